Source: an optimization exercise on an open RTL-to-GDS flow (aim: small area). Production flows keep margins and buffers that such runs may drop.
At most, simulation tests tie the RTL to the original design; equivalence was not proved.
The runs stand in the order in which they began. Some may have run side by side, so a run need not build on the results above it, and the first need not be the original design.
Not every run is shown, and edits may drop behaviour that the tests do not exercise.
The RTL of runs 1 to 4, 13, 16 and 17 was laid out without a check of its function.
The clock port is modelled as an ideal driver, which makes a skipped or thinned clock tree look cheaper than it is; a real chip needs a root buffer or a tree.

**constraint.sdc**
```tcl
create_clock -name core_clock -period 20.0 [get_ports {clk}]
set_input_delay 4.0000 -clock core_clock [delete_from_list [all_inputs] [get_ports {clk}]]
set_output_delay 4.0000 -clock core_clock [all_outputs]
set_load 0.01 [all_outputs]
```
**config.mk**
```make
export PLATFORM = sky130hd
export DESIGN_NAME = UART_wrapper
export DESIGN_NICKNAME = UART_wrapper
export VERILOG_FILES = /design/flow/design.v
export SDC_FILE = /design/flow/constraint.sdc
export NUM_CORES = 4
export LEC_CHECK = 0
export CAP_MARGIN = 20
export CORE_MARGIN = 2
export CORE_UTILIZATION = 40
export SLEW_MARGIN = 20
```
**design.v**
```verilog
`timescale 1ns / 1ps
module baud_rate_gen (clk, rst, S_tick);
    input clk, rst;
    output S_tick;
    reg [8:0] count;
    assign S_tick = (count == 9'd325);
    always @ (posedge clk, posedge rst) begin
        if (rst)
            count <= 9'd0;
        else if (S_tick)
            count <= 9'd1;
        else
            count <= count + 1'b1;
    end
endmodule
`timescale 1ns / 1ps
module UART_FIFO (clk, rst, wr_en, wr_data, rd_en, rd_data, empty, full, head);
    input clk, rst, wr_en, rd_en;
    input [7:0] wr_data;
    output empty, full;
    output reg [7:0] rd_data;
    output [7:0] head;
    reg [7:0] fifo [15:0];
    reg [4:0] wr_ptr, rd_ptr;
    wire [4:0] diff = wr_ptr ^ rd_ptr;
    assign empty = (diff == 5'b00000);
    assign full  = (diff == 5'b10000);
    assign head  = fifo[rd_ptr[3:0]];
    wire do_wr = wr_en & ~full;
    wire do_rd = rd_en & ~empty;
    always @ (posedge clk) begin
        if (do_wr)
            fifo[wr_ptr[3:0]] <= wr_data;
    end
    always @ (posedge clk) begin
        if (rst) begin
            rd_data <= 8'd0;
            wr_ptr <= 5'd0;
            rd_ptr <= 5'd0;
        end
        else begin
            if (do_wr)
                wr_ptr <= wr_ptr + 1'b1;
            if (do_rd) begin
                rd_ptr <= rd_ptr + 1'b1;
                rd_data <= head;
            end
        end
    end
endmodule
`timescale 1ns / 1ps
module UART_TX (clk, S_tick, tx_start, rst, din, head, tx, tx_done_tick);
    input clk, tx_start, rst;
    input S_tick;
    input [7:0] din, head;
    output reg tx_done_tick;
    output reg tx;
    reg active, same, ready;
    reg [3:0] idx, tick_count;
    wire bit_end = S_tick & (tick_count == 4'd15);
    wire last = (idx == 4'd10);
    reg frame_bit;
    always @ (*) begin
        case (idx)
            4'd0: frame_bit = 1'b0;
            4'd1: frame_bit = din[0];
            4'd2: frame_bit = din[1];
            4'd3: frame_bit = din[2];
            4'd4: frame_bit = din[3];
            4'd5: frame_bit = din[4];
            4'd6: frame_bit = din[5];
            4'd7: frame_bit = din[6];
            4'd8: frame_bit = din[7];
            4'd9: frame_bit = ^din;
            default: frame_bit = 1'b1;
        endcase
    end
    always @ (posedge clk, posedge rst) begin
        if (rst) begin
            active <= 1'b0;
            same <= 1'b0;
            ready <= 1'b0;
            tx <= 1'b1;
            tx_done_tick <= 1'b0;
        end
        else begin
            tx <= active ? frame_bit : 1'b1;
            tx_done_tick <= active & bit_end & last;
            ready <= ~active & same;
            if (~active & tx_start)
                same <= tx_done_tick ? (head == din) : 1'b1;
            if (~active)
                active <= tx_start & ready;
            else if (bit_end & last)
                active <= 1'b0;
        end
    end
    always @ (posedge clk) begin
        if (~active) begin
            tick_count <= 4'd0;
            idx <= 4'd0;
        end
        else if (S_tick) begin
            tick_count <= tick_count + 1'b1;
            if (tick_count == 4'd15)
                idx <= idx + 1'b1;
        end
    end
endmodule
`timescale 1ns / 1ps
module UART_RX (clk, S_tick, rst, rx, dout, rx_done_tick, parity_error, frame_error);
    parameter IDLE = 2'b00;
    parameter START = 2'b01;
    parameter SHIFT = 2'b10;
    parameter STOP = 2'b11;
    input clk, rst;
    input S_tick;
    input rx;
    output [7:0] dout;
    output reg rx_done_tick;
    output reg parity_error, frame_error;
    reg [1:0] cs;
    reg [3:0] tick_count, bit_count;
    reg [7:0] data;
    reg par, start_bit;
    assign dout = data;
    wire bit_end = S_tick & (tick_count == 4'd15);
    always @ (posedge clk, posedge rst) begin
        if (rst) begin
            cs <= IDLE;
            rx_done_tick <= 1'b0;
            parity_error <= 1'b0;
            frame_error <= 1'b0;
        end
        else begin
            rx_done_tick <= (cs == STOP) & bit_end;
            parity_error <= (cs == STOP) & par;
            frame_error <= (cs == STOP) & bit_end & (start_bit | ~rx);
            case (cs)
                IDLE:  if (~rx) cs <= START;
                START: if (bit_end) cs <= SHIFT;
                SHIFT: if (bit_end & bit_count[3]) cs <= STOP;
                STOP:  if (bit_end & rx) cs <= IDLE;
            endcase
        end
    end
    always @ (posedge clk) begin
        if (cs == IDLE) begin
            tick_count <= 4'd8;
            bit_count <= 4'd0;
        end
        else if (S_tick)
            tick_count <= tick_count + 1'b1;
        if (bit_end) begin
            if (cs == START) begin
                start_bit <= rx;
                par <= 1'b0;
            end
            if (cs == SHIFT) begin
                par <= par ^ rx;
                bit_count <= bit_count + 1'b1;
                if (~bit_count[3])
                    data <= {rx, data[7:1]};
            end
        end
    end
endmodule
`timescale 1ns / 1ps
module Transmitter_TOP (clk, rst, S_tick, tx_wr_data, tx_wr_en, tx, tx_full);
    input clk, rst, S_tick, tx_wr_en;
    input [7:0] tx_wr_data;
    output tx, tx_full;
    wire tx_rd_en;
    wire [7:0] tx_rd_data, tx_head;
    wire tx_empty;
    UART_TX transmitter (.clk(clk), .S_tick(S_tick), .rst(rst), .tx_start(~tx_empty),
                         .din(tx_rd_data), .head(tx_head), .tx(tx), .tx_done_tick(tx_rd_en));
    UART_FIFO tx_fifo (.clk(clk), .rst(rst), .wr_en(tx_wr_en), .wr_data(tx_wr_data),
                       .rd_en(tx_rd_en), .rd_data(tx_rd_data), .empty(tx_empty), .full(tx_full),
                       .head(tx_head));
endmodule
`timescale 1ns / 1ps
module Receiver_TOP (clk, rst, S_tick, rx, rx_rd_en, rx_rd_data, rx_empty, rx_full, rx_parity_error, rx_frame_error);
    input clk, rst, S_tick, rx, rx_rd_en;
    output [7:0] rx_rd_data;
    output rx_empty, rx_full, rx_parity_error, rx_frame_error;
    wire rx_wr_en;
    wire [7:0] rx_wr_data;
    wire [7:0] rx_head;
    UART_RX receiver (.clk(clk), .S_tick(S_tick), .rst(rst), .rx(rx), .dout(rx_wr_data),
                      .rx_done_tick(rx_wr_en), .parity_error(rx_parity_error), .frame_error(rx_frame_error));
    UART_FIFO rx_fifo (.clk(clk), .rst(rst), .wr_en(rx_wr_en), .wr_data(rx_wr_data), .rd_en(rx_rd_en),
                       .rd_data(rx_rd_data), .empty(rx_empty), .full(rx_full), .head(rx_head));
endmodule
`timescale 1ns / 1ps
module UART_wrapper (clk, rst, rx, rx_rd_en, tx_wr_data, tx_wr_en, rx_rd_data, rx_empty, rx_full, tx, tx_full,
                     rx_parity_error, rx_frame_error);
    parameter N_BIT = 8;   
    input clk, rst;
    input rx;   
    input rx_rd_en;   
    input tx_wr_en;   
    input [N_BIT - 1 : 0] tx_wr_data;   
    output rx_empty, rx_full;   
    output tx;   
    output tx_full;   
    output rx_parity_error, rx_frame_error;   
    output [N_BIT - 1 : 0] rx_rd_data;   
    wire S_tick;   
    baud_rate_gen baud_rate_generator (.clk(clk), .rst(rst), .S_tick(S_tick));
    Transmitter_TOP tx_top (.clk(clk), .rst(rst), .S_tick(S_tick), .tx_wr_data(tx_wr_data), .tx_wr_en(tx_wr_en),
                           .tx(tx), .tx_full(tx_full));
    Receiver_TOP rx_top (.clk(clk), .rst(rst), .S_tick(S_tick), .rx(rx), .rx_rd_en(rx_rd_en), .rx_rd_data(rx_rd_data),
                         .rx_empty(rx_empty), .rx_full(rx_full), .rx_parity_error(rx_parity_error), .rx_frame_error(rx_frame_error));
endmodule
```
**run.sh**
```bash
#!/bin/bash
# synth_recipe.tcl (not shown) runs the flow's synth.tcl, then flattens the netlist and writes it again
# the make line also repeats each setting of config.mk as NAME=value (left out here)
make -C /OpenROAD-flow-scripts/flow DESIGN_CONFIG=/design/flow/config.mk WORK_HOME=/design/flow/orfs CLKGATE_MAP_FILE= SYNTH_SCRIPT=/design/flow/synth_recipe.tcl finish
```
==> results_dict.tcl, run 1 <==
set metrics [dict create \
    drv_cap 0 \
    cp_top_family "simple AND/OR/NAND/NOR gates" \
    grt_pass1_wl_um 41830 \
    ys_top_cells_by_area "edfxtp_1, mux4_2, dfxtp_1, dfrtp_1, mux2i_1" \
    critPathBufInv 2 \
    syn_nets 878 \
    r2r_cells 8 \
    cts.clk_slew.worst_paths_ps 60 \
    die_w_um 190.3 \
    routed_wl_um 26950 \
    hold_class "register to register" \
    globalRouteOverflowTotal 0 \
    clock_path_buffers 3 \
    drc 0 \
    min_path_cells 1 \
    synth_edf_count 266 \
    multi_input_area_um2 4026 \
    arrival_ps 2920 \
    r2r-end "tx_top.transmitter.same" \
    cts_made_buffers 36 \
    fin_nets 910 \
    cp_slowest_cell "dfxtp_1" \
    synth-seq-cells 341 \
    start_kind "register" \
    firstDrtPassIters 5 \
    max-slew-margin-rel_pct 31.24 \
    tightest_slew_ps 1024 \
    clock-sinks 341 \
    postCtsSetupBuffers 0 \
    antenna_found_initial 0 \
    yosysWarnings 4 \
    yosysTopAreaCell "edfxtp_1" \
    grt_max_degree 39 \
    area_growth_pct 13.75 \
    stdcell_count 1355 \
    critPathCaptureType "primary output" \
    setup_viol 0 \
    dpl.hpwl_um 17380 \
    setup_ws_ps 13080 \
    fin_skew_ps 15.52 \
    hp-start "tx_top.transmitter.ready" \
    num_rows 68 \
    yosysMostFrequentCell "edfxtp_1" \
    antenna_left 0 \
    synth_cell_types 52 \
    port-buffer-count 26 \
    insertion_delay_ps 520 \
    htreeDepth 2 \
    die_h_um 190.3 \
    dpl.cell_count 1291 \
    period_minus_slack_ps 6924 \
    status "timing/DRC/antenna clean" \
    async_flop_share_pct 5.572 \
    slew_violations 0 \
    layout_worst_path_cycle_share_pct 34.62 \
    final-seq-area_um2 9588 \
    max_clock_freq_mhz 144.4 \
    viasPerCell 5.227 \
    tns_ps 0 \
    path_class "register to primary output" \
    slowest_delay_ps 750 \
    drtIter0Drc 728 \
    die-area_um2 36230 \
    vias 7083 \
    cp_max_fo 12 \
    synth_top_area_share_pct 57.51 \
    path_cells "xor2_1 > nor4_1 > nand2b_1 > inv_1 > clkdlybuf4s50_1" \
    cts_root_buffer "clkbuf_16" \
    place_ws_ps 13650 \
    routedWlPerCell_um 19.89 \
    ctsHoldBuffers 0 \
    finalHoldViolations 0 \
    initial_core_util_pct 40.40 \
    core_area_um2 34370 \
    holdPathEnd "tx_top.transmitter.active" \
    required_ps 16000 \
    reg2reg_slack_ps 16660 \
    grt_pass1_vias 7007 \
    ys.flop_type "edfxtp_1" \
    cts_tree "yes" \
    rsz0062_at_grt "no" \
    n_fill_cell 2948 \
    drive_gt1_share_pct 15.33 \
    gp_congestion 0.7641 \
    cts_resized 0 \
    avgSynthCellArea_um2 16.49 \
    synthCells 842 \
    num_antenna_cells 0 \
    synth_commonest_cells "edfxtp_1, nor2_1, mux4_2" \
    io_pins 27 \
    track_usage_pct 15.20 \
    synthesis.area_um2 13890 \
    synth_seq_area_share_pct 69.02 \
    cp-startpoint "rx_top.rx_fifo.rd_ptr[2]" \
]
-- placed cells by master (no fill, tap or decap), types with 23 or more instances in the layout --
cell	count
clkbuf_16	37
mux4_2	57
clkdlybuf4s50_1	26
nor2_1	79
dfxtp_1	54
ha_1	23
mux2i_1	35
xnor2_1	23
nand2_1	44
edfxtp_1	266
xor2_1	34
-- flip-flops by register name, indices dropped and copies added (netlist names), 2 cells and up, named ones only --
name and cells:
baud_rate_generator.count 9, tx_top.transmitter.idx 4, tx_top.tx_fifo.wr_ptr 5, rx_top.rx_fifo.fifo 128
tx_top.transmitter.tick_count 4, rx_top.rx_fifo.rd_data 8, rx_top.receiver.cs 2, rx_top.rx_fifo.wr_ptr 5
tx_top.tx_fifo.rd_data 8, rx_top.receiver.bit_count 4, rx_top.receiver.tick_count 4, tx_top.tx_fifo.fifo 128
tx_top.tx_fifo.rd_ptr 5, rx_top.rx_fifo.rd_ptr 5, rx_top.receiver.data 8
-- cell type report --
type                    count  share of cell area, %
inverters                  18                 0.4277
well taps                 455                  3.604
clock buffers              49                  6.399
multi-input cells         440                  25.49
flip-flops and latches    341                  60.69
clock inverters            15                  1.220
repair buffers             37                  2.170
-- through the flow --
step / hold slack, ps / instance area [um2] / util, %
6_report: 472.8 / 15800 / 45.96
5_1_grt: 484.1 / 15800 / 45.96
4_1_cts: 472.8 / 15790 / 45.95
3_5_place_dp: 466.7 / 14590 / 42.44
3_3_place_gp: 454.3 / 14590 / 42.44
2_1_floorplan: 437.3 / 13890 / -
-- cells by family after synthesis --
group,Yosys count,synth area share [%]
fa+ha+maj,23,2.072
flops,341,69.02
compound gates,44,2.063
xor+xnor,57,3.595
mux,109,13.90
simple gates,207,7.324
buf+inv,61,2.027
-- per-layer routing --
metal	up-vias	track usage [%]	share of wire, %
li1	3276	-	-
met1	3589	22.98	48
met2	175	22.27	45
met3	43	2.742	5.0
met4	0	4.830	2.2
met5	-	0	0
-- how the worst max path moves through the flow --
stage / end / slack (ps) / cells after the start
2_1_floorplan: tx_top.tx_fifo.fifo[3][0] / 14490 / 4
4_1_cts: rx_full / 13110 / 5
5_1_grt: rx_full / 12930 / 5
3_3_place_gp: rx_empty / 13680 / 5
6_report: rx_full / 13080 / 5
3_5_place_dp: tx_top.tx_fifo.fifo[3][5] / 13650 / 4
Power of run 1 is not shown: the default activity estimate is doubtful for this run.
==> run 2, diff against run 1 <==
--- a/config.mk
+++ b/config.mk
@@ -8,4 +8,6 @@
 export CAP_MARGIN = 20
 export CORE_MARGIN = 2
 export CORE_UTILIZATION = 40
+export CTS_BUF_LIST = sky130_fd_sc_hd__clkbuf_8
+export CTS_CLUSTER_SIZE = 20
 export SLEW_MARGIN = 20
==> run 2 against run 1 <==
- hold slack is essentially flat
- final cell count grew 2.7%
- count of clock-buffer cells in the layout grew 12
- die area is the same
- maximum frequency increased by 0.26%
- design area is 1.2% lower
- global-route usage increased by 0.081 points
- register-to-register slack about the same
- core utilization shrank 0.56 points
- first-iteration DRC count decreased by 14%
- routed wire length grew 0.43%
- worst setup slack better by 18 ps
- largest cell class unchanged
==> results_dict.tcl, run 2 <==
set metrics [dict create \
    die_h_um 190.3 \
    die_w_um 190.3 \
    viasPerCell 5.134 \
    final-seq-area_um2 9588 \
    fin_skew_ps 32.69 \
    hold_class "register to register" \
    dpl.hpwl_um 17380 \
    fin_nets 928 \
    synth_top_area_share_pct 57.51 \
    antenna_left 0 \
    yosysTopAreaCell "edfxtp_1" \
    grt_max_degree 39 \
    port-buffer-count 26 \
    core_area_um2 34370 \
    num_antenna_cells 0 \
    grt_pass1_vias 7139 \
    required_ps 16000 \
    slowest_delay_ps 740 \
    yosysMostFrequentCell "edfxtp_1" \
    cts_made_buffers 54 \
    drv_cap 0 \
    start_kind "register" \
    htreeDepth 2 \
    num_rows 68 \
    routedWlPerCell_um 19.45 \
    synthesis.area_um2 13890 \
    cts_root_buffer "clkbuf_8" \
    drc 0 \
    cts_tree "yes" \
    ys.flop_type "edfxtp_1" \
    firstDrtPassIters 5 \
    period_minus_slack_ps 6906 \
    insertion_delay_ps 590 \
    layout_common_cells "edfxtp_1, nor2_1, clkbuf_8, mux4_2, dfxtp_1" \
    synth_cell_types 52 \
    path_cells "xor2_1 > nor4_1 > nand2b_1 > inv_1 > clkdlybuf4s50_1" \
    synth_seq_area_share_pct 69.02 \
    setup_ws_ps 13090 \
    ctsHoldBuffers 0 \
    max-slew-margin-rel_pct 30.55 \
    gp_congestion 0.7641 \
    area_growth_pct 12.36 \
    path_class "register to primary output" \
    drtIter0Drc 629 \
    multi_input_area_um2 4026 \
    async_flop_share_pct 5.572 \
    place_ws_ps 13650 \
    finalHoldViolations 0 \
    cts.clk_slew.worst_paths_ps 60 \
    cp_slowest_cell "dfxtp_1" \
    routed_wl_um 27060 \
    synth-seq-cells 341 \
    cts_resized 0 \
    rsz0062_at_grt "no" \
    status "timing/DRC/antenna clean" \
    synth_commonest_cells "edfxtp_1, nor2_1, mux4_2" \
    grt_pass1_wl_um 41940 \
    tns_ps 0 \
    syn_nets 878 \
    max_clock_freq_mhz 144.8 \
    die-area_um2 36230 \
    layout_worst_path_cycle_share_pct 34.53 \
    track_usage_pct 15.28 \
    ys_top_cells_by_area "edfxtp_1, mux4_2, dfxtp_1, dfrtp_1, mux2i_1" \
    clock-sinks 341 \
    tightest_slew_ps 1034 \
    slew_violations 0 \
    globalRouteOverflowTotal 0 \
    clock_path_buffers 3 \
    arrival_ps 2910 \
    avgSynthCellArea_um2 16.49 \
    io_pins 27 \
    n_fill_cell 2993 \
    initial_core_util_pct 40.40 \
    critPathCaptureType "primary output" \
    vias 7142 \
    yosysWarnings 4 \
    drive_gt1_share_pct 16.77 \
    post-route-util_pct 45.40 \
    cp_max_fo 12 \
    synth_edf_count 266 \
    synthCells 842 \
    final_common_cell "edfxtp_1" \
    setup_viol 0 \
    antenna_found_initial 0 \
    postCtsSetupBuffers 0 \
]
==> run 2: cell count changes in the layout (fill, tap and decap cells not counted), moves of 6 or more <==
| cell | delta |
|---|---|
| inv_1 | +16 |
| clkbuf_8 | +57 |
| clkinv_2 | +6 |
| clkbuf_1 | -8 |
| clkbuf_16 | -37 |
| clkinv_1 | +9 |
==> run 2: layer usage <==
metal | GRT usage, % | vias to the layer above | routed length [um]
li1 | - | 3312 | -
met1 | 22.72 | 3620 | 13120
met2 | 22.48 | 165 | 12070
met3 | 3.184 | 45 | 1277
met4 | 4.890 | 0 | 585
met5 | 0 | - | 0
==> run 2: cell type report <==
type	count	area share (%)
clock buffer	61	5.380
clock inverter	39	1.098
inverter	18	0.4330
multi-input combinational	440	25.80
sequential	341	61.44
tap	455	3.648
timing repair buffer	37	2.197
==> run 2: cells by family (layout without fill, tap and decap cells) <==
family	after synthesis	after routing	share of synthesized area (%)
DFF	341	341	69.02
and+or+nand+nor	207	207	7.324
muxes	109	109	13.90
buffers and inverters	61	155	2.027
xor gates and xnor gates	57	57	3.595
AOI/OAI and AO/OA	44	44	2.063
adders and majority gates	23	23	2.072
==> run 2: worst max-delay path: cells and delay by family, from the launching register on <==
family	cells	cell delay (ps)
flops	1	740
xor+xnor	1	150
buf+inv	2	620
simple gates	2	830
==> run 2: path summary, 6_finish.rpt <==
| check | slack (ps) | to | startpoint | depth (start not counted) |
|---|---|---|---|---|
| worst max-delay path | 13090 | rx_full | rx_top.rx_fifo.rd_ptr[2] | 5 |
| worst min-delay path | 470 | tx_top.transmitter.active | tx_top.transmitter.ready | 1 |
| worst max register to register | 16670 | tx_top.transmitter.same | register | 8 |
| worst min register to register | 470 | tx_top.transmitter.active | tx_top.transmitter.ready | 1 |
| max in group asynchronous | 15300 | baud_rate_generator.count[7] | rst | 3 |
| min in group asynchronous | 4200 | tx_top.transmitter.same | rst | 3 |
==> run 2: through the flow <==
step	cell area [um2]	cells	hold WS (ps)
global placement	14590	1291	454.3
global route	15610	1391	484.4
detailed placement	14590	1291	466.7
CTS	15600	1391	465.6
floorplan	13890	842	437.3
finish	15610	1391	472.8
Power of run 2 is not shown: the default activity estimate is doubtful for this run.
==> run 3, diff against run 2 <==
--- a/design.v
+++ b/design.v
@@ -2,15 +2,13 @@
 module baud_rate_gen (clk, rst, S_tick);
     input clk, rst;
     output S_tick;
-    reg [8:0] count;
-    assign S_tick = (count == 9'd325);
+    reg [8:0] lfsr;
+    assign S_tick = ~lfsr[8] & lfsr[6] & ~lfsr[4] & ~lfsr[3] & lfsr[2] & ~lfsr[1] & ~lfsr[0];
     always @ (posedge clk, posedge rst) begin
         if (rst)
-            count <= 9'd0;
-        else if (S_tick)
-            count <= 9'd1;
+            lfsr <= 9'h164;
         else
-            count <= count + 1'b1;
+            lfsr <= {lfsr[7:0], (lfsr[8] ^ lfsr[4]) | S_tick};
     end
 endmodule
 `timescale 1ns / 1ps
@@ -20,31 +18,29 @@
     output empty, full;
     output reg [7:0] rd_data;
     output [7:0] head;
-    reg [7:0] fifo [15:0];
-    reg [4:0] wr_ptr, rd_ptr;
-    wire [4:0] diff = wr_ptr ^ rd_ptr;
-    assign empty = (diff == 5'b00000);
-    assign full  = (diff == 5'b10000);
-    assign head  = fifo[rd_ptr[3:0]];
+    reg [127:0] mem;
+    reg [4:0] last;
+    assign empty = (last == 5'b11111);
+    assign full  = (last == 5'b01111);
+    assign head  = mem[{last[3:0], 3'b000} +: 8];
     wire do_wr = wr_en & ~full;
     wire do_rd = rd_en & ~empty;
     always @ (posedge clk) begin
         if (do_wr)
-            fifo[wr_ptr[3:0]] <= wr_data;
+            mem <= {mem[119:0], wr_data};
     end
     always @ (posedge clk) begin
         if (rst) begin
             rd_data <= 8'd0;
-            wr_ptr <= 5'd0;
-            rd_ptr <= 5'd0;
+            last <= 5'b11111;
         end
         else begin
-            if (do_wr)
-                wr_ptr <= wr_ptr + 1'b1;
-            if (do_rd) begin
-                rd_ptr <= rd_ptr + 1'b1;
+            if (do_wr & ~do_rd)
+                last <= last + 1'b1;
+            else if (do_rd & ~do_wr)
+                last <= last - 1'b1;
+            if (do_rd)
                 rd_data <= head;
-            end
         end
     end
 endmodule
--- a/config.mk
+++ b/config.mk
@@ -8,6 +8,6 @@
 export CAP_MARGIN = 20
 export CORE_MARGIN = 2
 export CORE_UTILIZATION = 40
-export CTS_BUF_LIST = sky130_fd_sc_hd__clkbuf_8
-export CTS_CLUSTER_SIZE = 20
+export CTS_BUF_LIST = sky130_fd_sc_hd__clkbuf_2 sky130_fd_sc_hd__clkbuf_4 sky130_fd_sc_hd__clkbuf_8
+export CTS_CLUSTER_SIZE = 16
 export SLEW_MARGIN = 20
==> run 3 against run 2 <==
- clock skew about the same
- hold slack worse by 120 ps
- critical path type unchanged
- worst setup slack improved by 250 ps
- via count down 1.5%
- die area down 2.5%
- core utilization up 0.33 points
- routed wire length down 9.8%
- synthesized cell count is 5.1% lower
- critical endpoint is now tx_full
- critical path depth down 1
- sequential cell count decreased by 14
- register-to-register slack got worse by 220 ps
- still clean on timing, DRC and antenna
- largest cell class unchanged
- final cell count decreased by 3.6%
==> results_dict.tcl, run 3 <==
set metrics [dict create \
    layout_worst_path_cycle_share_pct 33.29 \
    core_area_um2 33450 \
    firstDrtPassIters 5 \
    ys_top_cells_by_area "edfxtp_1, mux4_2, dfxtp_1, mux2i_1, dfrtp_1" \
    final_common_cell "edfxtp_1" \
    hold_class "register to register" \
    viasPerCell 5.248 \
    arrival_ps 2660 \
    ctsHoldBuffers 0 \
    avgSynthCellArea_um2 16.93 \
    drv_cap 0 \
    vias 7037 \
    grt_pass1_wl_um 39420 \
    grt_pass1_vias 7065 \
    routedWlPerCell_um 18.20 \
    synthCells 799 \
    cts_made_buffers 53 \
    synth-seq-cells 327 \
    max_clock_freq_mhz 150.2 \
    status "timing/DRC/antenna clean" \
    synth_seq_area_share_pct 68.82 \
    cts_tree "yes" \
    die_h_um 187.9 \
    fin_skew_ps 32.83 \
    htreeDepth 2 \
    gp_congestion 0.7399 \
    yosysMostFrequentCell "edfxtp_1" \
    initial_core_util_pct 40.44 \
    synth_top_area_share_pct 59.05 \
    path_class "register to primary output" \
    die-area_um2 35310 \
    tightest_slew_ps 1067 \
    insertion_delay_ps 630 \
    yosysTopAreaCell "edfxtp_1" \
    drc 0 \
    antenna_left 0 \
    num_rows 67 \
    synth_edf_count 266 \
    cts_root_buffer "clkbuf_8" \
    track_usage_pct 14.10 \
    async_flop_share_pct 5.810 \
    fin_nets 884 \
    die_w_um 187.9 \
    drive_gt1_share_pct 19.04 \
    period_minus_slack_ps 6658 \
    syn_nets 833 \
    slew_violations 0 \
    clock-sinks 327 \
    rsz0062_at_grt "no" \
    dpl.hpwl_um 14150 \
    tns_ps 0 \
    drtIter0Drc 609 \
    grt_max_degree 88 \
    num_antenna_cells 0 \
    layout_common_cells "edfxtp_1, clkbuf_8, mux2i_1, mux4_2, nor2_1" \
    globalRouteOverflowTotal 0 \
    synthesis.area_um2 13530 \
    routed_wl_um 24410 \
    cp_max_fo 58 \
    port-buffer-count 26 \
    synth_cell_types 63 \
    postCtsSetupBuffers 0 \
    clock_path_buffers 3 \
    io_pins 27 \
    area_growth_pct 13.07 \
    required_ps 16000 \
    setup_viol 0 \
    antenna_found_initial 0 \
    yosysWarnings 4 \
    finalHoldViolations 0 \
    critPathCaptureType "primary output" \
    synth_commonest_cells "edfxtp_1, mux2i_1, mux4_2" \
    cts_resized 0 \
    max-slew-margin-rel_pct 28.86 \
    start_kind "register" \
    ys.flop_type "edfxtp_1" \
    cts.clk_slew.worst_paths_ps 60 \
]
-- run 3: cell types whose count changed after synthesis, sizes merged, moves of 8 or more --
cell / previous run / this run
mux2i: 35 / 55
nor2: 79 / 47
dfxtp: 56 / 42
nand2: 44 / 33
mux2: 10 / 2
xor2: 34 / 16
o21ai: 10 / 21
nor3: 8 / 20
xnor2: 23 / 13
-- run 3: layout make-up --
type / instances / area (um2)
Clock buffer: 77 / 922.1
Clock inverter: 21 / 156.4
Sequential cell: 327 / 9314
Timing Repair Buffer: 38 / 350.3
Tap cell: 448 / 560.5
Inverter: 24 / 90.09
Multi-Input combinational cell: 406 / 3902
Fill cell: 2898 / 18150
-- run 3: worst paths after layout --
check | from | to | slack (ps) | cells after the start
worst min register to register | baud_rate_generator.lfsr[5] | baud_rate_generator.lfsr[6] | 350 | 0
worst max-delay path | tx_top.tx_fifo.last[2] | tx_full | 13340 | 4
max in group asynchronous | rst | rx_top.receiver.rx_done_tick | 15560 | 3
worst min-delay path | baud_rate_generator.lfsr[5] | baud_rate_generator.lfsr[6] | 350 | 0
min in group asynchronous | rst | tx_top.transmitter.same | 4020 | 3
worst max register to register | tx_top.tx_fifo.last[2] | tx_top.tx_fifo.last[4] | 16450 | 13
-- run 3: stage by stage --
| step | cells | hold WS, ps | area (um2) | setup WS, ps | utilization [%] |
|---|---|---|---|---|---|
| floorplan | 799 | 333.0 | 13530 | 8212 | - |
| global placement | 1243 | 340.1 | 14220 | 13110 | 42.51 |
| detailed placement | 1243 | 339.4 | 14220 | 13060 | 42.51 |
| CTS | 1341 | 353.5 | 15300 | 13210 | 45.73 |
| global route | 1341 | 361.0 | 15300 | 13120 | 45.73 |
| finish | 1341 | 351.9 | 15300 | 13340 | 45.73 |
-- run 3: kinds of logic (layout without fill, tap and decap cells) --
family | Yosys count | count (layout) | synth area share (%)
flops | 327 | 327 | 68.82
simple gates | 162 | 162 | 5.957
buf+inv | 66 | 160 | 2.442
xor+xnor | 29 | 29 | 1.878
mux | 120 | 120 | 15.12
fa+ha+maj | 21 | 21 | 2.053
compound gates | 74 | 74 | 3.727
-- run 3: per-layer routing --
layer	vias up	part of all wire (%)	wire [um]	global-route usage [%]
met3	50	4.8	1169	2.845
li1	3253	-	-	-
met4	0	3.0	729	6.390
met5	-	0	0	0
met2	152	43	10410	19.74
met1	3582	50	12100	21.16
-- run 3: critical path, cell delays in order, from the launching register on --
cell and delay, ps:
dfxtp_2 310, buf_4 580, nand4_1 210, nor2_1 330, clkdlybuf4s50_1 610
Power of run 3 is not shown: the default activity estimate is doubtful for this run.
==> run 4, diff against run 3 <==
==> flow/run.sh (new file) <==
#!/bin/bash
# Own flow: the standard synthesis, then the standard ORFS steps with
#  - cells downsized to their smallest equivalent before placement (flow/downsize.tcl),
#  - port buffers made with buf_1,
#  - a clock tree of small clock buffers without dummy loads.
set -euo pipefail
HERE=$(pwd)
bash standard.sh synth > synth.log 2>&1
export PRE_GLOBAL_PLACE_TCL=$HERE/flow/downsize.tcl
export BUFFER_PORTS_ARGS="-buffer_cell sky130_fd_sc_hd__buf_1"
export CTS_ARGS="-sink_clustering_enable -repair_clock_nets -buf_list {sky130_fd_sc_hd__clkbuf_4 sky130_fd_sc_hd__clkbuf_8} -sink_clustering_size 12 -sink_clustering_max_diameter 60 -dont_use_dummy_load"
bash standard.sh > layout.log 2>&1
==> flow/downsize.tcl (new file) <==
# Area recovery before placement: give every cell the smallest-area cell of the same function
# and pins (its drive strength may change; a register stays the same kind of register). Repair
# later in the flow upsizes or buffers again where slew, capacitance or timing need it.
set lib [lindex [get_libs *] 0]
sta::make_equiv_cells $lib
set dont_use_pat {probe|lpflow|clkdlybuf|dlygate|dlymetal|clkbuf|clkinv}
set saved 0.0
set n 0
foreach inst [[ord::get_db_block] getInsts] {
  set master [$inst getMaster]
  if { [$master getType] ne "CORE" } { continue }
  set name [$master getName]
  set cell [get_lib_cells -quiet $name]
  if { $cell eq "" } { continue }
  set best $name
  set best_area [expr { [$master getWidth] * [$master getHeight] }]
  foreach eq [sta::find_equiv_cells $cell] {
    set en [get_name $eq]
    if { [regexp $dont_use_pat $en] } { continue }
    set m [[ord::get_db] findMaster $en]
    if { $m eq "NULL" } { continue }
    set a [expr { [$m getWidth] * [$m getHeight] }]
    if { $a < $best_area } { set best $en; set best_area $a }
  }
  if { $best ne $name } {
    set old [expr { [$master getWidth] * [$master getHeight] }]
    set saved [expr { $saved + $old - $best_area }]
    incr n
    replace_cell [$inst getName] $best
  }
}
set dbu [[ord::get_db_block] getDbUnitsPerMicron]
puts "downsize: $n cells replaced, [expr { $saved / $dbu / $dbu }] um2 saved"
==> standard.sh (new file) <==
#!/bin/bash
# synth_recipe.tcl (not shown) runs the flow's synth.tcl, then flattens the netlist and writes it again
# the make line also repeats each setting of config.mk as NAME=value (left out here)
make -C /OpenROAD-flow-scripts/flow DESIGN_CONFIG=/design/flow/config.mk WORK_HOME=/design/flow/orfs CLKGATE_MAP_FILE= SYNTH_SCRIPT=/design/flow/synth_recipe.tcl "${@:-finish}"
--- a/config.mk
+++ b/config.mk
@@ -8,6 +8,4 @@
 export CAP_MARGIN = 20
 export CORE_MARGIN = 2
 export CORE_UTILIZATION = 40
-export CTS_BUF_LIST = sky130_fd_sc_hd__clkbuf_2 sky130_fd_sc_hd__clkbuf_4 sky130_fd_sc_hd__clkbuf_8
-export CTS_CLUSTER_SIZE = 16
 export SLEW_MARGIN = 20
removed: run.sh
==> run 4 against run 3 <==
- still clean on timing, DRC and antenna
- via count is 3.8% lower
- non-clock buffer count rose by 1
- synthesized cell count unchanged
- global-route usage fell by 0.87 points
- clock skew rose by 38 ps
- largest cell class unchanged
==> results_dict.tcl, run 4 <==
set metrics [dict create \
    synth_edf_count 266 \
    cts.clk_slew.worst_paths_ps 80 \
    postCtsSetupBuffers 0 \
    rsz0062_at_grt "no" \
    layout_worst_path_cycle_share_pct 31.81 \
    track_usage_pct 13.23 \
    stdcell_count 1275 \
    initial_core_util_pct 40.44 \
    post-route-util_pct 43.11 \
    path_class "register to primary output" \
    synth-seq-cells 327 \
    avgSynthCellArea_um2 16.93 \
    fin_hold_ws_ps 357.5 \
    dpl.hpwl_um 14260 \
    vias 6770 \
    gp_congestion 0.7702 \
    clock_path_buffers 3 \
    antenna_found_initial 0 \
    io_pins 27 \
    core_area_um2 33450 \
    final_common_cell "edfxtp_1" \
    arrival_ps 2360 \
    finalHoldViolations 0 \
    viasPerCell 5.310 \
    cp_top_family "buffers and inverters" \
    syn_nets 833 \
    cts_made_buffers 31 \
    num_antenna_cells 0 \
    met3_usage_pct 1.928 \
    setup_viol 0 \
    grt_pass1_vias 6740 \
    async_flop_share_pct 5.810 \
    critPathBufInv 2 \
    synth_commonest_cells "edfxtp_1, mux2i_1, mux4_2" \
    required_ps 16000 \
    routedWlPerCell_um 18.52 \
    grt-busiest-layer "met1" \
    grt_pass1_wl_um 37520 \
    status "timing/DRC/antenna clean" \
    path_cells "buf_4 > nand4_1 > nor2_1 > buf_1" \
    synth_seq_area_share_pct 68.82 \
    synthesis.area_um2 13530 \
    yosysMostFrequentCell "edfxtp_1" \
    reg2reg_slack_ps 16290 \
    num_rows 67 \
    hold_class "register to register" \
    cts_resized 0 \
    dpl.cell_count 1244 \
    ys_top_cells_by_area "edfxtp_1, mux4_2, dfxtp_1, mux2i_1, dfrtp_1" \
    n_fill_cell 2940 \
    die-area_um2 35310 \
    drv_cap 0 \
    layout_common_cells "edfxtp_1, mux4_2, mux2i_1, nor2_1, dfxtp_1" \
    max-slew-margin-rel_pct 34.61 \
    drc 0 \
    fin_skew_ps 71.14 \
    firstDrtPassIters 4 \
    globalRouteOverflowTotal 0 \
    use_met1_pct 20.22 \
    die_w_um 187.9 \
    cp_slowest_cell "buf_4" \
    clock-sinks 327 \
    cp_max_fo 58 \
    drive_gt1_share_pct 14.87 \
    period_minus_slack_ps 6361 \
    routed_wl_um 23620 \
    antenna_left 0 \
    area_growth_pct 6.595 \
    cts_tree "yes" \
    htreeDepth 1 \
    die_h_um 187.9 \
    ys.flop_type "edfxtp_1" \
    fin_nets 863 \
    slowest_delay_ps 640 \
    synth_cell_types 63 \
    critPathCaptureType "primary output" \
    ctsHoldBuffers 0 \
    drtIter0Drc 540 \
    tns_ps 0 \
    max_clock_freq_mhz 157.2 \
    cts_root_buffer "clkbuf_8" \
    synthCells 799 \
    start_kind "register" \
    tightest_slew_ps 980.8 \
    yosysTopAreaCell "edfxtp_1" \
    met2_usage_pct 19.94 \
    insertion_delay_ps 600 \
    synth_top_area_share_pct 59.05 \
    port-buffer-count 26 \
    slew_violations 0 \
    yosysWarnings 4 \
    grt_max_degree 78 \
]
[run 4: cell families after synthesis]
kind of cell	count (synthesis)	share of synthesized area, %
xor gates and xnor gates	29	1.878
AOI/OAI and AO/OA	74	3.727
adders and majority gates	21	2.053
buffers and inverters	66	2.442
and+or+nand+nor	162	5.957
DFF	327	68.82
muxes	120	15.12
[run 4: stage by stage]
stage | instance area [um2] | setup slack (ps)
final | 14420 | 13640
after global placement | 13990 | 13550
after detailed placement | 13990 | 13460
after CTS | 14420 | 13580
after global routing | 14420 | 13460
after floorplan | 13530 | 8212
[run 4: layout make-up]
type	count	area [um2]	share of cell area (%)
flip-flops and latches	327	9314	64.59
multi-input cells	406	3834	26.59
well taps	448	560.5	3.887
clock buffers	31	426.7	2.959
repair buffers	39	195.2	1.354
inverters	24	90.09	0.6247
[run 4: worst paths after layout]
path | start | to | cells after the start
worst max-delay path | tx_top.tx_fifo.last[2] | tx_full | 4
worst min-delay path | baud_rate_generator.lfsr[7] | baud_rate_generator.lfsr[8] | 0
worst max register to register | tx_top.tx_fifo.last[2] | tx_top.tx_fifo.last[4] | 14
worst min register to register | baud_rate_generator.lfsr[7] | baud_rate_generator.lfsr[8] | 0
max in group asynchronous | rst | tx_top.transmitter.ready | 3
min in group asynchronous | rst | baud_rate_generator.lfsr[7] | 3
[run 4: routing by layer]
layer  part of all wire, %  up-vias
li1                      -     3143
met1                    49     3454
met2                    45      141
met3                   4.3       32
met4                   1.9        0
met5                     0        -
Power of run 4 is not shown: the default activity estimate is doubtful for this run.
==> run 5, diff against run 4 <==
--- a/design.v
+++ b/design.v
@@ -49,10 +49,11 @@
     input clk, tx_start, rst;
     input S_tick;
     input [7:0] din, head;
-    output reg tx_done_tick;
+    output tx_done_tick;
     output reg tx;
-    reg active, same, ready;
+    reg active, same, ready, par;
     reg [3:0] idx, tick_count;
+    assign tx_done_tick = ~active & idx[3];
     wire bit_end = S_tick & (tick_count == 4'd15);
     wire last = (idx == 4'd10);
     reg frame_bit;
@@ -67,7 +68,7 @@
             4'd6: frame_bit = din[5];
             4'd7: frame_bit = din[6];
             4'd8: frame_bit = din[7];
-            4'd9: frame_bit = ^din;
+            4'd9: frame_bit = par;
             default: frame_bit = 1'b1;
         endcase
     end
@@ -77,11 +78,9 @@
             same <= 1'b0;
             ready <= 1'b0;
             tx <= 1'b1;
-            tx_done_tick <= 1'b0;
         end
         else begin
             tx <= active ? frame_bit : 1'b1;
-            tx_done_tick <= active & bit_end & last;
             ready <= ~active & same;
             if (~active & tx_start)
                 same <= tx_done_tick ? (head == din) : 1'b1;
@@ -95,11 +94,15 @@
         if (~active) begin
             tick_count <= 4'd0;
             idx <= 4'd0;
+            par <= 1'b0;
         end
         else if (S_tick) begin
             tick_count <= tick_count + 1'b1;
-            if (tick_count == 4'd15)
+            if (tick_count == 4'd15) begin
                 idx <= idx + 1'b1;
+                if (idx != 4'd0 && idx <= 4'd8)
+                    par <= par ^ frame_bit;
+            end
         end
     end
 endmodule
@@ -114,24 +117,24 @@
     input rx;
     output [7:0] dout;
     output reg rx_done_tick;
-    output reg parity_error, frame_error;
+    output reg parity_error;
+    output frame_error;
     reg [1:0] cs;
     reg [3:0] tick_count, bit_count;
     reg [7:0] data;
     reg par, start_bit;
     assign dout = data;
     wire bit_end = S_tick & (tick_count == 4'd15);
+    assign frame_error = rx_done_tick & (start_bit | (cs == STOP));
     always @ (posedge clk, posedge rst) begin
         if (rst) begin
             cs <= IDLE;
             rx_done_tick <= 1'b0;
             parity_error <= 1'b0;
-            frame_error <= 1'b0;
         end
         else begin
             rx_done_tick <= (cs == STOP) & bit_end;
             parity_error <= (cs == STOP) & par;
-            frame_error <= (cs == STOP) & bit_end & (start_bit | ~rx);
             case (cs)
                 IDLE:  if (~rx) cs <= START;
                 START: if (bit_end) cs <= SHIFT;
==> run 5 against run 4 <==
- hold slack about the same
- synthesized cell count decreased by 5.4%
- largest cell class unchanged
- global-route usage increased by 0.57 points
==> results_dict.tcl, run 5 <==
set metrics [dict create \
    yosysWarnings 4 \
    yosysTopAreaCell "edfxtp_1" \
    gp_congestion 0.7549 \
    synth_commonest_cells "edfxtp_1, mux4_2, mux2i_1" \
    synthCells 756 \
    avgSynthCellArea_um2 17.40 \
    die_h_um 185.4 \
    path_class "register to primary output" \
    rsz0062_at_grt "no" \
    antenna_left 0 \
    dpl.hpwl_um 13770 \
    grt_max_degree 70 \
    cts_made_buffers 34 \
    period_minus_slack_ps 6285 \
    initial_core_util_pct 40.54 \
    postCtsSetupBuffers 0 \
    reg2reg_slack_ps 16280 \
    dr.max_layer_used "met4" \
    synth_top_area_share_pct 60.71 \
    vias 6502 \
    layout_worst_path_cycle_share_pct 31.42 \
    synth-seq-cells 326 \
    drtIter0Drc 625 \
    synthesis.area_um2 13160 \
    start_kind "register" \
    grt_pass1_vias 6578 \
    num_antenna_cells 0 \
    ctsHoldBuffers 0 \
    synth_cell_types 56 \
    core_area_um2 32450 \
    wl_met2_um 9909 \
    async_flop_share_pct 5.215 \
    slew_violations 0 \
    drv_cap 0 \
    required_ps 16000 \
    path_cells "nand4_1 > nor2_1 > buf_1" \
    critPathCaptureType "primary output" \
    drc 0 \
    yosysMostFrequentCell "edfxtp_1" \
    cp_slowest_cell "dfxtp_1" \
    slowest_delay_ps 800 \
    ys.flop_type "edfxtp_1" \
    synth_edf_count 266 \
    clock-sinks 326 \
    tns_ps 0 \
    cp_top_family "flip-flops" \
    setup_viol 0 \
    fin_skew_ps 52.25 \
    max-slew-margin-rel_pct 38.66 \
    globalRouteOverflowTotal 0 \
    cts.clk_slew.worst_paths_ps 80 \
    ys_top_cells_by_area "edfxtp_1, mux4_2, dfxtp_1, mux2i_1, dfrtp_1" \
    area_growth_pct 8.046 \
    status "timing/DRC/antenna clean" \
    final_common_cell "edfxtp_1" \
    hold_class "register to register" \
    max_clock_freq_mhz 159.1 \
    cts_tree "yes" \
    routed_wl_um 22890 \
    cts_root_buffer "clkbuf_8" \
    clock_path_buffers 3 \
    antenna_found_initial 0 \
    n_fill_cell 2854 \
    critPathBufInv 1 \
    port-buffer-count 26 \
    drive_gt1_share_pct 16.16 \
    routedWlPerCell_um 18.55 \
    fin_nets 828 \
    wl_met1_um 11660 \
    cp_max_fo 11 \
    viasPerCell 5.269 \
    finalHoldViolations 0 \
    num_rows 66 \
    wl_met3_um 877 \
    track_usage_pct 13.80 \
    tightest_slew_ps 914.5 \
    arrival_ps 2280 \
    die_w_um 185.4 \
    insertion_delay_ps 540 \
    syn_nets 790 \
    htreeDepth 2 \
    layout_common_cells "edfxtp_1, mux4_2, mux2i_1, nand2_1, dfxtp_1" \
    die-area_um2 34360 \
    firstDrtPassIters 4 \
    io_pins 27 \
    synth_seq_area_share_pct 70.54 \
    cts_resized 0 \
    grt_pass1_wl_um 37080 \
]
## run 5: changes by cell type in the layout (fill, tap and decap cells not counted), sizes merged, moves of 5 or more
cell    before  now
o211ai       3    8
nand2       33   41
and2         7   13
nor4        12    3
a22oi        3    9
nor3        20    1
o21ai       21    9
mux4        63   56
inv         23   12
a22o         6    1
nor2b        6   11
mux2         2   17
nor2        47   33
## run 5: through the flow
stage / std cells / setup slack (ps) / util, % / hold WS, ps / area [um2]
floorplan: 756 / 8214 / - / 333.0 / 13160
global placement: 1200 / 13920 / 42.36 / 339.3 / 13750
detailed placement: 1200 / 13900 / 42.36 / 347.1 / 13750
CTS: 1234 / 13640 / 43.80 / 359.2 / 14210
global route: 1234 / 13440 / 43.80 / 363.3 / 14210
finish: 1234 / 13720 / 43.80 / 357.6 / 14210
## run 5: cells by family (layout without fill, tap and decap cells)
family / Yosys count / after routing / synth area share (%)
compound gates: 74 / 74 / 3.814
xor+xnor: 32 / 32 / 2.130
fa+ha+maj: 21 / 21 / 2.111
buf+inv: 48 / 84 / 1.464
flops: 326 / 326 / 70.54
mux: 124 / 124 / 14.95
simple gates: 131 / 131 / 4.993
## run 5: area by class of cell
type | count | area (um2) | area share (%)
Sequential cell | 326 | 9283 | 65.30
Multi-Input combinational cell | 382 | 3682 | 25.90
Tap cell | 442 | 553.0 | 3.890
Clock buffer | 34 | 467.9 | 3.292
Timing Repair Buffer | 37 | 180.2 | 1.267
Inverter | 13 | 48.80 | 0.3433
## run 5: worst paths after layout
| kind | startpoint | endpoint | cells after the start |
|---|---|---|---|
| max | rx_top.rx_fifo.last[2] | rx_full | 3 |
| min | baud_rate_generator.lfsr[5] | baud_rate_generator.lfsr[6] | 0 |
| max reg2reg | rx_top.rx_fifo.last[2] | rx_top.rx_fifo.last[4] | 12 |
| min reg2reg | baud_rate_generator.lfsr[5] | baud_rate_generator.lfsr[6] | 0 |
| max in group asynchronous | rst | tx_top.transmitter.ready | 3 |
| min in group asynchronous | rst | baud_rate_generator.lfsr[7] | 3 |
## run 5: metal layers
| layer | track usage, % | up-vias |
|---|---|---|
| met2 | 19.75 | 107 |
| met1 | 21.67 | 3353 |
| met3 | 2.300 | 35 |
| li1 | - | 3007 |
| met5 | 0 | - |
| met4 | 3.746 | 0 |
## run 5: worst reg2reg max path: cells and delay by family (launching register included)
family                   cells  cell delay (ps)
buffers and inverters        2              540
AO/OA/AOI/OAI                2              350
adder cells (fa/ha/maj)      2              650
XOR/XNOR                     1               90
AND/OR/NAND/NOR              5             1180
flip-flops                   1              800
Power of run 5 is not shown: the default activity estimate is doubtful for this run.
==> run 6, diff against run 5 <==
--- a/flow/run.sh
+++ b/flow/run.sh
@@ -8,5 +8,5 @@
 bash standard.sh synth > synth.log 2>&1
 export PRE_GLOBAL_PLACE_TCL=$HERE/flow/downsize.tcl
 export BUFFER_PORTS_ARGS="-buffer_cell sky130_fd_sc_hd__buf_1"
-export CTS_ARGS="-sink_clustering_enable -repair_clock_nets -buf_list {sky130_fd_sc_hd__clkbuf_4 sky130_fd_sc_hd__clkbuf_8} -sink_clustering_size 12 -sink_clustering_max_diameter 60 -dont_use_dummy_load"
+export CTS_ARGS="-sink_clustering_enable -repair_clock_nets -buf_list {sky130_fd_sc_hd__clkbuf_8} -sink_clustering_size 16 -sink_clustering_max_diameter 60 -dont_use_dummy_load"
 bash standard.sh > layout.log 2>&1
--- a/config.mk
+++ b/config.mk
@@ -7,5 +7,5 @@
 export LEC_CHECK = 0
 export CAP_MARGIN = 20
 export CORE_MARGIN = 2
-export CORE_UTILIZATION = 40
+export CORE_UTILIZATION = 55
 export SLEW_MARGIN = 20
==> run 6 against run 5 <==
- still clean on timing, DRC and antenna
- first-iteration DRC count is 9.9% lower
- worst setup slack got worse by 68 ps
- design area shrank 1.4%
- register-to-register slack got worse by 40 ps
- routed wire length rose by 0.94%
- largest cell class unchanged
- highest routed layer unchanged
==> results_dict.tcl, run 6 <==
set metrics [dict create \
    viasPerCell 5.916 \
    arrival_ps 2350 \
    die_h_um 158.7 \
    synth_top_area_share_pct 60.71 \
    num_rows 56 \
    slowest_delay_ps 620 \
    slew_violations 0 \
    synth.area.mux_share_pct 14.95 \
    critPathBufInv 2 \
    dr.max_layer_used "met4" \
    setup_viol 0 \
    async_flop_share_pct 5.215 \
    final_common_cell "edfxtp_1" \
    cp_slowest_cell "buf_4" \
    cp_top_family "buffers and inverters" \
    cts_tree "yes" \
    avgSynthCellArea_um2 17.40 \
    antenna_found_initial 0 \
    finalHoldViolations 0 \
    start_kind "register" \
    tns_ps 0 \
    gp_congestion 0.8348 \
    drc 0 \
    wl_met3_um 1062 \
    dpl.hpwl_um 14380 \
    synth_commonest_cells "edfxtp_1, mux4_2, mux2i_1" \
    layout_common_cells "edfxtp_1, mux4_2, mux2i_1, nand2_1, dfxtp_1" \
    path_class "register to primary output" \
    synth_edf_count 266 \
    grt_pass1_vias 6775 \
    grt_pass1_wl_um 37280 \
    clock-sinks 326 \
    synth_compound_area_share_pct 3.814 \
    yosys.area_share.simple_pct 4.993 \
    cp_max_fo 53 \
    fin_nets 824 \
    drv_cap 0 \
    yosysTopAreaCell "edfxtp_1" \
    globalRouteOverflowTotal 0 \
    grt_max_degree 93 \
    cts.clk_slew.worst_paths_ps 90 \
    yosysWarnings 4 \
    routedWlPerCell_um 20.87 \
    status "timing/DRC/antenna clean" \
    cts_resized 0 \
    insertion_delay_ps 580 \
    area_growth_pct 6.486 \
    synth-seq-cells 326 \
    max_clock_freq_mhz 157.4 \
    critPathCaptureType "primary output" \
    firstDrtPassIters 5 \
    num_antenna_cells 0 \
    drtIter0Drc 563 \
    htreeDepth 1 \
    cts_root_buffer "clkbuf_8" \
    vias 6549 \
    antenna_left 0 \
    synthesis.area_um2 13160 \
    rsz0062_at_grt "no" \
    ys_top_cells_by_area "edfxtp_1, mux4_2, dfxtp_1, mux2i_1, dfrtp_1" \
    die-area_um2 25170 \
    n_fill_cell 1790 \
    track_usage_pct 19.17 \
    drive_gt1_share_pct 15.74 \
    die_w_um 158.7 \
    port-buffer-count 26 \
    synth_top_family_by_area "multiplexers" \
    required_ps 16000 \
    synth_seq_area_share_pct 70.54 \
    max-slew-margin-rel_pct 30.11 \
    period_minus_slack_ps 6353 \
    fin_skew_ps 49.69 \
    wl_met1_um 11030 \
    core_area_um2 23470 \
    clock_path_buffers 3 \
    synth_cell_types 56 \
    initial_core_util_pct 56.05 \
    synthAdderAreaFrac_pct 2.111 \
    syn_nets 790 \
    hold_class "register to register" \
    routed_wl_um 23110 \
    synthCells 756 \
    tightest_slew_ps 1048 \
    postCtsSetupBuffers 0 \
    wl_met2_um 10550 \
    ys.flop_type "edfxtp_1" \
    ctsHoldBuffers 0 \
    synth_xor_area_share_pct 2.130 \
    layout_worst_path_cycle_share_pct 31.76 \
    io_pins 27 \
    cts_made_buffers 30 \
    yosysMostFrequentCell "edfxtp_1" \
    path_cells "buf_4 > nand2_1 > nor3_1 > buf_1" \
]
## run 6: cell counts after synthesis
No cell type changed its count.
## run 6: worst reg2reg max path, cell delays in order, from the launching register on
cell	delay, ps
dfxtp_2	330
buf_4	620
and2_1	330
a41oi_1	190
nand2_1	510
ha_1	360
inv_1	110
ha_1	350
a21o_1	200
a21oi_1	180
xnor2_1	90
or3_1	310
nand3_1	80
## run 6: per-layer routing
metal  vias up  track usage, %
li1       2992               -
met1      3382           29.97
met2       144           28.80
met3        31           2.940
met4         0           4.290
met5         -               0
## run 6: per-stage QoR
step                util [%]  hold WS [ps]  cell area [um2]  setup WS (ps)  std cells
finish                 59.69         334.7            14010          13650       1107
global placement       57.91         339.7            13590          13930       1077
global route           59.69         338.4            14010          13400       1107
CTS                    59.67         337.8            14010          13570       1107
floorplan                  -         333.0            13160           8214        756
detailed placement     57.91         345.7            13590          13870       1077
## run 6: area by class of cell
cell class | instances | area (um2) | area share (%)
Sequential cell | 326 | 9283 | 66.26
Multi-Input combinational cell | 382 | 3682 | 26.28
Clock buffer | 30 | 412.9 | 2.947
Tap cell | 319 | 399.1 | 2.849
Timing Repair Buffer | 37 | 183.9 | 1.313
Inverter | 13 | 48.80 | 0.3483
## run 6: worst paths after layout
kind / startpoint / to / slack (ps) / cells after the start
max in group asynchronous: rst / tx_top.transmitter.same / 15840 / 3
setup / recovery: tx_top.tx_fifo.last[1] / tx_full / 13650 / 4
hold / removal: baud_rate_generator.lfsr[5] / baud_rate_generator.lfsr[6] / 330 / 0
hold reg to reg: baud_rate_generator.lfsr[5] / baud_rate_generator.lfsr[6] / 330 / 0
setup reg to reg: tx_top.tx_fifo.last[1] / tx_top.tx_fifo.last[4] / 16240 / 12
min in group asynchronous: rst / baud_rate_generator.lfsr[4] / 3710 / 3
## run 6: cells by family (layout without fill, tap and decap cells)
kind of cell               Yosys count  in the layout
AOI/OAI and AO/OA                   74             74
xor gates and xnor gates            32             32
adders and majority gates           21             21
buffers and inverters               48             80
DFF                                326            326
muxes                              124            124
and+or+nand+nor                    131            131
Power of run 6 is not shown: the default activity estimate is doubtful for this run.
==> run 7, diff against run 6 <==
--- a/flow/run.sh
+++ b/flow/run.sh
@@ -8,5 +8,5 @@
 bash standard.sh synth > synth.log 2>&1
 export PRE_GLOBAL_PLACE_TCL=$HERE/flow/downsize.tcl
 export BUFFER_PORTS_ARGS="-buffer_cell sky130_fd_sc_hd__buf_1"
-export CTS_ARGS="-sink_clustering_enable -repair_clock_nets -buf_list {sky130_fd_sc_hd__clkbuf_8} -sink_clustering_size 16 -sink_clustering_max_diameter 60 -dont_use_dummy_load"
+export CTS_ARGS="-sink_clustering_enable -repair_clock_nets -buf_list {sky130_fd_sc_hd__clkbuf_16} -sink_clustering_size 28 -sink_clustering_max_diameter 80 -dont_use_dummy_load"
 bash standard.sh > layout.log 2>&1
==> run 7 against run 6 <==
- still clean
- core utilization fell by 0.053 points
- sequential cell count did not move
- non-clock buffer count did not move
- global-route usage fell by 0.23 points
- critical endpoint unchanged
==> results_dict.tcl, run 7 <==
set metrics [dict create \
    vias 6505 \
    start_kind "register" \
    place_area_um2 13590 \
    slew_violations 0 \
    path_cells "buf_4 > nand2_1 > nor3_1 > buf_1" \
    fin_skew_ps 51.63 \
    hold_class "register to register" \
    synth_xor_area_share_pct 2.130 \
    synth_top_area_share_pct 60.71 \
    critPathBufInv 2 \
    period_minus_slack_ps 6265 \
    critPathCaptureType "primary output" \
    synth_edf_count 266 \
    yosysMostFrequentCell "edfxtp_1" \
    required_ps 16000 \
    place_ws_ps 13870 \
    globalRouteOverflowTotal 0 \
    core_area_um2 23470 \
    initial_core_util_pct 56.05 \
    routed_wl_um 22960 \
    max-slew-margin-rel_pct 30.24 \
    ys_top_cells_by_area "edfxtp_1, mux4_2, dfxtp_1, mux2i_1, dfrtp_1" \
    layout_worst_path_cycle_share_pct 31.32 \
    slowest_delay_ps 620 \
    grt_max_degree 93 \
    finalHoldViolations 0 \
    antenna_found_initial 0 \
    yosysWarnings 4 \
    viasPerCell 5.952 \
    async_flop_share_pct 5.215 \
    cp_slowest_cell "buf_4" \
    max_clock_freq_mhz 159.6 \
    yosys.area_share.simple_pct 4.993 \
    status "timing/DRC/antenna clean" \
    synthesis.area_um2 13160 \
    cts_made_buffers 16 \
    insertion_delay_ps 500 \
    num_rows 56 \
    final_common_cell "edfxtp_1" \
    synthCells 756 \
    cts.clk_slew.worst_paths_ps 100 \
    design_area_um2 14000 \
    drive_gt1_share_pct 14.21 \
    die_w_um 158.7 \
    arrival_ps 2260 \
    path_class "register to primary output" \
    cp_top_family "buffers and inverters" \
    gp_congestion 0.8348 \
    syn_nets 790 \
    tightest_slew_ps 1046 \
    cts_tree "yes" \
    drc 0 \
    synth.area.mux_share_pct 14.95 \
    fin_nets 810 \
    die-area_um2 25170 \
    htreeDepth 1 \
    port-buffer-count 26 \
    dpl.hpwl_um 14380 \
    grt_pass1_wl_um 36840 \
    rsz0062_at_grt "no" \
    clock_path_buffers 3 \
    fin_hold_ws_ps 367.6 \
    layout_common_cells "edfxtp_1, mux4_2, mux2i_1, nand2_1, dfxtp_1" \
    synth_commonest_cells "edfxtp_1, mux4_2, mux2i_1" \
    synth_top_family_by_area "multiplexers" \
    die_h_um 158.7 \
    yosysTopAreaCell "edfxtp_1" \
    synth_cell_types 56 \
    postCtsSetupBuffers 0 \
    setup_viol 0 \
    synth_compound_area_share_pct 3.814 \
    drv_cap 0 \
    area_growth_pct 6.391 \
    tns_ps 0 \
    track_usage_pct 18.93 \
    reg2reg_slack_ps 16250 \
    ys.flop_type "edfxtp_1" \
    setup_ws_ps 13740 \
    routedWlPerCell_um 21.01 \
    firstDrtPassIters 5 \
    synth_seq_area_share_pct 70.54 \
    cts_root_buffer "clkbuf_16" \
    avgSynthCellArea_um2 17.40 \
    io_pins 27 \
    synth-seq-cells 326 \
    antenna_left 0 \
    ctsHoldBuffers 0 \
    clock-sinks 326 \
    num_antenna_cells 0 \
    grt_pass1_vias 6641 \
    cts_resized 0 \
    drtIter0Drc 506 \
    synthAdderAreaFrac_pct 2.111 \
    cp_max_fo 53 \
]
-- run 7: logic make-up after synthesis --
logic type      after synthesis
compound gates               74
mux                         124
flops                       326
buf+inv                      48
simple gates                131
fa+ha+maj                    21
xor+xnor                     32
-- run 7: layout make-up --
cell class / instances / area (um2)
clock buffer: 16 / 400.4
fill: 1777 / 9475
inverter: 13 / 48.80
multi-input combinational: 382 / 3682
sequential: 326 / 9283
tap: 319 / 399.1
timing repair buffer: 37 / 183.9
-- run 7: final timing paths --
| path | start | end | cells past startpoint |
|---|---|---|---|
| setup reg to reg | tx_top.tx_fifo.last[1] | tx_top.tx_fifo.last[4] | 12 |
| max in group asynchronous | rst | rx_top.receiver.cs[0] | 3 |
| hold reg to reg | baud_rate_generator.lfsr[7] | baud_rate_generator.lfsr[8] | 0 |
| setup / recovery | tx_top.tx_fifo.last[1] | tx_full | 4 |
| min in group asynchronous | rst | tx_top.transmitter.same | 3 |
| hold / removal | baud_rate_generator.lfsr[7] | baud_rate_generator.lfsr[8] | 0 |
-- run 7: through the flow --
step | std cells | utilization [%]
2_1_floorplan | 756 | -
3_3_place_gp | 1077 | 57.91
3_5_place_dp | 1077 | 57.91
4_1_cts | 1093 | 59.62
5_1_grt | 1093 | 59.63
6_report | 1093 | 59.63
-- run 7: worst reg2reg max path: cells and delay by family, from the launching register on --
kind / cells / cell delay [ps]
xor gates and xnor gates: 1 / 90
AOI/OAI and AO/OA: 3 / 580
and+or+nand+nor: 4 / 1230
buffers and inverters: 2 / 730
DFF: 1 / 330
adders and majority gates: 2 / 710
-- run 7: metal layers --
| metal | routed length, um | track usage, % |
|---|---|---|
| met3 | 954 | 2.940 |
| met5 | 0 | 0 |
| met4 | 352 | 3.432 |
| met2 | 10590 | 28.90 |
| met1 | 11070 | 29.52 |
Power of run 7 is not shown: the default activity estimate is doubtful for this run.
==> run 8, diff against run 7 <==
--- a/flow/downsize.tcl
+++ b/flow/downsize.tcl
@@ -1,6 +1,8 @@
 # Area recovery before placement: give every cell the smallest-area cell of the same function
 # and pins (its drive strength may change; a register stays the same kind of register). Repair
 # later in the flow upsizes or buffers again where slew, capacitance or timing need it.
+# Synthesis buffers go first; repair adds back only those that slew and capacitance need.
+remove_buffers
 set lib [lindex [get_libs *] 0]
 sta::make_equiv_cells $lib
 set dont_use_pat {probe|lpflow|clkdlybuf|dlygate|dlymetal|clkbuf|clkinv}
--- a/config.mk
+++ b/config.mk
@@ -5,7 +5,8 @@
 export SDC_FILE = /design/flow/constraint.sdc
 export NUM_CORES = 4
 export LEC_CHECK = 0
-export CAP_MARGIN = 20
+export CAP_MARGIN = 10
 export CORE_MARGIN = 2
 export CORE_UTILIZATION = 55
-export SLEW_MARGIN = 20
+export GPL_TIMING_DRIVEN = 0
+export SLEW_MARGIN = 10
==> run 8 against run 7 <==
- core utilization up 0.82 points
- hold slack worse by 2.7 ps
- first-iteration DRC count is 4.0% higher
- sequential share of layout area decreased by 0.84 points
- maximum frequency decreased by 0.34%
- die area stayed put
==> results_dict.tcl, run 8 <==
set metrics [dict create \
    syn_nets 790 \
    dpl.cell_count 1078 \
    critPathCaptureType "primary output" \
    max_clock_freq_mhz 159.1 \
    ys.flop_type "edfxtp_1" \
    status "timing/DRC/antenna clean" \
    arrival_ps 2290 \
    num_antenna_cells 0 \
    cp_max_fo 20 \
    synth_top_area_share_pct 60.71 \
    start_kind "register" \
    clock-sinks 326 \
    gp_congestion 0.8444 \
    cts_tree "yes" \
    routedWlPerCell_um 20.67 \
    grt_pass1_vias 6519 \
    setup_viol 0 \
    r2r_cells 12 \
    viasPerCell 5.916 \
    initial_core_util_pct 56.05 \
    drv_cap 0 \
    ys_top_cells_by_area "edfxtp_1, mux4_2, dfxtp_1, mux2i_1, dfrtp_1" \
    synth_cell_types 56 \
    slew_violations 0 \
    hold_class "register to register" \
    synthesis.area_um2 13160 \
    synth-seq-cells 326 \
    yosysWarnings 4 \
    firstDrtPassIters 5 \
    drtIter0Drc 526 \
    drive_gt1_share_pct 14.84 \
    design_area_um2 14190 \
    die-area_um2 25170 \
    drc 0 \
    antenna_found_initial 0 \
    num_rows 56 \
    cts_resized 0 \
    layout_worst_path_cycle_share_pct 31.43 \
    die_w_um 158.7 \
    required_ps 16000 \
    port-buffer-count 26 \
    final_common_cell "edfxtp_1" \
    cts.clk_slew.worst_paths_ps 100 \
    r2r-start "tx_top.tx_fifo.last[0]" \
    worstSetupEndpoint "tx_full" \
    period_minus_slack_ps 6286 \
    grt_max_degree 41 \
    cts_made_buffers 16 \
    reg2reg_slack_ps 16260 \
    cts_root_buffer "clkbuf_16" \
    tns_ps 0 \
    die_h_um 158.7 \
    io_pins 27 \
    clock_path_buffers 3 \
    dpl.hpwl_um 14320 \
    synth_commonest_cells "edfxtp_1, mux4_2, mux2i_1" \
    antenna_left 0 \
    globalRouteOverflowTotal 0 \
    ctsHoldBuffers 0 \
    max-slew-margin-rel_pct 36.99 \
    yosysTopAreaCell "edfxtp_1" \
    stdcell_count 1094 \
    postCtsSetupBuffers 0 \
    avgSynthCellArea_um2 17.40 \
    place_area_um2 13790 \
    vias 6472 \
    fin_skew_ps 52.78 \
    r2r-end "tx_top.tx_fifo.last[4]" \
    tightest_slew_ps 943.9 \
    synthCells 756 \
    htreeDepth 1 \
    core_area_um2 23470 \
    grt_pass1_wl_um 36020 \
    layout_common_cells "edfxtp_1, mux4_2, mux2i_1, nand2_1, dfxtp_1" \
    synth_seq_area_share_pct 70.54 \
    yosysMostFrequentCell "edfxtp_1" \
    track_usage_pct 18.54 \
    async_flop_share_pct 5.215 \
    finalHoldViolations 0 \
    path_class "register to primary output" \
    insertion_delay_ps 490 \
    fin_nets 811 \
    routed_wl_um 22610 \
    rsz0062_at_grt "no" \
    fin_hold_ws_ps 364.9 \
    area_growth_pct 7.846 \
    synth_edf_count 266 \
    cp-startpoint "tx_top.tx_fifo.last[0]" \
]
[run 8: cell counts after synthesis]
Identical to the previous run, type by type.
[run 8: how the worst min path moves through the flow]
stage                                            from                          end  slack [ps]  cells after the start
after floorplan           baud_rate_generator.lfsr[7]  baud_rate_generator.lfsr[8]         330                      0
after global placement    baud_rate_generator.lfsr[7]  baud_rate_generator.lfsr[8]         340                      0
after detailed placement  baud_rate_generator.lfsr[7]  baud_rate_generator.lfsr[8]         340                      0
after CTS                 baud_rate_generator.lfsr[5]  baud_rate_generator.lfsr[6]         370                      0
after global routing      baud_rate_generator.lfsr[5]  baud_rate_generator.lfsr[6]         370                      0
final                     baud_rate_generator.lfsr[5]  baud_rate_generator.lfsr[6]         360                      0
[run 8: final cells by class]
class                      instances  area (um2)
tap                              319       399.1
clock buffer                      16       400.4
multi-input combinational        382        3686
inverter                          13       48.80
sequential                       326        9290
timing repair buffer              38       364.1
fill                            1753        9284
[run 8: kinds of logic (layout without fill, tap and decap cells)]
group           count (synthesis)  in the layout  share of synthesized area [%]
compound gates                 74             74                          3.814
xor+xnor                       32             32                          2.130
fa+ha+maj                      21             21                          2.111
buf+inv                        48             67                          1.464
flops                         326            326                          70.54
mux                           124            124                          14.95
simple gates                  131            131                          4.993
[run 8: metrics by stage]
stage | setup WS (ps) | utilization, %
after global routing | 13540 | 60.45
after global placement | 6232 | 57.46
after floorplan | 8214 | -
final | 13710 | 60.45
after CTS | 13680 | 60.44
after detailed placement | 13350 | 58.74
[run 8: per-layer routing]
layer  track usage [%]  wire (um)  vias up
li1                  -          -     2970
met1             29.43      10920     3341
met2             27.46      10220      133
met3             2.695       1021       28
met4             4.204        440        0
met5                 0          0        -
[run 8: critical path: stages, from the launching register on]
cell     delay [ps]
dfxtp_1         950
nand2_1         150
nor3_1          470
buf_1           210
Power of run 8 is not shown: the default activity estimate is doubtful for this run.
==> run 9, diff against run 8 <==
--- a/flow/downsize.tcl
+++ b/flow/downsize.tcl
@@ -1,8 +1,6 @@
 # Area recovery before placement: give every cell the smallest-area cell of the same function
 # and pins (its drive strength may change; a register stays the same kind of register). Repair
 # later in the flow upsizes or buffers again where slew, capacitance or timing need it.
-# Synthesis buffers go first; repair adds back only those that slew and capacitance need.
-remove_buffers
 set lib [lindex [get_libs *] 0]
 sta::make_equiv_cells $lib
 set dont_use_pat {probe|lpflow|clkdlybuf|dlygate|dlymetal|clkbuf|clkinv}
==> config.mk (replaced) <==
export PLATFORM = sky130hd
export DESIGN_NAME = UART_wrapper
export DESIGN_NICKNAME = UART_wrapper
export VERILOG_FILES = /design/flow/design.v
export SDC_FILE = /design/flow/constraint.sdc
export NUM_CORES = 4
export LEC_CHECK = 0
export CAP_MARGIN = 20
export CORE_MARGIN = 2
export CORE_UTILIZATION = 70
export SLEW_MARGIN = 20
==> run 9 against run 8 <==
- non-clock buffer count decreased by 1
- die area decreased by 21%
- maximum frequency increased by 0.45%
- critical path type unchanged
- first-iteration DRC count increased by 21%
- global-route usage increased by 3.6 points
- clock skew decreased by 18 ps
- synthesized cell count unchanged
- via count increased by 0.36%
- sequential share of layout area increased by 1.4 points
==> results_dict.tcl, run 9 <==
set metrics [dict create \
    status "timing/DRC/antenna clean" \
    slowest_delay_ps 650 \
    holdPathEnd "baud_rate_generator.lfsr[6]" \
    num_antenna_cells 0 \
    async_flop_share_pct 5.215 \
    area_growth_pct 5.487 \
    fin_nets 809 \
    yosysTopAreaCell "edfxtp_1" \
    drv_cap 0 \
    finalHoldViolations 0 \
    rsz0062_at_grt "no" \
    start_kind "register" \
    critPathBufInv 2 \
    syn_nets 790 \
    ys_top_cells_by_area "edfxtp_1, mux4_2, dfxtp_1, mux2i_1, dfrtp_1" \
    final_common_cell "edfxtp_1" \
    r2r-end "tx_top.tx_fifo.last[4]" \
    cts_tree "yes" \
    cts_root_buffer "clkbuf_16" \
    yosysMostFrequentCell "edfxtp_1" \
    path_class "register to primary output" \
    htreeDepth 1 \
    slew_violations 0 \
    grt_pass1_wl_um 34850 \
    tns_ps 0 \
    setup_viol 0 \
    port-buffer-count 26 \
    reg2reg_slack_ps 16260 \
    die_h_um 141.1 \
    synthesis.area_um2 13160 \
    avgSynthCellArea_um2 17.40 \
    fin_skew_ps 34.44 \
    antenna_left 0 \
    cts_made_buffers 15 \
    antenna_found_initial 0 \
    required_ps 16000 \
    track_usage_pct 22.09 \
    period_minus_slack_ps 6258 \
    hold_class "register to register" \
    max_clock_freq_mhz 159.8 \
    n_fill_cell 1128 \
    hp-start "baud_rate_generator.lfsr[5]" \
    layout_common_cells "edfxtp_1, mux4_2, mux2i_1, nand2_1, dfxtp_1" \
    postCtsSetupBuffers 0 \
    synth_seq_area_share_pct 70.54 \
    cts.clk_slew.worst_paths_ps 120 \
    vias 6495 \
    clock-sinks 326 \
    arrival_ps 2260 \
    die-area_um2 19910 \
    cp_top_family "buffers and inverters" \
    core_area_um2 18580 \
    yosysWarnings 4 \
    critPathCaptureType "primary output" \
    clock_path_buffers 3 \
    routedWlPerCell_um 21.43 \
    ys.flop_type "edfxtp_1" \
    die_w_um 141.1 \
    max-slew-margin-rel_pct 32.04 \
    io_pins 27 \
    r2r-start "tx_top.tx_fifo.last[1]" \
    synth_cell_types 56 \
    r2r_cells 13 \
    grt_pass1_vias 6510 \
    routed_wl_um 21580 \
    cp_slowest_cell "buf_4" \
    firstDrtPassIters 5 \
    cts_resized 0 \
    initial_core_util_pct 70.81 \
    gp_congestion 0.7745 \
    dpl.hpwl_um 13340 \
    drtIter0Drc 636 \
    drc 0 \
    synth_edf_count 266 \
    min_path_cells 0 \
    cp_max_fo 53 \
    synth-seq-cells 326 \
    tightest_slew_ps 1019 \
    globalRouteOverflowTotal 0 \
    layout_worst_path_cycle_share_pct 31.29 \
    drive_gt1_share_pct 14.23 \
    grt_max_degree 86 \
    insertion_delay_ps 500 \
    synth_top_area_share_pct 60.71 \
    synth_commonest_cells "edfxtp_1, mux4_2, mux2i_1" \
    synthCells 756 \
    viasPerCell 6.450 \
    path_cells "buf_4 > nand2_1 > nor3_1 > buf_1" \
    num_rows 50 \
    cp-startpoint "tx_top.tx_fifo.last[1]" \
    ctsHoldBuffers 0 \
]
==> run 9: cell counts after synthesis <==
No cell type changed its count.
==> run 9: per-layer routing <==
layer | part of all wire, % | vias to the layer above | track usage [%]
li1 | - | 2964 | -
met3 | 4.8 | 24 | 2.751
met5 | 0 | - | 0
met2 | 46 | 158 | 33.65
met1 | 48 | 3349 | 35.65
met4 | 1.3 | 0 | 4.263
==> run 9: cell families (layout without fill, tap and decap cells) <==
family | after synthesis | after routing | share of synthesized area [%]
xor+xnor | 32 | 32 | 2.130
simple gates | 131 | 131 | 4.993
buf+inv | 48 | 65 | 1.464
flops | 326 | 326 | 70.54
mux | 124 | 124 | 14.95
fa+ha+maj | 21 | 21 | 2.111
compound gates | 74 | 74 | 3.814
==> run 9: layout make-up <==
class                           count  area [um2]  share of cell area [%]
Tap cell                          234       292.8                   2.110
Timing Repair Buffer               37       192.7                   1.388
Multi-Input combinational cell    382        3686                   26.56
Clock buffer                       15       375.4                   2.705
Inverter                           13       48.80                  0.3516
Sequential cell                   326        9283                   66.89
==> run 9: metrics by stage <==
step / setup WS [ps] / instance area, um2 / std cells / util, % / hold WS (ps)
2_1_floorplan: 8214 / 13160 / 756 / - / 333.0
3_3_place_gp: 13540 / 13480 / 991 / 72.55 / 343.1
3_5_place_dp: 13440 / 13480 / 991 / 72.55 / 349.2
4_1_cts: 13660 / 13850 / 1006 / 74.57 / 323.5
5_1_grt: 13560 / 13880 / 1007 / 74.69 / 331.2
6_report: 13740 / 13880 / 1007 / 74.69 / 330.0
==> run 9: how the worst max path moves through the flow <==
stage | endpoint | slack, ps | cells past startpoint
finish | tx_full | 13740 | 4
global route | tx_full | 13560 | 4
CTS | tx_full | 13660 | 4
detailed placement | rx_top.rx_fifo.last[4] | 13440 | 10
global placement | rx_top.rx_fifo.last[4] | 13540 | 10
floorplan | tx_top.tx_fifo.last[4] | 8210 | 9
Power of run 9 is not shown: the default activity estimate is doubtful for this run.
==> run 10, diff against run 9 <==
--- a/flow/run.sh
+++ b/flow/run.sh
@@ -8,5 +8,5 @@
 bash standard.sh synth > synth.log 2>&1
 export PRE_GLOBAL_PLACE_TCL=$HERE/flow/downsize.tcl
 export BUFFER_PORTS_ARGS="-buffer_cell sky130_fd_sc_hd__buf_1"
-export CTS_ARGS="-sink_clustering_enable -repair_clock_nets -buf_list {sky130_fd_sc_hd__clkbuf_16} -sink_clustering_size 28 -sink_clustering_max_diameter 80 -dont_use_dummy_load"
+export CTS_ARGS="-sink_clustering_enable -repair_clock_nets -buf_list {sky130_fd_sc_hd__clkbuf_16} -sink_clustering_size 34 -sink_clustering_max_diameter 100 -dont_use_dummy_load"
 bash standard.sh > layout.log 2>&1
--- a/config.mk
+++ b/config.mk
@@ -7,5 +7,5 @@
 export LEC_CHECK = 0
 export CAP_MARGIN = 20
 export CORE_MARGIN = 2
-export CORE_UTILIZATION = 70
+export CORE_UTILIZATION = 55
 export SLEW_MARGIN = 20
==> run 10 against run 9 <==
- still clean
- global-route usage decreased by 3.3 points
- count of clock-buffer cells in the layout decreased by 2
- first-iteration DRC count decreased by 10%
- critical path depth unchanged
- via count about the same
- area after synthesis unchanged
- die area increased by 26%
- clock skew decreased by 4.2 ps
- final cell count increased by 8.2%
- sequential cell count unchanged
- core utilization decreased by 15 points
- routed wire length increased by 6.3%
- critical path type unchanged
- largest cell class unchanged
==> results_dict.tcl, run 10 <==
set metrics [dict create \
    status "timing/DRC/antenna clean" \
    tns_ps 0 \
    die_w_um 158.7 \
    period_minus_slack_ps 6272 \
    start_kind "register" \
    track_usage_pct 18.79 \
    setup_viol 0 \
    arrival_ps 2270 \
    dpl.cell_count 1077 \
    ys.flop_type "edfxtp_1" \
    insertion_delay_ps 500 \
    synth_edf_count 266 \
    ys_top_cells_by_area "edfxtp_1, mux4_2, dfxtp_1, mux2i_1, dfrtp_1" \
    yosysWarnings 4 \
    r2r_cells 12 \
    fin_nets 807 \
    drive_gt1_share_pct 13.88 \
    antenna_found_initial 0 \
    firstDrtPassIters 5 \
    synth_top_area_share_pct 60.71 \
    drtIter0Drc 570 \
    cts_root_buffer "clkbuf_16" \
    hold_class "register to register" \
    rsz0062_at_grt "no" \
    cp_max_fo 53 \
    synth_cell_types 56 \
    tightest_slew_ps 1054 \
    design_area_um2 13920 \
    hp-start "baud_rate_generator.lfsr[5]" \
    cts_tree "yes" \
    port-buffer-count 26 \
    cts_resized 0 \
    required_ps 16000 \
    postCtsSetupBuffers 0 \
    r2r-start "tx_top.tx_fifo.last[1]" \
    num_antenna_cells 0 \
    grt_pass1_vias 6582 \
    core_area_um2 23470 \
    die-area_um2 25170 \
    drc 0 \
    routedWlPerCell_um 21.05 \
    grt_pass1_wl_um 36600 \
    synthesis.area_um2 13160 \
    synth_seq_area_share_pct 70.54 \
    area_growth_pct 5.820 \
    async_flop_share_pct 5.215 \
    dpl.hpwl_um 14380 \
    setup_ws_ps 13730 \
    finalHoldViolations 0 \
    ctsHoldBuffers 0 \
    num_rows 56 \
    synth_commonest_cells "edfxtp_1, mux4_2, mux2i_1" \
    vias 6499 \
    die_h_um 158.7 \
    clock-sinks 326 \
    path_class "register to primary output" \
    fin_skew_ps 30.19 \
    viasPerCell 5.962 \
    reg2reg_slack_ps 16240 \
    cts_made_buffers 13 \
    routed_wl_um 22950 \
    htreeDepth 1 \
    io_pins 27 \
    critPathCaptureType "primary output" \
    slew_violations 0 \
    drv_cap 0 \
    stdcell_count 1090 \
    synthCells 756 \
    syn_nets 790 \
    globalRouteOverflowTotal 0 \
    initial_core_util_pct 56.05 \
    clock_path_buffers 3 \
    min_path_cells 0 \
    final_common_cell "edfxtp_1" \
    cts.clk_slew.worst_paths_ps 120 \
    antenna_left 0 \
    max-slew-margin-rel_pct 29.71 \
    layout_worst_path_cycle_share_pct 31.36 \
    place_area_um2 13590 \
    layout_common_cells "edfxtp_1, mux4_2, mux2i_1, nand2_1, dfxtp_1" \
    place_ws_ps 13870 \
    synth-seq-cells 326 \
    avgSynthCellArea_um2 17.40 \
    holdPathEnd "baud_rate_generator.lfsr[6]" \
    max_clock_freq_mhz 159.4 \
    gp_congestion 0.8348 \
    yosysTopAreaCell "edfxtp_1" \
    yosysMostFrequentCell "edfxtp_1" \
    grt_max_degree 93 \
    r2r-end "tx_top.tx_fifo.last[4]" \
]
## run 10: cell counts after synthesis
Identical to the previous run, type by type.
## run 10: how the worst max path moves through the flow
stage | from | to | slack [ps] | cells after the start
after floorplan | tx_wr_en | tx_top.tx_fifo.last[4] | 8210 | 9
after global placement | rx_rd_en | rx_top.rx_fifo.last[4] | 13930 | 11
after detailed placement | rx_rd_en | rx_top.rx_fifo.last[4] | 13870 | 11
after CTS | tx_top.tx_fifo.last[1] | tx_full | 13670 | 4
after global routing | tx_top.tx_fifo.last[1] | tx_full | 13480 | 4
final | tx_top.tx_fifo.last[1] | tx_full | 13730 | 4
## run 10: layout make-up
class	count	area, um2
fillers	1786	9550
clock buffers	13	325.3
flip-flops and latches	326	9283
well taps	319	399.1
repair buffers	37	183.9
inverters	13	48.80
multi-input cells	382	3682
## run 10: stage by stage
step                      hold WS [ps]  utilization, %
after floorplan                  333.0               -
after global placement           339.7           57.91
after detailed placement         345.7           57.91
after CTS                        373.8           59.30
after global routing             364.2           59.31
final                            359.9           59.31
## run 10: critical path, stage by stage, from the launching register on
cell     delay, ps
dfxtp_2        330
buf_4          620
nand2_1        170
nor3_1         410
buf_1          210
## run 10: cell families (layout without fill, tap and decap cells)
family                     Yosys count  count (layout)  synth area share [%]
muxes                              124             124                 14.95
AOI/OAI and AO/OA                   74              74                 3.814
adders and majority gates           21              21                 2.111
xor gates and xnor gates            32              32                 2.130
buffers and inverters               48              63                 1.464
DFF                                326             326                 70.54
and+or+nand+nor                    131             131                 4.993
## run 10: layer usage
layer	routed length, um	GRT usage (%)	vias to the layer above
met1	11160	29.93	3423
met5	0	0	-
li1	-	-	2961
met4	230	2.960	0
met3	891	2.586	17
met2	10660	28.49	98
Power of run 10 is not shown: the default activity estimate is doubtful for this run.
==> run 11, diff against run 10 <==
--- a/flow/run.sh
+++ b/flow/run.sh
@@ -8,5 +8,5 @@
 bash standard.sh synth > synth.log 2>&1
 export PRE_GLOBAL_PLACE_TCL=$HERE/flow/downsize.tcl
 export BUFFER_PORTS_ARGS="-buffer_cell sky130_fd_sc_hd__buf_1"
-export CTS_ARGS="-sink_clustering_enable -repair_clock_nets -buf_list {sky130_fd_sc_hd__clkbuf_16} -sink_clustering_size 34 -sink_clustering_max_diameter 100 -dont_use_dummy_load"
+export CTS_ARGS="-sink_clustering_enable -repair_clock_nets -buf_list {sky130_fd_sc_hd__clkbuf_16} -sink_clustering_size 40 -sink_clustering_max_diameter 70 -dont_use_dummy_load"
 bash standard.sh > layout.log 2>&1
==> run 11 against run 10 <==
- clock skew is 23 ps higher
- non-clock buffer count stayed put
- worst setup slack worse by 3.4 ps
- critical path type unchanged
- critical endpoint unchanged
- highest routed layer unchanged
==> results_dict.tcl, run 11 <==
set metrics [dict create \
    arrival_ps 2280 \
    synth_top_area_share_pct 60.71 \
    synth_edf_count 266 \
    yosysWarnings 4 \
    hold_class "register to register" \
    firstDrtPassIters 5 \
    r2r-end "tx_top.tx_fifo.last[4]" \
    start_kind "register" \
    multi_input_area_um2 3682 \
    tightest_slew_ps 1044 \
    synthCells 756 \
    final_common_cell "edfxtp_1" \
    grt_max_degree 93 \
    async_flop_share_pct 5.215 \
    cts_root_buffer "clkbuf_16" \
    cts.clk_slew.worst_paths_ps 90 \
    final-seq-area_um2 9283 \
    critPathCaptureType "primary output" \
    dpl.hpwl_um 14380 \
    vias 6482 \
    antenna_found_initial 0 \
    clock-sinks 326 \
    syn_nets 790 \
    path_class "register to primary output" \
    cts_made_buffers 18 \
    reg2reg_slack_ps 16260 \
    required_ps 16000 \
    avgSynthCellArea_um2 17.40 \
    synth-seq-cells 326 \
    n_fill_cell 1773 \
    port-buffer-count 26 \
    track_usage_pct 19.00 \
    drc 0 \
    drive_gt1_share_pct 14.43 \
    io_pins 27 \
    finalHoldViolations 0 \
    synth_seq_area_share_pct 70.54 \
    postCtsSetupBuffers 0 \
    min_path_cells 0 \
    grt_pass1_wl_um 36980 \
    die_w_um 158.7 \
    fin_skew_ps 52.82 \
    ys.flop_type "edfxtp_1" \
    drtIter0Drc 585 \
    synth_commonest_cells "edfxtp_1, mux4_2, mux2i_1" \
    rsz0062_at_grt "no" \
    die_h_um 158.7 \
    globalRouteOverflowTotal 0 \
    fin_hold_ws_ps 347.8 \
    num_antenna_cells 0 \
    fin_nets 812 \
    antenna_left 0 \
    ctsHoldBuffers 0 \
    drv_cap 0 \
    layout_common_cells "edfxtp_1, mux4_2, mux2i_1, nand2_1, dfxtp_1" \
    layout_worst_path_cycle_share_pct 31.38 \
    r2r_cells 12 \
    insertion_delay_ps 520 \
    slew_violations 0 \
    htreeDepth 1 \
    viasPerCell 5.920 \
    synth_cell_types 56 \
    max-slew-margin-rel_pct 30.40 \
    initial_core_util_pct 56.05 \
    routedWlPerCell_um 20.93 \
    period_minus_slack_ps 6275 \
    clock_path_buffers 3 \
    cts_resized 0 \
    die-area_um2 25170 \
    grt_pass1_vias 6632 \
    ys_top_cells_by_area "edfxtp_1, mux4_2, dfxtp_1, mux2i_1, dfrtp_1" \
    holdPathEnd "baud_rate_generator.lfsr[2]" \
    status "timing/DRC/antenna clean" \
    num_rows 56 \
    gp_congestion 0.8348 \
    setup_viol 0 \
    core_area_um2 23470 \
    cp_max_fo 53 \
    r2r-start "tx_top.tx_fifo.last[1]" \
    yosysTopAreaCell "edfxtp_1" \
    tns_ps 0 \
    hp-start "baud_rate_generator.lfsr[1]" \
    yosysMostFrequentCell "edfxtp_1" \
    routed_wl_um 22920 \
    synthesis.area_um2 13160 \
    cts_tree "yes" \
    area_growth_pct 6.771 \
    max_clock_freq_mhz 159.4 \
]
==> run 11: layer usage <==
metal / vias to the layer above / GRT usage (%) / share of wire, % / routed length, um
met5: - / 0 / 0 / 0
met4: 0 / 3.432 / 1.4 / 320
met3: 18 / 3.021 / 4.5 / 1030
met2: 128 / 28.76 / 46 / 10590
met1: 3364 / 29.81 / 48 / 10980
li1: 2972 / - / - / -
==> run 11: critical path, cell delays in order (launching register included) <==
cell and delay, ps:
dfxtp_2 330, buf_4 620, nand2_1 170, nor3_1 410, buf_1 210
==> run 11: cells by family (layout without fill, tap and decap cells) <==
logic type	Yosys count	count (layout)	synth area share (%)
flip-flops	326	326	70.54
buffers and inverters	48	68	1.464
AO/OA/AOI/OAI	74	74	3.814
AND/OR/NAND/NOR	131	131	4.993
multiplexers	124	124	14.95
XOR/XNOR	32	32	2.130
adder cells (fa/ha/maj)	21	21	2.111
==> run 11: cell type report <==
cell class	instances	share of cell area [%]
Clock buffer	18	3.207
Inverter	13	0.3474
Multi-Input combinational cell	382	26.21
Sequential cell	326	66.08
Tap cell	319	2.841
Timing Repair Buffer	37	1.309
==> run 11: worst max-delay path by stage <==
stage	startpoint	end	slack, ps	cells after the start
floorplan	tx_wr_en	tx_top.tx_fifo.last[4]	8210	9
global placement	rx_rd_en	rx_top.rx_fifo.last[4]	13930	11
detailed placement	rx_rd_en	rx_top.rx_fifo.last[4]	13870	11
CTS	tx_top.tx_fifo.last[1]	tx_full	13650	4
global route	tx_top.tx_fifo.last[1]	tx_full	13470	4
finish	tx_top.tx_fifo.last[1]	tx_full	13730	4
==> run 11: stage by stage <==
stage / instance area (um2) / utilization (%) / setup slack, ps / std cells
6_report: 14050 / 59.85 / 13730 / 1095
5_1_grt: 14050 / 59.85 / 13470 / 1095
4_1_cts: 14040 / 59.83 / 13650 / 1095
3_5_place_dp: 13590 / 57.91 / 13870 / 1077
3_3_place_gp: 13590 / 57.91 / 13930 / 1077
2_1_floorplan: 13160 / - / 8214 / 756
Power of run 11 is not shown: the default activity estimate is doubtful for this run.
==> run 12, diff against run 11 <==
--- a/flow/run.sh
+++ b/flow/run.sh
@@ -8,5 +8,5 @@
 bash standard.sh synth > synth.log 2>&1
 export PRE_GLOBAL_PLACE_TCL=$HERE/flow/downsize.tcl
 export BUFFER_PORTS_ARGS="-buffer_cell sky130_fd_sc_hd__buf_1"
-export CTS_ARGS="-sink_clustering_enable -repair_clock_nets -buf_list {sky130_fd_sc_hd__clkbuf_16} -sink_clustering_size 40 -sink_clustering_max_diameter 70 -dont_use_dummy_load"
+export CTS_ARGS="-sink_clustering_enable -repair_clock_nets -buf_list {sky130_fd_sc_hd__clkbuf_16} -sink_clustering_size 34 -sink_clustering_max_diameter 100 -dont_use_dummy_load"
 bash standard.sh > layout.log 2>&1
--- a/config.mk
+++ b/config.mk
@@ -7,5 +7,5 @@
 export LEC_CHECK = 0
 export CAP_MARGIN = 20
 export CORE_MARGIN = 2
-export CORE_UTILIZATION = 55
+export CORE_UTILIZATION = 70
 export SLEW_MARGIN = 20
==> run 12 against run 11 <==
- still clean
- hold slack improved by 20 ps
- maximum frequency about the same
- register-to-register slack about the same
- die area decreased by 21%
- area after synthesis unchanged
- worst setup slack improved by 4.0 ps
- synthesized cell count unchanged
- count of clock-buffer cells in the layout decreased by 5
- clock skew decreased by 34 ps
- first-iteration DRC count increased by 20%
- non-clock buffer count unchanged
- sequential share of layout area increased by 1.0 points
- critical path type unchanged
- critical endpoint unchanged
==> results_dict.tcl, run 12 <==
set metrics [dict create \
    status "timing/DRC/antenna clean" \
    die-area_um2 19910 \
    viasPerCell 6.468 \
    drv_cap 0 \
    period_minus_slack_ps 6271 \
    min_path_cells 0 \
    max_clock_freq_mhz 159.5 \
    required_ps 16000 \
    final_common_cell "edfxtp_1" \
    num_rows 50 \
    tns_ps 0 \
    multi_input_area_um2 3686 \
    clock-sinks 326 \
    r2r-end "tx_top.tx_fifo.last[4]" \
    n_fill_cell 1127 \
    tightest_slew_ps 1011 \
    area_growth_pct 5.107 \
    start_kind "register" \
    yosysMostFrequentCell "edfxtp_1" \
    drtIter0Drc 700 \
    avgSynthCellArea_um2 17.40 \
    fin_nets 807 \
    antenna_found_initial 0 \
    routedWlPerCell_um 21.46 \
    ys_top_cells_by_area "edfxtp_1, mux4_2, dfxtp_1, mux2i_1, dfrtp_1" \
    die_w_um 141.1 \
    cts_made_buffers 13 \
    ys.flop_type "edfxtp_1" \
    port-buffer-count 26 \
    cp-startpoint "tx_top.tx_fifo.last[1]" \
    synth_edf_count 266 \
    initial_core_util_pct 70.81 \
    cts_resized 0 \
    cts.clk_slew.worst_paths_ps 120 \
    layout_worst_path_cycle_share_pct 31.36 \
    ctsHoldBuffers 0 \
    setup_viol 0 \
    grt_pass1_vias 6414 \
    core_area_um2 18580 \
    postCtsSetupBuffers 0 \
    grt_pass1_wl_um 34560 \
    drive_gt1_share_pct 14.01 \
    htreeDepth 1 \
    clock_path_buffers 3 \
    gp_congestion 0.7745 \
    hold_class "register to register" \
    firstDrtPassIters 7 \
    globalRouteOverflowTotal 0 \
    synthCells 756 \
    synth_top_area_share_pct 60.71 \
    cp_max_fo 53 \
    cts_root_buffer "clkbuf_16" \
    layout_common_cells "edfxtp_1, mux4_2, mux2i_1, nand2_1, dfxtp_1" \
    dpl.hpwl_um 13340 \
    arrival_ps 2270 \
    max-slew-margin-rel_pct 32.59 \
    syn_nets 790 \
    final-seq-area_um2 9283 \
    insertion_delay_ps 490 \
    fin_skew_ps 19.10 \
    synthesis.area_um2 13160 \
    vias 6500 \
    worstSetupEndpoint "tx_full" \
    yosysTopAreaCell "edfxtp_1" \
    io_pins 27 \
    slew_violations 0 \
    path_class "register to primary output" \
    num_antenna_cells 0 \
    synth_seq_area_share_pct 70.54 \
    reg2reg_slack_ps 16270 \
    r2r_cells 13 \
    drc 0 \
    r2r-start "tx_top.tx_fifo.last[1]" \
    critPathCaptureType "primary output" \
    track_usage_pct 22.00 \
    yosysWarnings 4 \
    synth_commonest_cells "edfxtp_1, mux4_2, mux2i_1" \
    grt_max_degree 86 \
    synth-seq-cells 326 \
    antenna_left 0 \
    routed_wl_um 21570 \
    rsz0062_at_grt "no" \
    synth_cell_types 56 \
    cts_tree "yes" \
    async_flop_share_pct 5.215 \
    die_h_um 141.1 \
    finalHoldViolations 0 \
]
[run 12: cell counts after synthesis]
Identical to the previous run, type by type.
[run 12: worst max-delay path, cell delays in order (launching register included)]
cell	delay, ps
dfxtp_2	330
buf_4	650
nand2_1	160
nor3_1	440
buf_1	200
[run 12: logic make-up (layout without fill, tap and decap cells)]
group,Yosys count,in the layout,synth area share [%]
flops,326,326,70.54
compound gates,74,74,3.814
buf+inv,48,63,1.464
fa+ha+maj,21,21,2.111
xor+xnor,32,32,2.130
mux,124,124,14.95
simple gates,131,131,4.993
[run 12: worst min-delay path by stage]
stage / slack, ps / end / from
finish: 370 / baud_rate_generator.lfsr[4] / baud_rate_generator.lfsr[3]
global route: 370 / baud_rate_generator.lfsr[6] / baud_rate_generator.lfsr[5]
CTS: 370 / baud_rate_generator.lfsr[6] / baud_rate_generator.lfsr[5]
detailed placement: 350 / baud_rate_generator.lfsr[6] / baud_rate_generator.lfsr[5]
global placement: 340 / baud_rate_generator.lfsr[8] / baud_rate_generator.lfsr[7]
floorplan: 330 / baud_rate_generator.lfsr[8] / baud_rate_generator.lfsr[7]
[run 12: cell type report]
cell class / count / area share [%]
clock buffer: 13 / 2.353
inverter: 13 / 0.3529
multi-input combinational: 382 / 26.66
sequential: 326 / 67.13
tap: 234 / 2.117
timing repair buffer: 37 / 1.393
[run 12: per-layer routing]
metal / up-vias / track usage [%] / routed length (um)
met3: 14 / 3.329 / 934
met1: 3395 / 35.51 / 10230
met2: 140 / 33.62 / 10150
met5: - / 0 / 0
li1: 2951 / - / -
met4: 0 / 3.105 / 255
[run 12: stage by stage]
step                setup WS, ps  util (%)  std cells  hold slack (ps)  area, um2
detailed placement         13440     72.55        991            349.2      13480
finish                     13730     74.42       1005            368.3      13830
global route               13550     74.42       1005            370.5      13830
CTS                        13660     74.30       1004            369.4      13800
global placement           13540     72.55        991            343.1      13480
floorplan                   8214         -        756            333.0      13160
Power of run 12 is not shown: the default activity estimate is doubtful for this run.
==> run 13, diff against run 12 <==
--- a/design.v
+++ b/design.v
@@ -22,7 +22,12 @@
     reg [4:0] last;
     assign empty = (last == 5'b11111);
     assign full  = (last == 5'b01111);
-    assign head  = mem[{last[3:0], 3'b000} +: 8];
+    wire [7:0] g0, g1, g2, g3;
+    UART_MUX4 m0 (.a(mem[7:0]),    .b(mem[15:8]),   .c(mem[23:16]),  .d(mem[31:24]),  .s(last[1:0]), .y(g0));
+    UART_MUX4 m1 (.a(mem[39:32]),  .b(mem[47:40]),  .c(mem[55:48]),  .d(mem[63:56]),  .s(last[1:0]), .y(g1));
+    UART_MUX4 m2 (.a(mem[71:64]),  .b(mem[79:72]),  .c(mem[87:80]),  .d(mem[95:88]),  .s(last[1:0]), .y(g2));
+    UART_MUX4 m3 (.a(mem[103:96]), .b(mem[111:104]), .c(mem[119:112]), .d(mem[127:120]), .s(last[1:0]), .y(g3));
+    UART_MUX4 m4 (.a(g0), .b(g1), .c(g2), .d(g3), .s(last[3:2]), .y(head));
     wire do_wr = wr_en & ~full;
     wire do_rd = rd_en & ~empty;
     always @ (posedge clk) begin
@@ -43,6 +48,12 @@
                 rd_data <= head;
         end
     end
+endmodule
+module UART_MUX4 (a, b, c, d, s, y);
+    input [7:0] a, b, c, d;
+    input [1:0] s;
+    output [7:0] y;
+    assign y = s[1] ? (s[0] ? d : c) : (s[0] ? b : a);
 endmodule
 `timescale 1ns / 1ps
 module UART_TX (clk, S_tick, tx_start, rst, din, head, tx, tx_done_tick);
--- a/config.mk
+++ b/config.mk
@@ -7,5 +7,7 @@
 export LEC_CHECK = 0
 export CAP_MARGIN = 20
 export CORE_MARGIN = 2
-export CORE_UTILIZATION = 70
+export CORE_UTILIZATION = 55
 export SLEW_MARGIN = 20
+export SYNTH_HIERARCHICAL = 1
+export SYNTH_MINIMUM_KEEP_SIZE = 0
==> run 13 against run 12 <==
- routed wire length shrank 6.8%
- clock skew grew 2.1 ps
- area after synthesis shrank 1.3%
- worst setup slack gained 120 ps
- design area shrank 1.7%
- register-to-register slack gained 340 ps
- first-iteration DRC count shrank 31%
- global-route usage shrank 5.2 points
- non-clock buffer count shrank 1
- die area grew 25%
==> results_dict.tcl, run 13 <==
set metrics [dict create \
    hold_class "register to register" \
    gp_congestion 0.8225 \
    vias 5874 \
    die_w_um 157.6 \
    cp_max_fo 36 \
    globalRouteOverflowTotal 0 \
    synth_edf_count 266 \
    area_growth_pct 4.684 \
    viasPerCell 5.851 \
    initial_core_util_pct 55.64 \
    grt_pass1_wl_um 32720 \
    clock_path_buffers 3 \
    synth_commonest_cells "edfxtp_1, mux4_2, dfxtp_1" \
    synthesis.area_um2 12980 \
    path_cells "buf_4 > nand4_1 > nor2_1 > buf_1" \
    setup_viol 0 \
    async_flop_share_pct 5.215 \
    clock-sinks 326 \
    ctsHoldBuffers 0 \
    track_usage_pct 16.85 \
    fin_hold_ws_ps 369.5 \
    firstDrtPassIters 5 \
    slew_violations 0 \
    cts_tree "yes" \
    num_antenna_cells 0 \
    dpl.hpwl_um 12190 \
    antenna_left 0 \
    cts_made_buffers 13 \
    io_pins 27 \
    slowest_delay_ps 560 \
    max-slew-margin-rel_pct 31.54 \
    place_area_um2 13260 \
    layout_worst_path_cycle_share_pct 30.78 \
    insertion_delay_ps 490 \
    die_h_um 157.6 \
    postCtsSetupBuffers 0 \
    synth_seq_area_share_pct 71.48 \
    tightest_slew_ps 1025 \
    synth-seq-cells 326 \
    htreeDepth 1 \
    syn_nets 701 \
    fin_skew_ps 21.16 \
    drive_gt1_share_pct 16.79 \
    core_area_um2 23330 \
    yosysTopAreaCell "edfxtp_1" \
    cp_top_family "buffers and inverters" \
    post-route-util_pct 58.25 \
    required_ps 16000 \
    ys.flop_type "edfxtp_1" \
    cts.clk_slew.worst_paths_ps 120 \
    ys_top_cells_by_area "edfxtp_1, mux4_2, dfxtp_1, dfrtp_1, ha_1" \
    start_kind "register" \
    finalHoldViolations 0 \
    arrival_ps 2150 \
    port-buffer-count 26 \
    synth_cell_types 56 \
    drtIter0Drc 480 \
    critPathCaptureType "primary output" \
    max_clock_freq_mhz 162.5 \
    cts_root_buffer "clkbuf_16" \
    cts_resized 0 \
    synthCells 666 \
    tns_ps 0 \
    drv_cap 0 \
    fin_nets 722 \
    final_common_cell "edfxtp_1" \
    path_class "register to primary output" \
    routedWlPerCell_um 20.01 \
    yosysMostFrequentCell "edfxtp_1" \
    num_rows 56 \
    antenna_found_initial 0 \
    yosysWarnings 10 \
    critPathBufInv 2 \
    design_area_um2 13590 \
    period_minus_slack_ps 6155 \
    cp_slowest_cell "buf_4" \
    avgSynthCellArea_um2 19.49 \
    synth_top_area_share_pct 61.53 \
    status "timing/DRC/antenna clean" \
    grt_pass1_vias 6035 \
    rsz0062_at_grt "no" \
    layout_common_cells "edfxtp_1, mux4_2, dfxtp_1, nor2_1, buf_1" \
    grt_max_degree 95 \
    drc 0 \
    routed_wl_um 20100 \
    die-area_um2 24850 \
]
run 13: cell types whose count changed in the layout (fill, tap and decap cells not counted), sizes merged, moves of 5 or more:
cell    delta
o22ai      -5
xnor2     -11
mux2      -16
mux4      +24
nor2       +7
nand2     -27
a21oi      -7
mux2i     -29
o211ai     -8
and2       -8
a22oi      -6
run 13: layout make-up:
type                       count  area, um2
fill                        1720       9742
tap                          319      399.1
timing repair buffer          36      180.2
sequential                   326       9283
inverter                      15      56.30
clock buffer                  13      325.3
multi-input combinational    295       3347
run 13: Yosys stat by module, one instance, submodules excluded, a selection:
module	flip-flops and latches	copies in the design	cell area [um2]
UART_FIFO	141	2	4479
Transmitter_TOP	0	1	3.754
baud_rate_gen	9	1	295.3
UART_TX	13	1	812.0
UART_RX	22	1	948.4
UART_MUX4	0	10	196.4
run 13: worst paths after layout:
check	from	end	slack, ps	cells past startpoint
max in group asynchronous	rst	baud_rate_generator.lfsr[6]	15990	3
min in group asynchronous	rst	rx_top.receiver.cs[0]	3660	3
hold reg to reg	baud_rate_generator.lfsr[5]	baud_rate_generator.lfsr[6]	370	0
setup reg to reg	tx_top.tx_fifo.last[2]	tx_top.tx_fifo.last[4]	16610	10
setup / recovery	rx_top.rx_fifo.last[0]	rx_full	13850	4
hold / removal	baud_rate_generator.lfsr[5]	baud_rate_generator.lfsr[6]	370	0
run 13: cells by family (layout without fill, tap and decap cells):
family	after synthesis	after routing	synth area share, %
buffers and inverters	45	64	2.313
AO/OA/AOI/OAI	42	42	2.226
AND/OR/NAND/NOR	103	103	4.395
XOR/XNOR	25	25	1.687
multiplexers	103	103	15.66
flip-flops	326	326	71.48
adder cells (fa/ha/maj)	22	22	2.236
run 13: per-stage QoR:
stage,std cells,worst slack [ps]
global placement,991,13700
finish,1004,13850
detailed placement,991,13480
floorplan,666,8514
CTS,1004,13740
global route,1004,13600
run 13: metal layers:
layer  wire length (um)  share of wire (%)  vias up  global-route usage, %
li1                   -                  -     2655                      -
met1               8886                 44     3088                  23.70
met4                350                1.7        0                  3.506
met2              10210                 51      112                  28.67
met5                  0                  0        -                      0
met3                645                3.2       19                  2.245
Power of run 13 is not shown: the default activity estimate is doubtful for this run.
==> run 14, diff against run 13 <==
--- a/design.v
+++ b/design.v
@@ -22,12 +22,19 @@
     reg [4:0] last;
     assign empty = (last == 5'b11111);
     assign full  = (last == 5'b01111);
-    wire [7:0] g0, g1, g2, g3;
-    UART_MUX4 m0 (.a(mem[7:0]),    .b(mem[15:8]),   .c(mem[23:16]),  .d(mem[31:24]),  .s(last[1:0]), .y(g0));
-    UART_MUX4 m1 (.a(mem[39:32]),  .b(mem[47:40]),  .c(mem[55:48]),  .d(mem[63:56]),  .s(last[1:0]), .y(g1));
-    UART_MUX4 m2 (.a(mem[71:64]),  .b(mem[79:72]),  .c(mem[87:80]),  .d(mem[95:88]),  .s(last[1:0]), .y(g2));
-    UART_MUX4 m3 (.a(mem[103:96]), .b(mem[111:104]), .c(mem[119:112]), .d(mem[127:120]), .s(last[1:0]), .y(g3));
-    UART_MUX4 m4 (.a(g0), .b(g1), .c(g2), .d(g3), .s(last[3:2]), .y(head));
+    wire [15:0] sel = 16'd1 << last[3:0];
+    wire [7:0] p0, p1, p2, p3, p4, p5, p6, p7, q0, q1;
+    UART_AOI22 s0 (.a(mem[7:0]),     .b(mem[15:8]),    .sa(sel[0]),  .sb(sel[1]),  .y(p0));
+    UART_AOI22 s1 (.a(mem[23:16]),   .b(mem[31:24]),   .sa(sel[2]),  .sb(sel[3]),  .y(p1));
+    UART_AOI22 s2 (.a(mem[39:32]),   .b(mem[47:40]),   .sa(sel[4]),  .sb(sel[5]),  .y(p2));
+    UART_AOI22 s3 (.a(mem[55:48]),   .b(mem[63:56]),   .sa(sel[6]),  .sb(sel[7]),  .y(p3));
+    UART_AOI22 s4 (.a(mem[71:64]),   .b(mem[79:72]),   .sa(sel[8]),  .sb(sel[9]),  .y(p4));
+    UART_AOI22 s5 (.a(mem[87:80]),   .b(mem[95:88]),   .sa(sel[10]), .sb(sel[11]), .y(p5));
+    UART_AOI22 s6 (.a(mem[103:96]),  .b(mem[111:104]), .sa(sel[12]), .sb(sel[13]), .y(p6));
+    UART_AOI22 s7 (.a(mem[119:112]), .b(mem[127:120]), .sa(sel[14]), .sb(sel[15]), .y(p7));
+    UART_NAND4 n0 (.a(p0), .b(p1), .c(p2), .d(p3), .y(q0));
+    UART_NAND4 n1 (.a(p4), .b(p5), .c(p6), .d(p7), .y(q1));
+    assign head = q0 | q1;
     wire do_wr = wr_en & ~full;
     wire do_rd = rd_en & ~empty;
     always @ (posedge clk) begin
@@ -49,11 +56,16 @@
         end
     end
 endmodule
-module UART_MUX4 (a, b, c, d, s, y);
+module UART_AOI22 (a, b, sa, sb, y);
+    input [7:0] a, b;
+    input sa, sb;
+    output [7:0] y;
+    assign y = ~((a & {8{sa}}) | (b & {8{sb}}));
+endmodule
+module UART_NAND4 (a, b, c, d, y);
     input [7:0] a, b, c, d;
-    input [1:0] s;
     output [7:0] y;
-    assign y = s[1] ? (s[0] ? d : c) : (s[0] ? b : a);
+    assign y = ~(a & b & c & d);
 endmodule
 `timescale 1ns / 1ps
 module UART_TX (clk, S_tick, tx_start, rst, din, head, tx, tx_done_tick);
==> run 14 against run 13 <==
- count of clock-buffer cells in the layout unchanged
- maximum frequency decreased by 2.4%
- core utilization decreased by 3.4 points
- final cell count increased by 14%
- global-route usage increased by 0.38 points
- clock skew about the same
- critical path depth decreased by 1
- via count increased by 15%
- critical path type unchanged
- highest routed layer unchanged
==> results_dict.tcl, run 14 <==
set metrics [dict create \
    async_flop_share_pct 5.215 \
    synthCells 824 \
    clock-sinks 326 \
    ys.flop_type "edfxtp_1" \
    synthesis.area_um2 13570 \
    num_rows 57 \
    drtIter0Drc 585 \
    fin_nets 861 \
    grt_pass1_vias 6602 \
    grt_max_degree 82 \
    arrival_ps 2300 \
    vias 6756 \
    postCtsSetupBuffers 0 \
    synth.area.mux_share_pct 1.706 \
    die-area_um2 25940 \
    slowest_delay_ps 780 \
    hold_class "register to register" \
    required_ps 16000 \
    setup_ws_ps 13700 \
    place_ws_ps 13790 \
    gp_congestion 0.8145 \
    avgSynthCellArea_um2 16.46 \
    yosys.area_share.simple_pct 7.969 \
    rsz0062_at_grt "no" \
    track_usage_pct 17.23 \
    grt_pass1_wl_um 35800 \
    synth_cell_types 56 \
    drv_cap 0 \
    setup_viol 0 \
    routedWlPerCell_um 19.36 \
    synthAdderAreaFrac_pct 2.140 \
    cp_max_fo 11 \
    path_class "register to primary output" \
    slew_violations 0 \
    synth_top_area_share_pct 58.88 \
    insertion_delay_ps 490 \
    viasPerCell 5.885 \
    path_cells "nand2_1 > nor3_1 > buf_1" \
    num_antenna_cells 0 \
    max-slew-margin-rel_pct 24.08 \
    layout_common_cells "edfxtp_1, a22oi_1, nor2_1, dfxtp_1, nand4_1" \
    synth-seq-cells 326 \
    yosysTopAreaCell "edfxtp_1" \
    final_common_cell "edfxtp_1" \
    cts_root_buffer "clkbuf_16" \
    period_minus_slack_ps 6305 \
    cts_tree "yes" \
    synth_commonest_cells "edfxtp_1, a22oi_2, nor2_1" \
    htreeDepth 1 \
    ctsHoldBuffers 0 \
    die_h_um 161.1 \
    status "timing/DRC/antenna clean" \
    antenna_left 0 \
    max_clock_freq_mhz 158.6 \
    core_area_um2 24250 \
    port-buffer-count 26 \
    drive_gt1_share_pct 6.432 \
    initial_core_util_pct 55.94 \
    die_w_um 161.1 \
    tns_ps 0 \
    cts_made_buffers 13 \
    syn_nets 859 \
    ys_top_cells_by_area "edfxtp_1, a22oi_2, dfxtp_1, buf_6, dfrtp_1" \
    synth_top_family_by_area "compound AO/OA/AOI/OAI gates" \
    routed_wl_um 22230 \
    start_kind "register" \
    cts.clk_slew.worst_paths_ps 120 \
    yosysWarnings 10 \
    n_fill_cell 1986 \
    synth_seq_area_share_pct 68.41 \
    yosysMostFrequentCell "edfxtp_1" \
    finalHoldViolations 0 \
    dpl.hpwl_um 15220 \
    antenna_found_initial 1 \
    synth_edf_count 266 \
    critPathCaptureType "primary output" \
    firstDrtPassIters 5 \
    tightest_slew_ps 1130 \
    layout_worst_path_cycle_share_pct 31.52 \
    io_pins 27 \
    cp_slowest_cell "nor3_1" \
    cts_resized 0 \
    area_growth_pct -2.038 \
    globalRouteOverflowTotal 0 \
    drc 0 \
    clock_path_buffers 3 \
    synth_compound_area_share_pct 13.95 \
    fin_skew_ps 20.83 \
    synth_xor_area_share_pct 1.614 \
]
-- run 14: cell types whose count changed after synthesis, sizes merged, moves of 8 or more --
cell	before	now
buf	18	46
nand4	8	38
nor2	40	50
mux4	80	0
clkbuf	12	4
nor3	0	14
a22oi	3	131
or2	0	16
-- run 14: path summary, 6_finish.rpt --
check                      depth (start not counted)                           to  slack (ps)                        start
max                                                3                      rx_full       13700       rx_top.rx_fifo.last[0]
min                                                0  baud_rate_generator.lfsr[6]         370  baud_rate_generator.lfsr[5]
max reg2reg                                       11       rx_top.rx_fifo.last[4]       16460       rx_top.rx_fifo.last[0]
min reg2reg                                        0  baud_rate_generator.lfsr[6]         370  baud_rate_generator.lfsr[5]
max in group asynchronous                          3  baud_rate_generator.lfsr[8]       16000                          rst
min in group asynchronous                          3      tx_top.transmitter.same        3630                          rst
-- run 14: cell type report --
class | count | area (um2) | area share, %
tap | 324 | 405.4 | 3.051
inverter | 15 | 56.30 | 0.4237
multi-input combinational | 433 | 3044 | 22.91
timing repair buffer | 37 | 177.7 | 1.337
clock buffer | 13 | 325.3 | 2.448
sequential | 326 | 9280 | 69.83
-- run 14: modules after synthesis (local to each module, per instance), a selection --
module	cells inside	flops+latches	area, um2
Transmitter_TOP	1	0	3.754
UART_AOI22	10	0	122.6
baud_rate_gen	14	9	295.3
UART_RX	77	22	948.4
UART_NAND4	8	0	50.05
UART_FIFO	225	141	4672
-- run 14: worst max-delay path: cells and delay by family, from the launching register on --
| kind | cells | cell delay (ps) |
|---|---|---|
| buffers and inverters | 1 | 220 |
| AND/OR/NAND/NOR | 2 | 1000 |
| flip-flops | 1 | 600 |
-- run 14: stage by stage --
stage                     utilization [%]  hold slack, ps  cell area [um2]  std cells
final                               54.80           367.3            13290       1148
after global routing                54.80           368.8            13290       1148
after CTS                           54.72           364.6            13270       1147
after detailed placement            53.38           338.4            12940       1134
after global placement              53.38           340.7            12940       1134
after floorplan                         -           333.0            13570        824
-- run 14: routing by layer --
layer | wire length (um) | vias up | global-route usage, % | share of wire (%)
li1 | - | 3178 | - | -
met1 | 10880 | 3411 | 26.65 | 49
met2 | 10070 | 145 | 26.63 | 45
met3 | 1022 | 22 | 2.491 | 4.6
met4 | 257 | 0 | 3.044 | 1.2
met5 | 0 | - | 0 | 0
-- run 14: cells by family after synthesis --
family | Yosys count
muxes | 23
xor gates and xnor gates | 25
buffers and inverters | 65
adders and majority gates | 22
AOI/OAI and AO/OA | 170
and+or+nand+nor | 193
DFF | 326
Power of run 14 is not shown: the default activity estimate is doubtful for this run.
==> run 15, diff against run 14 <==
--- a/design.v
+++ b/design.v
@@ -23,17 +23,20 @@
     assign empty = (last == 5'b11111);
     assign full  = (last == 5'b01111);
     wire [15:0] sel = 16'd1 << last[3:0];
-    wire [7:0] p0, p1, p2, p3, p4, p5, p6, p7, q0, q1;
-    UART_AOI22 s0 (.a(mem[7:0]),     .b(mem[15:8]),    .sa(sel[0]),  .sb(sel[1]),  .y(p0));
-    UART_AOI22 s1 (.a(mem[23:16]),   .b(mem[31:24]),   .sa(sel[2]),  .sb(sel[3]),  .y(p1));
-    UART_AOI22 s2 (.a(mem[39:32]),   .b(mem[47:40]),   .sa(sel[4]),  .sb(sel[5]),  .y(p2));
-    UART_AOI22 s3 (.a(mem[55:48]),   .b(mem[63:56]),   .sa(sel[6]),  .sb(sel[7]),  .y(p3));
-    UART_AOI22 s4 (.a(mem[71:64]),   .b(mem[79:72]),   .sa(sel[8]),  .sb(sel[9]),  .y(p4));
-    UART_AOI22 s5 (.a(mem[87:80]),   .b(mem[95:88]),   .sa(sel[10]), .sb(sel[11]), .y(p5));
-    UART_AOI22 s6 (.a(mem[103:96]),  .b(mem[111:104]), .sa(sel[12]), .sb(sel[13]), .y(p6));
-    UART_AOI22 s7 (.a(mem[119:112]), .b(mem[127:120]), .sa(sel[14]), .sb(sel[15]), .y(p7));
-    UART_NAND4 n0 (.a(p0), .b(p1), .c(p2), .d(p3), .y(q0));
-    UART_NAND4 n1 (.a(p4), .b(p5), .c(p6), .d(p7), .y(q1));
+    wire [7:0] p0, p1, p2, p3, p4, p5, q0, q1;
+    UART_AOI222 s0 (.a(mem[7:0]),     .b(mem[15:8]),    .c(mem[23:16]),
+                    .sa(sel[0]),  .sb(sel[1]),  .sc(sel[2]),  .y(p0));
+    UART_AOI222 s1 (.a(mem[31:24]),   .b(mem[39:32]),   .c(mem[47:40]),
+                    .sa(sel[3]),  .sb(sel[4]),  .sc(sel[5]),  .y(p1));
+    UART_AOI222 s2 (.a(mem[55:48]),   .b(mem[63:56]),   .c(mem[71:64]),
+                    .sa(sel[6]),  .sb(sel[7]),  .sc(sel[8]),  .y(p2));
+    UART_AOI222 s3 (.a(mem[79:72]),   .b(mem[87:80]),   .c(mem[95:88]),
+                    .sa(sel[9]),  .sb(sel[10]), .sc(sel[11]), .y(p3));
+    UART_AOI222 s4 (.a(mem[103:96]),  .b(mem[111:104]), .c(mem[119:112]),
+                    .sa(sel[12]), .sb(sel[13]), .sc(sel[14]), .y(p4));
+    UART_NAND2  s5 (.a(mem[127:120]), .sa(sel[15]), .y(p5));
+    UART_NAND3  n0 (.a(p0), .b(p1), .c(p2), .y(q0));
+    UART_NAND3  n1 (.a(p3), .b(p4), .c(p5), .y(q1));
     assign head = q0 | q1;
     wire do_wr = wr_en & ~full;
     wire do_rd = rd_en & ~empty;
@@ -56,16 +59,22 @@
         end
     end
 endmodule
-module UART_AOI22 (a, b, sa, sb, y);
-    input [7:0] a, b;
-    input sa, sb;
+module UART_AOI222 (a, b, c, sa, sb, sc, y);
+    input [7:0] a, b, c;
+    input sa, sb, sc;
     output [7:0] y;
-    assign y = ~((a & {8{sa}}) | (b & {8{sb}}));
-endmodule
-module UART_NAND4 (a, b, c, d, y);
-    input [7:0] a, b, c, d;
+    assign y = ~((a & {8{sa}}) | (b & {8{sb}}) | (c & {8{sc}}));
+endmodule
+module UART_NAND2 (a, sa, y);
+    input [7:0] a;
+    input sa;
     output [7:0] y;
-    assign y = ~(a & b & c & d);
+    assign y = ~(a & {8{sa}});
+endmodule
+module UART_NAND3 (a, b, c, y);
+    input [7:0] a, b, c;
+    output [7:0] y;
+    assign y = ~(a & b & c);
 endmodule
 `timescale 1ns / 1ps
 module UART_TX (clk, S_tick, tx_start, rst, din, head, tx, tx_done_tick);
==> run 15 against run 14 <==
- sequential share of layout area is 1.0 points higher
- register-to-register slack better by 100 ps
- global-route usage is 1.5 points higher
- worst setup slack better by 83 ps
- critical path type unchanged
- hold slack worse by 2.6 ps
- maximum frequency is 1.3% higher
- sequential cell count stayed put
- die area is 7.4% lower
- area after synthesis is 7.6% lower
- routed wire length is 2.1% higher
- clock skew is 2.4 ps higher
==> results_dict.tcl, run 15 <==
set metrics [dict create \
    critPathCaptureType "primary output" \
    period_minus_slack_ps 6222 \
    cts_made_buffers 13 \
    finalHoldViolations 0 \
    critPathBufInv 1 \
    synth_compound_area_share_pct 8.714 \
    arrival_ps 2220 \
    area_growth_pct 4.472 \
    fin_hold_ws_ps 364.6 \
    synth_edf_count 266 \
    dpl.cell_count 1063 \
    async_flop_share_pct 5.215 \
    required_ps 16000 \
    fin_nets 828 \
    cts.clk_slew.worst_paths_ps 110 \
    layout_common_cells "edfxtp_1, a222oi_1, nor2_1, dfxtp_1, nand3_1" \
    cts_root_buffer "clkbuf_16" \
    max_clock_freq_mhz 160.7 \
    drc 0 \
    gp_congestion 0.7871 \
    path_class "register to primary output" \
    initial_core_util_pct 55.70 \
    tightest_slew_ps 1191 \
    rsz0062_at_grt "no" \
    drv_cap 0 \
    clock-sinks 326 \
    track_usage_pct 18.76 \
    yosysWarnings 10 \
    yosysTopAreaCell "edfxtp_1" \
    fin_skew_ps 23.27 \
    stdcell_count 1076 \
    synth.area.mux_share_pct 1.847 \
    status "timing/DRC/antenna clean" \
    slew_violations 0 \
    routed_wl_um 22700 \
    path_cells "nand2_1 > nor3_1 > buf_1" \
    synth_seq_area_share_pct 74.04 \
    synthCells 782 \
    synth_top_area_share_pct 63.73 \
    cp_top_family "simple AND/OR/NAND/NOR gates" \
    grt_pass1_wl_um 35820 \
    cp_max_fo 11 \
    ys_top_cells_by_area "edfxtp_1, dfxtp_1, a222oi_1, dfrtp_1, ha_1" \
    cts_tree "yes" \
    grt_pass1_vias 6631 \
    synth-seq-cells 326 \
    io_pins 27 \
    synth_commonest_cells "edfxtp_1, a222oi_1, nor2_1" \
    clock_path_buffers 3 \
    die-area_um2 24010 \
    synth_top_family_by_area "simple AND/OR/NAND/NOR gates" \
    antenna_left 0 \
    hold_class "register to register" \
    ys.flop_type "edfxtp_1" \
    synth_xor_area_share_pct 1.747 \
    setup_viol 0 \
    num_rows 55 \
    drive_gt1_share_pct 6.574 \
    postCtsSetupBuffers 0 \
    synth_cell_types 58 \
    grt_max_degree 84 \
    die_w_um 155.0 \
    dpl.hpwl_um 14890 \
    cp_slowest_cell "nor3_1" \
    drtIter0Drc 981 \
    yosysMostFrequentCell "edfxtp_1" \
    num_antenna_cells 0 \
    max-slew-margin-rel_pct 19.98 \
    synthAdderAreaFrac_pct 2.316 \
    final_common_cell "edfxtp_1" \
    layout_worst_path_cycle_share_pct 31.11 \
    port-buffer-count 26 \
    avgSynthCellArea_um2 16.03 \
    firstDrtPassIters 9 \
    antenna_found_initial 0 \
    insertion_delay_ps 490 \
    die_h_um 155.0 \
    slowest_delay_ps 730 \
    start_kind "register" \
    yosys.area_share.simple_pct 8.784 \
    vias 6828 \
    globalRouteOverflowTotal 0 \
    core_area_um2 22500 \
    ctsHoldBuffers 0 \
    post-route-util_pct 58.19 \
    cts_resized 0 \
    viasPerCell 6.346 \
    tns_ps 0 \
    syn_nets 817 \
    htreeDepth 1 \
    synthesis.area_um2 12530 \
    routedWlPerCell_um 21.09 \
]
-- run 15: cell types whose count changed after synthesis --
cell      previous run  this run
a22oi_2            128         0
a222oi_1             0        80
nand4_1             38         6
buf_2                0         2
buf_6               41         9
nand3_1             10        42
clkbuf_2             0        20
nand2_1             16        32
-- run 15: Yosys stat by module (local to each module, per instance), excerpt --
module	area, um2	cells
baud_rate_gen	295.3	14
UART_AOI222	90.09	10
UART_FIFO	4672	225
UART_TX	812.0	90
UART_RX	948.4	77
UART_NAND2	35.03	9
UART_NAND3	40.04	8
Transmitter_TOP	3.754	1
-- run 15: metal layers --
metal | track usage (%) | part of all wire [%] | vias to the layer above
li1 | - | - | 3117
met1 | 28.51 | 46 | 3458
met2 | 29.10 | 45 | 230
met3 | 3.175 | 7.4 | 23
met4 | 3.704 | 1.4 | 0
met5 | 0 | 0 | -
-- run 15: worst paths after layout --
kind,end,slack (ps),depth (start not counted),from
worst max-delay path,rx_full,13780,3,rx_top.rx_fifo.last[0]
worst min-delay path,baud_rate_generator.lfsr[6],360,0,baud_rate_generator.lfsr[5]
worst max register to register,rx_top.rx_fifo.last[4],16560,11,rx_top.rx_fifo.last[0]
worst min register to register,baud_rate_generator.lfsr[6],360,0,baud_rate_generator.lfsr[5]
max in group asynchronous,baud_rate_generator.lfsr[5],16010,3,rst
min in group asynchronous,rx_top.receiver.cs[1],3640,3,rst
-- run 15: logic make-up after synthesis --
kind of cell	count (synthesis)
buffers and inverters	55
DFF	326
AOI/OAI and AO/OA	122
adders and majority gates	22
xor gates and xnor gates	25
muxes	23
and+or+nand+nor	209
-- run 15: layout make-up --
class	count	area, um2
multi-input cells	401	2904
flip-flops and latches	326	9280
fillers	1712	9408
clock buffers	13	325.3
well taps	285	356.6
inverters	15	56.30
repair buffers	36	172.7
-- run 15: through the flow --
stage / instance area, um2 / worst slack, ps
2_1_floorplan: 12530 / 8508
3_3_place_gp: 12750 / 13830
3_5_place_dp: 12760 / 13740
4_1_cts: 13090 / 13760
5_1_grt: 13100 / 13640
6_report: 13100 / 13780
Power of run 15 is not shown: the default activity estimate is doubtful for this run.
==> run 16, diff against run 15 <==
--- a/design.v
+++ b/design.v
@@ -40,6 +40,14 @@
     assign head = q0 | q1;
     wire do_wr = wr_en & ~full;
     wire do_rd = rd_en & ~empty;
+    wire up = do_wr & ~do_rd;
+    wire down = do_rd & ~do_wr;
+    wire [4:0] flip;
+    assign flip[0] = up | down;
+    assign flip[1] = (up & last[0]) | (down & ~last[0]);
+    assign flip[2] = (up & (&last[1:0])) | (down & ~(|last[1:0]));
+    assign flip[3] = (up & (&last[2:0])) | (down & ~(|last[2:0]));
+    assign flip[4] = (up & (&last[3:0])) | (down & ~(|last[3:0]));
     always @ (posedge clk) begin
         if (do_wr)
             mem <= {mem[119:0], wr_data};
@@ -50,10 +58,7 @@
             last <= 5'b11111;
         end
         else begin
-            if (do_wr & ~do_rd)
-                last <= last + 1'b1;
-            else if (do_rd & ~do_wr)
-                last <= last - 1'b1;
+            last <= last ^ flip;
             if (do_rd)
                 rd_data <= head;
         end
@@ -132,8 +137,7 @@
             tick_count <= tick_count + 1'b1;
             if (tick_count == 4'd15) begin
                 idx <= idx + 1'b1;
-                if (idx != 4'd0 && idx <= 4'd8)
-                    par <= par ^ frame_bit;
+                par <= par ^ frame_bit;
             end
         end
     end
@@ -152,10 +156,10 @@
     output reg parity_error;
     output frame_error;
     reg [1:0] cs;
-    reg [3:0] tick_count, bit_count;
-    reg [7:0] data;
+    reg [3:0] tick_count;
+    reg [8:0] data;
     reg par, start_bit;
-    assign dout = data;
+    assign dout = data[8:1];
     wire bit_end = S_tick & (tick_count == 4'd15);
     assign frame_error = rx_done_tick & (start_bit | (cs == STOP));
     always @ (posedge clk, posedge rst) begin
@@ -170,7 +174,7 @@
             case (cs)
                 IDLE:  if (~rx) cs <= START;
                 START: if (bit_end) cs <= SHIFT;
-                SHIFT: if (bit_end & bit_count[3]) cs <= STOP;
+                SHIFT: if (bit_end & data[0]) cs <= STOP;
                 STOP:  if (bit_end & rx) cs <= IDLE;
             endcase
         end
@@ -178,7 +182,7 @@
     always @ (posedge clk) begin
         if (cs == IDLE) begin
             tick_count <= 4'd8;
-            bit_count <= 4'd0;
+            data <= 9'h100;
         end
         else if (S_tick)
             tick_count <= tick_count + 1'b1;
@@ -189,9 +193,8 @@
             end
             if (cs == SHIFT) begin
                 par <= par ^ rx;
-                bit_count <= bit_count + 1'b1;
-                if (~bit_count[3])
-                    data <= {rx, data[7:1]};
+                if (~data[0])
+                    data <= {rx, data[8:1]};
             end
         end
     end
==> run 16 against run 15 <==
- hold slack got worse by 0.78 ps
- global-route usage down 0.33 points
- count of clock-buffer cells in the layout unchanged
- die area shrank 0.37%
- sequential share of layout area fell by 0.24 points
- maximum frequency up 2.7%
- critical endpoint is now tx_full
- highest routed layer unchanged
==> results_dict.tcl, run 16 <==
set metrics [dict create \
    htreeDepth 1 \
    tightest_slew_ps 1071 \
    clock-sinks 323 \
    r2r-end "tx_top.tx_fifo.mem[125]" \
    synth-seq-cells 323 \
    port-buffer-count 26 \
    drv_cap 0 \
    die_w_um 154.7 \
    cp_max_fo 13 \
    grt_pass1_wl_um 35550 \
    cts_resized 0 \
    cp-startpoint "tx_top.tx_fifo.last[0]" \
    drc 0 \
    ys_top_cells_by_area "edfxtp_1, dfxtp_1, a222oi_1, dfrtp_1, ha_1" \
    drtIter0Drc 1087 \
    critPathCaptureType "primary output" \
    final_common_cell "edfxtp_1" \
    synth_seq_area_share_pct 73.20 \
    finalHoldViolations 0 \
    dpl.hpwl_um 14820 \
    yosysWarnings 10 \
    firstDrtPassIters 6 \
    num_antenna_cells 0 \
    cts.clk_slew.worst_paths_ps 110 \
    dr.max_layer_used "met4" \
    gp_congestion 0.7686 \
    die_h_um 154.7 \
    globalRouteOverflowTotal 0 \
    status "timing/DRC/antenna clean" \
    insertion_delay_ps 490 \
    slew_violations 0 \
    setup_ws_ps 13940 \
    grt_pass1_vias 6452 \
    fin_nets 817 \
    r2r-start "tx_top.tx_fifo.last[0]" \
    avgSynthCellArea_um2 15.77 \
    cts_made_buffers 13 \
    required_ps 16000 \
    synth_cell_types 65 \
    cts_tree "yes" \
    wl_met2_um 9740 \
    start_kind "register" \
    ctsHoldBuffers 0 \
    layout_worst_path_cycle_share_pct 30.29 \
    tns_ps 0 \
    post-route-util_pct 57.69 \
    initial_core_util_pct 55.66 \
    synthesis.area_um2 12490 \
    die-area_um2 23920 \
    setup_viol 0 \
    synthCells 792 \
    layout_common_cells "edfxtp_1, a222oi_1, dfxtp_1, nand2_1, nor2_1" \
    antenna_found_initial 0 \
    place_ws_ps 13910 \
    max-slew-margin-rel_pct 28.04 \
    track_usage_pct 18.44 \
    cts_root_buffer "clkbuf_16" \
    synth_edf_count 258 \
    io_pins 27 \
    grt_max_degree 75 \
    synth_top_area_share_pct 62.04 \
    synth_commonest_cells "edfxtp_1, a222oi_1, dfxtp_1" \
    fin_skew_ps 19.79 \
    clock_path_buffers 3 \
    reg2reg_slack_ps 16970 \
    routedWlPerCell_um 20.65 \
    worstSetupEndpoint "tx_full" \
    r2r_cells 4 \
    core_area_um2 22430 \
    rsz0062_at_grt "no" \
    wl_met1_um 10620 \
    async_flop_share_pct 5.263 \
    syn_nets 820 \
    antenna_left 0 \
    yosysTopAreaCell "edfxtp_1" \
    yosysMostFrequentCell "edfxtp_1" \
    hold_class "register to register" \
    routed_wl_um 22140 \
    period_minus_slack_ps 6058 \
    arrival_ps 2060 \
    drive_gt1_share_pct 6.226 \
    vias 6793 \
    path_class "register to primary output" \
    num_rows 55 \
    viasPerCell 6.337 \
    max_clock_freq_mhz 165.1 \
    ys.flop_type "edfxtp_1" \
    area_growth_pct 3.638 \
    postCtsSetupBuffers 0 \
    wl_met3_um 1423 \
    n_fill_cell 1759 \
]
## run 16: cell count changes in the layout (fill, tap and decap cells not counted), moves of 9 or more
cell      previous run  this run
a31o_1               0        12
nor2_1              50        41
o2111a_1             0        16
nand2_1             34        44
mux2i_1             22        10
## run 16: final cells by class
cell class	count	area (um2)	area share [%]
clock buffers	13	325.3	2.514
inverters	21	83.83	0.6478
multi-input cells	400	2910	22.49
flip-flops and latches	323	9140	70.63
well taps	285	356.6	2.755
repair buffers	30	125.1	0.9668
## run 16: cell families (layout without fill, tap and decap cells)
group           Yosys count  count (layout)  share of synthesized area [%]
xor+xnor                 21              21                          1.473
mux                      11              11                         0.9218
buf+inv                  69              64                          2.906
fa+ha+maj                15              15                          1.503
compound gates          156             156                          11.60
flops                   323             323                          73.20
simple gates            197             197                          8.397
## run 16: per-stage QoR
step,instances,hold WS (ps),instance area (um2)
final,1072,363.8,12940
after global routing,1072,371.1,12940
after CTS,1071,367.1,12920
after detailed placement,1058,337.6,12600
after global placement,1058,340.6,12600
after floorplan,792,333.0,12490
## run 16: modules after synthesis, one instance, submodules excluded, excerpt
module / cells / cell area [um2] / flops+latches
UART_AOI222: 10 / 90.09 / 0
UART_FIFO: 225 / 4657 / 141
UART_NAND2: 9 / 35.03 / 0
UART_NAND3: 8 / 40.04 / 0
UART_RX: 92 / 912.1 / 19
UART_TX: 85 / 830.8 / 13
## run 16: how the worst min path moves through the flow
stage | start | end | slack [ps] | cells after the start
2_1_floorplan | baud_rate_generator.lfsr[7] | baud_rate_generator.lfsr[8] | 330 | 0
6_report | baud_rate_generator.lfsr[5] | baud_rate_generator.lfsr[6] | 360 | 0
5_1_grt | baud_rate_generator.lfsr[5] | baud_rate_generator.lfsr[6] | 370 | 0
3_5_place_dp | baud_rate_generator.lfsr[7] | baud_rate_generator.lfsr[8] | 340 | 0
4_1_cts | baud_rate_generator.lfsr[5] | baud_rate_generator.lfsr[6] | 370 | 0
3_3_place_gp | baud_rate_generator.lfsr[7] | baud_rate_generator.lfsr[8] | 340 | 0
## run 16: metal layers
metal | GRT usage (%) | up-vias
met4 | 3.968 | 0
li1 | - | 3147
met5 | 0 | -
met1 | 28.94 | 3400
met2 | 27.85 | 226
met3 | 2.522 | 20
## run 16: worst max-delay path: stages (launching register included)
cell,delay (ps)
dfxtp_1,610
nand4_1,570
nor2_1,220
buf_1,170
Power of run 16 is not shown: the default activity estimate is doubtful for this run.
==> run 17, diff against run 16 <==
--- a/design.v
+++ b/design.v
@@ -90,25 +90,13 @@
     output reg tx;
     reg active, same, ready, par;
     reg [3:0] idx, tick_count;
-    assign tx_done_tick = ~active & idx[3];
+    assign tx_done_tick = ~active & ~idx[0];
     wire bit_end = S_tick & (tick_count == 4'd15);
-    wire last = (idx == 4'd10);
-    reg frame_bit;
-    always @ (*) begin
-        case (idx)
-            4'd0: frame_bit = 1'b0;
-            4'd1: frame_bit = din[0];
-            4'd2: frame_bit = din[1];
-            4'd3: frame_bit = din[2];
-            4'd4: frame_bit = din[3];
-            4'd5: frame_bit = din[4];
-            4'd6: frame_bit = din[5];
-            4'd7: frame_bit = din[6];
-            4'd8: frame_bit = din[7];
-            4'd9: frame_bit = par;
-            default: frame_bit = 1'b1;
-        endcase
-    end
+    wire last = (idx == 4'd1);
+    wire equal;
+    UART_EQ8 compare (.a(head), .b(din), .y(equal));
+    wire frame_bit;
+    UART_FRAME_BIT frame (.idx(idx), .din(din), .par(par), .y(frame_bit));
     always @ (posedge clk, posedge rst) begin
         if (rst) begin
             active <= 1'b0;
@@ -120,7 +108,7 @@
             tx <= active ? frame_bit : 1'b1;
             ready <= ~active & same;
             if (~active & tx_start)
-                same <= tx_done_tick ? (head == din) : 1'b1;
+                same <= ~tx_done_tick | equal;
             if (~active)
                 active <= tx_start & ready;
             else if (bit_end & last)
@@ -130,7 +118,7 @@
     always @ (posedge clk) begin
         if (~active) begin
             tick_count <= 4'd0;
-            idx <= 4'd0;
+            idx <= 4'd7;
             par <= 1'b0;
         end
         else if (S_tick) begin
@@ -141,6 +129,18 @@
             end
         end
     end
+endmodule
+module UART_EQ8 (a, b, y);
+    input [7:0] a, b;
+    output y;
+    assign y = (a == b);
+endmodule
+module UART_FRAME_BIT (idx, din, par, y);
+    input [3:0] idx;
+    input [7:0] din;
+    input par;
+    output y;
+    assign y = idx[3] ? din[idx[2:0]] : (~idx[1] & (idx[0] | par));
 endmodule
 `timescale 1ns / 1ps
 module UART_RX (clk, S_tick, rst, rx, dout, rx_done_tick, parity_error, frame_error);
@@ -183,14 +183,13 @@
         if (cs == IDLE) begin
             tick_count <= 4'd8;
             data <= 9'h100;
+            par <= 1'b0;
         end
         else if (S_tick)
             tick_count <= tick_count + 1'b1;
         if (bit_end) begin
-            if (cs == START) begin
+            if (cs == START)
                 start_bit <= rx;
-                par <= 1'b0;
-            end
             if (cs == SHIFT) begin
                 par <= par ^ rx;
                 if (~data[0])
==> run 17 against run 16 <==
- critical path type unchanged
- largest cell class unchanged
- still clean on timing, DRC and antenna
- core utilization rose by 0.80 points
- highest routed layer unchanged
- sequential share of layout area rose by 0.47 points
- clock skew rose by 28 ps
==> results_dict.tcl, run 17 <==
set metrics [dict create \
    status "timing/DRC/antenna clean" \
    cts_tree "yes" \
    synthCells 783 \
    grt-busiest-layer "met1" \
    fin_skew_ps 48.11 \
    drv_cap 0 \
    n_fill_cell 1672 \
    synth_commonest_cells "edfxtp_1, a222oi_1, dfxtp_1" \
    dpl.hpwl_um 14680 \
    cts_resized 0 \
    synthesis.area_um2 12380 \
    required_ps 16000 \
    yosys.area_share.simple_pct 8.407 \
    antenna_found_initial 0 \
    synth-seq-cells 323 \
    layout_common_cells "edfxtp_1, a222oi_1, dfxtp_1, nor2_1, nand2_1" \
    slew_violations 0 \
    cp_max_fo 13 \
    drc 0 \
    antenna_left 0 \
    area_growth_pct 3.708 \
    ctsHoldBuffers 0 \
    cts_made_buffers 13 \
    drive_gt1_share_pct 6.555 \
    firstDrtPassIters 6 \
    routed_wl_um 22250 \
    io_pins 27 \
    initial_core_util_pct 56.39 \
    fin_nets 806 \
    finalHoldViolations 0 \
    yosysTopAreaCell "edfxtp_1" \
    cp_slowest_cell "dfxtp_1" \
    arrival_ps 2130 \
    use_met1_pct 29.50 \
    setup_viol 0 \
    die_w_um 154.1 \
    path_class "register to primary output" \
    final_common_cell "edfxtp_1" \
    ys.flop_type "edfxtp_1" \
    synthAdderAreaFrac_pct 1.314 \
    routedWlPerCell_um 21.03 \
    globalRouteOverflowTotal 0 \
    vias 6781 \
    tightest_slew_ps 1041 \
    syn_nets 809 \
    tns_ps 0 \
    hold_class "register to register" \
    rsz0062_at_grt "no" \
    critPathCaptureType "primary output" \
    met3_usage_pct 2.255 \
    postCtsSetupBuffers 0 \
    period_minus_slack_ps 6133 \
    synth_top_family_by_area "compound AO/OA/AOI/OAI gates" \
    met2_usage_pct 27.72 \
    grt_max_degree 74 \
    slowest_delay_ps 620 \
    port-buffer-count 26 \
    num_rows 54 \
    num_antenna_cells 0 \
    cts_root_buffer "clkbuf_16" \
    gp_congestion 0.7878 \
    insertion_delay_ps 500 \
    ys_top_cells_by_area "edfxtp_1, dfxtp_1, a222oi_1, dfrtp_1, o2111a_1" \
    drtIter0Drc 961 \
    clock-sinks 323 \
    core_area_um2 21960 \
    synth_compound_area_share_pct 10.85 \
    grt_pass1_wl_um 34980 \
    yosysMostFrequentCell "edfxtp_1" \
    viasPerCell 6.409 \
    synth_cell_types 51 \
    cts.clk_slew.worst_paths_ps 120 \
    synth_edf_count 257 \
    yosysWarnings 10 \
    max_clock_freq_mhz 163.1 \
    max-slew-margin-rel_pct 30.09 \
    synth.area.mux_share_pct 1.374 \
    cp_top_family "simple AND/OR/NAND/NOR gates" \
    layout_worst_path_cycle_share_pct 30.66 \
    grt_pass1_vias 6351 \
    track_usage_pct 18.48 \
    start_kind "register" \
    path_cells "nand4_1 > nor2_1 > buf_1" \
    die-area_um2 23730 \
    die_h_um 154.1 \
    critPathBufInv 1 \
    synth_top_area_share_pct 62.32 \
    synth_seq_area_share_pct 73.73 \
    async_flop_share_pct 5.263 \
    avgSynthCellArea_um2 15.81 \
    clock_path_buffers 3 \
    synth_xor_area_share_pct 1.485 \
    htreeDepth 1 \
]
run 17: per-module statistics from Yosys (local to each module, per instance), excerpt:
module | times used | flops+latches | cells inside
UART_NAND2 | 2 | 0 | 9
baud_rate_gen | 1 | 9 | 14
UART_AOI222 | 10 | 0 | 10
UART_EQ8 | 1 | 0 | 11
UART_FIFO | 2 | 141 | 225
UART_NAND3 | 4 | 0 | 8
Transmitter_TOP | 1 | 0 | 1
UART_TX | 1 | 13 | 57
UART_FRAME_BIT | 1 | 0 | 7
run 17: final timing paths:
| check | startpoint | end | slack, ps | depth (start not counted) |
|---|---|---|---|---|
| worst max-delay path | tx_top.tx_fifo.last[0] | tx_full | 13870 | 3 |
| worst min-delay path | baud_rate_generator.lfsr[5] | baud_rate_generator.lfsr[6] | 360 | 0 |
| worst max register to register | tx_top.tx_fifo.last[0] | tx_top.tx_fifo.last[4] | 16380 | 8 |
| worst min register to register | baud_rate_generator.lfsr[5] | baud_rate_generator.lfsr[6] | 360 | 0 |
| max in group asynchronous | rst | baud_rate_generator.lfsr[8] | 16080 | 3 |
| min in group asynchronous | rst | tx_top.transmitter.active | 3550 | 3 |
run 17: area by class of cell:
cell class	count	area (um2)	area share [%]
clock buffers	13	325.3	2.533
inverters	22	87.58	0.6820
multi-input cells	391	2829	22.03
flip-flops and latches	323	9130	71.09
well taps	280	350.3	2.728
repair buffers	29	120.1	0.9353
run 17: stage by stage:
stage               hold WS (ps)  setup slack [ps]  utilization, %  std cells  instance area [um2]
global route               374.0             13610           58.48       1058                12840
detailed placement         346.8             13390           56.93       1045                12500
floorplan                  333.0             12320               -        783                12380
finish                     363.7             13870           58.48       1058                12840
global placement           338.3             13500           56.93       1045                12500
CTS                        364.6             13900           58.42       1058                12830
run 17: layer usage:
layer | vias to the layer above | part of all wire, %
li1 | 3095 | -
met1 | 3395 | 46
met2 | 268 | 45
met3 | 23 | 7.1
met4 | 0 | 1.6
met5 | - | 0
run 17: kinds of logic after synthesis:
kind of cell | count (synthesis)
adder cells (fa/ha/maj) | 13
flip-flops | 323
multiplexers | 14
AO/OA/AOI/OAI | 148
AND/OR/NAND/NOR | 195
XOR/XNOR | 21
buffers and inverters | 69
Power of run 17 is not shown: the default activity estimate is doubtful for this run.
==> run 18, diff against run 17 <==
--- a/design.v
+++ b/design.v
@@ -53,15 +53,14 @@
             mem <= {mem[119:0], wr_data};
     end
     always @ (posedge clk) begin
-        if (rst) begin
-            rd_data <= 8'd0;
+        if (rst)
             last <= 5'b11111;
-        end
-        else begin
+        else
             last <= last ^ flip;
-            if (do_rd)
-                rd_data <= head;
-        end
+    end
+    always @ (posedge clk) begin
+        if (do_rd | rst)
+            rd_data <= head & {8{~rst}};
     end
 endmodule
 module UART_AOI222 (a, b, c, sa, sb, sc, y);
==> run 18 against run 17 <==
- critical path type unchanged
- count of clock-buffer cells in the layout is the same
- sequential cell count is the same
- critical endpoint unchanged
- area after synthesis shrank 0.67%
==> results_dict.tcl, run 18 <==
set metrics [dict create \
    reg2reg_slack_ps 17140 \
    firstDrtPassIters 6 \
    grt_max_degree 96 \
    syn_nets 789 \
    synth_seq_area_share_pct 75.53 \
    max-slew-margin-rel_pct 22.12 \
    layout_common_cells "edfxtp_1, a222oi_1, nand2_1, nor2_1" \
    tightest_slew_ps 1159 \
    slowest_delay_ps 630 \
    finalHoldViolations 0 \
    clock-sinks 323 \
    drc 0 \
    die-area_um2 23580 \
    cp-startpoint "tx_top.tx_fifo.last[0]" \
    ys_top_cells_by_area "edfxtp_1, a222oi_1, dfxtp_1, dfrtp_1, nand3_1" \
    track_usage_pct 18.08 \
    slew_violations 0 \
    cp_num_cells 3 \
    drive_gt1_share_pct 6.307 \
    required_ps 16000 \
    antenna_found_initial 0 \
    port-buffer-count 26 \
    r2r_cells 10 \
    rsz0062_at_grt "no" \
    initial_core_util_pct 56.19 \
    drtIter0Drc 1136 \
    cts_root_buffer "clkbuf_16" \
    clock_path_buffers 3 \
    max_clock_freq_mhz 173.2 \
    grt_pass1_vias 6335 \
    layout_worst_path_cycle_share_pct 28.88 \
    routedWlPerCell_um 20.68 \
    cp_max_fo 12 \
    cts_tree "yes" \
    gp_congestion 0.8152 \
    r2r-end "tx_top.transmitter.same" \
    die_w_um 153.6 \
    die_h_um 153.6 \
    vias 6595 \
    path_class "register to primary output" \
    start_kind "register" \
    status "timing/DRC/antenna clean" \
    synth_cell_types 47 \
    period_minus_slack_ps 5775 \
    fin_skew_ps 49.98 \
    place_ws_ps 14010 \
    hp-start "baud_rate_generator.lfsr[5]" \
    postCtsSetupBuffers 0 \
    final_common_cell "edfxtp_1" \
    min_path_cells 0 \
    fin_nets 789 \
    dpl.hpwl_um 14370 \
    antenna_left 0 \
    cts_made_buffers 13 \
    viasPerCell 6.335 \
    avgSynthCellArea_um2 16.12 \
    area_growth_pct 4.170 \
    drv_cap 0 \
    synth-seq-cells 323 \
    async_flop_share_pct 5.263 \
    globalRouteOverflowTotal 0 \
    synth_top_area_share_pct 66.65 \
    n_fill_cell 1722 \
    synth_edf_count 273 \
    setup_ws_ps 14230 \
    cp_slowest_cell "dfxtp_1" \
    hold_class "register to register" \
    tns_ps 0 \
    cts.clk_slew.worst_paths_ps 120 \
    critPathBufInv 1 \
    htreeDepth 1 \
    path_cells "nand4_1 > nor2_1 > buf_1" \
    routed_wl_um 21530 \
    insertion_delay_ps 490 \
    yosysMostFrequentCell "edfxtp_1" \
    io_pins 27 \
    num_antenna_cells 0 \
    critPathCaptureType "primary output" \
    ctsHoldBuffers 0 \
    r2r-start "tx_top.tx_fifo.last[0]" \
    yosysWarnings 10 \
    synth_commonest_cells "edfxtp_1, a222oi_1, nand2_1" \
    ys.flop_type "edfxtp_1" \
    arrival_ps 1780 \
    yosysTopAreaCell "edfxtp_1" \
    synthCells 763 \
    grt_pass1_wl_um 34680 \
    synthesis.area_um2 12300 \
    cp_top_family "flip-flops" \
    core_area_um2 21890 \
    setup_viol 0 \
    cts_resized 0 \
    worstSetupEndpoint "tx_full" \
    num_rows 54 \
]
==> run 18: kinds of logic (layout without fill, tap and decap cells) <==
family,after synthesis,after routing,share of synthesized area (%)
DFF,323,323,75.53
and+or+nand+nor,211,211,9.134
AOI/OAI and AO/OA,114,114,8.198
buffers and inverters,65,63,2.777
xor gates and xnor gates,21,21,1.495
muxes,16,16,1.546
adders and majority gates,13,13,1.322
==> run 18: area by class of cell <==
type	instances	area (um2)	share of cell area, %
Sequential cell	323	9290	72.50
Clock buffer	13	325.3	2.539
Multi-Input combinational cell	375	2633	20.54
Tap cell	280	350.3	2.734
Inverter	20	80.08	0.6249
Timing Repair Buffer	30	135.1	1.055
==> run 18: routing by layer <==
metal,vias to the layer above,track usage [%],wire length [um]
met5,-,0,0
met3,25,2.198,1299
met1,3322,27.97,9877
met2,268,28.00,9981
met4,0,4.063,370
li1,2980,-,-
==> run 18: worst min-delay path by stage <==
stage	to	slack, ps
final	baud_rate_generator.lfsr[6]	370
after global routing	baud_rate_generator.lfsr[6]	380
after CTS	baud_rate_generator.lfsr[6]	370
after floorplan	baud_rate_generator.lfsr[8]	330
after detailed placement	baud_rate_generator.lfsr[8]	350
after global placement	baud_rate_generator.lfsr[8]	340
==> run 18: stage by stage <==
| stage | utilization (%) | cells | instance area (um2) | hold WS [ps] |
|---|---|---|---|---|
| after global routing | 58.53 | 1041 | 12810 | 379.4 |
| after CTS | 58.39 | 1041 | 12780 | 373.3 |
| after detailed placement | 56.90 | 1028 | 12460 | 347.0 |
| final | 58.53 | 1041 | 12810 | 370.4 |
| after floorplan | - | 763 | 12300 | 333.0 |
| after global placement | 56.90 | 1028 | 12460 | 340.5 |
==> run 18: Yosys stat by module, one instance, submodules excluded, excerpt <==
module	flops+latches	times used
UART_FIFO	141	2
UART_TX	13	1
baud_rate_gen	9	1
UART_AOI222	0	10
UART_EQ8	0	1
UART_FRAME_BIT	0	1
UART_NAND3	0	4
UART_NAND2	0	2
Transmitter_TOP	0	1
Power of run 18 is not shown: the default activity estimate is doubtful for this run.
==> run 19, diff against run 18 <==
--- a/flow/run.sh
+++ b/flow/run.sh
@@ -8,5 +8,5 @@
 bash standard.sh synth > synth.log 2>&1
 export PRE_GLOBAL_PLACE_TCL=$HERE/flow/downsize.tcl
 export BUFFER_PORTS_ARGS="-buffer_cell sky130_fd_sc_hd__buf_1"
-export CTS_ARGS="-sink_clustering_enable -repair_clock_nets -buf_list {sky130_fd_sc_hd__clkbuf_16} -sink_clustering_size 34 -sink_clustering_max_diameter 100 -dont_use_dummy_load"
+export CTS_ARGS="-sink_clustering_enable -repair_clock_nets -buf_list {sky130_fd_sc_hd__clkbuf_16} -sink_clustering_size 34 -sink_clustering_max_diameter 100 -distance_between_buffers 1000 -branching_point_buffers_distance 1000 -dont_use_dummy_load"
 bash standard.sh > layout.log 2>&1
==> run 19 against run 18 <==
- area after synthesis is the same
- design area stayed put
- count of clock-buffer cells in the layout is the same
- non-clock buffer count is the same
- global-route usage unchanged
- via count unchanged
- register-to-register slack hardly changed
- largest cell class unchanged
- highest routed layer unchanged
==> results_dict.tcl, run 19 <==
set metrics [dict create \
    insertion_delay_ps 490 \
    finalHoldViolations 0 \
    start_kind "register" \
    drv_cap 0 \
    rsz0062_at_grt "no" \
    io_pins 27 \
    num_rows 54 \
    slowest_delay_ps 630 \
    tightest_slew_ps 1159 \
    die_h_um 153.6 \
    area_growth_pct 4.170 \
    synth_compound_area_share_pct 8.199 \
    syn_nets 789 \
    path_class "register to primary output" \
    max-slew-margin-rel_pct 22.12 \
    globalRouteOverflowTotal 0 \
    die_w_um 153.6 \
    hp-start "baud_rate_generator.lfsr[5]" \
    firstDrtPassIters 6 \
    max_clock_freq_mhz 173.2 \
    r2r-start "tx_top.tx_fifo.last[0]" \
    synth_cell_types 47 \
    grt_max_degree 96 \
    synthCells 763 \
    cts_made_buffers 13 \
    arrival_ps 1780 \
    gp_congestion 0.8152 \
    grt_pass1_vias 6335 \
    critPathCaptureType "primary output" \
    slew_violations 0 \
    synthAdderAreaFrac_pct 1.322 \
    final_common_cell "edfxtp_1" \
    clock_path_buffers 3 \
    drive_gt1_share_pct 6.307 \
    cts.clk_slew.worst_paths_ps 120 \
    tns_ps 0 \
    synth_top_family_by_area "simple AND/OR/NAND/NOR gates" \
    yosysMostFrequentCell "edfxtp_1" \
    postCtsSetupBuffers 0 \
    yosysWarnings 10 \
    path_cells "nand4_1 > nor2_1 > buf_1" \
    ys_top_cells_by_area "edfxtp_1, a222oi_1, dfxtp_1, dfrtp_1, nand3_1" \
    htreeDepth 1 \
    cts_resized 0 \
    dpl.hpwl_um 14370 \
    vias 6595 \
    core_area_um2 21890 \
    layout_worst_path_cycle_share_pct 28.88 \
    clock-sinks 323 \
    viasPerCell 6.335 \
    synth.area.mux_share_pct 1.546 \
    layout_common_cells "edfxtp_1, a222oi_1, nand2_1, nor2_1" \
    setup_viol 0 \
    required_ps 16000 \
    fin_nets 789 \
    synthesis.area_um2 12300 \
    synth_top_area_share_pct 66.65 \
    avgSynthCellArea_um2 16.12 \
    die-area_um2 23580 \
    num_antenna_cells 0 \
    yosys.area_share.simple_pct 9.134 \
    port-buffer-count 26 \
    cp_slowest_cell "dfxtp_1" \
    grt_pass1_wl_um 34680 \
    cts_tree "yes" \
    antenna_left 0 \
    cp-startpoint "tx_top.tx_fifo.last[0]" \
    synth_edf_count 273 \
    drc 0 \
    routed_wl_um 21530 \
    antenna_found_initial 0 \
    synth_seq_area_share_pct 75.53 \
    hold_class "register to register" \
    yosysTopAreaCell "edfxtp_1" \
    synth_commonest_cells "edfxtp_1, a222oi_1, nand2_1" \
    period_minus_slack_ps 5775 \
    status "timing/DRC/antenna clean" \
    synth-seq-cells 323 \
    fin_skew_ps 49.98 \
    cp_max_fo 12 \
    drtIter0Drc 1136 \
    ctsHoldBuffers 0 \
    synth_xor_area_share_pct 1.495 \
    track_usage_pct 18.08 \
    async_flop_share_pct 5.263 \
    ys.flop_type "edfxtp_1" \
    reg2reg_slack_ps 17140 \
    initial_core_util_pct 56.19 \
    routedWlPerCell_um 20.68 \
    cts_root_buffer "clkbuf_16" \
]
-- run 19: cell counts after synthesis --
Identical to the previous run, type by type.
-- run 19: cell type report --
type,count,area [um2]
multi-input combinational,375,2633
tap,280,350.3
timing repair buffer,30,135.1
sequential,323,9290
inverter,20,80.08
fill,1722,9077
clock buffer,13,325.3
-- run 19: critical path: cells and delay by family (launching register included) --
kind	cells	cell delay, ps
and+or+nand+nor	2	480
buffers and inverters	1	170
DFF	1	630
-- run 19: path summary, 6_finish.rpt --
check	to	cells after the start
max	tx_full	3
min	baud_rate_generator.lfsr[6]	0
max reg2reg	tx_top.transmitter.same	10
min reg2reg	baud_rate_generator.lfsr[6]	0
max in group asynchronous	baud_rate_generator.lfsr[2]	2
min in group asynchronous	tx_top.transmitter.active	2
-- run 19: per-stage QoR --
stage          setup slack [ps]  instance area, um2  hold slack (ps)  util (%)  std cells
2_1_floorplan             12400               12300            333.0         -        763
3_3_place_gp              14130               12460            340.5     56.90       1028
3_5_place_dp              14010               12460            347.0     56.90       1028
4_1_cts                   14230               12780            373.3     58.39       1041
5_1_grt                   14000               12810            379.4     58.53       1041
6_report                  14230               12810            370.4     58.53       1041
-- run 19: metal layers --
metal / global-route usage, % / share of wire (%) / wire length, um / up-vias
li1: - / - / - / 2980
met1: 27.97 / 46 / 9877 / 3322
met2: 28.00 / 46 / 9981 / 268
met3: 2.198 / 6.0 / 1299 / 25
met4: 4.063 / 1.7 / 370 / 0
met5: 0 / 0 / 0 / -
-- run 19: cells by family (layout without fill, tap and decap cells) --
logic type | after synthesis | in the layout
flip-flops | 323 | 323
AND/OR/NAND/NOR | 211 | 211
AO/OA/AOI/OAI | 114 | 114
buffers and inverters | 65 | 63
XOR/XNOR | 21 | 21
multiplexers | 16 | 16
adder cells (fa/ha/maj) | 13 | 13
-- run 19: per-module statistics from Yosys, one instance, submodules excluded, excerpt --
module	flip-flops and latches	cells inside
UART_TX	13	57
UART_RX	19	93
UART_EQ8	0	11
UART_NAND3	0	8
baud_rate_gen	9	14
UART_AOI222	0	10
UART_FRAME_BIT	0	7
UART_NAND2	0	9
Transmitter_TOP	0	1
UART_FIFO	141	215
Power of run 19 is not shown: the default activity estimate is doubtful for this run.
==> run 20, diff against run 19 <==
==> flow/run.sh (replaced) <==
#!/bin/bash
# Own flow: the standard synthesis, then the standard ORFS steps with
#  - cells downsized to their smallest equivalent before placement (flow/downsize.tcl),
#  - port buffers made with buf_1,
#  - a clock tree of small clock buffers without dummy loads.
set -euo pipefail
HERE=$(pwd)
bash standard.sh synth > synth.log 2>&1
export PRE_GLOBAL_PLACE_TCL=$HERE/flow/downsize.tcl
export BUFFER_PORTS_ARGS="-buffer_cell sky130_fd_sc_hd__buf_1"
export CTS_ARGS="-sink_clustering_enable -repair_clock_nets -buf_list {sky130_fd_sc_hd__clkbuf_16} -sink_clustering_size 34 -sink_clustering_max_diameter 100 -dont_use_dummy_load"
bash standard.sh > layout.log 2>&1
--- a/config.mk
+++ b/config.mk
@@ -5,9 +5,9 @@
 export SDC_FILE = /design/flow/constraint.sdc
 export NUM_CORES = 4
 export LEC_CHECK = 0
-export CAP_MARGIN = 20
+export CAP_MARGIN = 5
 export CORE_MARGIN = 2
 export CORE_UTILIZATION = 55
-export SLEW_MARGIN = 20
+export SLEW_MARGIN = 5
 export SYNTH_HIERARCHICAL = 1
 export SYNTH_MINIMUM_KEEP_SIZE = 0
==> run 20 against run 19 <==
- sequential share of layout area is 0.18 points higher
- count of clock-buffer cells in the layout stayed put
- largest cell class unchanged
- critical path type unchanged
- die area stayed put
- first-iteration DRC count is 6.1% lower
- highest routed layer unchanged
- still clean on timing, DRC and antenna
- sequential cell count stayed put
- clock skew is 4.6 ps higher
- register-to-register slack worse by 260 ps
- via count hardly changed
- worst setup slack better by 25 ps
- hold slack hardly changed
- final cell count stayed put
==> results_dict.tcl, run 20 <==
set metrics [dict create \
    avgSynthCellArea_um2 16.12 \
    path_cells "nand4_1 > nor2_1 > buf_1" \
    synth_cell_types 47 \
    place_area_um2 12460 \
    die-area_um2 23580 \
    required_ps 16000 \
    htreeDepth 1 \
    tns_ps 0 \
    ys.flop_type "edfxtp_1" \
    clock-sinks 323 \
    cp_max_fo 12 \
    ys_top_cells_by_area "edfxtp_1, a222oi_1, dfxtp_1, dfrtp_1, nand3_1" \
    antenna_left 0 \
    cp_slowest_cell "dfxtp_1" \
    yosysWarnings 10 \
    grt_pass1_vias 6335 \
    cts.clk_slew.worst_paths_ps 120 \
    synth_commonest_cells "edfxtp_1, a222oi_1, nand2_1" \
    drive_gt1_share_pct 5.913 \
    layout_worst_path_cycle_share_pct 28.75 \
    fin_skew_ps 54.56 \
    drc 0 \
    track_usage_pct 18.08 \
    cts_made_buffers 13 \
    max-slew-margin-rel_pct 16.39 \
    synth-seq-cells 323 \
    critPathBufInv 1 \
    yosysTopAreaCell "edfxtp_1" \
    slowest_delay_ps 600 \
    syn_nets 789 \
    setup_ws_ps 14250 \
    finalHoldViolations 0 \
    synthesis.area_um2 12300 \
    routedWlPerCell_um 20.76 \
    cts_resized 0 \
    num_rows 54 \
    dpl.cell_count 1028 \
    setup_viol 0 \
    gp_congestion 0.8152 \
    ctsHoldBuffers 0 \
    tightest_slew_ps 1245 \
    synth_top_area_share_pct 66.65 \
    layout_common_cells "edfxtp_1, a222oi_1, nand2_1, nor2_1" \
    critPathCaptureType "primary output" \
    rsz0062_at_grt "no" \
    path_class "register to primary output" \
    fin_nets 789 \
    initial_core_util_pct 56.19 \
    antenna_found_initial 0 \
    synthCells 763 \
    area_growth_pct 3.917 \
    cts_root_buffer "clkbuf_16" \
    yosysMostFrequentCell "edfxtp_1" \
    design_area_um2 12780 \
    drtIter0Drc 1067 \
    place_ws_ps 14010 \
    arrival_ps 1750 \
    async_flop_share_pct 5.263 \
    core_area_um2 21890 \
    io_pins 27 \
    firstDrtPassIters 9 \
    insertion_delay_ps 500 \
    vias 6591 \
    n_fill_cell 1725 \
    routed_wl_um 21610 \
    status "timing/DRC/antenna clean" \
    cts_tree "yes" \
    dpl.hpwl_um 14370 \
    slew_violations 0 \
    stdcell_count 1041 \
    max_clock_freq_mhz 173.9 \
    die_w_um 153.6 \
    cp_top_family "flip-flops" \
    drv_cap 0 \
    grt_pass1_wl_um 34680 \
    postCtsSetupBuffers 0 \
    hold_class "register to register" \
    start_kind "register" \
    period_minus_slack_ps 5750 \
    die_h_um 153.6 \
    port-buffer-count 26 \
    synth_seq_area_share_pct 75.53 \
    globalRouteOverflowTotal 0 \
    viasPerCell 6.331 \
    final_common_cell "edfxtp_1" \
    synth_edf_count 273 \
    clock_path_buffers 3 \
    num_antenna_cells 0 \
    grt_max_degree 96 \
]
-- run 20: layer usage --
layer  track usage (%)  routed length [um]  up-vias
li1                  -                   -     2982
met1             27.97               10020     3343
met2             28.00                9956      239
met3             2.198                1247       27
met4             4.063                 380        0
met5                 0                   0        -
-- run 20: worst paths after layout --
kind,to,startpoint,depth (start not counted),slack (ps)
min in group asynchronous,tx_top.transmitter.active,rst,2,3720
max in group asynchronous,baud_rate_generator.lfsr[2],rst,2,15900
hold reg to reg,baud_rate_generator.lfsr[6],baud_rate_generator.lfsr[5],0,370
setup / recovery,tx_full,tx_top.tx_fifo.last[0],3,14250
hold / removal,baud_rate_generator.lfsr[6],baud_rate_generator.lfsr[5],0,370
setup reg to reg,tx_top.transmitter.same,tx_top.tx_fifo.last[3],10,16880
-- run 20: modules after synthesis (local to each module, per instance), excerpt --
module	cells	area, um2	times used
UART_FIFO	215	4616	2
UART_RX	93	905.9	1
UART_TX	57	576.8	1
baud_rate_gen	14	295.3	1
UART_AOI222	10	90.09	10
UART_EQ8	11	86.33	1
UART_FRAME_BIT	7	70.07	1
UART_NAND3	8	40.04	4
UART_NAND2	9	35.03	2
Transmitter_TOP	1	3.754	1
-- run 20: cell type report --
| cell class | count | area [um2] | share of cell area [%] |
|---|---|---|---|
| sequential | 323 | 9290 | 72.68 |
| tap | 280 | 350.3 | 2.741 |
| inverter | 20 | 80.08 | 0.6265 |
| clock buffer | 13 | 325.3 | 2.545 |
| timing repair buffer | 30 | 127.6 | 0.9984 |
| multi-input combinational | 375 | 2609 | 20.41 |
-- run 20: worst register-to-register path, delay by kind of cell, from the launching register on --
family	cells	cell delay [ps]
and+or+nand+nor	7	1910
xor gates and xnor gates	1	120
AOI/OAI and AO/OA	2	450
DFF	1	570
-- run 20: metrics by stage --
step / utilization, % / hold WS, ps
floorplan: - / 333.0
global placement: 56.90 / 340.5
detailed placement: 56.90 / 347.0
CTS: 58.39 / 373.3
global route: 58.39 / 379.4
finish: 58.39 / 370.5
-- run 20: logic make-up (layout without fill, tap and decap cells) --
group	count (synthesis)	in the layout	synth area share (%)
flops	323	323	75.53
simple gates	211	211	9.134
compound gates	114	114	8.198
buf+inv	65	63	2.777
xor+xnor	21	21	1.495
mux	16	16	1.546
fa+ha+maj	13	13	1.322
Power of run 20 is not shown: the default activity estimate is doubtful for this run.
==> run 21, diff against run 20 <==
--- a/design.v
+++ b/design.v
@@ -22,7 +22,7 @@
     reg [4:0] last;
     assign empty = (last == 5'b11111);
     assign full  = (last == 5'b01111);
-    wire [15:0] sel = 16'd1 << last[3:0];
+    wire [15:0] sel = (16'd1 << last[3:0]) & {16{~rst}};
     wire [7:0] p0, p1, p2, p3, p4, p5, q0, q1;
     UART_AOI222 s0 (.a(mem[7:0]),     .b(mem[15:8]),    .c(mem[23:16]),
                     .sa(sel[0]),  .sb(sel[1]),  .sc(sel[2]),  .y(p0));
@@ -60,7 +60,7 @@
     end
     always @ (posedge clk) begin
         if (do_rd | rst)
-            rd_data <= head & {8{~rst}};
+            rd_data <= head;
     end
 endmodule
 module UART_AOI222 (a, b, c, sa, sb, sc, y);
--- a/config.mk
+++ b/config.mk
@@ -5,9 +5,9 @@
 export SDC_FILE = /design/flow/constraint.sdc
 export NUM_CORES = 4
 export LEC_CHECK = 0
-export CAP_MARGIN = 5
+export CAP_MARGIN = 20
 export CORE_MARGIN = 2
 export CORE_UTILIZATION = 55
-export SLEW_MARGIN = 5
+export SLEW_MARGIN = 20
 export SYNTH_HIERARCHICAL = 1
 export SYNTH_MINIMUM_KEEP_SIZE = 0
==> run 21 against run 20 <==
- count of clock-buffer cells in the layout unchanged
- worst setup slack got worse by 680 ps
- synthesized cell count decreased by 1.6%
- critical path type is now input pin to register
==> results_dict.tcl, run 21 <==
set metrics [dict create \
    die_h_um 153.0 \
    drtIter0Drc 982 \
    max_clock_freq_mhz 155.5 \
    r2r_cells 10 \
    status "timing/DRC/antenna clean" \
    worstSetupEndpoint "tx_top.transmitter.same" \
    r2r-end "tx_top.transmitter.same" \
    post-route-util_pct 58.30 \
    firstDrtPassIters 6 \
    cp-startpoint "rst" \
    period_minus_slack_ps 6430 \
    dpl.hpwl_um 14260 \
    synth_compound_area_share_pct 8.483 \
    place_ws_ps 13120 \
    synthAdderAreaFrac_pct 1.332 \
    yosys.area_share.simple_pct 8.790 \
    cts_made_buffers 13 \
    synth.area.mux_share_pct 1.229 \
    max-slew-margin-rel_pct 26.16 \
    critPathCaptureType "register" \
    start_kind "input pin" \
    syn_nets 777 \
    core_area_um2 21820 \
    yosysTopAreaCell "edfxtp_1" \
    synth_edf_count 273 \
    grt_max_degree 70 \
    vias 6456 \
    setup_ws_ps 13570 \
    cts_tree "yes" \
    track_usage_pct 17.94 \
    drive_gt1_share_pct 5.843 \
    routed_wl_um 21370 \
    finalHoldViolations 0 \
    layout_worst_path_cycle_share_pct 32.15 \
    io_pins 27 \
    drc 0 \
    synth_top_family_by_area "simple AND/OR/NAND/NOR gates" \
    die_w_um 153.0 \
    cts_resized 0 \
    viasPerCell 6.250 \
    ys.flop_type "edfxtp_1" \
    ys_top_cells_by_area "edfxtp_1, a222oi_1, dfxtp_1, dfrtp_1, nand3_1" \
    drv_cap 0 \
    clock-sinks 323 \
    fin_nets 781 \
    required_ps 20420 \
    cts_root_buffer "clkbuf_16" \
    tightest_slew_ps 1099 \
    synth_xor_area_share_pct 1.506 \
    port-buffer-count 26 \
    cts.clk_slew.worst_paths_ps 120 \
    insertion_delay_ps 500 \
    postCtsSetupBuffers 0 \
    htreeDepth 1 \
    hold_class "register to register" \
    r2r-start "tx_top.tx_fifo.last[2]" \
    async_flop_share_pct 5.263 \
    synthCells 751 \
    die-area_um2 23410 \
    synth_commonest_cells "edfxtp_1, a222oi_1, nand2_1, nor2_1, nand3_1" \
    initial_core_util_pct 55.96 \
    layout_common_cells "edfxtp_1, a222oi_1, nor2_1, nand2_1, nand3_1" \
    area_growth_pct 4.180 \
    yosysWarnings 10 \
    globalRouteOverflowTotal 0 \
    rsz0062_at_grt "no" \
    synth_seq_area_share_pct 76.07 \
    routedWlPerCell_um 20.68 \
    reg2reg_slack_ps 17060 \
    grt_pass1_vias 6026 \
    grt_pass1_wl_um 33900 \
    antenna_found_initial 1 \
    setup_viol 0 \
    synthesis.area_um2 12210 \
    cp_max_fo 15 \
    yosysMostFrequentCell "edfxtp_1" \
    avgSynthCellArea_um2 16.26 \
    antenna_left 0 \
    fin_hold_ws_ps 364.5 \
    clock_path_buffers 3 \
    num_rows 54 \
    synth_cell_types 51 \
    fin_skew_ps 44.56 \
    slew_violations 0 \
    path_class "input pin to register" \
    ctsHoldBuffers 0 \
    gp_congestion 0.8171 \
    synth_top_area_share_pct 67.12 \
    final_common_cell "edfxtp_1" \
    tns_ps 0 \
    synth-seq-cells 323 \
    num_antenna_cells 0 \
    arrival_ps 6850 \
]
-- run 21: per-layer routing --
layer	vias up	share of wire [%]	GRT usage, %
met1	3185	49	29.96
met2	278	41	24.41
li1	2971	-	-
met4	0	1.5	3.263
met5	-	0	0
met3	22	8.3	4.026
-- run 21: worst min-delay path by stage --
stage / depth (start not counted) / endpoint / slack [ps] / startpoint
finish: 0 / baud_rate_generator.lfsr[6] / 360 / baud_rate_generator.lfsr[5]
floorplan: 0 / baud_rate_generator.lfsr[8] / 330 / baud_rate_generator.lfsr[7]
CTS: 0 / baud_rate_generator.lfsr[6] / 360 / baud_rate_generator.lfsr[5]
detailed placement: 0 / baud_rate_generator.lfsr[6] / 350 / baud_rate_generator.lfsr[5]
global placement: 0 / baud_rate_generator.lfsr[8] / 340 / baud_rate_generator.lfsr[7]
global route: 0 / baud_rate_generator.lfsr[6] / 370 / baud_rate_generator.lfsr[5]
-- run 21: Yosys stat by module (local to each module, per instance), a selection --
module | flip-flops and latches | cells
Transmitter_TOP | 0 | 1
UART_AOI222 | 0 | 10
UART_EQ8 | 0 | 11
UART_FIFO | 141 | 209
UART_FRAME_BIT | 0 | 7
UART_NAND2 | 0 | 9
UART_NAND3 | 0 | 8
UART_RX | 19 | 93
UART_TX | 13 | 57
baud_rate_gen | 9 | 14
-- run 21: cells by family (layout without fill, tap and decap cells) --
| logic type | after synthesis | after routing |
|---|---|---|
| XOR/XNOR | 21 | 21 |
| buffers and inverters | 61 | 63 |
| AO/OA/AOI/OAI | 118 | 118 |
| adder cells (fa/ha/maj) | 13 | 13 |
| AND/OR/NAND/NOR | 203 | 203 |
| multiplexers | 12 | 12 |
| flip-flops | 323 | 323 |
-- run 21: cell type report --
cell class | instances | area, um2
timing repair buffer | 30 | 140.1
clock buffer | 13 | 325.3
fill | 1666 | 9100
inverter | 20 | 80.08
tap | 280 | 350.3
multi-input combinational | 367 | 2537
sequential | 323 | 9290
-- run 21: stage by stage --
stage	instances	instance area [um2]
2_1_floorplan	751	12210
3_3_place_gp	1019	12380
3_5_place_dp	1020	12400
4_1_cts	1033	12720
5_1_grt	1033	12720
6_report	1033	12720
-- run 21: critical path, cell delays in order --
cell	delay, ps
buf_1	310
or3_1	530
nor3_1	750
a222oi_1	300
nand3_1	230
or2_2	160
xnor2_1	110
nand4_1	90
nor2_1	120
nor2_1	40
o21ai_0	190
Power of run 21 is not shown: the default activity estimate is doubtful for this run.
==> run 22, diff against run 21 <==
--- a/config.mk
+++ b/config.mk
@@ -5,9 +5,9 @@
 export SDC_FILE = /design/flow/constraint.sdc
 export NUM_CORES = 4
 export LEC_CHECK = 0
-export CAP_MARGIN = 20
+export CAP_MARGIN = 5
 export CORE_MARGIN = 2
 export CORE_UTILIZATION = 55
-export SLEW_MARGIN = 20
+export SLEW_MARGIN = 5
 export SYNTH_HIERARCHICAL = 1
 export SYNTH_MINIMUM_KEEP_SIZE = 0
==> run 22 against run 21 <==
- routed wire length decreased by 0.72%
- synthesized cell count unchanged
- final cell count unchanged
- critical path depth unchanged
- hold slack better by 1.0 ps
- area after synthesis did not move
- core utilization decreased by 0.080 points
- non-clock buffer count is 1 lower
- maximum frequency grew 0.38%
- sequential cell count did not move
- sequential share of layout area rose by 0.10 points
- critical endpoint unchanged
- largest cell class unchanged
==> results_dict.tcl, run 22 <==
set metrics [dict create \
    track_usage_pct 17.94 \
    holdPathEnd "baud_rate_generator.lfsr[6]" \
    grt_pass1_wl_um 33670 \
    synthCells 751 \
    fin_skew_ps 46.99 \
    synth_top_family_by_area "simple AND/OR/NAND/NOR gates" \
    clock-sinks 323 \
    ys_top_cells_by_area "edfxtp_1, a222oi_1, dfxtp_1, dfrtp_1, nand3_1" \
    tns_ps 0 \
    vias 6440 \
    max-slew-margin-rel_pct 18.17 \
    layout_worst_path_cycle_share_pct 32.03 \
    synth.area.mux_share_pct 1.229 \
    cts_tree "yes" \
    synth_edf_count 273 \
    cts_root_buffer "clkbuf_16" \
    htreeDepth 1 \
    r2r_cells 10 \
    hold_class "register to register" \
    drtIter0Drc 1046 \
    fin_nets 780 \
    cp_top_family "simple AND/OR/NAND/NOR gates" \
    synthAdderAreaFrac_pct 1.332 \
    clock_path_buffers 3 \
    grt_max_degree 101 \
    rsz0062_at_grt "no" \
    io_pins 27 \
    synthesis.area_um2 12210 \
    min_path_cells 0 \
    slew_violations 0 \
    port-buffer-count 26 \
    initial_core_util_pct 55.96 \
    setup_viol 0 \
    drc 0 \
    synth_cell_types 51 \
    ctsHoldBuffers 0 \
    final_common_cell "edfxtp_1" \
    die-area_um2 23410 \
    ys.flop_type "edfxtp_1" \
    synth_top_area_share_pct 67.12 \
    synth_commonest_cells "edfxtp_1, a222oi_1, nand2_1, nor2_1, nand3_1" \
    globalRouteOverflowTotal 0 \
    antenna_left 0 \
    drv_cap 0 \
    path_cells "buf_1 > or3_1 > nor3_1 > a222oi_1 > nand3_1 > or2_2 > xnor2_1 > nand4_1 > nor2_1 > nor2_1 > o21ai_0" \
    r2r-start "tx_top.tx_fifo.last[2]" \
    r2r-end "tx_top.transmitter.same" \
    postCtsSetupBuffers 0 \
    start_kind "input pin" \
    avgSynthCellArea_um2 16.26 \
    cts_resized 0 \
    die_w_um 153.0 \
    max_clock_freq_mhz 156.1 \
    critPathCaptureType "register" \
    cp_max_fo 15 \
    num_rows 54 \
    tightest_slew_ps 1228 \
    gp_congestion 0.8171 \
    path_common_cell "nor2_1" \
    required_ps 20420 \
    routed_wl_um 21210 \
    layout_common_cells "edfxtp_1, a222oi_1, nor2_1, nand2_1, nand3_1" \
    dpl.hpwl_um 14170 \
    slowest_delay_ps 730 \
    synth_xor_area_share_pct 1.506 \
    antenna_found_initial 1 \
    syn_nets 777 \
    yosys.area_share.simple_pct 8.790 \
    period_minus_slack_ps 6405 \
    synth_seq_area_share_pct 76.07 \
    critPathBufInv 1 \
    core_area_um2 21820 \
    post-route-util_pct 58.22 \
    synth_compound_area_share_pct 8.483 \
    grt_pass1_vias 5977 \
    reg2reg_slack_ps 17110 \
    yosysWarnings 10 \
    die_h_um 153.0 \
    async_flop_share_pct 5.263 \
    insertion_delay_ps 490 \
    status "timing/DRC/antenna clean" \
    path_class "input pin to register" \
    cp_slowest_cell "nor3_1" \
    drive_gt1_share_pct 5.718 \
    cts.clk_slew.worst_paths_ps 120 \
    cts_made_buffers 13 \
    n_fill_cell 1656 \
    area_growth_pct 4.036 \
    yosysMostFrequentCell "edfxtp_1" \
    arrival_ps 6830 \
    finalHoldViolations 0 \
    yosysTopAreaCell "edfxtp_1" \
    hp-start "baud_rate_generator.lfsr[5]" \
    routedWlPerCell_um 20.53 \
    synth-seq-cells 323 \
    viasPerCell 6.234 \
    firstDrtPassIters 8 \
]
[run 22: cell counts after synthesis]
No cell type changed its count.
[run 22: metal layers]
metal | track usage, % | routed length [um]
met1 | 30.34 | 10380
met2 | 24.47 | 8779
met3 | 3.232 | 1739
met4 | 3.527 | 311
met5 | 0 | 0
[run 22: worst max-delay path by stage]
stage	startpoint	end	slack, ps	cells after the start
final	rst	tx_top.transmitter.same	13590	11
after global routing	rst	tx_top.transmitter.same	13440	11
after CTS	rst	tx_top.transmitter.same	13620	11
after detailed placement	rst	tx_top.transmitter.same	13070	11
after global placement	rst	tx_top.transmitter.same	13170	11
after floorplan	tx_wr_en	tx_top.tx_fifo.last[2]	12380	6
[run 22: worst reg2reg max path: stages, from the launching register on]
cell and delay (ps):
dfxtp_1 410, or3_1 440, nor3_1 730, a222oi_1 330, nand3_1 210, or2_2 150
xnor2_1 110, nand4_1 110, nor2_1 130, nor2_1 40, o21ai_0 170
[run 22: per-module statistics from Yosys, one instance, submodules excluded, a selection]
module           times used  area (um2)  flip-flops and latches  cells inside
UART_NAND2                2       35.03                       0             9
Transmitter_TOP           1       3.754                       0             1
UART_FRAME_BIT            1       70.07                       0             7
UART_NAND3                4       40.04                       0             8
UART_TX                   1       576.8                      13            57
UART_RX                   1       905.9                      19            93
[run 22: per-stage QoR]
stage	setup slack, ps	hold WS (ps)	cells	area, um2
finish	13590	365.5	1033	12710
global route	13440	372.7	1032	12700
CTS	13620	365.2	1032	12700
detailed placement	13070	348.2	1019	12380
global placement	13170	340.8	1019	12380
floorplan	12380	333.0	751	12210
[run 22: layout make-up]
class / count / area [um2] / area share [%]
Sequential cell: 323 / 9290 / 73.12
Multi-Input combinational cell: 367 / 2537 / 19.97
Tap cell: 280 / 350.3 / 2.757
Clock buffer: 13 / 325.3 / 2.560
Timing Repair Buffer: 29 / 120.1 / 0.9453
Inverter: 20 / 80.08 / 0.6302
Antenna cell: 1 / 2.502 / 0.01969
[run 22: cell families after synthesis]
kind of cell	Yosys count
DFF	323
and+or+nand+nor	203
AOI/OAI and AO/OA	118
buffers and inverters	61
xor gates and xnor gates	21
adders and majority gates	13
muxes	12
Power of run 22 is not shown: the default activity estimate is doubtful for this run.
==> run 23, diff against run 22 <==
--- a/flow/run.sh
+++ b/flow/run.sh
@@ -8,5 +8,5 @@
 bash standard.sh synth > synth.log 2>&1
 export PRE_GLOBAL_PLACE_TCL=$HERE/flow/downsize.tcl
 export BUFFER_PORTS_ARGS="-buffer_cell sky130_fd_sc_hd__buf_1"
-export CTS_ARGS="-sink_clustering_enable -repair_clock_nets -buf_list {sky130_fd_sc_hd__clkbuf_16} -sink_clustering_size 34 -sink_clustering_max_diameter 100 -dont_use_dummy_load"
+export CTS_ARGS="-sink_clustering_enable -repair_clock_nets -buf_list {sky130_fd_sc_hd__clkbuf_8 sky130_fd_sc_hd__clkbuf_16} -sink_clustering_size 34 -sink_clustering_max_diameter 100 -dont_use_dummy_load"
 bash standard.sh > layout.log 2>&1
==> run 23 against run 22 <==
- still clean
- critical path depth stayed put
- worst setup slack did not move
- clock skew unchanged
- via count stayed put
- die area stayed put
- routed wire length stayed put
- core utilization unchanged
- highest routed layer unchanged
==> results_dict.tcl, run 23 <==
set metrics [dict create \
    layout_worst_path_cycle_share_pct 32.03 \
    synth_top_area_share_pct 67.12 \
    antenna_found_initial 1 \
    drive_gt1_share_pct 5.718 \
    final_common_cell "edfxtp_1" \
    required_ps 20420 \
    async_flop_share_pct 5.263 \
    synthAdderAreaFrac_pct 1.332 \
    finalHoldViolations 0 \
    die_h_um 153.0 \
    layout_common_cells "edfxtp_1, a222oi_1, nor2_1, nand2_1, nand3_1" \
    critPathBufInv 1 \
    path_common_cell "nor2_1" \
    fin_nets 780 \
    area_growth_pct 4.036 \
    die_w_um 153.0 \
    setup_viol 0 \
    cts.clk_slew.worst_paths_ps 120 \
    rsz0062_at_grt "no" \
    ctsHoldBuffers 0 \
    drv_cap 0 \
    period_minus_slack_ps 6405 \
    routed_wl_um 21210 \
    avgSynthCellArea_um2 16.26 \
    synth_seq_area_share_pct 76.07 \
    clock_path_buffers 3 \
    viasPerCell 6.234 \
    arrival_ps 6830 \
    yosysWarnings 10 \
    critPathCaptureType "register" \
    core_area_um2 21820 \
    cts_resized 0 \
    yosysMostFrequentCell "edfxtp_1" \
    fin_skew_ps 46.99 \
    grt_max_degree 101 \
    gp_congestion 0.8171 \
    synth_cell_types 51 \
    postCtsSetupBuffers 0 \
    htreeDepth 1 \
    synth_edf_count 273 \
    n_fill_cell 1656 \
    synthesis.area_um2 12210 \
    grt_pass1_vias 5977 \
    yosysTopAreaCell "edfxtp_1" \
    hold_class "register to register" \
    synth_xor_area_share_pct 1.506 \
    synth.area.mux_share_pct 1.229 \
    port-buffer-count 26 \
    tightest_slew_ps 1228 \
    slew_violations 0 \
    final-seq-area_um2 9290 \
    drc 0 \
    cp_max_fo 15 \
    slowest_delay_ps 730 \
    synthCells 751 \
    die-area_um2 23410 \
    synth_commonest_cells "edfxtp_1, a222oi_1, nand2_1, nor2_1, nand3_1" \
    clock-sinks 323 \
    path_cells "buf_1 > or3_1 > nor3_1 > a222oi_1 > nand3_1 > or2_2 > xnor2_1 > nand4_1 > nor2_1 > nor2_1 > o21ai_0" \
    synth-seq-cells 323 \
    insertion_delay_ps 490 \
    cts_root_buffer "clkbuf_16" \
    path_class "input pin to register" \
    ys_top_cells_by_area "edfxtp_1, a222oi_1, dfxtp_1, dfrtp_1, nand3_1" \
    tns_ps 0 \
    routedWlPerCell_um 20.53 \
    synth_compound_area_share_pct 8.483 \
    firstDrtPassIters 8 \
    num_rows 54 \
    syn_nets 777 \
    cp_slowest_cell "nor3_1" \
    globalRouteOverflowTotal 0 \
    start_kind "input pin" \
    ys.flop_type "edfxtp_1" \
    max_clock_freq_mhz 156.1 \
    multi_input_area_um2 2537 \
    antenna_left 0 \
    max-slew-margin-rel_pct 18.17 \
    cts_made_buffers 13 \
    io_pins 27 \
    synth_top_family_by_area "simple AND/OR/NAND/NOR gates" \
    dpl.hpwl_um 14170 \
    cp_top_family "simple AND/OR/NAND/NOR gates" \
    status "timing/DRC/antenna clean" \
    drtIter0Drc 1046 \
    cts_tree "yes" \
    initial_core_util_pct 55.96 \
    yosys.area_share.simple_pct 8.790 \
    vias 6440 \
    track_usage_pct 17.94 \
    grt_pass1_wl_um 33670 \
]
==> run 23: logic make-up after synthesis <==
kind of cell,count (synthesis)
AOI/OAI and AO/OA,118
muxes,12
buffers and inverters,61
DFF,323
xor gates and xnor gates,21
adders and majority gates,13
and+or+nand+nor,203
==> run 23: worst paths after layout <==
path,from,end,slack [ps],cells after the start
max,rst,tx_top.transmitter.same,13590,11
min,baud_rate_generator.lfsr[5],baud_rate_generator.lfsr[6],370,0
max reg2reg,tx_top.tx_fifo.last[2],tx_top.transmitter.same,17110,10
max in group asynchronous,rst,baud_rate_generator.lfsr[6],15910,2
min in group asynchronous,rst,rx_top.receiver.parity_error,3730,2
min reg2reg,baud_rate_generator.lfsr[5],baud_rate_generator.lfsr[6],370,0
==> run 23: metrics by stage <==
stage	util, %	instances	cell area (um2)	setup slack [ps]	hold WS [ps]
global route	58.21	1032	12700	13440	372.7
detailed placement	56.72	1019	12380	13070	348.2
finish	58.22	1033	12710	13590	365.5
CTS	58.21	1032	12700	13620	365.2
floorplan	-	751	12210	12380	333.0
global placement	56.72	1019	12380	13170	340.8
==> run 23: layer usage <==
metal / GRT usage, % / up-vias / wire, um
met5: 0 / - / 0
met4: 3.527 / 0 / 311
met3: 3.232 / 20 / 1739
met2: 24.47 / 305 / 8779
met1: 30.34 / 3147 / 10380
li1: - / 2968 / -
==> run 23: area by class of cell <==
| cell class | count | area share [%] |
|---|---|---|
| Antenna cell | 1 | 0.01969 |
| Clock buffer | 13 | 2.560 |
| Inverter | 20 | 0.6302 |
| Multi-Input combinational cell | 367 | 19.97 |
| Sequential cell | 323 | 73.12 |
| Tap cell | 280 | 2.757 |
| Timing Repair Buffer | 29 | 0.9453 |
==> run 23: modules after synthesis (local to each module, per instance), excerpt <==
module	cell area, um2	flops+latches	copies in the design
UART_FIFO	4572	141	2
UART_RX	905.9	19	1
UART_TX	576.8	13	1
baud_rate_gen	295.3	9	1
UART_AOI222	90.09	0	10
UART_EQ8	86.33	0	1
UART_FRAME_BIT	70.07	0	1
UART_NAND3	40.04	0	4
UART_NAND2	35.03	0	2
Transmitter_TOP	3.754	0	1
Power of run 23 is not shown: the default activity estimate is doubtful for this run.
==> run 24, diff against run 23 <==
==> flow/run.sh (replaced) <==
#!/bin/bash
# Own flow: the standard synthesis, then the standard ORFS steps with
#  - cells downsized to their smallest equivalent before placement (flow/downsize.tcl),
#  - port buffers made with buf_1,
#  - a clock tree without dummy loads, whose root buffer drives the leaf buffers directly
#    (flow/flatten_tree.tcl removes the branching level CTS puts between them).
set -euo pipefail
HERE=$(pwd)
bash standard.sh synth > synth.log 2>&1
export PRE_GLOBAL_PLACE_TCL=$HERE/flow/downsize.tcl
export BUFFER_PORTS_ARGS="-buffer_cell sky130_fd_sc_hd__buf_1"
export POST_CTS_TCL=$HERE/flow/flatten_tree.tcl
export CTS_ARGS="-sink_clustering_enable -repair_clock_nets -buf_list {sky130_fd_sc_hd__clkbuf_16} -sink_clustering_size 34 -sink_clustering_max_diameter 100 -dont_use_dummy_load"
bash standard.sh > layout.log 2>&1
==> flow/flatten_tree.tcl (new file) <==
# Clock tree: drop the branching level between the root buffer and the leaf buffers. A clock
# buffer that is driven by another clock buffer and drives only clock buffers is removed, and its
# loads move to the net that fed it, so the root buffer drives every leaf buffer directly.
set block [ord::get_db_block]
proc clk_buffer { inst } {
  return [string match "sky130_fd_sc_hd__clkbuf_*" [[$inst getMaster] getName]]
}
set removed 0
foreach inst [$block getInsts] {
  if { ![clk_buffer $inst] } { continue }
  set a [$inst findITerm A]
  set x [$inst findITerm X]
  set in_net [$a getNet]
  set out_net [$x getNet]
  if { $in_net eq "NULL" || $out_net eq "NULL" } { continue }
  set driver ""
  foreach it [$in_net getITerms] {
    if { [$it isOutputSignal] } { set driver [$it getInst] }
  }
  if { $driver eq "" || ![clk_buffer $driver] } { continue }
  set loads {}
  set only_buffers 1
  foreach it [$out_net getITerms] {
    if { [$it isInputSignal] } {
      lappend loads $it
      if { ![clk_buffer [$it getInst]] } { set only_buffers 0 }
    }
  }
  if { !$only_buffers || [llength [$out_net getBTerms]] > 0 } { continue }
  foreach it $loads {
    $it disconnect
    $it connect $in_net
  }
  $a disconnect
  $x disconnect
  odb::dbInst_destroy $inst
  odb::dbNet_destroy $out_net
  incr removed
}
puts "flatten_tree: removed $removed clock buffers"
==> run 24 against run 23 <==
- hold slack got worse by 1.7 ps
- first-iteration DRC count rose by 2.1%
- routed wire length down 0.39%
- critical path depth unchanged
- maximum frequency down 1.1%
- synthesized cell count unchanged
- highest routed layer unchanged
- sequential cell count unchanged
==> results_dict.tcl, run 24 <==
set metrics [dict create \
    status "timing/DRC/antenna clean" \
    period_minus_slack_ps 6479 \
    initial_core_util_pct 55.96 \
    fin_nets 778 \
    required_ps 20360 \
    layout_common_cells "edfxtp_1, a222oi_1, nor2_1, nand2_1, nand3_1" \
    yosysMostFrequentCell "edfxtp_1" \
    syn_nets 777 \
    r2r_cells 10 \
    path_class "input pin to register" \
    drive_gt1_share_pct 5.467 \
    final_common_cell "edfxtp_1" \
    synth_cell_types 51 \
    ys_top_cells_by_area "edfxtp_1, a222oi_1, dfxtp_1, dfrtp_1, nand3_1" \
    tightest_slew_ps 1225 \
    dpl.hpwl_um 14170 \
    viasPerCell 6.254 \
    synth_top_area_share_pct 67.12 \
    antenna_found_initial 1 \
    vias 6448 \
    grt_pass1_vias 5949 \
    synth-seq-cells 323 \
    n_fill_cell 1661 \
    grt_max_degree 101 \
    r2r-end "tx_top.transmitter.same" \
    gp_congestion 0.8171 \
    holdPathEnd "baud_rate_generator.lfsr[6]" \
    core_area_um2 21820 \
    port-buffer-count 26 \
    clock-sinks 323 \
    grt_pass1_wl_um 33590 \
    hp-start "baud_rate_generator.lfsr[5]" \
    ys.flop_type "edfxtp_1" \
    io_pins 27 \
    tns_ps 0 \
    globalRouteOverflowTotal 0 \
    min_path_cells 0 \
    avgSynthCellArea_um2 16.26 \
    die_h_um 153.0 \
    drtIter0Drc 1068 \
    synthCells 751 \
    cp_max_fo 15 \
    arrival_ps 6840 \
    cts.clk_slew.worst_paths_ps 120 \
    firstDrtPassIters 9 \
    num_rows 54 \
    die-area_um2 23410 \
    drv_cap 0 \
    r2r-start "tx_top.tx_fifo.last[2]" \
    synth_seq_area_share_pct 76.07 \
    drc 0 \
    reg2reg_slack_ps 17090 \
    rsz0062_at_grt "no" \
    routedWlPerCell_um 20.49 \
    track_usage_pct 18.52 \
    synth_commonest_cells "edfxtp_1, a222oi_1, nand2_1, nor2_1, nand3_1" \
    routed_wl_um 21130 \
    layout_worst_path_cycle_share_pct 32.40 \
    finalHoldViolations 0 \
    start_kind "input pin" \
    slew_violations 0 \
    hold_class "register to register" \
    fin_skew_ps 44.41 \
    insertion_delay_ps 430 \
    synthesis.area_um2 12210 \
    yosysWarnings 10 \
    synth_edf_count 273 \
    critPathCaptureType "register" \
    die_w_um 153.0 \
    max_clock_freq_mhz 154.3 \
    async_flop_share_pct 5.263 \
    yosysTopAreaCell "edfxtp_1" \
    antenna_left 0 \
    setup_viol 0 \
    area_growth_pct 3.627 \
    max-slew-margin-rel_pct 18.34 \
]
run 24: cell counts after synthesis:
No cell type changed its count.
run 24: metal layers:
| layer | GRT usage (%) | wire length (um) |
|---|---|---|
| met1 | 30.34 | 10380 |
| met2 | 24.47 | 8837 |
| met3 | 4.678 | 1653 |
| met4 | 5.379 | 253 |
| met5 | 0 | 0 |
run 24: modules after synthesis (local to each module, per instance), a selection:
module	cells inside	times used
Transmitter_TOP	1	1
UART_EQ8	11	1
UART_NAND3	8	4
UART_NAND2	9	2
UART_TX	57	1
UART_FIFO	209	2
baud_rate_gen	14	1
UART_RX	93	1
UART_FRAME_BIT	7	1
UART_AOI222	10	10
run 24: cell families (layout without fill, tap and decap cells):
group / count (synthesis) / after routing / synth area share (%)
AO/OA/AOI/OAI: 118 / 118 / 8.483
XOR/XNOR: 21 / 21 / 1.506
adder cells (fa/ha/maj): 13 / 13 / 1.332
buffers and inverters: 61 / 60 / 2.592
flip-flops: 323 / 323 / 76.07
multiplexers: 12 / 12 / 1.229
other: 0 / 1 / 0
AND/OR/NAND/NOR: 203 / 203 / 8.790
run 24: worst max path at each step:
stage / from / end / slack, ps / cells past startpoint
3_3_place_gp: rst / tx_top.transmitter.same / 13170 / 11
5_1_grt: rst / tx_top.transmitter.same / 13390 / 11
3_5_place_dp: rst / tx_top.transmitter.same / 13070 / 11
2_1_floorplan: tx_wr_en / tx_top.tx_fifo.last[2] / 12380 / 6
6_report: rst / tx_top.transmitter.same / 13520 / 11
run 24: area by class of cell:
class / instances / area, um2 / share of cell area (%)
repair buffers: 29 / 120.1 / 0.9491
multi-input cells: 367 / 2537 / 20.05
clock buffers: 11 / 275.3 / 2.175
inverters: 20 / 80.08 / 0.6327
well taps: 280 / 350.3 / 2.768
diodes: 1 / 2.502 / 0.01977
flip-flops and latches: 323 / 9290 / 73.41
run 24: worst max-delay path, stage by stage:
cell and delay, ps:
buf_1 310, or3_1 530, nor3_1 750, a222oi_1 320
nand3_1 200, or2_2 150, xnor2_1 110, nand4_1 110
nor2_1 130, nor2_1 40, o21ai_0 170
run 24: metrics by stage:
| step | hold slack, ps | std cells | worst slack [ps] | cell area [um2] | utilization, % |
|---|---|---|---|---|---|
| 2_1_floorplan | 333.0 | 751 | 12380 | 12210 | - |
| 3_3_place_gp | 340.8 | 1019 | 13170 | 12380 | 56.72 |
| 3_5_place_dp | 348.2 | 1019 | 13070 | 12380 | 56.72 |
| 5_1_grt | 372.7 | 1030 | 13390 | 12650 | 57.98 |
| 6_report | 363.8 | 1031 | 13520 | 12660 | 57.99 |
Power of run 24 is not shown: the default activity estimate is doubtful for this run.

## afterwards: timing with drivers on the ports
Ports are ideal in the flow. The routed layouts listed here were re-timed in OpenROAD.
Step 1, drivers: a clkbuf_16 drives clk and a buf_2 each remaining input, both assumed.
Step 2 moves the port delays by t, midway between the first and last clock arrival at a register: inputs arrive t later, outputs are due t later. That takes back most of the time a late clock gives input paths.
a / b / c = ideal / step 1 / step 2; a / b = the first two.
run	shift t [ns]	setup slack, ns	clock arrival spread, ns	cell pins on the clock port's net
run 1	0.554	13.076 / 13.030 / 13.585	0.017 / 0.017	1
run 2	0.617	13.094 / 13.051 / 13.668	0.034 / 0.034	1
run 3	0.658	13.342 / 13.295 / 13.081	0.034 / 0.034	1
run 4	0.609	13.639 / 13.592 / 13.517	0.074 / 0.074	1
run 5	0.555	13.715 / 13.673 / 13.907	0.053 / 0.053	1
run 6	0.598	13.647 / 13.605 / 13.859	0.054 / 0.054	1
run 7	0.529	13.735 / 13.687 / 13.859	0.060 / 0.060	1
run 8	0.514	13.714 / 13.666 / 13.371	0.059 / 0.059	1
run 9	0.524	13.742 / 13.698 / 13.405	0.036 / 0.036	1
run 10	0.532	13.728 / 13.680 / 13.864	0.031 / 0.031	1
run 11	0.540	13.725 / 13.676 / 13.880	0.055 / 0.055	1
run 12	0.527	13.729 / 13.682 / 13.428	0.020 / 0.020	1
run 13	0.524	13.845 / 13.797 / 13.460	0.021 / 0.021	1
run 14	0.527	13.695 / 13.649 / 13.808	0.023 / 0.024	1
run 15	0.529	13.778 / 13.732 / 13.694	0.024 / 0.024	1
run 16	0.525	13.942 / 13.894 / 13.974	0.022 / 0.022	1
run 17	0.520	13.867 / 13.825 / 13.443	0.050 / 0.050	1
run 18	0.516	14.225 / 14.178 / 14.312	0.051 / 0.051	1
run 19	0.516	14.225 / 14.178 / 14.312	0.051 / 0.051	1
run 20	0.517	14.250 / 14.203 / 14.050	0.057 / 0.056	1
run 21	0.529	13.570 / 13.594 / 13.065	0.047 / 0.048	1
run 22	0.512	13.595 / 13.614 / 13.102	0.048 / 0.048	1
run 23	0.512	13.595 / 13.614 / 13.102	0.048 / 0.048	1
run 24	0.450	13.521 / 13.540 / 13.090	0.046 / 0.046	1
After both steps setup and hold are still met in every run listed. The setup slack of run 21, which loses most, moves by +0.024 ns with the drivers and by -0.505 ns with both steps.
